This is an optimization exercise on Yosys and OpenROAD, whose aim is small area, not a production implementation.
At most, simulation tests tie the RTL to the original design; equivalence was not proved.
Runs are listed by start time; runs that overlapped did not see each other's results, and the first one shown may already differ from the original design.
Some runs may be left out. An edit can pass the tests and still lose a function that they never use.
Only the layout flow was run in run 3; the RTL was not checked for function there.
No activity file was given, so power comes from the tool's default toggle rates.

<file path="config.mk">
export PLATFORM = sky130hd
export DESIGN_NAME = fifo
export DESIGN_NICKNAME = fifo
export VERILOG_FILES = /design/flow/design.v
export SDC_FILE = /design/flow/constraint.sdc
export NUM_CORES = 4
export LEC_CHECK = 0
export CAP_MARGIN = 20
export CORE_MARGIN = 2
export CORE_UTILIZATION = 40
export SLEW_MARGIN = 20
</file>
<file path="run.sh">
#!/bin/bash
# synth_recipe.tcl (not shown) runs the flow's synth.tcl, then flattens the netlist and writes it again
# the make line also repeats each setting of config.mk as NAME=value (left out here)
make -C /OpenROAD-flow-scripts/flow DESIGN_CONFIG=/design/flow/config.mk WORK_HOME=/design/flow/orfs CLKGATE_MAP_FILE= SYNTH_SCRIPT=/design/flow/synth_recipe.tcl finish
</file>
<file path="design.v">
module memory #(
  parameter DWIDTH             = 4,
  parameter AWIDTH             = 8
)(
  input                     clk_i,
  input [DWIDTH-1:0]        data_write_i,
  input [AWIDTH-1:0]  data_write_ind_i,
  input                     wrreq_i,
  input [AWIDTH-1:0]  data_read_ind_i,
  input                     rdreq_i,
  output logic [DWIDTH-1:0] readen_out
);
  logic[DWIDTH - 1:0] data[(1 << AWIDTH) - 1:0];
  always_ff @(posedge clk_i)
    begin
      if(wrreq_i)
        begin
          data[data_write_ind_i] <= data_write_i;
        end
    end
  always_ff @(posedge clk_i)
    begin
      if(rdreq_i)
        begin
          readen_out <= data[data_read_ind_i];
        end
    end
endmodule
module fifo #(
  parameter DWIDTH             = 4,
  parameter AWIDTH             = 8,
  parameter SHOWAHEAD          = 1,
  parameter ALMOST_FULL_VALUE  = 6,
  parameter ALMOST_EMPTY_VALUE = 2,
  parameter REGISTER_OUTPUT    = 0
)(
  input                     clk_i,
  input                     srst_i,
  input [DWIDTH-1:0]        data_i,
  input                     wrreq_i,
  input                     rdreq_i,
  output logic [DWIDTH-1:0] q_o,
  output logic              empty_o,
  output logic              full_o,
  output logic [AWIDTH:0]   usedw_o,
  output logic              almost_full_o,
  output logic              almost_empty_o
);
  logic [(AWIDTH):0] read_ind;
  logic [(AWIDTH):0] write_ind;
  logic [AWIDTH:0]                    size;
  logic [DWIDTH-1:0] q_o2;
  logic[(AWIDTH):0] read_ind_memory;
  logic writen_to_empty;
  logic  read_allow;
  assign read_allow      = (rdreq_i || (writen_to_empty));
  memory #(
  .DWIDTH ( DWIDTH ),
  .AWIDTH ( AWIDTH + 1 )
  ) memory_block (
    .clk_i            (clk_i),
    .data_write_i     (data_i),
    .data_write_ind_i (write_ind),
    .wrreq_i          (wrreq_i),
    .data_read_ind_i  (read_ind_memory),
    .rdreq_i          (read_allow),
    .readen_out       (q_o2)
  );
  assign usedw_o = size;
  always_ff @(posedge clk_i)
    begin
      if(srst_i)
        begin
          almost_full_o <= '0;
        end
      else
        begin
          if(rdreq_i && !wrreq_i)
            almost_full_o <= (size - 1 >= ALMOST_FULL_VALUE);
          else
            if(!rdreq_i && wrreq_i)
              almost_full_o <= (size + 1 >= ALMOST_FULL_VALUE);
        end
    end
  always_ff @(posedge clk_i)
    begin
      if(srst_i)
        begin
          almost_empty_o <= '1;
        end
      else
        begin
          if(rdreq_i && !wrreq_i)
            almost_empty_o <= (size - 1 < ALMOST_EMPTY_VALUE);
          else
            if(!rdreq_i && wrreq_i)
              almost_empty_o <= (size + 1 < ALMOST_EMPTY_VALUE);
        end
    end
  always_ff @(posedge clk_i)
    begin
      if(srst_i)
        begin
          read_ind <= '0;
        end
      else
        begin
          if(rdreq_i)
            if(read_ind != (1 << AWIDTH))
              read_ind <= read_ind + 1'b1;
            else
              read_ind <= '0;
        end
    end
  always_ff @(posedge clk_i)
    begin
      if(srst_i)
        begin
          write_ind <= '0;
        end
      else
        begin
          if(wrreq_i)
            if(write_ind != (1 << AWIDTH))
              write_ind <= write_ind + 1'b1;
            else
              write_ind <= '0;
        end
    end
  always_ff @(posedge clk_i)
    begin
      if(srst_i)
        size <= 0;
      else
        begin
          if(!rdreq_i && wrreq_i)
            size <= size + 1;
          else
            if(rdreq_i && !wrreq_i)
              size <= size - 1;
        end
    end
  always_comb
    begin
      if(!rdreq_i)
        read_ind_memory = (read_ind);
      else
        if(read_ind != (1 << AWIDTH))
          read_ind_memory = read_ind + 1'b1;
        else
          read_ind_memory = '0;
    end
  always_comb
    begin
      if(!((read_ind == write_ind || writen_to_empty)))
        q_o = q_o2;
      else
        q_o = '0;
    end
  always_ff @(posedge clk_i)
    begin
      if(srst_i)
        begin
          full_o <= '0;
        end
      else
        begin
          if(size + 1 == (1 << AWIDTH) && wrreq_i && !rdreq_i)
            full_o <= 1'b1;
          else
            if(full_o && rdreq_i)
              full_o <= 1'b0;
        end
    end
  always_ff @(posedge clk_i)
    begin
      if(srst_i)
        begin
          writen_to_empty <= 0;
        end
      else
        begin
          writen_to_empty <= 0;
          if(size == 0)
            begin
              if(wrreq_i)
                writen_to_empty <= 1;
            end
          else
            if(size == 1)
              if(wrreq_i && rdreq_i)
                writen_to_empty <= 1;     
        end
    end
  always_ff @(posedge clk_i)
    begin
      if(srst_i)
        empty_o <= 1;
      else
        begin
          if(size == 0 && !wrreq_i && !rdreq_i)
            empty_o <= 1;
          else
            if(size == 0 && wrreq_i)
              empty_o <= 1;
            else
              if(size == 1 && rdreq_i)
                empty_o <= 1; 
              else
                empty_o <= 0; 
         end
    end
endmodule
</file>
<file path="constraint.sdc">
create_clock -name core_clock -period 5.0 [get_ports {clk_i}]
set_input_delay 1.0000 -clock core_clock [delete_from_list [all_inputs] [get_ports {clk_i}]]
set_output_delay 1.0000 -clock core_clock [all_outputs]
set_load 0.01 [all_outputs]
</file>
==> results.txt, run 1 <==
CTS buffer count=210; Synth Net Count=6378; worst r2r path cells=15; Comb power frac=11.0%; asr flop ratio synth=0%; Final nets=6551; Slew @ Worst Pin=1.20 ns; RSZ-0062 raised after global routing=no; via/cell ratio=5.81; most frequent cells in the layout=edfxtp_1, nand2_1, nand3_1, nor2_1, buf_4; Synth Instances=6355; Initial DRT Pass Iterations=6; Cell Area, Synth=0.0849 mm^2; Tmin final=4.66 ns; DRT iter0 DRCs=7253; initial antenna violation count=1; Buf/Inv on CP=5; Final Hold Viols=0; Slew HR=19.9%; Synth warnings=2; Reg area=0.0623 mm^2; initial core utilization=40.1%; status=complete, no violations; total number of vias=55300; Max Cap Viol=0; hold crit path type=reg -> reg; DIE HEIGHT=465 um; sequential share of power=49.5%; post-synthesis sequential area ratio=73.3%; Worst-Skew Late Latency=0.86 ns; PnR worst setup slack=0.339 ns; Pint=29500 uW; Area after DPL=0.0909 mm^2; Peak Freq=0.215 GHz; element type at the critical path start=flip-flop; number of post-CTS setup repair buffers=0; Unique masters post-synth=77; Static Leak=0.0322 uW; CTS sink cnt=2084; P&R area growth vs syn=14.8%; critical path class=reg -> reg; WHS Path Cells=2; post-cts resize count=0; Yosys top cell by area=edfxtp_1; Setup crit end kind=flip-flop; DR DRC count=0; Port Buffer Count=24; Clock Power Share=39.5%; Yosys reg bits=2084; critical path required time=5.58 ns; Max Root-Sink Buffers=3; Max VDD drop=353 uV; Worst path depth=15; post-DP HPWL=161000 um; Mapped Avg Cell Area=13.4 um^2; remaining global-route overflow=0; Fin Setup TNS=0 ns; Layout Skew=0.0420 ns; CP arrival=5.24 ns; core area=0.212 mm^2; first-pass GRT wire length=375000 um; reg-to-reg slack, setup=0.34 ns; CTS tree=built; routability cong.=0.909; wire per inst=27.1 um; Top FF cell, synth=edfxtp_1; Crit-path slowest cell=a221oi_1; most common cell after layout, fill and taps aside=edfxtp_1; Slew Viols, Final=0; # fillers=18500; Reg clk slew, reported paths=0.06 ns; PwrDens=399 mW/mm^2; top cells by area in the synthesized netlist=edfxtp_1, nand2_1, nand3_1; share of cells above drive strength 1=12.8%; crit path cell chain=inv_1 > ha_1 > mux2_8 > buf_12 > buf_4 > mux2i_1 > mux2i_1 > a32oi_1 > nand3_1 > a221oi_1 > buf_4 > o21ai_0 > a31oi_1 > buf_4 > o311ai_1; EDFF count, synth=2052; H-tree levels=4; Die ar.=0.216 mm^2; P_sw=9470 uW; GRT Overall Usage=23.5%; CP max FO=29; largest net degree at the start of global routing=137; delay-heaviest family, CP=compound AO/OA/AOI/OAI gates; clk root buf=clkbuf_16; Row Count=169; post-layout instance area=0.0975 mm^2; die width=465 um; Total Wirelength=258000 um; number of global-route vias before repair=54000; I/O pin count=25; sw frac=24.3%; Place WS=-0.325 ns; Multi-input gate area=0.0208 mm^2; CP dominant cell by count=buf_4; Tcrit/Tclk final=93.2%; Hold-fix buffers, CTS=0; final setup fails=0; max incr delay on CP=0.86 ns; Post-DRT Antenna Nets=0; Yosys top cell area share=72.5%
-- layout make-up --
| type | count | share of cell area [%] |
|---|---|---|
| timing repair buffer | 416 | 4.38 |
| multi-input combinational | 3806 | 21.3 |
| clock inverter | 108 | 0.974 |
| antenna | 1 | 0.00257 |
| clock buffer | 277 | 5.86 |
| inverter | 10 | 0.0385 |
| sequential | 2084 | 63.8 |
| tap | 2821 | 3.62 |
-- worst register-to-register path, cell delays in order, from the launching register on --
cell      delay [ns]
dfxtp_1         0.47
inv_1           0.11
ha_1            0.42
mux2_8          0.46
buf_12          0.26
buf_4           0.37
mux2i_1         0.23
mux2i_1         0.10
a32oi_1         0.15
nand3_1         0.10
a221oi_1        0.86
buf_4           0.30
o21ai_0         0.11
a31oi_1         0.18
buf_4           0.15
o311ai_1        0.10
-- power by group through the flow --
stage	sequential, uW	clock, uW	combinational [uW]
2_1_floorplan	19600	0	2440
3_3_place_gp	19600	0	4230
3_5_place_dp	19600	0	4250
4_1_cts	19300	15500	4270
5_1_grt	19300	16200	4590
6_report	19300	15400	4290
-- registers in the layout, summed over array words and instances, names as in the netlist --
| name | flops |
|---|---|
| size | 9 |
| writen_to_empty | 1 |
| almost_full_o | 1 |
| memory_block.readen_out | 4 |
| empty_o | 1 |
| full_o | 1 |
| write_ind | 9 |
| memory_block.data | 2048 |
| almost_empty_o | 1 |
| read_ind | 9 |
-- synthesized netlist by cell type (all sizes together) (37+ instances only) --
| cell | count |
|---|---|
| clkbuf | 211 |
| nand3 | 833 |
| mux2i | 99 |
| and3 | 67 |
| buf | 244 |
| nand2 | 1522 |
| a31oi | 109 |
| a32oi | 46 |
| a21oi | 56 |
| nor2 | 583 |
| o21ai | 37 |
| mux4 | 120 |
| edfxtp | 2052 |
-- worst paths after layout --
kind                                     start                    endpoint
worst max-delay path               read_ind[0]  memory_block.readen_out[2]
worst min-delay path            almost_empty_o              almost_empty_o
worst max register to register     read_ind[0]  memory_block.readen_out[2]
worst min register to register  almost_empty_o              almost_empty_o
-- cell families (layout without fill, tap and decap cells) --
kind of cell,count (synthesis),count (layout),share of synthesized area [%]
mux,224,224,4.45
xor+xnor,34,34,0.351
fa+ha+maj,15,15,0.221
simple gates,3110,3110,15.5
flops,2084,2084,73.3
buf+inv,465,811,2.61
other cells,0,1,0
compound gates,423,423,3.58
-- routing by layer --
metal / track usage, % / vias to the layer above / wire [um]
li1: - / 23800 / -
met1: 32.1 / 28100 / 103000
met2: 36.9 / 2869 / 119000
met3: 4.61 / 548 / 24800
met4: 9.60 / 0 / 11300
met5: 0 / - / 0
-- through the flow --
stage                     hold slack (ns)  cells  util [%]  power (uW)
after CTS                           0.530   9521      46.1       39000
after detailed placement            0.515   9136      42.9       23900
after floorplan                     0.514   6355         -       22100
after global placement              0.503   9136      42.9       23900
after global routing                0.546   9522      46.1       40000
final                               0.532   9523      46.1       38900
==> run 2, diff against run 1 <==
==> design.v (replaced) <==
module memory #(
  parameter DWIDTH = 4,
  parameter AWIDTH = 8
)(
  input                     clk_i,
  input [DWIDTH-1:0]        data_i,
  input                     wrreq_i,
  input [AWIDTH-1:0]        rd_ind_i,
  output logic [DWIDTH-1:0] q_o
);
  logic [DWIDTH-1:0] data [(1 << AWIDTH) - 1:0];
  always_ff @(posedge clk_i)
    if (wrreq_i)
      for (int i = 0; i < (1 << AWIDTH); i++)
        data[(i + 1) % (1 << AWIDTH)] <= (i == 0) ? data_i : data[i];
  assign q_o = data[rd_ind_i];
endmodule
module fifo #(
  parameter DWIDTH             = 4,
  parameter AWIDTH             = 8,
  parameter SHOWAHEAD          = 1,
  parameter ALMOST_FULL_VALUE  = 6,
  parameter ALMOST_EMPTY_VALUE = 2,
  parameter REGISTER_OUTPUT    = 0
)(
  input                     clk_i,
  input                     srst_i,
  input [DWIDTH-1:0]        data_i,
  input                     wrreq_i,
  input                     rdreq_i,
  output logic [DWIDTH-1:0] q_o,
  output logic              empty_o,
  output logic              full_o,
  output logic [AWIDTH:0]   usedw_o,
  output logic              almost_full_o,
  output logic              almost_empty_o
);
  logic [AWIDTH:0]   size;
  logic [DWIDTH-1:0] rd_word;
  memory #(
    .DWIDTH ( DWIDTH ),
    .AWIDTH ( AWIDTH )
  ) memory_block (
    .clk_i   (clk_i),
    .data_i  (data_i),
    .wrreq_i (wrreq_i),
    .rd_ind_i(size[AWIDTH-1:0]),
    .q_o     (rd_word)
  );
  assign usedw_o        = size;
  assign almost_full_o  = (size >= ALMOST_FULL_VALUE);
  assign almost_empty_o = (size < ALMOST_EMPTY_VALUE);
  assign q_o            = empty_o ? '0 : rd_word;
  always_ff @(posedge clk_i)
    if (srst_i)
      size <= '0;
    else if (wrreq_i && !rdreq_i)
      size <= size + 1'b1;
    else if (rdreq_i && !wrreq_i)
      size <= size - 1'b1;
  always_ff @(posedge clk_i)
    if (srst_i)
      full_o <= 1'b0;
    else if (size == (1 << AWIDTH) - 1 && wrreq_i && !rdreq_i)
      full_o <= 1'b1;
    else if (rdreq_i)
      full_o <= 1'b0;
  always_ff @(posedge clk_i)
    if (srst_i)
      empty_o <= 1'b1;
    else
      empty_o <= (size == 0) || (size == 1 && rdreq_i);
endmodule
==> run 2 against run 1 <==
  * Now fails the layout checks on negative setup slack
  * Maximum frequency shrank 8.4%
  * Critical path depth shrank 3
  * Register-to-register slack gained 2.2 ns
  * Sequential power shrank 45%
  * Combinational power shrank 18%
  * Global-route usage grew 12 points
  * Final cell count shrank 54%
  * Core utilization grew 3.2 points
  * Clock power shrank 47%
==> results.txt, run 2 <==
status=failed layout checks; violated checks=negative setup slack; Final nets=2927; WHS Endpoint=memory_block.data[200][0]; final setup fails=3; placed cell count=4088; max reg flops=1024; Finished Layout Cells=4379; DR DRC count=0; remaining global-route overflow=0; most frequent cells in the layout=edfxtp_1, buf_4, a22oi_1, nand3_1, clkbuf_16; routability cong.=1.02; Reg clk slew, reported paths=0.06 ns; Cell Area, Synth=0.0410 mm^2; total number of vias=30500; Yosys reg bits=1035; Yosys top cell by area=edfxtp_1; Max Cap Viol=0; critical path required time=4.00 ns; H-tree levels=3; Static Leak=0.0166 uW; Slew @ Worst Pin=1.04 ns; EDFF count, synth=1024; Peak Freq=0.197 GHz; Most flops, register=memory_block.data; Top FF cell, synth=edfxtp_1; Yosys top cell area share=75.0%; Initial DRT Pass Iterations=6; Crit-path slowest cell=or4_4; WHS Path Cells=0; GRT Overall Usage=35.7%; DIE HEIGHT=324 um; Final Hold Viols=0; wire per inst=43.2 um; most numerous cell in the Yosys netlist=edfxtp_1; Tmin final=5.09 ns; reg-to-reg slack, setup=2.53 ns; Post-DRT Antenna Nets=0; P&R area growth vs syn=22.3%; top cells by area in the synthesized netlist=edfxtp_1, a22oi_1, nand3_1; CP dominant cell by count=buf_6; post-DP HPWL=132000 um; clk root buf=clkbuf_16; Layout Skew=0.0288 ns; Worst-Skew Late Latency=0.74 ns; crit path cell chain=buf_6 > ha_4 > and3b_2 > buf_12 > a22oi_2 > o22ai_2 > or4_4 > nor4_4 > nand4_1 > or3_1 > o21a_2 > buf_6; Slew Viols, Final=0; DRT iter0 DRCs=5940; first-pass GRT wire length=252000 um; Slew HR=30.3%; post-synthesis sequential area ratio=75.5%; Reg2Reg Launch Point=size[3]; Mapped Avg Cell Area=15.7 um^2; CTS tree=built; die width=324 um; Max VDD drop=324 uV; Post-synth top cells=edfxtp_1, a22oi_1, nand3_1, clkbuf_1, o22ai_1; Worst R2R End=size[7]; Hold-fix buffers, CTS=0; Worst path depth=12; PwrDens=444 mW/mm^2; number of global-route vias before repair=28700; most common cell after layout, fill and taps aside=edfxtp_1; hold crit path type=reg -> reg; I/O pin count=25; Total Wirelength=189000 um; max incr delay on CP=0.57 ns; largest net degree at the start of global routing=164; Die ar.=0.105 mm^2; Max Root-Sink Buffers=3; Synth warnings=3; Largest regs=memory_block.data: 1024 flops, size: 9 flops; CTS buffer count=109; delay-heaviest family, CP=simple AND/OR/NAND/NOR gates; CP max FO=20; via/cell ratio=6.95; initial antenna violation count=12; Tcrit/Tclk final=102%; Buf/Inv on CP=3; HP Start=memory_block.data[199][0]; Setup crit end kind=output pin; share of cells above drive strength 1=23.6%; element type at the critical path start=flip-flop; post-layout util=49.3%; Power Total=22300 uW; CTS sink cnt=1035; asr flop ratio synth=0%; Hold WS=0.442 ns; RSZ-0062 raised after global routing=yes; critical path class=reg -> out; Unique masters post-synth=80; worst r2r path cells=9; Row Count=117; core area=0.102 mm^2; Port Buffer Count=24; PnR worst setup slack=-0.0879 ns; initial core utilization=40.3%; Synth Instances=2609; CP arrival=4.09 ns; Synth Net Count=2624
[run 2: worst register-to-register path: stages (launching register included)]
cell,delay [ns]
dfxtp_4,0.46
buf_12,0.19
buf_4,0.24
nand2_1,0.36
buf_4,0.33
nor3_1,0.21
nand2_1,0.07
a21oi_1,0.27
xnor2_1,0.15
nor2_1,0.05
[run 2: cells by family after synthesis]
group           after synthesis  synth area share (%)
flops                      1035                  75.5
compound gates              695                  12.4
simple gates                606                  8.48
buf+inv                     237                  2.61
mux                          20                 0.522
xor+xnor                      9                 0.192
fa+ha+maj                     7                 0.214
[run 2: report_power, final]
group / leakage [uW] / switching (uW) / internal, uW
sequential: 0.0101 / 444 / 10100
combinational: 0.00478 / 2290 / 1230
clock: 0.00171 / 3570 / 4600
total: 0.0166 / 6300 / 16000
[run 2: area by class of cell]
cell class / instances / area, um^2
antenna: 6 / 15.0
clock buffer: 136 / 2910
sequential: 1035 / 31000
timing repair buffer: 418 / 4140
multi-input combinational: 1337 / 9690
tap: 1368 / 1710
clock inverter: 68 / 607
fill: 8630 / 51600
inverter: 11 / 43.8
[run 2: metrics by stage]
step | TNS [ns] | cell area [um^2] | setup WS (ns)
after floorplan | 0 | 41000 | 0.843
after global placement | -1.03 | 45000 | -0.361
after detailed placement | -0.785 | 45000 | -0.297
after CTS | -0.118 | 49800 | -0.110
after global routing | -0.368 | 50100 | -0.147
final | -0.174 | 50100 | -0.0879
[run 2: what timing repair did]
| item | 4_1_cts | 5_1_grt |
|---|---|---|
| resized for setup | 147 | 54 |
| pin swaps | 47 | 35 |
| endpoints found under the setup margin | 4 | 4 |
| setup buffers | 69 | 10 |
| cloned | 4 | 1 |
[run 2: routing by layer]
metal	vias up	GRT usage, %	routed length [um]
li1	11500	-	-
met1	15500	48.3	70900
met5	-	0	46
met2	2779	52.2	81000
met4	6	20.0	13400
met3	646	9.46	23800
[run 2: worst max path at each step]
stage                        end  startpoint  slack [ns]
final                     q_o[3]     size[0]       -0.09
after global routing      q_o[0]     size[6]       -0.15
after CTS                 q_o[3]     size[0]       -0.11
after detailed placement  q_o[0]     size[7]       -0.30
after global placement    q_o[1]     size[2]       -0.36
after floorplan           q_o[0]     size[1]        0.84
==> run 3, diff against run 2 <==
--- a/design.v
+++ b/design.v
@@ -8,10 +8,744 @@
   input [AWIDTH-1:0]        rd_ind_i,
+  input                     rd_en_i,
   output logic [DWIDTH-1:0] q_o
 );
-  logic [DWIDTH-1:0] data [(1 << AWIDTH) - 1:0];
+  localparam DEPTH = 1 << AWIDTH;
+  logic [DWIDTH-1:0] data [DEPTH-1:0];
   always_ff @(posedge clk_i)
     if (wrreq_i)
-      for (int i = 0; i < (1 << AWIDTH); i++)
-        data[(i + 1) % (1 << AWIDTH)] <= (i == 0) ? data_i : data[i];
-  assign q_o = data[rd_ind_i];
+      for (int i = 0; i < DEPTH; i++)
+        data[(i + 1) % DEPTH] <= (i == 0) ? data_i : data[i];
+  logic [63:0] row;
+  logic [3:0] col;
+  wire n1, n2, n3, n4, n5, n6, n7, n8, n9, n10, n11, n12, n13, n14, n15, n16, n17, n18, n19, n20, n21, n22, n23, n24, n25, n26, n27, n28, n29, n30, n31, n32, n33, n34, n35, n36, n37, n38, n39, n40, n41, n42, n43, n44, n45, n46, n47, n48, n49, n50, n51, n52, n53, n54, n55, n56, n57, n58, n59, n60, n61, n62, n63, n64, n65, n66, n67, n68, n69, n70, n71, n72, n73, n74, n75, n76, n77, n78, n79, n80, n81, n82, n83, n84, n85, n86, n87, n88, n89, n90, n91, n92, n93, n94, n95, n96, n97, n98, n99, n100, n101, n102, n103, n104, n105, n106, n107, n108, n109, n110, n111, n112, n113, n114, n115, n116, n117, n118, n119, n120, n121, n122, n123, n124, n125, n126, n127, n128, n129, n130, n131, n132, n133, n134, n135, n136, n137, n138, n139, n140, n141, n142, n143, n144, n145, n146, n147, n148, n149, n150, n151, n152, n153, n154, n155, n156, n157, n158, n159, n160, n161, n162, n163, n164, n165, n166, n167, n168, n169, n170, n171, n172, n173, n174, n175, n176, n177, n178, n179, n180, n181, n182, n183, n184, n185, n186, n187, n188, n189, n190, n191, n192, n193, n194, n195, n196, n197, n198, n199, n200, n201, n202, n203, n204, n205, n206, n207, n208, n209, n210, n211, n212, n213, n214, n215, n216, n217, n218, n219, n220, n221, n222, n223, n224, n225, n226, n227, n228, n229, n230, n231, n232, n233, n234, n235, n236, n237, n238, n239, n240, n241, n242, n243, n244, n245, n246, n247, n248, n249, n250, n251, n252, n253, n254, n255, n256, n257, n258, n259, n260, n261, n262, n263, n264, n265, n266, n267, n268, n269, n270, n271, n272, n273, n274, n275, n276, n277, n278, n279, n280, n281, n282, n283, n284, n285, n286, n287, n288, n289, n290, n291, n292, n293, n294, n295, n296, n297, n298, n299, n300, n301, n302, n303, n304, n305, n306, n307, n308, n309, n310, n311, n312, n313, n314, n315, n316, n317, n318, n319, n320, n321, n322, n323, n324, n325, n326, n327, n328, n329, n330, n331, n332, n333, n334, n335, n336, n337, n338, n339, n340, n341, n342, n343, n344, n345, n346, n347, n348, n349, n350, n351, n352, n353, n354, n355, n356, n357, n358, n359, n360, n361, n362, n363, n364, n365, n366, n367, n368, n369, n370, n371, n372, n373, n374, n375, n376, n377, n378, n379, n380, n381, n382, n383, n384, n385, n386, n387, n388, n389, n390, n391, n392, n393, n394, n395, n396, n397, n398, n399, n400, n401, n402, n403, n404, n405, n406, n407, n408, n409, n410, n411, n412, n413, n414, n415, n416, n417, n418, n419, n420, n421, n422, n423, n424, n425, n426, n427, n428, n429, n430, n431, n432, n433, n434, n435, n436, n437, n438, n439, n440, n441, n442, n443, n444, n445, n446, n447, n448, n449, n450, n451, n452, n453, n454, n455, n456, n457, n458, n459, n460, n461, n462, n463, n464, n465, n466, n467, n468, n469, n470, n471, n472, n473, n474, n475, n476, n477, n478, n479, n480, n481, n482, n483, n484, n485, n486, n487, n488, n489, n490, n491, n492, n493, n494, n495, n496, n497, n498, n499, n500, n501, n502, n503, n504, n505, n506, n507, n508, n509, n510, n511, n512, n513, n514, n515, n516, n517, n518, n519, n520, n521, n522, n523, n524, n525, n526, n527, n528, n529, n530, n531, n532, n533, n534, n535, n536, n537, n538, n539, n540, n541, n542, n543, n544, n545, n546, n547, n548, n549, n550, n551, n552, n553, n554, n555, n556, n557, n558, n559, n560, n561, n562, n563, n564, n565, n566, n567, n568, n569, n570, n571, n572, n573, n574, n575, n576, n577, n578, n579, n580, n581, n582, n583, n584, n585, n586, n587, n588, n589, n590, n591, n592, n593, n594, n595, n596, n597, n598, n599, n600, n601, n602, n603, n604, n605, n606, n607, n608, n609, n610, n611, n612, n613, n614, n615, n616;
+  rd_inv u1 (rd_ind_i[0], n1);
+  rd_inv u2 (rd_ind_i[1], n2);
+  rd_inv u3 (rd_ind_i[2], n3);
+  rd_inv u4 (rd_ind_i[3], n4);
+  rd_inv u5 (rd_ind_i[4], n5);
+  rd_inv u6 (rd_ind_i[5], n6);
+  rd_inv u7 (rd_ind_i[6], n7);
+  rd_inv u8 (rd_ind_i[7], n8);
+  rd_nand3 u9 (n3, n4, n5, n9);
+  rd_nand3 u10 (rd_ind_i[2], n4, n5, n10);
+  rd_nand3 u11 (n3, rd_ind_i[3], n5, n11);
+  rd_nand3 u12 (rd_ind_i[2], rd_ind_i[3], n5, n12);
+  rd_nand3 u13 (n3, n4, rd_ind_i[4], n13);
+  rd_nand3 u14 (rd_ind_i[2], n4, rd_ind_i[4], n14);
+  rd_nand3 u15 (n3, rd_ind_i[3], rd_ind_i[4], n15);
+  rd_nand3 u16 (rd_ind_i[2], rd_ind_i[3], rd_ind_i[4], n16);
+  rd_nand3 u17 (n6, n7, n8, n17);
+  rd_nand3 u18 (rd_ind_i[5], n7, n8, n18);
+  rd_nand3 u19 (n6, rd_ind_i[6], n8, n19);
+  rd_nand3 u20 (rd_ind_i[5], rd_ind_i[6], n8, n20);
+  rd_nand3 u21 (n6, n7, rd_ind_i[7], n21);
+  rd_nand3 u22 (rd_ind_i[5], n7, rd_ind_i[7], n22);
+  rd_nand3 u23 (n6, rd_ind_i[6], rd_ind_i[7], n23);
+  rd_nand3 u24 (rd_ind_i[5], rd_ind_i[6], rd_ind_i[7], n24);
+  rd_nor2 u25 (n17, n9, n25);
+  assign row[0] = n25;
+  rd_nor2 u26 (n17, n10, n26);
+  assign row[1] = n26;
+  rd_nor2 u27 (n17, n11, n27);
+  assign row[2] = n27;
+  rd_nor2 u28 (n17, n12, n28);
+  assign row[3] = n28;
+  rd_nor2 u29 (n17, n13, n29);
+  assign row[4] = n29;
+  rd_nor2 u30 (n17, n14, n30);
+  assign row[5] = n30;
+  rd_nor2 u31 (n17, n15, n31);
+  assign row[6] = n31;
+  rd_nor2 u32 (n17, n16, n32);
+  assign row[7] = n32;
+  rd_nor2 u33 (n18, n9, n33);
+  assign row[8] = n33;
+  rd_nor2 u34 (n18, n10, n34);
+  assign row[9] = n34;
+  rd_nor2 u35 (n18, n11, n35);
+  assign row[10] = n35;
+  rd_nor2 u36 (n18, n12, n36);
+  assign row[11] = n36;
+  rd_nor2 u37 (n18, n13, n37);
+  assign row[12] = n37;
+  rd_nor2 u38 (n18, n14, n38);
+  assign row[13] = n38;
+  rd_nor2 u39 (n18, n15, n39);
+  assign row[14] = n39;
+  rd_nor2 u40 (n18, n16, n40);
+  assign row[15] = n40;
+  rd_nor2 u41 (n19, n9, n41);
+  assign row[16] = n41;
+  rd_nor2 u42 (n19, n10, n42);
+  assign row[17] = n42;
+  rd_nor2 u43 (n19, n11, n43);
+  assign row[18] = n43;
+  rd_nor2 u44 (n19, n12, n44);
+  assign row[19] = n44;
+  rd_nor2 u45 (n19, n13, n45);
+  assign row[20] = n45;
+  rd_nor2 u46 (n19, n14, n46);
+  assign row[21] = n46;
+  rd_nor2 u47 (n19, n15, n47);
+  assign row[22] = n47;
+  rd_nor2 u48 (n19, n16, n48);
+  assign row[23] = n48;
+  rd_nor2 u49 (n20, n9, n49);
+  assign row[24] = n49;
+  rd_nor2 u50 (n20, n10, n50);
+  assign row[25] = n50;
+  rd_nor2 u51 (n20, n11, n51);
+  assign row[26] = n51;
+  rd_nor2 u52 (n20, n12, n52);
+  assign row[27] = n52;
+  rd_nor2 u53 (n20, n13, n53);
+  assign row[28] = n53;
+  rd_nor2 u54 (n20, n14, n54);
+  assign row[29] = n54;
+  rd_nor2 u55 (n20, n15, n55);
+  assign row[30] = n55;
+  rd_nor2 u56 (n20, n16, n56);
+  assign row[31] = n56;
+  rd_nor2 u57 (n21, n9, n57);
+  assign row[32] = n57;
+  rd_nor2 u58 (n21, n10, n58);
+  assign row[33] = n58;
+  rd_nor2 u59 (n21, n11, n59);
+  assign row[34] = n59;
+  rd_nor2 u60 (n21, n12, n60);
+  assign row[35] = n60;
+  rd_nor2 u61 (n21, n13, n61);
+  assign row[36] = n61;
+  rd_nor2 u62 (n21, n14, n62);
+  assign row[37] = n62;
+  rd_nor2 u63 (n21, n15, n63);
+  assign row[38] = n63;
+  rd_nor2 u64 (n21, n16, n64);
+  assign row[39] = n64;
+  rd_nor2 u65 (n22, n9, n65);
+  assign row[40] = n65;
+  rd_nor2 u66 (n22, n10, n66);
+  assign row[41] = n66;
+  rd_nor2 u67 (n22, n11, n67);
+  assign row[42] = n67;
+  rd_nor2 u68 (n22, n12, n68);
+  assign row[43] = n68;
+  rd_nor2 u69 (n22, n13, n69);
+  assign row[44] = n69;
+  rd_nor2 u70 (n22, n14, n70);
+  assign row[45] = n70;
+  rd_nor2 u71 (n22, n15, n71);
+  assign row[46] = n71;
+  rd_nor2 u72 (n22, n16, n72);
+  assign row[47] = n72;
+  rd_nor2 u73 (n23, n9, n73);
+  assign row[48] = n73;
+  rd_nor2 u74 (n23, n10, n74);
+  assign row[49] = n74;
+  rd_nor2 u75 (n23, n11, n75);
+  assign row[50] = n75;
+  rd_nor2 u76 (n23, n12, n76);
+  assign row[51] = n76;
+  rd_nor2 u77 (n23, n13, n77);
+  assign row[52] = n77;
+  rd_nor2 u78 (n23, n14, n78);
+  assign row[53] = n78;
+  rd_nor2 u79 (n23, n15, n79);
+  assign row[54] = n79;
+  rd_nor2 u80 (n23, n16, n80);
+  assign row[55] = n80;
+  rd_nor2 u81 (n24, n9, n81);
+  assign row[56] = n81;
+  rd_nor2 u82 (n24, n10, n82);
+  assign row[57] = n82;
+  rd_nor2 u83 (n24, n11, n83);
+  assign row[58] = n83;
+  rd_nor2 u84 (n24, n12, n84);
+  assign row[59] = n84;
+  rd_nor2 u85 (n24, n13, n85);
+  assign row[60] = n85;
+  rd_nor2 u86 (n24, n14, n86);
+  assign row[61] = n86;
+  rd_nor2 u87 (n24, n15, n87);
+  assign row[62] = n87;
+  rd_nor2 u88 (n24, n16, n88);
+  assign row[63] = n88;
+  rd_and3 u89 (rd_en_i, n1, n2, n89);
+  assign col[0] = n89;
+  rd_and3 u90 (rd_en_i, rd_ind_i[0], n2, n90);
+  assign col[1] = n90;
+  rd_and3 u91 (rd_en_i, n1, rd_ind_i[1], n91);
+  assign col[2] = n91;
+  rd_and3 u92 (rd_en_i, rd_ind_i[0], rd_ind_i[1], n92);
+  assign col[3] = n92;
+  rd_aoi222 u93 (data[0][0], row[0], data[4][0], row[1], data[8][0], row[2], n93);
+  rd_aoi222 u94 (data[12][0], row[3], data[16][0], row[4], data[20][0], row[5], n94);
+  rd_aoi222 u95 (data[24][0], row[6], data[28][0], row[7], data[32][0], row[8], n95);
+  rd_aoi222 u96 (data[36][0], row[9], data[40][0], row[10], data[44][0], row[11], n96);
+  rd_aoi222 u97 (data[48][0], row[12], data[52][0], row[13], data[56][0], row[14], n97);
+  rd_aoi222 u98 (data[60][0], row[15], data[64][0], row[16], data[68][0], row[17], n98);
+  rd_aoi222 u99 (data[72][0], row[18], data[76][0], row[19], data[80][0], row[20], n99);
+  rd_aoi222 u100 (data[84][0], row[21], data[88][0], row[22], data[92][0], row[23], n100);
+  rd_aoi222 u101 (data[96][0], row[24], data[100][0], row[25], data[104][0], row[26], n101);
+  rd_aoi222 u102 (data[108][0], row[27], data[112][0], row[28], data[116][0], row[29], n102);
+  rd_aoi222 u103 (data[120][0], row[30], data[124][0], row[31], data[128][0], row[32], n103);
+  rd_aoi222 u104 (data[132][0], row[33], data[136][0], row[34], data[140][0], row[35], n104);
+  rd_aoi222 u105 (data[144][0], row[36], data[148][0], row[37], data[152][0], row[38], n105);
+  rd_aoi222 u106 (data[156][0], row[39], data[160][0], row[40], data[164][0], row[41], n106);
+  rd_aoi222 u107 (data[168][0], row[42], data[172][0], row[43], data[176][0], row[44], n107);
+  rd_aoi222 u108 (data[180][0], row[45], data[184][0], row[46], data[188][0], row[47], n108);
+  rd_aoi222 u109 (data[192][0], row[48], data[196][0], row[49], data[200][0], row[50], n109);
+  rd_aoi222 u110 (data[204][0], row[51], data[208][0], row[52], data[212][0], row[53], n110);
+  rd_aoi222 u111 (data[216][0], row[54], data[220][0], row[55], data[224][0], row[56], n111);
+  rd_aoi222 u112 (data[228][0], row[57], data[232][0], row[58], data[236][0], row[59], n112);
+  rd_aoi222 u113 (data[240][0], row[60], data[244][0], row[61], data[248][0], row[62], n113);
+  rd_nand2 u114 (data[252][0], row[63], n114);
+  rd_nand4 u115 (n93, n94, n95, n96, n115);
+  rd_nand4 u116 (n97, n98, n99, n100, n116);
+  rd_nand4 u117 (n101, n102, n103, n104, n117);
+  rd_nand4 u118 (n105, n106, n107, n108, n118);
+  rd_nand4 u119 (n109, n110, n111, n112, n119);
+  rd_nand2 u120 (n113, n114, n120);
+  rd_nor2 u121 (n115, n116, n121);
+  rd_nor2 u122 (n117, n118, n122);
+  rd_nor2 u123 (n119, n120, n123);
+  rd_nand3 u124 (n121, n122, n123, n124);
+  rd_aoi222 u125 (data[1][0], row[0], data[5][0], row[1], data[9][0], row[2], n125);
+  rd_aoi222 u126 (data[13][0], row[3], data[17][0], row[4], data[21][0], row[5], n126);
+  rd_aoi222 u127 (data[25][0], row[6], data[29][0], row[7], data[33][0], row[8], n127);
+  rd_aoi222 u128 (data[37][0], row[9], data[41][0], row[10], data[45][0], row[11], n128);
+  rd_aoi222 u129 (data[49][0], row[12], data[53][0], row[13], data[57][0], row[14], n129);
+  rd_aoi222 u130 (data[61][0], row[15], data[65][0], row[16], data[69][0], row[17], n130);
+  rd_aoi222 u131 (data[73][0], row[18], data[77][0], row[19], data[81][0], row[20], n131);
+  rd_aoi222 u132 (data[85][0], row[21], data[89][0], row[22], data[93][0], row[23], n132);
+  rd_aoi222 u133 (data[97][0], row[24], data[101][0], row[25], data[105][0], row[26], n133);
+  rd_aoi222 u134 (data[109][0], row[27], data[113][0], row[28], data[117][0], row[29], n134);
+  rd_aoi222 u135 (data[121][0], row[30], data[125][0], row[31], data[129][0], row[32], n135);
+  rd_aoi222 u136 (data[133][0], row[33], data[137][0], row[34], data[141][0], row[35], n136);
+  rd_aoi222 u137 (data[145][0], row[36], data[149][0], row[37], data[153][0], row[38], n137);
+  rd_aoi222 u138 (data[157][0], row[39], data[161][0], row[40], data[165][0], row[41], n138);
+  rd_aoi222 u139 (data[169][0], row[42], data[173][0], row[43], data[177][0], row[44], n139);
+  rd_aoi222 u140 (data[181][0], row[45], data[185][0], row[46], data[189][0], row[47], n140);
+  rd_aoi222 u141 (data[193][0], row[48], data[197][0], row[49], data[201][0], row[50], n141);
+  rd_aoi222 u142 (data[205][0], row[51], data[209][0], row[52], data[213][0], row[53], n142);
+  rd_aoi222 u143 (data[217][0], row[54], data[221][0], row[55], data[225][0], row[56], n143);
+  rd_aoi222 u144 (data[229][0], row[57], data[233][0], row[58], data[237][0], row[59], n144);
+  rd_aoi222 u145 (data[241][0], row[60], data[245][0], row[61], data[249][0], row[62], n145);
+  rd_nand2 u146 (data[253][0], row[63], n146);
+  rd_nand4 u147 (n125, n126, n127, n128, n147);
+  rd_nand4 u148 (n129, n130, n131, n132, n148);
+  rd_nand4 u149 (n133, n134, n135, n136, n149);
+  rd_nand4 u150 (n137, n138, n139, n140, n150);
+  rd_nand4 u151 (n141, n142, n143, n144, n151);
+  rd_nand2 u152 (n145, n146, n152);
+  rd_nor2 u153 (n147, n148, n153);
+  rd_nor2 u154 (n149, n150, n154);
+  rd_nor2 u155 (n151, n152, n155);
+  rd_nand3 u156 (n153, n154, n155, n156);
+  rd_aoi222 u157 (data[2][0], row[0], data[6][0], row[1], data[10][0], row[2], n157);
+  rd_aoi222 u158 (data[14][0], row[3], data[18][0], row[4], data[22][0], row[5], n158);
+  rd_aoi222 u159 (data[26][0], row[6], data[30][0], row[7], data[34][0], row[8], n159);
+  rd_aoi222 u160 (data[38][0], row[9], data[42][0], row[10], data[46][0], row[11], n160);
+  rd_aoi222 u161 (data[50][0], row[12], data[54][0], row[13], data[58][0], row[14], n161);
+  rd_aoi222 u162 (data[62][0], row[15], data[66][0], row[16], data[70][0], row[17], n162);
+  rd_aoi222 u163 (data[74][0], row[18], data[78][0], row[19], data[82][0], row[20], n163);
+  rd_aoi222 u164 (data[86][0], row[21], data[90][0], row[22], data[94][0], row[23], n164);
+  rd_aoi222 u165 (data[98][0], row[24], data[102][0], row[25], data[106][0], row[26], n165);
+  rd_aoi222 u166 (data[110][0], row[27], data[114][0], row[28], data[118][0], row[29], n166);
+  rd_aoi222 u167 (data[122][0], row[30], data[126][0], row[31], data[130][0], row[32], n167);
+  rd_aoi222 u168 (data[134][0], row[33], data[138][0], row[34], data[142][0], row[35], n168);
+  rd_aoi222 u169 (data[146][0], row[36], data[150][0], row[37], data[154][0], row[38], n169);
+  rd_aoi222 u170 (data[158][0], row[39], data[162][0], row[40], data[166][0], row[41], n170);
+  rd_aoi222 u171 (data[170][0], row[42], data[174][0], row[43], data[178][0], row[44], n171);
+  rd_aoi222 u172 (data[182][0], row[45], data[186][0], row[46], data[190][0], row[47], n172);
+  rd_aoi222 u173 (data[194][0], row[48], data[198][0], row[49], data[202][0], row[50], n173);
+  rd_aoi222 u174 (data[206][0], row[51], data[210][0], row[52], data[214][0], row[53], n174);
+  rd_aoi222 u175 (data[218][0], row[54], data[222][0], row[55], data[226][0], row[56], n175);
+  rd_aoi222 u176 (data[230][0], row[57], data[234][0], row[58], data[238][0], row[59], n176);
+  rd_aoi222 u177 (data[242][0], row[60], data[246][0], row[61], data[250][0], row[62], n177);
+  rd_nand2 u178 (data[254][0], row[63], n178);
+  rd_nand4 u179 (n157, n158, n159, n160, n179);
+  rd_nand4 u180 (n161, n162, n163, n164, n180);
+  rd_nand4 u181 (n165, n166, n167, n168, n181);
+  rd_nand4 u182 (n169, n170, n171, n172, n182);
+  rd_nand4 u183 (n173, n174, n175, n176, n183);
+  rd_nand2 u184 (n177, n178, n184);
+  rd_nor2 u185 (n179, n180, n185);
+  rd_nor2 u186 (n181, n182, n186);
+  rd_nor2 u187 (n183, n184, n187);
+  rd_nand3 u188 (n185, n186, n187, n188);
+  rd_aoi222 u189 (data[3][0], row[0], data[7][0], row[1], data[11][0], row[2], n189);
+  rd_aoi222 u190 (data[15][0], row[3], data[19][0], row[4], data[23][0], row[5], n190);
+  rd_aoi222 u191 (data[27][0], row[6], data[31][0], row[7], data[35][0], row[8], n191);
+  rd_aoi222 u192 (data[39][0], row[9], data[43][0], row[10], data[47][0], row[11], n192);
+  rd_aoi222 u193 (data[51][0], row[12], data[55][0], row[13], data[59][0], row[14], n193);
+  rd_aoi222 u194 (data[63][0], row[15], data[67][0], row[16], data[71][0], row[17], n194);
+  rd_aoi222 u195 (data[75][0], row[18], data[79][0], row[19], data[83][0], row[20], n195);
+  rd_aoi222 u196 (data[87][0], row[21], data[91][0], row[22], data[95][0], row[23], n196);
+  rd_aoi222 u197 (data[99][0], row[24], data[103][0], row[25], data[107][0], row[26], n197);
+  rd_aoi222 u198 (data[111][0], row[27], data[115][0], row[28], data[119][0], row[29], n198);
+  rd_aoi222 u199 (data[123][0], row[30], data[127][0], row[31], data[131][0], row[32], n199);
+  rd_aoi222 u200 (data[135][0], row[33], data[139][0], row[34], data[143][0], row[35], n200);
+  rd_aoi222 u201 (data[147][0], row[36], data[151][0], row[37], data[155][0], row[38], n201);
+  rd_aoi222 u202 (data[159][0], row[39], data[163][0], row[40], data[167][0], row[41], n202);
+  rd_aoi222 u203 (data[171][0], row[42], data[175][0], row[43], data[179][0], row[44], n203);
+  rd_aoi222 u204 (data[183][0], row[45], data[187][0], row[46], data[191][0], row[47], n204);
+  rd_aoi222 u205 (data[195][0], row[48], data[199][0], row[49], data[203][0], row[50], n205);
+  rd_aoi222 u206 (data[207][0], row[51], data[211][0], row[52], data[215][0], row[53], n206);
+  rd_aoi222 u207 (data[219][0], row[54], data[223][0], row[55], data[227][0], row[56], n207);
+  rd_aoi222 u208 (data[231][0], row[57], data[235][0], row[58], data[239][0], row[59], n208);
+  rd_aoi222 u209 (data[243][0], row[60], data[247][0], row[61], data[251][0], row[62], n209);
+  rd_nand2 u210 (data[255][0], row[63], n210);
+  rd_nand4 u211 (n189, n190, n191, n192, n211);
+  rd_nand4 u212 (n193, n194, n195, n196, n212);
+  rd_nand4 u213 (n197, n198, n199, n200, n213);
+  rd_nand4 u214 (n201, n202, n203, n204, n214);
+  rd_nand4 u215 (n205, n206, n207, n208, n215);
+  rd_nand2 u216 (n209, n210, n216);
+  rd_nor2 u217 (n211, n212, n217);
+  rd_nor2 u218 (n213, n214, n218);
+  rd_nor2 u219 (n215, n216, n219);
+  rd_nand3 u220 (n217, n218, n219, n220);
+  rd_aoi222 u221 (n124, col[0], n156, col[1], n188, col[2], n221);
+  rd_nand2 u222 (n220, col[3], n222);
+  rd_nand2 u223 (n221, n222, n223);
+  assign q_o[0] = n223;
+  rd_aoi222 u224 (data[0][1], row[0], data[4][1], row[1], data[8][1], row[2], n224);
+  rd_aoi222 u225 (data[12][1], row[3], data[16][1], row[4], data[20][1], row[5], n225);
+  rd_aoi222 u226 (data[24][1], row[6], data[28][1], row[7], data[32][1], row[8], n226);
+  rd_aoi222 u227 (data[36][1], row[9], data[40][1], row[10], data[44][1], row[11], n227);
+  rd_aoi222 u228 (data[48][1], row[12], data[52][1], row[13], data[56][1], row[14], n228);
+  rd_aoi222 u229 (data[60][1], row[15], data[64][1], row[16], data[68][1], row[17], n229);
+  rd_aoi222 u230 (data[72][1], row[18], data[76][1], row[19], data[80][1], row[20], n230);
+  rd_aoi222 u231 (data[84][1], row[21], data[88][1], row[22], data[92][1], row[23], n231);
+  rd_aoi222 u232 (data[96][1], row[24], data[100][1], row[25], data[104][1], row[26], n232);
+  rd_aoi222 u233 (data[108][1], row[27], data[112][1], row[28], data[116][1], row[29], n233);
+  rd_aoi222 u234 (data[120][1], row[30], data[124][1], row[31], data[128][1], row[32], n234);
+  rd_aoi222 u235 (data[132][1], row[33], data[136][1], row[34], data[140][1], row[35], n235);
+  rd_aoi222 u236 (data[144][1], row[36], data[148][1], row[37], data[152][1], row[38], n236);
+  rd_aoi222 u237 (data[156][1], row[39], data[160][1], row[40], data[164][1], row[41], n237);
+  rd_aoi222 u238 (data[168][1], row[42], data[172][1], row[43], data[176][1], row[44], n238);
+  rd_aoi222 u239 (data[180][1], row[45], data[184][1], row[46], data[188][1], row[47], n239);
+  rd_aoi222 u240 (data[192][1], row[48], data[196][1], row[49], data[200][1], row[50], n240);
+  rd_aoi222 u241 (data[204][1], row[51], data[208][1], row[52], data[212][1], row[53], n241);
+  rd_aoi222 u242 (data[216][1], row[54], data[220][1], row[55], data[224][1], row[56], n242);
+  rd_aoi222 u243 (data[228][1], row[57], data[232][1], row[58], data[236][1], row[59], n243);
+  rd_aoi222 u244 (data[240][1], row[60], data[244][1], row[61], data[248][1], row[62], n244);
+  rd_nand2 u245 (data[252][1], row[63], n245);
+  rd_nand4 u246 (n224, n225, n226, n227, n246);
+  rd_nand4 u247 (n228, n229, n230, n231, n247);
+  rd_nand4 u248 (n232, n233, n234, n235, n248);
+  rd_nand4 u249 (n236, n237, n238, n239, n249);
+  rd_nand4 u250 (n240, n241, n242, n243, n250);
+  rd_nand2 u251 (n244, n245, n251);
+  rd_nor2 u252 (n246, n247, n252);
+  rd_nor2 u253 (n248, n249, n253);
+  rd_nor2 u254 (n250, n251, n254);
+  rd_nand3 u255 (n252, n253, n254, n255);
+  rd_aoi222 u256 (data[1][1], row[0], data[5][1], row[1], data[9][1], row[2], n256);
+  rd_aoi222 u257 (data[13][1], row[3], data[17][1], row[4], data[21][1], row[5], n257);
+  rd_aoi222 u258 (data[25][1], row[6], data[29][1], row[7], data[33][1], row[8], n258);
+  rd_aoi222 u259 (data[37][1], row[9], data[41][1], row[10], data[45][1], row[11], n259);
+  rd_aoi222 u260 (data[49][1], row[12], data[53][1], row[13], data[57][1], row[14], n260);
+  rd_aoi222 u261 (data[61][1], row[15], data[65][1], row[16], data[69][1], row[17], n261);
+  rd_aoi222 u262 (data[73][1], row[18], data[77][1], row[19], data[81][1], row[20], n262);
+  rd_aoi222 u263 (data[85][1], row[21], data[89][1], row[22], data[93][1], row[23], n263);
+  rd_aoi222 u264 (data[97][1], row[24], data[101][1], row[25], data[105][1], row[26], n264);
+  rd_aoi222 u265 (data[109][1], row[27], data[113][1], row[28], data[117][1], row[29], n265);
+  rd_aoi222 u266 (data[121][1], row[30], data[125][1], row[31], data[129][1], row[32], n266);
+  rd_aoi222 u267 (data[133][1], row[33], data[137][1], row[34], data[141][1], row[35], n267);
+  rd_aoi222 u268 (data[145][1], row[36], data[149][1], row[37], data[153][1], row[38], n268);
+  rd_aoi222 u269 (data[157][1], row[39], data[161][1], row[40], data[165][1], row[41], n269);
+  rd_aoi222 u270 (data[169][1], row[42], data[173][1], row[43], data[177][1], row[44], n270);
+  rd_aoi222 u271 (data[181][1], row[45], data[185][1], row[46], data[189][1], row[47], n271);
+  rd_aoi222 u272 (data[193][1], row[48], data[197][1], row[49], data[201][1], row[50], n272);
+  rd_aoi222 u273 (data[205][1], row[51], data[209][1], row[52], data[213][1], row[53], n273);
+  rd_aoi222 u274 (data[217][1], row[54], data[221][1], row[55], data[225][1], row[56], n274);
+  rd_aoi222 u275 (data[229][1], row[57], data[233][1], row[58], data[237][1], row[59], n275);
+  rd_aoi222 u276 (data[241][1], row[60], data[245][1], row[61], data[249][1], row[62], n276);
+  rd_nand2 u277 (data[253][1], row[63], n277);
+  rd_nand4 u278 (n256, n257, n258, n259, n278);
+  rd_nand4 u279 (n260, n261, n262, n263, n279);
+  rd_nand4 u280 (n264, n265, n266, n267, n280);
+  rd_nand4 u281 (n268, n269, n270, n271, n281);
+  rd_nand4 u282 (n272, n273, n274, n275, n282);
+  rd_nand2 u283 (n276, n277, n283);
+  rd_nor2 u284 (n278, n279, n284);
+  rd_nor2 u285 (n280, n281, n285);
+  rd_nor2 u286 (n282, n283, n286);
+  rd_nand3 u287 (n284, n285, n286, n287);
+  rd_aoi222 u288 (data[2][1], row[0], data[6][1], row[1], data[10][1], row[2], n288);
+  rd_aoi222 u289 (data[14][1], row[3], data[18][1], row[4], data[22][1], row[5], n289);
+  rd_aoi222 u290 (data[26][1], row[6], data[30][1], row[7], data[34][1], row[8], n290);
+  rd_aoi222 u291 (data[38][1], row[9], data[42][1], row[10], data[46][1], row[11], n291);
+  rd_aoi222 u292 (data[50][1], row[12], data[54][1], row[13], data[58][1], row[14], n292);
+  rd_aoi222 u293 (data[62][1], row[15], data[66][1], row[16], data[70][1], row[17], n293);
+  rd_aoi222 u294 (data[74][1], row[18], data[78][1], row[19], data[82][1], row[20], n294);
+  rd_aoi222 u295 (data[86][1], row[21], data[90][1], row[22], data[94][1], row[23], n295);
+  rd_aoi222 u296 (data[98][1], row[24], data[102][1], row[25], data[106][1], row[26], n296);
+  rd_aoi222 u297 (data[110][1], row[27], data[114][1], row[28], data[118][1], row[29], n297);
+  rd_aoi222 u298 (data[122][1], row[30], data[126][1], row[31], data[130][1], row[32], n298);
+  rd_aoi222 u299 (data[134][1], row[33], data[138][1], row[34], data[142][1], row[35], n299);
+  rd_aoi222 u300 (data[146][1], row[36], data[150][1], row[37], data[154][1], row[38], n300);
+  rd_aoi222 u301 (data[158][1], row[39], data[162][1], row[40], data[166][1], row[41], n301);
+  rd_aoi222 u302 (data[170][1], row[42], data[174][1], row[43], data[178][1], row[44], n302);
+  rd_aoi222 u303 (data[182][1], row[45], data[186][1], row[46], data[190][1], row[47], n303);
+  rd_aoi222 u304 (data[194][1], row[48], data[198][1], row[49], data[202][1], row[50], n304);
+  rd_aoi222 u305 (data[206][1], row[51], data[210][1], row[52], data[214][1], row[53], n305);
+  rd_aoi222 u306 (data[218][1], row[54], data[222][1], row[55], data[226][1], row[56], n306);
+  rd_aoi222 u307 (data[230][1], row[57], data[234][1], row[58], data[238][1], row[59], n307);
+  rd_aoi222 u308 (data[242][1], row[60], data[246][1], row[61], data[250][1], row[62], n308);
+  rd_nand2 u309 (data[254][1], row[63], n309);
+  rd_nand4 u310 (n288, n289, n290, n291, n310);
+  rd_nand4 u311 (n292, n293, n294, n295, n311);
+  rd_nand4 u312 (n296, n297, n298, n299, n312);
+  rd_nand4 u313 (n300, n301, n302, n303, n313);
+  rd_nand4 u314 (n304, n305, n306, n307, n314);
+  rd_nand2 u315 (n308, n309, n315);
+  rd_nor2 u316 (n310, n311, n316);
+  rd_nor2 u317 (n312, n313, n317);
+  rd_nor2 u318 (n314, n315, n318);
+  rd_nand3 u319 (n316, n317, n318, n319);
+  rd_aoi222 u320 (data[3][1], row[0], data[7][1], row[1], data[11][1], row[2], n320);
+  rd_aoi222 u321 (data[15][1], row[3], data[19][1], row[4], data[23][1], row[5], n321);
+  rd_aoi222 u322 (data[27][1], row[6], data[31][1], row[7], data[35][1], row[8], n322);
+  rd_aoi222 u323 (data[39][1], row[9], data[43][1], row[10], data[47][1], row[11], n323);
+  rd_aoi222 u324 (data[51][1], row[12], data[55][1], row[13], data[59][1], row[14], n324);
+  rd_aoi222 u325 (data[63][1], row[15], data[67][1], row[16], data[71][1], row[17], n325);
+  rd_aoi222 u326 (data[75][1], row[18], data[79][1], row[19], data[83][1], row[20], n326);
+  rd_aoi222 u327 (data[87][1], row[21], data[91][1], row[22], data[95][1], row[23], n327);
+  rd_aoi222 u328 (data[99][1], row[24], data[103][1], row[25], data[107][1], row[26], n328);
+  rd_aoi222 u329 (data[111][1], row[27], data[115][1], row[28], data[119][1], row[29], n329);
+  rd_aoi222 u330 (data[123][1], row[30], data[127][1], row[31], data[131][1], row[32], n330);
+  rd_aoi222 u331 (data[135][1], row[33], data[139][1], row[34], data[143][1], row[35], n331);
+  rd_aoi222 u332 (data[147][1], row[36], data[151][1], row[37], data[155][1], row[38], n332);
+  rd_aoi222 u333 (data[159][1], row[39], data[163][1], row[40], data[167][1], row[41], n333);
+  rd_aoi222 u334 (data[171][1], row[42], data[175][1], row[43], data[179][1], row[44], n334);
+  rd_aoi222 u335 (data[183][1], row[45], data[187][1], row[46], data[191][1], row[47], n335);
+  rd_aoi222 u336 (data[195][1], row[48], data[199][1], row[49], data[203][1], row[50], n336);
+  rd_aoi222 u337 (data[207][1], row[51], data[211][1], row[52], data[215][1], row[53], n337);
+  rd_aoi222 u338 (data[219][1], row[54], data[223][1], row[55], data[227][1], row[56], n338);
+  rd_aoi222 u339 (data[231][1], row[57], data[235][1], row[58], data[239][1], row[59], n339);
+  rd_aoi222 u340 (data[243][1], row[60], data[247][1], row[61], data[251][1], row[62], n340);
+  rd_nand2 u341 (data[255][1], row[63], n341);
+  rd_nand4 u342 (n320, n321, n322, n323, n342);
+  rd_nand4 u343 (n324, n325, n326, n327, n343);
+  rd_nand4 u344 (n328, n329, n330, n331, n344);
+  rd_nand4 u345 (n332, n333, n334, n335, n345);
+  rd_nand4 u346 (n336, n337, n338, n339, n346);
+  rd_nand2 u347 (n340, n341, n347);
+  rd_nor2 u348 (n342, n343, n348);
+  rd_nor2 u349 (n344, n345, n349);
+  rd_nor2 u350 (n346, n347, n350);
+  rd_nand3 u351 (n348, n349, n350, n351);
+  rd_aoi222 u352 (n255, col[0], n287, col[1], n319, col[2], n352);
+  rd_nand2 u353 (n351, col[3], n353);
+  rd_nand2 u354 (n352, n353, n354);
+  assign q_o[1] = n354;
+  rd_aoi222 u355 (data[0][2], row[0], data[4][2], row[1], data[8][2], row[2], n355);
+  rd_aoi222 u356 (data[12][2], row[3], data[16][2], row[4], data[20][2], row[5], n356);
+  rd_aoi222 u357 (data[24][2], row[6], data[28][2], row[7], data[32][2], row[8], n357);
+  rd_aoi222 u358 (data[36][2], row[9], data[40][2], row[10], data[44][2], row[11], n358);
+  rd_aoi222 u359 (data[48][2], row[12], data[52][2], row[13], data[56][2], row[14], n359);
+  rd_aoi222 u360 (data[60][2], row[15], data[64][2], row[16], data[68][2], row[17], n360);
+  rd_aoi222 u361 (data[72][2], row[18], data[76][2], row[19], data[80][2], row[20], n361);
+  rd_aoi222 u362 (data[84][2], row[21], data[88][2], row[22], data[92][2], row[23], n362);
+  rd_aoi222 u363 (data[96][2], row[24], data[100][2], row[25], data[104][2], row[26], n363);
+  rd_aoi222 u364 (data[108][2], row[27], data[112][2], row[28], data[116][2], row[29], n364);
+  rd_aoi222 u365 (data[120][2], row[30], data[124][2], row[31], data[128][2], row[32], n365);
+  rd_aoi222 u366 (data[132][2], row[33], data[136][2], row[34], data[140][2], row[35], n366);
+  rd_aoi222 u367 (data[144][2], row[36], data[148][2], row[37], data[152][2], row[38], n367);
+  rd_aoi222 u368 (data[156][2], row[39], data[160][2], row[40], data[164][2], row[41], n368);
+  rd_aoi222 u369 (data[168][2], row[42], data[172][2], row[43], data[176][2], row[44], n369);
+  rd_aoi222 u370 (data[180][2], row[45], data[184][2], row[46], data[188][2], row[47], n370);
+  rd_aoi222 u371 (data[192][2], row[48], data[196][2], row[49], data[200][2], row[50], n371);
+  rd_aoi222 u372 (data[204][2], row[51], data[208][2], row[52], data[212][2], row[53], n372);
+  rd_aoi222 u373 (data[216][2], row[54], data[220][2], row[55], data[224][2], row[56], n373);
+  rd_aoi222 u374 (data[228][2], row[57], data[232][2], row[58], data[236][2], row[59], n374);
+  rd_aoi222 u375 (data[240][2], row[60], data[244][2], row[61], data[248][2], row[62], n375);
+  rd_nand2 u376 (data[252][2], row[63], n376);
+  rd_nand4 u377 (n355, n356, n357, n358, n377);
+  rd_nand4 u378 (n359, n360, n361, n362, n378);
+  rd_nand4 u379 (n363, n364, n365, n366, n379);
+  rd_nand4 u380 (n367, n368, n369, n370, n380);
+  rd_nand4 u381 (n371, n372, n373, n374, n381);
+  rd_nand2 u382 (n375, n376, n382);
+  rd_nor2 u383 (n377, n378, n383);
+  rd_nor2 u384 (n379, n380, n384);
+  rd_nor2 u385 (n381, n382, n385);
+  rd_nand3 u386 (n383, n384, n385, n386);
+  rd_aoi222 u387 (data[1][2], row[0], data[5][2], row[1], data[9][2], row[2], n387);
+  rd_aoi222 u388 (data[13][2], row[3], data[17][2], row[4], data[21][2], row[5], n388);
+  rd_aoi222 u389 (data[25][2], row[6], data[29][2], row[7], data[33][2], row[8], n389);
+  rd_aoi222 u390 (data[37][2], row[9], data[41][2], row[10], data[45][2], row[11], n390);
+  rd_aoi222 u391 (data[49][2], row[12], data[53][2], row[13], data[57][2], row[14], n391);
+  rd_aoi222 u392 (data[61][2], row[15], data[65][2], row[16], data[69][2], row[17], n392);
+  rd_aoi222 u393 (data[73][2], row[18], data[77][2], row[19], data[81][2], row[20], n393);
+  rd_aoi222 u394 (data[85][2], row[21], data[89][2], row[22], data[93][2], row[23], n394);
+  rd_aoi222 u395 (data[97][2], row[24], data[101][2], row[25], data[105][2], row[26], n395);
+  rd_aoi222 u396 (data[109][2], row[27], data[113][2], row[28], data[117][2], row[29], n396);
+  rd_aoi222 u397 (data[121][2], row[30], data[125][2], row[31], data[129][2], row[32], n397);
+  rd_aoi222 u398 (data[133][2], row[33], data[137][2], row[34], data[141][2], row[35], n398);
+  rd_aoi222 u399 (data[145][2], row[36], data[149][2], row[37], data[153][2], row[38], n399);
+  rd_aoi222 u400 (data[157][2], row[39], data[161][2], row[40], data[165][2], row[41], n400);
+  rd_aoi222 u401 (data[169][2], row[42], data[173][2], row[43], data[177][2], row[44], n401);
+  rd_aoi222 u402 (data[181][2], row[45], data[185][2], row[46], data[189][2], row[47], n402);
+  rd_aoi222 u403 (data[193][2], row[48], data[197][2], row[49], data[201][2], row[50], n403);
+  rd_aoi222 u404 (data[205][2], row[51], data[209][2], row[52], data[213][2], row[53], n404);
+  rd_aoi222 u405 (data[217][2], row[54], data[221][2], row[55], data[225][2], row[56], n405);
+  rd_aoi222 u406 (data[229][2], row[57], data[233][2], row[58], data[237][2], row[59], n406);
+  rd_aoi222 u407 (data[241][2], row[60], data[245][2], row[61], data[249][2], row[62], n407);
+  rd_nand2 u408 (data[253][2], row[63], n408);
+  rd_nand4 u409 (n387, n388, n389, n390, n409);
+  rd_nand4 u410 (n391, n392, n393, n394, n410);
+  rd_nand4 u411 (n395, n396, n397, n398, n411);
+  rd_nand4 u412 (n399, n400, n401, n402, n412);
+  rd_nand4 u413 (n403, n404, n405, n406, n413);
+  rd_nand2 u414 (n407, n408, n414);
+  rd_nor2 u415 (n409, n410, n415);
+  rd_nor2 u416 (n411, n412, n416);
+  rd_nor2 u417 (n413, n414, n417);
+  rd_nand3 u418 (n415, n416, n417, n418);
+  rd_aoi222 u419 (data[2][2], row[0], data[6][2], row[1], data[10][2], row[2], n419);
+  rd_aoi222 u420 (data[14][2], row[3], data[18][2], row[4], data[22][2], row[5], n420);
+  rd_aoi222 u421 (data[26][2], row[6], data[30][2], row[7], data[34][2], row[8], n421);
+  rd_aoi222 u422 (data[38][2], row[9], data[42][2], row[10], data[46][2], row[11], n422);
+  rd_aoi222 u423 (data[50][2], row[12], data[54][2], row[13], data[58][2], row[14], n423);
+  rd_aoi222 u424 (data[62][2], row[15], data[66][2], row[16], data[70][2], row[17], n424);
+  rd_aoi222 u425 (data[74][2], row[18], data[78][2], row[19], data[82][2], row[20], n425);
+  rd_aoi222 u426 (data[86][2], row[21], data[90][2], row[22], data[94][2], row[23], n426);
+  rd_aoi222 u427 (data[98][2], row[24], data[102][2], row[25], data[106][2], row[26], n427);
+  rd_aoi222 u428 (data[110][2], row[27], data[114][2], row[28], data[118][2], row[29], n428);
+  rd_aoi222 u429 (data[122][2], row[30], data[126][2], row[31], data[130][2], row[32], n429);
+  rd_aoi222 u430 (data[134][2], row[33], data[138][2], row[34], data[142][2], row[35], n430);
+  rd_aoi222 u431 (data[146][2], row[36], data[150][2], row[37], data[154][2], row[38], n431);
+  rd_aoi222 u432 (data[158][2], row[39], data[162][2], row[40], data[166][2], row[41], n432);
+  rd_aoi222 u433 (data[170][2], row[42], data[174][2], row[43], data[178][2], row[44], n433);
+  rd_aoi222 u434 (data[182][2], row[45], data[186][2], row[46], data[190][2], row[47], n434);
+  rd_aoi222 u435 (data[194][2], row[48], data[198][2], row[49], data[202][2], row[50], n435);
+  rd_aoi222 u436 (data[206][2], row[51], data[210][2], row[52], data[214][2], row[53], n436);
+  rd_aoi222 u437 (data[218][2], row[54], data[222][2], row[55], data[226][2], row[56], n437);
+  rd_aoi222 u438 (data[230][2], row[57], data[234][2], row[58], data[238][2], row[59], n438);
+  rd_aoi222 u439 (data[242][2], row[60], data[246][2], row[61], data[250][2], row[62], n439);
+  rd_nand2 u440 (data[254][2], row[63], n440);
+  rd_nand4 u441 (n419, n420, n421, n422, n441);
+  rd_nand4 u442 (n423, n424, n425, n426, n442);
+  rd_nand4 u443 (n427, n428, n429, n430, n443);
+  rd_nand4 u444 (n431, n432, n433, n434, n444);
+  rd_nand4 u445 (n435, n436, n437, n438, n445);
+  rd_nand2 u446 (n439, n440, n446);
+  rd_nor2 u447 (n441, n442, n447);
+  rd_nor2 u448 (n443, n444, n448);
+  rd_nor2 u449 (n445, n446, n449);
+  rd_nand3 u450 (n447, n448, n449, n450);
+  rd_aoi222 u451 (data[3][2], row[0], data[7][2], row[1], data[11][2], row[2], n451);
+  rd_aoi222 u452 (data[15][2], row[3], data[19][2], row[4], data[23][2], row[5], n452);
+  rd_aoi222 u453 (data[27][2], row[6], data[31][2], row[7], data[35][2], row[8], n453);
+  rd_aoi222 u454 (data[39][2], row[9], data[43][2], row[10], data[47][2], row[11], n454);
+  rd_aoi222 u455 (data[51][2], row[12], data[55][2], row[13], data[59][2], row[14], n455);
+  rd_aoi222 u456 (data[63][2], row[15], data[67][2], row[16], data[71][2], row[17], n456);
+  rd_aoi222 u457 (data[75][2], row[18], data[79][2], row[19], data[83][2], row[20], n457);
+  rd_aoi222 u458 (data[87][2], row[21], data[91][2], row[22], data[95][2], row[23], n458);
+  rd_aoi222 u459 (data[99][2], row[24], data[103][2], row[25], data[107][2], row[26], n459);
+  rd_aoi222 u460 (data[111][2], row[27], data[115][2], row[28], data[119][2], row[29], n460);
+  rd_aoi222 u461 (data[123][2], row[30], data[127][2], row[31], data[131][2], row[32], n461);
+  rd_aoi222 u462 (data[135][2], row[33], data[139][2], row[34], data[143][2], row[35], n462);
+  rd_aoi222 u463 (data[147][2], row[36], data[151][2], row[37], data[155][2], row[38], n463);
+  rd_aoi222 u464 (data[159][2], row[39], data[163][2], row[40], data[167][2], row[41], n464);
+  rd_aoi222 u465 (data[171][2], row[42], data[175][2], row[43], data[179][2], row[44], n465);
+  rd_aoi222 u466 (data[183][2], row[45], data[187][2], row[46], data[191][2], row[47], n466);
+  rd_aoi222 u467 (data[195][2], row[48], data[199][2], row[49], data[203][2], row[50], n467);
+  rd_aoi222 u468 (data[207][2], row[51], data[211][2], row[52], data[215][2], row[53], n468);
+  rd_aoi222 u469 (data[219][2], row[54], data[223][2], row[55], data[227][2], row[56], n469);
+  rd_aoi222 u470 (data[231][2], row[57], data[235][2], row[58], data[239][2], row[59], n470);
+  rd_aoi222 u471 (data[243][2], row[60], data[247][2], row[61], data[251][2], row[62], n471);
+  rd_nand2 u472 (data[255][2], row[63], n472);
+  rd_nand4 u473 (n451, n452, n453, n454, n473);
+  rd_nand4 u474 (n455, n456, n457, n458, n474);
+  rd_nand4 u475 (n459, n460, n461, n462, n475);
+  rd_nand4 u476 (n463, n464, n465, n466, n476);
+  rd_nand4 u477 (n467, n468, n469, n470, n477);
+  rd_nand2 u478 (n471, n472, n478);
+  rd_nor2 u479 (n473, n474, n479);
+  rd_nor2 u480 (n475, n476, n480);
+  rd_nor2 u481 (n477, n478, n481);
+  rd_nand3 u482 (n479, n480, n481, n482);
+  rd_aoi222 u483 (n386, col[0], n418, col[1], n450, col[2], n483);
+  rd_nand2 u484 (n482, col[3], n484);
+  rd_nand2 u485 (n483, n484, n485);
+  assign q_o[2] = n485;
+  rd_aoi222 u486 (data[0][3], row[0], data[4][3], row[1], data[8][3], row[2], n486);
+  rd_aoi222 u487 (data[12][3], row[3], data[16][3], row[4], data[20][3], row[5], n487);
+  rd_aoi222 u488 (data[24][3], row[6], data[28][3], row[7], data[32][3], row[8], n488);
+  rd_aoi222 u489 (data[36][3], row[9], data[40][3], row[10], data[44][3], row[11], n489);
+  rd_aoi222 u490 (data[48][3], row[12], data[52][3], row[13], data[56][3], row[14], n490);
+  rd_aoi222 u491 (data[60][3], row[15], data[64][3], row[16], data[68][3], row[17], n491);
+  rd_aoi222 u492 (data[72][3], row[18], data[76][3], row[19], data[80][3], row[20], n492);
+  rd_aoi222 u493 (data[84][3], row[21], data[88][3], row[22], data[92][3], row[23], n493);
+  rd_aoi222 u494 (data[96][3], row[24], data[100][3], row[25], data[104][3], row[26], n494);
+  rd_aoi222 u495 (data[108][3], row[27], data[112][3], row[28], data[116][3], row[29], n495);
+  rd_aoi222 u496 (data[120][3], row[30], data[124][3], row[31], data[128][3], row[32], n496);
+  rd_aoi222 u497 (data[132][3], row[33], data[136][3], row[34], data[140][3], row[35], n497);
+  rd_aoi222 u498 (data[144][3], row[36], data[148][3], row[37], data[152][3], row[38], n498);
+  rd_aoi222 u499 (data[156][3], row[39], data[160][3], row[40], data[164][3], row[41], n499);
+  rd_aoi222 u500 (data[168][3], row[42], data[172][3], row[43], data[176][3], row[44], n500);
+  rd_aoi222 u501 (data[180][3], row[45], data[184][3], row[46], data[188][3], row[47], n501);
+  rd_aoi222 u502 (data[192][3], row[48], data[196][3], row[49], data[200][3], row[50], n502);
+  rd_aoi222 u503 (data[204][3], row[51], data[208][3], row[52], data[212][3], row[53], n503);
+  rd_aoi222 u504 (data[216][3], row[54], data[220][3], row[55], data[224][3], row[56], n504);
+  rd_aoi222 u505 (data[228][3], row[57], data[232][3], row[58], data[236][3], row[59], n505);
+  rd_aoi222 u506 (data[240][3], row[60], data[244][3], row[61], data[248][3], row[62], n506);
+  rd_nand2 u507 (data[252][3], row[63], n507);
+  rd_nand4 u508 (n486, n487, n488, n489, n508);
+  rd_nand4 u509 (n490, n491, n492, n493, n509);
+  rd_nand4 u510 (n494, n495, n496, n497, n510);
+  rd_nand4 u511 (n498, n499, n500, n501, n511);
+  rd_nand4 u512 (n502, n503, n504, n505, n512);
+  rd_nand2 u513 (n506, n507, n513);
+  rd_nor2 u514 (n508, n509, n514);
+  rd_nor2 u515 (n510, n511, n515);
+  rd_nor2 u516 (n512, n513, n516);
+  rd_nand3 u517 (n514, n515, n516, n517);
+  rd_aoi222 u518 (data[1][3], row[0], data[5][3], row[1], data[9][3], row[2], n518);
+  rd_aoi222 u519 (data[13][3], row[3], data[17][3], row[4], data[21][3], row[5], n519);
+  rd_aoi222 u520 (data[25][3], row[6], data[29][3], row[7], data[33][3], row[8], n520);
+  rd_aoi222 u521 (data[37][3], row[9], data[41][3], row[10], data[45][3], row[11], n521);
+  rd_aoi222 u522 (data[49][3], row[12], data[53][3], row[13], data[57][3], row[14], n522);
+  rd_aoi222 u523 (data[61][3], row[15], data[65][3], row[16], data[69][3], row[17], n523);
+  rd_aoi222 u524 (data[73][3], row[18], data[77][3], row[19], data[81][3], row[20], n524);
+  rd_aoi222 u525 (data[85][3], row[21], data[89][3], row[22], data[93][3], row[23], n525);
+  rd_aoi222 u526 (data[97][3], row[24], data[101][3], row[25], data[105][3], row[26], n526);
+  rd_aoi222 u527 (data[109][3], row[27], data[113][3], row[28], data[117][3], row[29], n527);
+  rd_aoi222 u528 (data[121][3], row[30], data[125][3], row[31], data[129][3], row[32], n528);
+  rd_aoi222 u529 (data[133][3], row[33], data[137][3], row[34], data[141][3], row[35], n529);
+  rd_aoi222 u530 (data[145][3], row[36], data[149][3], row[37], data[153][3], row[38], n530);
+  rd_aoi222 u531 (data[157][3], row[39], data[161][3], row[40], data[165][3], row[41], n531);
+  rd_aoi222 u532 (data[169][3], row[42], data[173][3], row[43], data[177][3], row[44], n532);
+  rd_aoi222 u533 (data[181][3], row[45], data[185][3], row[46], data[189][3], row[47], n533);
+  rd_aoi222 u534 (data[193][3], row[48], data[197][3], row[49], data[201][3], row[50], n534);
+  rd_aoi222 u535 (data[205][3], row[51], data[209][3], row[52], data[213][3], row[53], n535);
+  rd_aoi222 u536 (data[217][3], row[54], data[221][3], row[55], data[225][3], row[56], n536);
+  rd_aoi222 u537 (data[229][3], row[57], data[233][3], row[58], data[237][3], row[59], n537);
+  rd_aoi222 u538 (data[241][3], row[60], data[245][3], row[61], data[249][3], row[62], n538);
+  rd_nand2 u539 (data[253][3], row[63], n539);
+  rd_nand4 u540 (n518, n519, n520, n521, n540);
+  rd_nand4 u541 (n522, n523, n524, n525, n541);
+  rd_nand4 u542 (n526, n527, n528, n529, n542);
+  rd_nand4 u543 (n530, n531, n532, n533, n543);
+  rd_nand4 u544 (n534, n535, n536, n537, n544);
+  rd_nand2 u545 (n538, n539, n545);
+  rd_nor2 u546 (n540, n541, n546);
+  rd_nor2 u547 (n542, n543, n547);
+  rd_nor2 u548 (n544, n545, n548);
+  rd_nand3 u549 (n546, n547, n548, n549);
+  rd_aoi222 u550 (data[2][3], row[0], data[6][3], row[1], data[10][3], row[2], n550);
+  rd_aoi222 u551 (data[14][3], row[3], data[18][3], row[4], data[22][3], row[5], n551);
+  rd_aoi222 u552 (data[26][3], row[6], data[30][3], row[7], data[34][3], row[8], n552);
+  rd_aoi222 u553 (data[38][3], row[9], data[42][3], row[10], data[46][3], row[11], n553);
+  rd_aoi222 u554 (data[50][3], row[12], data[54][3], row[13], data[58][3], row[14], n554);
+  rd_aoi222 u555 (data[62][3], row[15], data[66][3], row[16], data[70][3], row[17], n555);
+  rd_aoi222 u556 (data[74][3], row[18], data[78][3], row[19], data[82][3], row[20], n556);
+  rd_aoi222 u557 (data[86][3], row[21], data[90][3], row[22], data[94][3], row[23], n557);
+  rd_aoi222 u558 (data[98][3], row[24], data[102][3], row[25], data[106][3], row[26], n558);
+  rd_aoi222 u559 (data[110][3], row[27], data[114][3], row[28], data[118][3], row[29], n559);
+  rd_aoi222 u560 (data[122][3], row[30], data[126][3], row[31], data[130][3], row[32], n560);
+  rd_aoi222 u561 (data[134][3], row[33], data[138][3], row[34], data[142][3], row[35], n561);
+  rd_aoi222 u562 (data[146][3], row[36], data[150][3], row[37], data[154][3], row[38], n562);
+  rd_aoi222 u563 (data[158][3], row[39], data[162][3], row[40], data[166][3], row[41], n563);
+  rd_aoi222 u564 (data[170][3], row[42], data[174][3], row[43], data[178][3], row[44], n564);
+  rd_aoi222 u565 (data[182][3], row[45], data[186][3], row[46], data[190][3], row[47], n565);
+  rd_aoi222 u566 (data[194][3], row[48], data[198][3], row[49], data[202][3], row[50], n566);
+  rd_aoi222 u567 (data[206][3], row[51], data[210][3], row[52], data[214][3], row[53], n567);
+  rd_aoi222 u568 (data[218][3], row[54], data[222][3], row[55], data[226][3], row[56], n568);
+  rd_aoi222 u569 (data[230][3], row[57], data[234][3], row[58], data[238][3], row[59], n569);
+  rd_aoi222 u570 (data[242][3], row[60], data[246][3], row[61], data[250][3], row[62], n570);
+  rd_nand2 u571 (data[254][3], row[63], n571);
+  rd_nand4 u572 (n550, n551, n552, n553, n572);
+  rd_nand4 u573 (n554, n555, n556, n557, n573);
+  rd_nand4 u574 (n558, n559, n560, n561, n574);
+  rd_nand4 u575 (n562, n563, n564, n565, n575);
+  rd_nand4 u576 (n566, n567, n568, n569, n576);
+  rd_nand2 u577 (n570, n571, n577);
+  rd_nor2 u578 (n572, n573, n578);
+  rd_nor2 u579 (n574, n575, n579);
+  rd_nor2 u580 (n576, n577, n580);
+  rd_nand3 u581 (n578, n579, n580, n581);
+  rd_aoi222 u582 (data[3][3], row[0], data[7][3], row[1], data[11][3], row[2], n582);
+  rd_aoi222 u583 (data[15][3], row[3], data[19][3], row[4], data[23][3], row[5], n583);
+  rd_aoi222 u584 (data[27][3], row[6], data[31][3], row[7], data[35][3], row[8], n584);
+  rd_aoi222 u585 (data[39][3], row[9], data[43][3], row[10], data[47][3], row[11], n585);
+  rd_aoi222 u586 (data[51][3], row[12], data[55][3], row[13], data[59][3], row[14], n586);
+  rd_aoi222 u587 (data[63][3], row[15], data[67][3], row[16], data[71][3], row[17], n587);
+  rd_aoi222 u588 (data[75][3], row[18], data[79][3], row[19], data[83][3], row[20], n588);
+  rd_aoi222 u589 (data[87][3], row[21], data[91][3], row[22], data[95][3], row[23], n589);
+  rd_aoi222 u590 (data[99][3], row[24], data[103][3], row[25], data[107][3], row[26], n590);
+  rd_aoi222 u591 (data[111][3], row[27], data[115][3], row[28], data[119][3], row[29], n591);
+  rd_aoi222 u592 (data[123][3], row[30], data[127][3], row[31], data[131][3], row[32], n592);
+  rd_aoi222 u593 (data[135][3], row[33], data[139][3], row[34], data[143][3], row[35], n593);
+  rd_aoi222 u594 (data[147][3], row[36], data[151][3], row[37], data[155][3], row[38], n594);
+  rd_aoi222 u595 (data[159][3], row[39], data[163][3], row[40], data[167][3], row[41], n595);
+  rd_aoi222 u596 (data[171][3], row[42], data[175][3], row[43], data[179][3], row[44], n596);
+  rd_aoi222 u597 (data[183][3], row[45], data[187][3], row[46], data[191][3], row[47], n597);
+  rd_aoi222 u598 (data[195][3], row[48], data[199][3], row[49], data[203][3], row[50], n598);
+  rd_aoi222 u599 (data[207][3], row[51], data[211][3], row[52], data[215][3], row[53], n599);
+  rd_aoi222 u600 (data[219][3], row[54], data[223][3], row[55], data[227][3], row[56], n600);
+  rd_aoi222 u601 (data[231][3], row[57], data[235][3], row[58], data[239][3], row[59], n601);
+  rd_aoi222 u602 (data[243][3], row[60], data[247][3], row[61], data[251][3], row[62], n602);
+  rd_nand2 u603 (data[255][3], row[63], n603);
+  rd_nand4 u604 (n582, n583, n584, n585, n604);
+  rd_nand4 u605 (n586, n587, n588, n589, n605);
+  rd_nand4 u606 (n590, n591, n592, n593, n606);
+  rd_nand4 u607 (n594, n595, n596, n597, n607);
+  rd_nand4 u608 (n598, n599, n600, n601, n608);
+  rd_nand2 u609 (n602, n603, n609);
+  rd_nor2 u610 (n604, n605, n610);
+  rd_nor2 u611 (n606, n607, n611);
+  rd_nor2 u612 (n608, n609, n612);
+  rd_nand3 u613 (n610, n611, n612, n613);
+  rd_aoi222 u614 (n517, col[0], n549, col[1], n581, col[2], n614);
+  rd_nand2 u615 (n613, col[3], n615);
+  rd_nand2 u616 (n614, n615, n616);
+  assign q_o[3] = n616;
+endmodule
+module rd_aoi222 (
+  input  a0, s0, a1, s1, a2, s2,
+  output y
+);
+  assign y = ~(a0 & s0 | a1 & s1 | a2 & s2);
+endmodule
+module rd_nand2 (
+  input  a, b,
+  output y
+);
+  assign y = ~(a & b);
+endmodule
+module rd_nand3 (
+  input  a, b, c,
+  output y
+);
+  assign y = ~(a & b & c);
+endmodule
+module rd_nand4 (
+  input  a, b, c, d,
+  output y
+);
+  assign y = ~(a & b & c & d);
+endmodule
+module rd_nor2 (
+  input  a, b,
+  output y
+);
+  assign y = ~(a | b);
+endmodule
+module rd_inv (
+  input  a,
+  output y
+);
+  assign y = ~a;
+endmodule
+module rd_and3 (
+  input  a, b, c,
+  output y
+);
+  assign y = a & b & c;
 endmodule
@@ -47,2 +781,3 @@
     .rd_ind_i(size[AWIDTH-1:0]),
+    .rd_en_i (!empty_o),
     .q_o     (rd_word)
@@ -52,3 +787,3 @@
   assign almost_empty_o = (size < ALMOST_EMPTY_VALUE);
-  assign q_o            = empty_o ? '0 : rd_word;
+  assign q_o            = rd_word;
   always_ff @(posedge clk_i)
--- a/config.mk
+++ b/config.mk
@@ -9,3 +9,6 @@
 export CORE_MARGIN = 2
-export CORE_UTILIZATION = 40
+export CORE_UTILIZATION = 70
+export CTS_BUF_LIST = sky130_fd_sc_hd__clkbuf_4 sky130_fd_sc_hd__clkbuf_8
 export SLEW_MARGIN = 20
+export SYNTH_HIERARCHICAL = 1
+export SYNTH_MINIMUM_KEEP_SIZE = 0
==> run 3 against run 2 <==
  * Now clean on timing, DRC and antenna
  * Clock power down 18%
  * Clock skew down 0.0089 ns
  * Combinational power shrank 66%
  * Die area fell by 49%
  * Largest power group unchanged
==> results.txt, run 3 <==
status=complete, no violations; Area after DPL=0.0380 mm^2; P&R area growth vs syn=13.8%; asr flop ratio synth=0%; DRT iter0 DRCs=4924; largest family of logic cells by synthesized area=compound AO/OA/AOI/OAI gates; Power Total=18300 uW; total number of vias=20300; EDFF count, synth=1024; placed cell count=2509; remaining global-route overflow=0; length of routed met2 wiring=37100 um; Post-DRT Antenna Nets=0; via/cell ratio=7.26; Peak Freq=0.202 GHz; Max Cap Viol=0; core area=0.0512 mm^2; element type at the critical path start=flip-flop; Yosys reg bits=1035; DIE HEIGHT=231 um; DR DRC count=0; Final Hold Viols=0; top sig layer=met5; Yosys top cell area share=84.9%; PwrDens=445 mW/mm^2; CP max FO=16; Top FF cell, synth=edfxtp_1; Unique masters post-synth=34; post-synthesis sequential area ratio=85.5%; Synth warnings=10; Max VDD drop=348 uV; Tcrit/Tclk final=99.0%; Tmin final=4.95 ns; routability cong.=0.916; Slew Viols, Final=0; Post-synth top cells=edfxtp_1, a222oi_1, nor2_1, nand4_1, nand2_1; I/O pin count=25; Row Count=83; clk root buf=clkbuf_8; post-layout instance area=0.0412 mm^2; most common cell after layout, fill and taps aside=edfxtp_1; hold crit path type=reg -> reg; critical path required time=4.00 ns; XOR/XNOR Fraction of Synth Area=0.0967%; initial antenna violation count=2; Reg clk slew, reported paths=0.06 ns; initial core utilization=70.7%; Slew HR=22.7%; Largest regs=memory_block.data: 1024 flops, size: 9 flops; most frequent cells in the layout=edfxtp_1, a222oi_1, clkbuf_8, nor2_1, nand4_1; wire per inst=29.3 um; Synth Net Count=1744; CTS buffer count=157; Compound-Gate Fraction of Synth Area=9.74%; Worst-Skew Late Latency=0.80 ns; max reg flops=1024; Port Buffer Count=24; H-tree levels=4; simple-gate share of the synthesized area=3.99%; largest net degree at the start of global routing=202; Total Wirelength=81800 um; Initial DRT Pass Iterations=14; Setup crit end kind=output pin; CTS tree=built; Layout Skew=0.0199 ns; Finished Layout Cells=2792; # fillers=2542; die width=231 um; share of cells above drive strength 1=18.1%; post-DP HPWL=51400 um; met1 wire length=31600 um; CTS sink cnt=1035; Static Leak=0.0139 uW; met3 routed WL=10400 um; critical path class=reg -> out; top cells by area in the synthesized netlist=edfxtp_1, a222oi_1, nand4_1; Die ar.=0.0536 mm^2; final setup fails=0; Post-Synth Adder-Cell Area=0.242%; Cell Area, Synth=0.0362 mm^2; Slew @ Worst Pin=1.16 ns; Synth Instances=1729; Most flops, register=memory_block.data; mux cell area share after synthesis=0.114%; PnR worst setup slack=0.0509 ns; Place WS=0.468 ns; Yosys top cell by area=edfxtp_1; Max Root-Sink Buffers=3; CP arrival=3.95 ns; Final nets=2006; first-pass GRT wire length=121000 um; Mapped Avg Cell Area=20.9 um^2; most numerous cell in the Yosys netlist=edfxtp_1; number of global-route vias before repair=19400; GRT Overall Usage=31.1%
## run 3: changes by cell type in the layout (fill, tap and decap cells not counted), moves of 46 or more
cell / delta
a222oi_1: +328
buf_12: -49
nand3_1: -183
clkbuf_4: +46
buf_4: -224
a32oi_1: -60
a22oi_1: -210
o22ai_1: -85
a21oi_1: -53
clkbuf_8: +168
a22o_1: -48
clkbuf_16: -114
## run 3: logic make-up after synthesis
kind of cell,count (synthesis)
flops,1035
compound gates,359
simple gates,299
buf+inv,21
fa+ha+maj,7
xor+xnor,4
mux,4
## run 3: final timing paths
kind / start / to / slack [ns] / depth (start not counted)
max: size[5] / q_o[1] / 0.05 / 12
min: memory_block.data[72][0] / memory_block.data[73][0] / 0.44 / 0
max reg2reg: size[1] / size[8] / 2.85 / 8
min reg2reg: memory_block.data[72][0] / memory_block.data[73][0] / 0.44 / 0
## run 3: final cells by class
class,instances,area [um^2],share of cell area (%)
clock inverter,65,360,0.875
antenna,1,2.50,0.00607
timing repair buffer,110,963,2.34
multi-input combinational,673,5330,12.9
inverter,14,56.3,0.137
sequential,1035,31000,75.2
tap,680,851,2.06
clock buffer,214,2660,6.45
## run 3: metal layers
metal  up-vias  track usage [%]
li1       8479                -
met1     10100             46.7
met3       179             8.65
met2      1531             44.1
met4         2             13.0
met5         -                0
## run 3: worst max-delay path, stage by stage, from the launching register on
cell and delay [ns]:
dfxtp_4 0.39, clkinvlp_4 0.15, nand3_1 0.13, buf_4 0.18
nor2_1 0.05, buf_4 0.21, a222oi_1 0.35, nand4_1 0.34
nor2_2 0.32, nand3_1 0.11, a222oi_1 0.37, nand2_1 0.20
dlygate4sd2_1 0.33
## run 3: per-stage QoR
stage	setup TNS, ns	hold slack [ns]	util (%)
final	0	0.440	80.5
after detailed placement	0	0.431	74.2
after global routing	-0.0601	0.449	80.5
after global placement	0	0.427	74.1
after floorplan	0	0.426	-
after CTS	-0.0385	0.438	80.2
## run 3: timing repair
action                     CTS  global route
pin swaps                   23            22
buffers inserted             0             3
resized for setup           35            25
hold buffers                 0             0
setup endpoints to repair    4             4
## run 3: modules after synthesis (local to each module, per instance), a selection
| module | copies in the design | area (um^2) | flops+latches | cells inside |
|---|---|---|---|---|
| rd_nand4 | 80 | 6.26 | 0 | 1 |
| rd_nand2 | 40 | 3.75 | 0 | 1 |
| rd_nand3 | 32 | 5.00 | 0 | 1 |
| fifo | 1 | 749 | 11 | 85 |
| rd_and3 | 4 | 6.26 | 0 | 1 |
| rd_aoi222 | 340 | 10.0 | 0 | 1 |
| rd_nor2 | 112 | 3.75 | 0 | 1 |
| rd_inv | 8 | 3.75 | 0 | 1 |
## run 3: power breakdown
group	internal, uW	switching, uW	leakage, uW
Sequential	10100	306	0.0101
Combinational	368	817	0.00215
Clock	3580	3130	0.00160
Total	14100	4260	0.0139
==> run 4, diff against run 3 <==
==> design.v (replaced) <==
module memory #(
  parameter DWIDTH = 4,
  parameter AWIDTH = 8
)(
  input                     clk_i,
  input [DWIDTH-1:0]        data_i,
  input                     wrreq_i,
  input [AWIDTH-1:0]        rd_ind_i,
  output logic [DWIDTH-1:0] q_o
);
  localparam DEPTH = 1 << AWIDTH;
  logic [DWIDTH-1:0] data [DEPTH-1:0];
  always_ff @(posedge clk_i)
    if (wrreq_i) begin
      data[2] <= data_i;
      for (int i = 2; i < DEPTH; i++)
        data[(i + 1) % DEPTH] <= data[i];
    end
  logic [63:0] row;
  logic [3:0] col;
  wire n1, n2, n3, n4, n5, n6, n7, n8, n9, n10, n11, n12, n13, n14, n15, n16, n17, n18, n19, n20, n21, n22, n23, n24, n25, n26, n27, n28, n29, n30, n31, n32, n33, n34, n35, n36, n37, n38, n39, n40, n41, n42, n43, n44, n45, n46, n47, n48, n49, n50, n51, n52, n53, n54, n55, n56, n57, n58, n59, n60, n61, n62, n63, n64, n65, n66, n67, n68, n69, n70, n71, n72, n73, n74, n75, n76, n77, n78, n79, n80, n81, n82, n83, n84, n85, n86, n87, n88, n89, n90, n91, n92, n93, n94, n95, n96, n97, n98, n99, n100, n101, n102, n103, n104, n105, n106, n107, n108, n109, n110, n111, n112, n113, n114, n115, n116, n117, n118, n119, n120, n121, n122, n123, n124, n125, n126, n127, n128, n129, n130, n131, n132, n133, n134, n135, n136, n137, n138, n139, n140, n141, n142, n143, n144, n145, n146, n147, n148, n149, n150, n151, n152, n153, n154, n155, n156, n157, n158, n159, n160, n161, n162, n163, n164, n165, n166, n167, n168, n169, n170, n171, n172, n173, n174, n175, n176, n177, n178, n179, n180, n181, n182, n183, n184, n185, n186, n187, n188, n189, n190, n191, n192, n193, n194, n195, n196, n197, n198, n199, n200, n201, n202, n203, n204, n205, n206, n207, n208, n209, n210, n211, n212, n213, n214, n215, n216, n217, n218, n219, n220, n221, n222, n223, n224, n225, n226, n227, n228, n229, n230, n231, n232, n233, n234, n235, n236, n237, n238, n239, n240, n241, n242, n243, n244, n245, n246, n247, n248, n249, n250, n251, n252, n253, n254, n255, n256, n257, n258, n259, n260, n261, n262, n263, n264, n265, n266, n267, n268, n269, n270, n271, n272, n273, n274, n275, n276, n277, n278, n279, n280, n281, n282, n283, n284, n285, n286, n287, n288, n289, n290, n291, n292, n293, n294, n295, n296, n297, n298, n299, n300, n301, n302, n303, n304, n305, n306, n307, n308, n309, n310, n311, n312, n313, n314, n315, n316, n317, n318, n319, n320, n321, n322, n323, n324, n325, n326, n327, n328, n329, n330, n331, n332, n333, n334, n335, n336, n337, n338, n339, n340, n341, n342, n343, n344, n345, n346, n347, n348, n349, n350, n351, n352, n353, n354, n355, n356, n357, n358, n359, n360, n361, n362, n363, n364, n365, n366, n367, n368, n369, n370, n371, n372, n373, n374, n375, n376, n377, n378, n379, n380, n381, n382, n383, n384, n385, n386, n387, n388, n389, n390, n391, n392, n393, n394, n395, n396, n397, n398, n399, n400, n401, n402, n403, n404, n405, n406, n407, n408, n409, n410, n411, n412, n413, n414, n415, n416, n417, n418, n419, n420, n421, n422, n423, n424, n425, n426, n427, n428, n429, n430, n431, n432, n433, n434, n435, n436, n437, n438, n439, n440, n441, n442, n443, n444, n445, n446, n447, n448, n449, n450, n451, n452, n453, n454, n455, n456, n457, n458, n459, n460, n461, n462, n463, n464, n465, n466, n467, n468, n469, n470, n471, n472, n473, n474, n475, n476, n477, n478, n479, n480, n481, n482, n483, n484, n485, n486, n487, n488, n489, n490, n491, n492, n493, n494, n495, n496, n497, n498, n499, n500, n501, n502, n503, n504, n505, n506, n507, n508, n509, n510, n511, n512, n513, n514, n515, n516, n517, n518, n519, n520, n521, n522, n523, n524, n525, n526, n527, n528, n529, n530, n531, n532, n533, n534, n535, n536, n537, n538, n539, n540, n541, n542, n543, n544, n545, n546, n547, n548, n549, n550, n551, n552, n553, n554, n555, n556, n557, n558, n559, n560, n561, n562, n563, n564, n565, n566, n567, n568, n569, n570, n571, n572, n573, n574, n575, n576, n577, n578, n579, n580, n581, n582, n583, n584, n585, n586, n587, n588, n589, n590, n591, n592, n593, n594, n595, n596, n597, n598, n599, n600, n601, n602, n603, n604, n605, n606, n607, n608, n609, n610, n611, n612;
  rd_inv u1 (rd_ind_i[0], n1);
  rd_inv u2 (rd_ind_i[1], n2);
  rd_inv u3 (rd_ind_i[2], n3);
  rd_inv u4 (rd_ind_i[3], n4);
  rd_inv u5 (rd_ind_i[4], n5);
  rd_inv u6 (rd_ind_i[5], n6);
  rd_inv u7 (rd_ind_i[6], n7);
  rd_inv u8 (rd_ind_i[7], n8);
  rd_nand3 u9 (n3, n4, n5, n9);
  rd_nand3 u10 (rd_ind_i[2], n4, n5, n10);
  rd_nand3 u11 (n3, rd_ind_i[3], n5, n11);
  rd_nand3 u12 (rd_ind_i[2], rd_ind_i[3], n5, n12);
  rd_nand3 u13 (n3, n4, rd_ind_i[4], n13);
  rd_nand3 u14 (rd_ind_i[2], n4, rd_ind_i[4], n14);
  rd_nand3 u15 (n3, rd_ind_i[3], rd_ind_i[4], n15);
  rd_nand3 u16 (rd_ind_i[2], rd_ind_i[3], rd_ind_i[4], n16);
  rd_nand3 u17 (n6, n7, n8, n17);
  rd_nand3 u18 (rd_ind_i[5], n7, n8, n18);
  rd_nand3 u19 (n6, rd_ind_i[6], n8, n19);
  rd_nand3 u20 (rd_ind_i[5], rd_ind_i[6], n8, n20);
  rd_nand3 u21 (n6, n7, rd_ind_i[7], n21);
  rd_nand3 u22 (rd_ind_i[5], n7, rd_ind_i[7], n22);
  rd_nand3 u23 (n6, rd_ind_i[6], rd_ind_i[7], n23);
  rd_nand3 u24 (rd_ind_i[5], rd_ind_i[6], rd_ind_i[7], n24);
  rd_nor2 u25 (n17, n9, n25);
  assign row[0] = n25;
  rd_nor2 u26 (n17, n10, n26);
  assign row[1] = n26;
  rd_nor2 u27 (n17, n11, n27);
  assign row[2] = n27;
  rd_nor2 u28 (n17, n12, n28);
  assign row[3] = n28;
  rd_nor2 u29 (n17, n13, n29);
  assign row[4] = n29;
  rd_nor2 u30 (n17, n14, n30);
  assign row[5] = n30;
  rd_nor2 u31 (n17, n15, n31);
  assign row[6] = n31;
  rd_nor2 u32 (n17, n16, n32);
  assign row[7] = n32;
  rd_nor2 u33 (n18, n9, n33);
  assign row[8] = n33;
  rd_nor2 u34 (n18, n10, n34);
  assign row[9] = n34;
  rd_nor2 u35 (n18, n11, n35);
  assign row[10] = n35;
  rd_nor2 u36 (n18, n12, n36);
  assign row[11] = n36;
  rd_nor2 u37 (n18, n13, n37);
  assign row[12] = n37;
  rd_nor2 u38 (n18, n14, n38);
  assign row[13] = n38;
  rd_nor2 u39 (n18, n15, n39);
  assign row[14] = n39;
  rd_nor2 u40 (n18, n16, n40);
  assign row[15] = n40;
  rd_nor2 u41 (n19, n9, n41);
  assign row[16] = n41;
  rd_nor2 u42 (n19, n10, n42);
  assign row[17] = n42;
  rd_nor2 u43 (n19, n11, n43);
  assign row[18] = n43;
  rd_nor2 u44 (n19, n12, n44);
  assign row[19] = n44;
  rd_nor2 u45 (n19, n13, n45);
  assign row[20] = n45;
  rd_nor2 u46 (n19, n14, n46);
  assign row[21] = n46;
  rd_nor2 u47 (n19, n15, n47);
  assign row[22] = n47;
  rd_nor2 u48 (n19, n16, n48);
  assign row[23] = n48;
  rd_nor2 u49 (n20, n9, n49);
  assign row[24] = n49;
  rd_nor2 u50 (n20, n10, n50);
  assign row[25] = n50;
  rd_nor2 u51 (n20, n11, n51);
  assign row[26] = n51;
  rd_nor2 u52 (n20, n12, n52);
  assign row[27] = n52;
  rd_nor2 u53 (n20, n13, n53);
  assign row[28] = n53;
  rd_nor2 u54 (n20, n14, n54);
  assign row[29] = n54;
  rd_nor2 u55 (n20, n15, n55);
  assign row[30] = n55;
  rd_nor2 u56 (n20, n16, n56);
  assign row[31] = n56;
  rd_nor2 u57 (n21, n9, n57);
  assign row[32] = n57;
  rd_nor2 u58 (n21, n10, n58);
  assign row[33] = n58;
  rd_nor2 u59 (n21, n11, n59);
  assign row[34] = n59;
  rd_nor2 u60 (n21, n12, n60);
  assign row[35] = n60;
  rd_nor2 u61 (n21, n13, n61);
  assign row[36] = n61;
  rd_nor2 u62 (n21, n14, n62);
  assign row[37] = n62;
  rd_nor2 u63 (n21, n15, n63);
  assign row[38] = n63;
  rd_nor2 u64 (n21, n16, n64);
  assign row[39] = n64;
  rd_nor2 u65 (n22, n9, n65);
  assign row[40] = n65;
  rd_nor2 u66 (n22, n10, n66);
  assign row[41] = n66;
  rd_nor2 u67 (n22, n11, n67);
  assign row[42] = n67;
  rd_nor2 u68 (n22, n12, n68);
  assign row[43] = n68;
  rd_nor2 u69 (n22, n13, n69);
  assign row[44] = n69;
  rd_nor2 u70 (n22, n14, n70);
  assign row[45] = n70;
  rd_nor2 u71 (n22, n15, n71);
  assign row[46] = n71;
  rd_nor2 u72 (n22, n16, n72);
  assign row[47] = n72;
  rd_nor2 u73 (n23, n9, n73);
  assign row[48] = n73;
  rd_nor2 u74 (n23, n10, n74);
  assign row[49] = n74;
  rd_nor2 u75 (n23, n11, n75);
  assign row[50] = n75;
  rd_nor2 u76 (n23, n12, n76);
  assign row[51] = n76;
  rd_nor2 u77 (n23, n13, n77);
  assign row[52] = n77;
  rd_nor2 u78 (n23, n14, n78);
  assign row[53] = n78;
  rd_nor2 u79 (n23, n15, n79);
  assign row[54] = n79;
  rd_nor2 u80 (n23, n16, n80);
  assign row[55] = n80;
  rd_nor2 u81 (n24, n9, n81);
  assign row[56] = n81;
  rd_nor2 u82 (n24, n10, n82);
  assign row[57] = n82;
  rd_nor2 u83 (n24, n11, n83);
  assign row[58] = n83;
  rd_nor2 u84 (n24, n12, n84);
  assign row[59] = n84;
  rd_nor2 u85 (n24, n13, n85);
  assign row[60] = n85;
  rd_nor2 u86 (n24, n14, n86);
  assign row[61] = n86;
  rd_nor2 u87 (n24, n15, n87);
  assign row[62] = n87;
  rd_nor2 u88 (n24, n16, n88);
  assign row[63] = n88;
  rd_and2 u89 (n1, n2, n89);
  assign col[0] = n89;
  rd_and2 u90 (rd_ind_i[0], n2, n90);
  assign col[1] = n90;
  rd_and2 u91 (n1, rd_ind_i[1], n91);
  assign col[2] = n91;
  rd_and2 u92 (rd_ind_i[0], rd_ind_i[1], n92);
  assign col[3] = n92;
  rd_aoi222 u93 (data[0][0], row[0], data[4][0], row[1], data[8][0], row[2], n93);
  rd_aoi222 u94 (data[12][0], row[3], data[16][0], row[4], data[20][0], row[5], n94);
  rd_aoi222 u95 (data[24][0], row[6], data[28][0], row[7], data[32][0], row[8], n95);
  rd_aoi222 u96 (data[36][0], row[9], data[40][0], row[10], data[44][0], row[11], n96);
  rd_aoi222 u97 (data[48][0], row[12], data[52][0], row[13], data[56][0], row[14], n97);
  rd_aoi222 u98 (data[60][0], row[15], data[64][0], row[16], data[68][0], row[17], n98);
  rd_aoi222 u99 (data[72][0], row[18], data[76][0], row[19], data[80][0], row[20], n99);
  rd_aoi222 u100 (data[84][0], row[21], data[88][0], row[22], data[92][0], row[23], n100);
  rd_aoi222 u101 (data[96][0], row[24], data[100][0], row[25], data[104][0], row[26], n101);
  rd_aoi222 u102 (data[108][0], row[27], data[112][0], row[28], data[116][0], row[29], n102);
  rd_aoi222 u103 (data[120][0], row[30], data[124][0], row[31], data[128][0], row[32], n103);
  rd_aoi222 u104 (data[132][0], row[33], data[136][0], row[34], data[140][0], row[35], n104);
  rd_aoi222 u105 (data[144][0], row[36], data[148][0], row[37], data[152][0], row[38], n105);
  rd_aoi222 u106 (data[156][0], row[39], data[160][0], row[40], data[164][0], row[41], n106);
  rd_aoi222 u107 (data[168][0], row[42], data[172][0], row[43], data[176][0], row[44], n107);
  rd_aoi222 u108 (data[180][0], row[45], data[184][0], row[46], data[188][0], row[47], n108);
  rd_aoi222 u109 (data[192][0], row[48], data[196][0], row[49], data[200][0], row[50], n109);
  rd_aoi222 u110 (data[204][0], row[51], data[208][0], row[52], data[212][0], row[53], n110);
  rd_aoi222 u111 (data[216][0], row[54], data[220][0], row[55], data[224][0], row[56], n111);
  rd_aoi222 u112 (data[228][0], row[57], data[232][0], row[58], data[236][0], row[59], n112);
  rd_aoi222 u113 (data[240][0], row[60], data[244][0], row[61], data[248][0], row[62], n113);
  rd_nand2 u114 (data[252][0], row[63], n114);
  rd_nand4 u115 (n93, n94, n95, n96, n115);
  rd_nand4 u116 (n97, n98, n99, n100, n116);
  rd_nand4 u117 (n101, n102, n103, n104, n117);
  rd_nand4 u118 (n105, n106, n107, n108, n118);
  rd_nand4 u119 (n109, n110, n111, n112, n119);
  rd_nand2 u120 (n113, n114, n120);
  rd_nor2 u121 (n115, n116, n121);
  rd_nor2 u122 (n117, n118, n122);
  rd_nor2 u123 (n119, n120, n123);
  rd_nand3 u124 (n121, n122, n123, n124);
  rd_aoi222 u125 (data[5][0], row[1], data[9][0], row[2], data[13][0], row[3], n125);
  rd_aoi222 u126 (data[17][0], row[4], data[21][0], row[5], data[25][0], row[6], n126);
  rd_aoi222 u127 (data[29][0], row[7], data[33][0], row[8], data[37][0], row[9], n127);
  rd_aoi222 u128 (data[41][0], row[10], data[45][0], row[11], data[49][0], row[12], n128);
  rd_aoi222 u129 (data[53][0], row[13], data[57][0], row[14], data[61][0], row[15], n129);
  rd_aoi222 u130 (data[65][0], row[16], data[69][0], row[17], data[73][0], row[18], n130);
  rd_aoi222 u131 (data[77][0], row[19], data[81][0], row[20], data[85][0], row[21], n131);
  rd_aoi222 u132 (data[89][0], row[22], data[93][0], row[23], data[97][0], row[24], n132);
  rd_aoi222 u133 (data[101][0], row[25], data[105][0], row[26], data[109][0], row[27], n133);
  rd_aoi222 u134 (data[113][0], row[28], data[117][0], row[29], data[121][0], row[30], n134);
  rd_aoi222 u135 (data[125][0], row[31], data[129][0], row[32], data[133][0], row[33], n135);
  rd_aoi222 u136 (data[137][0], row[34], data[141][0], row[35], data[145][0], row[36], n136);
  rd_aoi222 u137 (data[149][0], row[37], data[153][0], row[38], data[157][0], row[39], n137);
  rd_aoi222 u138 (data[161][0], row[40], data[165][0], row[41], data[169][0], row[42], n138);
  rd_aoi222 u139 (data[173][0], row[43], data[177][0], row[44], data[181][0], row[45], n139);
  rd_aoi222 u140 (data[185][0], row[46], data[189][0], row[47], data[193][0], row[48], n140);
  rd_aoi222 u141 (data[197][0], row[49], data[201][0], row[50], data[205][0], row[51], n141);
  rd_aoi222 u142 (data[209][0], row[52], data[213][0], row[53], data[217][0], row[54], n142);
  rd_aoi222 u143 (data[221][0], row[55], data[225][0], row[56], data[229][0], row[57], n143);
  rd_aoi222 u144 (data[233][0], row[58], data[237][0], row[59], data[241][0], row[60], n144);
  rd_aoi222 u145 (data[245][0], row[61], data[249][0], row[62], data[253][0], row[63], n145);
  rd_nand4 u146 (n125, n126, n127, n128, n146);
  rd_nand4 u147 (n129, n130, n131, n132, n147);
  rd_nand4 u148 (n133, n134, n135, n136, n148);
  rd_nand4 u149 (n137, n138, n139, n140, n149);
  rd_nand4 u150 (n141, n142, n143, n144, n150);
  rd_inv u151 (n145, n151);
  rd_nor2 u152 (n146, n147, n152);
  rd_nor2 u153 (n148, n149, n153);
  rd_nor2 u154 (n150, n151, n154);
  rd_nand3 u155 (n152, n153, n154, n155);
  rd_aoi222 u156 (data[2][0], row[0], data[6][0], row[1], data[10][0], row[2], n156);
  rd_aoi222 u157 (data[14][0], row[3], data[18][0], row[4], data[22][0], row[5], n157);
  rd_aoi222 u158 (data[26][0], row[6], data[30][0], row[7], data[34][0], row[8], n158);
  rd_aoi222 u159 (data[38][0], row[9], data[42][0], row[10], data[46][0], row[11], n159);
  rd_aoi222 u160 (data[50][0], row[12], data[54][0], row[13], data[58][0], row[14], n160);
  rd_aoi222 u161 (data[62][0], row[15], data[66][0], row[16], data[70][0], row[17], n161);
  rd_aoi222 u162 (data[74][0], row[18], data[78][0], row[19], data[82][0], row[20], n162);
  rd_aoi222 u163 (data[86][0], row[21], data[90][0], row[22], data[94][0], row[23], n163);
  rd_aoi222 u164 (data[98][0], row[24], data[102][0], row[25], data[106][0], row[26], n164);
  rd_aoi222 u165 (data[110][0], row[27], data[114][0], row[28], data[118][0], row[29], n165);
  rd_aoi222 u166 (data[122][0], row[30], data[126][0], row[31], data[130][0], row[32], n166);
  rd_aoi222 u167 (data[134][0], row[33], data[138][0], row[34], data[142][0], row[35], n167);
  rd_aoi222 u168 (data[146][0], row[36], data[150][0], row[37], data[154][0], row[38], n168);
  rd_aoi222 u169 (data[158][0], row[39], data[162][0], row[40], data[166][0], row[41], n169);
  rd_aoi222 u170 (data[170][0], row[42], data[174][0], row[43], data[178][0], row[44], n170);
  rd_aoi222 u171 (data[182][0], row[45], data[186][0], row[46], data[190][0], row[47], n171);
  rd_aoi222 u172 (data[194][0], row[48], data[198][0], row[49], data[202][0], row[50], n172);
  rd_aoi222 u173 (data[206][0], row[51], data[210][0], row[52], data[214][0], row[53], n173);
  rd_aoi222 u174 (data[218][0], row[54], data[222][0], row[55], data[226][0], row[56], n174);
  rd_aoi222 u175 (data[230][0], row[57], data[234][0], row[58], data[238][0], row[59], n175);
  rd_aoi222 u176 (data[242][0], row[60], data[246][0], row[61], data[250][0], row[62], n176);
  rd_nand2 u177 (data[254][0], row[63], n177);
  rd_nand4 u178 (n156, n157, n158, n159, n178);
  rd_nand4 u179 (n160, n161, n162, n163, n179);
  rd_nand4 u180 (n164, n165, n166, n167, n180);
  rd_nand4 u181 (n168, n169, n170, n171, n181);
  rd_nand4 u182 (n172, n173, n174, n175, n182);
  rd_nand2 u183 (n176, n177, n183);
  rd_nor2 u184 (n178, n179, n184);
  rd_nor2 u185 (n180, n181, n185);
  rd_nor2 u186 (n182, n183, n186);
  rd_nand3 u187 (n184, n185, n186, n187);
  rd_aoi222 u188 (data[3][0], row[0], data[7][0], row[1], data[11][0], row[2], n188);
  rd_aoi222 u189 (data[15][0], row[3], data[19][0], row[4], data[23][0], row[5], n189);
  rd_aoi222 u190 (data[27][0], row[6], data[31][0], row[7], data[35][0], row[8], n190);
  rd_aoi222 u191 (data[39][0], row[9], data[43][0], row[10], data[47][0], row[11], n191);
  rd_aoi222 u192 (data[51][0], row[12], data[55][0], row[13], data[59][0], row[14], n192);
  rd_aoi222 u193 (data[63][0], row[15], data[67][0], row[16], data[71][0], row[17], n193);
  rd_aoi222 u194 (data[75][0], row[18], data[79][0], row[19], data[83][0], row[20], n194);
  rd_aoi222 u195 (data[87][0], row[21], data[91][0], row[22], data[95][0], row[23], n195);
  rd_aoi222 u196 (data[99][0], row[24], data[103][0], row[25], data[107][0], row[26], n196);
  rd_aoi222 u197 (data[111][0], row[27], data[115][0], row[28], data[119][0], row[29], n197);
  rd_aoi222 u198 (data[123][0], row[30], data[127][0], row[31], data[131][0], row[32], n198);
  rd_aoi222 u199 (data[135][0], row[33], data[139][0], row[34], data[143][0], row[35], n199);
  rd_aoi222 u200 (data[147][0], row[36], data[151][0], row[37], data[155][0], row[38], n200);
  rd_aoi222 u201 (data[159][0], row[39], data[163][0], row[40], data[167][0], row[41], n201);
  rd_aoi222 u202 (data[171][0], row[42], data[175][0], row[43], data[179][0], row[44], n202);
  rd_aoi222 u203 (data[183][0], row[45], data[187][0], row[46], data[191][0], row[47], n203);
  rd_aoi222 u204 (data[195][0], row[48], data[199][0], row[49], data[203][0], row[50], n204);
  rd_aoi222 u205 (data[207][0], row[51], data[211][0], row[52], data[215][0], row[53], n205);
  rd_aoi222 u206 (data[219][0], row[54], data[223][0], row[55], data[227][0], row[56], n206);
  rd_aoi222 u207 (data[231][0], row[57], data[235][0], row[58], data[239][0], row[59], n207);
  rd_aoi222 u208 (data[243][0], row[60], data[247][0], row[61], data[251][0], row[62], n208);
  rd_nand2 u209 (data[255][0], row[63], n209);
  rd_nand4 u210 (n188, n189, n190, n191, n210);
  rd_nand4 u211 (n192, n193, n194, n195, n211);
  rd_nand4 u212 (n196, n197, n198, n199, n212);
  rd_nand4 u213 (n200, n201, n202, n203, n213);
  rd_nand4 u214 (n204, n205, n206, n207, n214);
  rd_nand2 u215 (n208, n209, n215);
  rd_nor2 u216 (n210, n211, n216);
  rd_nor2 u217 (n212, n213, n217);
  rd_nor2 u218 (n214, n215, n218);
  rd_nand3 u219 (n216, n217, n218, n219);
  rd_aoi222 u220 (n124, col[0], n155, col[1], n187, col[2], n220);
  rd_nand2 u221 (n219, col[3], n221);
  rd_nand2 u222 (n220, n221, n222);
  assign q_o[0] = n222;
  rd_aoi222 u223 (data[0][1], row[0], data[4][1], row[1], data[8][1], row[2], n223);
  rd_aoi222 u224 (data[12][1], row[3], data[16][1], row[4], data[20][1], row[5], n224);
  rd_aoi222 u225 (data[24][1], row[6], data[28][1], row[7], data[32][1], row[8], n225);
  rd_aoi222 u226 (data[36][1], row[9], data[40][1], row[10], data[44][1], row[11], n226);
  rd_aoi222 u227 (data[48][1], row[12], data[52][1], row[13], data[56][1], row[14], n227);
  rd_aoi222 u228 (data[60][1], row[15], data[64][1], row[16], data[68][1], row[17], n228);
  rd_aoi222 u229 (data[72][1], row[18], data[76][1], row[19], data[80][1], row[20], n229);
  rd_aoi222 u230 (data[84][1], row[21], data[88][1], row[22], data[92][1], row[23], n230);
  rd_aoi222 u231 (data[96][1], row[24], data[100][1], row[25], data[104][1], row[26], n231);
  rd_aoi222 u232 (data[108][1], row[27], data[112][1], row[28], data[116][1], row[29], n232);
  rd_aoi222 u233 (data[120][1], row[30], data[124][1], row[31], data[128][1], row[32], n233);
  rd_aoi222 u234 (data[132][1], row[33], data[136][1], row[34], data[140][1], row[35], n234);
  rd_aoi222 u235 (data[144][1], row[36], data[148][1], row[37], data[152][1], row[38], n235);
  rd_aoi222 u236 (data[156][1], row[39], data[160][1], row[40], data[164][1], row[41], n236);
  rd_aoi222 u237 (data[168][1], row[42], data[172][1], row[43], data[176][1], row[44], n237);
  rd_aoi222 u238 (data[180][1], row[45], data[184][1], row[46], data[188][1], row[47], n238);
  rd_aoi222 u239 (data[192][1], row[48], data[196][1], row[49], data[200][1], row[50], n239);
  rd_aoi222 u240 (data[204][1], row[51], data[208][1], row[52], data[212][1], row[53], n240);
  rd_aoi222 u241 (data[216][1], row[54], data[220][1], row[55], data[224][1], row[56], n241);
  rd_aoi222 u242 (data[228][1], row[57], data[232][1], row[58], data[236][1], row[59], n242);
  rd_aoi222 u243 (data[240][1], row[60], data[244][1], row[61], data[248][1], row[62], n243);
  rd_nand2 u244 (data[252][1], row[63], n244);
  rd_nand4 u245 (n223, n224, n225, n226, n245);
  rd_nand4 u246 (n227, n228, n229, n230, n246);
  rd_nand4 u247 (n231, n232, n233, n234, n247);
  rd_nand4 u248 (n235, n236, n237, n238, n248);
  rd_nand4 u249 (n239, n240, n241, n242, n249);
  rd_nand2 u250 (n243, n244, n250);
  rd_nor2 u251 (n245, n246, n251);
  rd_nor2 u252 (n247, n248, n252);
  rd_nor2 u253 (n249, n250, n253);
  rd_nand3 u254 (n251, n252, n253, n254);
  rd_aoi222 u255 (data[5][1], row[1], data[9][1], row[2], data[13][1], row[3], n255);
  rd_aoi222 u256 (data[17][1], row[4], data[21][1], row[5], data[25][1], row[6], n256);
  rd_aoi222 u257 (data[29][1], row[7], data[33][1], row[8], data[37][1], row[9], n257);
  rd_aoi222 u258 (data[41][1], row[10], data[45][1], row[11], data[49][1], row[12], n258);
  rd_aoi222 u259 (data[53][1], row[13], data[57][1], row[14], data[61][1], row[15], n259);
  rd_aoi222 u260 (data[65][1], row[16], data[69][1], row[17], data[73][1], row[18], n260);
  rd_aoi222 u261 (data[77][1], row[19], data[81][1], row[20], data[85][1], row[21], n261);
  rd_aoi222 u262 (data[89][1], row[22], data[93][1], row[23], data[97][1], row[24], n262);
  rd_aoi222 u263 (data[101][1], row[25], data[105][1], row[26], data[109][1], row[27], n263);
  rd_aoi222 u264 (data[113][1], row[28], data[117][1], row[29], data[121][1], row[30], n264);
  rd_aoi222 u265 (data[125][1], row[31], data[129][1], row[32], data[133][1], row[33], n265);
  rd_aoi222 u266 (data[137][1], row[34], data[141][1], row[35], data[145][1], row[36], n266);
  rd_aoi222 u267 (data[149][1], row[37], data[153][1], row[38], data[157][1], row[39], n267);
  rd_aoi222 u268 (data[161][1], row[40], data[165][1], row[41], data[169][1], row[42], n268);
  rd_aoi222 u269 (data[173][1], row[43], data[177][1], row[44], data[181][1], row[45], n269);
  rd_aoi222 u270 (data[185][1], row[46], data[189][1], row[47], data[193][1], row[48], n270);
  rd_aoi222 u271 (data[197][1], row[49], data[201][1], row[50], data[205][1], row[51], n271);
  rd_aoi222 u272 (data[209][1], row[52], data[213][1], row[53], data[217][1], row[54], n272);
  rd_aoi222 u273 (data[221][1], row[55], data[225][1], row[56], data[229][1], row[57], n273);
  rd_aoi222 u274 (data[233][1], row[58], data[237][1], row[59], data[241][1], row[60], n274);
  rd_aoi222 u275 (data[245][1], row[61], data[249][1], row[62], data[253][1], row[63], n275);
  rd_nand4 u276 (n255, n256, n257, n258, n276);
  rd_nand4 u277 (n259, n260, n261, n262, n277);
  rd_nand4 u278 (n263, n264, n265, n266, n278);
  rd_nand4 u279 (n267, n268, n269, n270, n279);
  rd_nand4 u280 (n271, n272, n273, n274, n280);
  rd_inv u281 (n275, n281);
  rd_nor2 u282 (n276, n277, n282);
  rd_nor2 u283 (n278, n279, n283);
  rd_nor2 u284 (n280, n281, n284);
  rd_nand3 u285 (n282, n283, n284, n285);
  rd_aoi222 u286 (data[2][1], row[0], data[6][1], row[1], data[10][1], row[2], n286);
  rd_aoi222 u287 (data[14][1], row[3], data[18][1], row[4], data[22][1], row[5], n287);
  rd_aoi222 u288 (data[26][1], row[6], data[30][1], row[7], data[34][1], row[8], n288);
  rd_aoi222 u289 (data[38][1], row[9], data[42][1], row[10], data[46][1], row[11], n289);
  rd_aoi222 u290 (data[50][1], row[12], data[54][1], row[13], data[58][1], row[14], n290);
  rd_aoi222 u291 (data[62][1], row[15], data[66][1], row[16], data[70][1], row[17], n291);
  rd_aoi222 u292 (data[74][1], row[18], data[78][1], row[19], data[82][1], row[20], n292);
  rd_aoi222 u293 (data[86][1], row[21], data[90][1], row[22], data[94][1], row[23], n293);
  rd_aoi222 u294 (data[98][1], row[24], data[102][1], row[25], data[106][1], row[26], n294);
  rd_aoi222 u295 (data[110][1], row[27], data[114][1], row[28], data[118][1], row[29], n295);
  rd_aoi222 u296 (data[122][1], row[30], data[126][1], row[31], data[130][1], row[32], n296);
  rd_aoi222 u297 (data[134][1], row[33], data[138][1], row[34], data[142][1], row[35], n297);
  rd_aoi222 u298 (data[146][1], row[36], data[150][1], row[37], data[154][1], row[38], n298);
  rd_aoi222 u299 (data[158][1], row[39], data[162][1], row[40], data[166][1], row[41], n299);
  rd_aoi222 u300 (data[170][1], row[42], data[174][1], row[43], data[178][1], row[44], n300);
  rd_aoi222 u301 (data[182][1], row[45], data[186][1], row[46], data[190][1], row[47], n301);
  rd_aoi222 u302 (data[194][1], row[48], data[198][1], row[49], data[202][1], row[50], n302);
  rd_aoi222 u303 (data[206][1], row[51], data[210][1], row[52], data[214][1], row[53], n303);
  rd_aoi222 u304 (data[218][1], row[54], data[222][1], row[55], data[226][1], row[56], n304);
  rd_aoi222 u305 (data[230][1], row[57], data[234][1], row[58], data[238][1], row[59], n305);
  rd_aoi222 u306 (data[242][1], row[60], data[246][1], row[61], data[250][1], row[62], n306);
  rd_nand2 u307 (data[254][1], row[63], n307);
  rd_nand4 u308 (n286, n287, n288, n289, n308);
  rd_nand4 u309 (n290, n291, n292, n293, n309);
  rd_nand4 u310 (n294, n295, n296, n297, n310);
  rd_nand4 u311 (n298, n299, n300, n301, n311);
  rd_nand4 u312 (n302, n303, n304, n305, n312);
  rd_nand2 u313 (n306, n307, n313);
  rd_nor2 u314 (n308, n309, n314);
  rd_nor2 u315 (n310, n311, n315);
  rd_nor2 u316 (n312, n313, n316);
  rd_nand3 u317 (n314, n315, n316, n317);
  rd_aoi222 u318 (data[3][1], row[0], data[7][1], row[1], data[11][1], row[2], n318);
  rd_aoi222 u319 (data[15][1], row[3], data[19][1], row[4], data[23][1], row[5], n319);
  rd_aoi222 u320 (data[27][1], row[6], data[31][1], row[7], data[35][1], row[8], n320);
  rd_aoi222 u321 (data[39][1], row[9], data[43][1], row[10], data[47][1], row[11], n321);
  rd_aoi222 u322 (data[51][1], row[12], data[55][1], row[13], data[59][1], row[14], n322);
  rd_aoi222 u323 (data[63][1], row[15], data[67][1], row[16], data[71][1], row[17], n323);
  rd_aoi222 u324 (data[75][1], row[18], data[79][1], row[19], data[83][1], row[20], n324);
  rd_aoi222 u325 (data[87][1], row[21], data[91][1], row[22], data[95][1], row[23], n325);
  rd_aoi222 u326 (data[99][1], row[24], data[103][1], row[25], data[107][1], row[26], n326);
  rd_aoi222 u327 (data[111][1], row[27], data[115][1], row[28], data[119][1], row[29], n327);
  rd_aoi222 u328 (data[123][1], row[30], data[127][1], row[31], data[131][1], row[32], n328);
  rd_aoi222 u329 (data[135][1], row[33], data[139][1], row[34], data[143][1], row[35], n329);
  rd_aoi222 u330 (data[147][1], row[36], data[151][1], row[37], data[155][1], row[38], n330);
  rd_aoi222 u331 (data[159][1], row[39], data[163][1], row[40], data[167][1], row[41], n331);
  rd_aoi222 u332 (data[171][1], row[42], data[175][1], row[43], data[179][1], row[44], n332);
  rd_aoi222 u333 (data[183][1], row[45], data[187][1], row[46], data[191][1], row[47], n333);
  rd_aoi222 u334 (data[195][1], row[48], data[199][1], row[49], data[203][1], row[50], n334);
  rd_aoi222 u335 (data[207][1], row[51], data[211][1], row[52], data[215][1], row[53], n335);
  rd_aoi222 u336 (data[219][1], row[54], data[223][1], row[55], data[227][1], row[56], n336);
  rd_aoi222 u337 (data[231][1], row[57], data[235][1], row[58], data[239][1], row[59], n337);
  rd_aoi222 u338 (data[243][1], row[60], data[247][1], row[61], data[251][1], row[62], n338);
  rd_nand2 u339 (data[255][1], row[63], n339);
  rd_nand4 u340 (n318, n319, n320, n321, n340);
  rd_nand4 u341 (n322, n323, n324, n325, n341);
  rd_nand4 u342 (n326, n327, n328, n329, n342);
  rd_nand4 u343 (n330, n331, n332, n333, n343);
  rd_nand4 u344 (n334, n335, n336, n337, n344);
  rd_nand2 u345 (n338, n339, n345);
  rd_nor2 u346 (n340, n341, n346);
  rd_nor2 u347 (n342, n343, n347);
  rd_nor2 u348 (n344, n345, n348);
  rd_nand3 u349 (n346, n347, n348, n349);
  rd_aoi222 u350 (n254, col[0], n285, col[1], n317, col[2], n350);
  rd_nand2 u351 (n349, col[3], n351);
  rd_nand2 u352 (n350, n351, n352);
  assign q_o[1] = n352;
  rd_aoi222 u353 (data[0][2], row[0], data[4][2], row[1], data[8][2], row[2], n353);
  rd_aoi222 u354 (data[12][2], row[3], data[16][2], row[4], data[20][2], row[5], n354);
  rd_aoi222 u355 (data[24][2], row[6], data[28][2], row[7], data[32][2], row[8], n355);
  rd_aoi222 u356 (data[36][2], row[9], data[40][2], row[10], data[44][2], row[11], n356);
  rd_aoi222 u357 (data[48][2], row[12], data[52][2], row[13], data[56][2], row[14], n357);
  rd_aoi222 u358 (data[60][2], row[15], data[64][2], row[16], data[68][2], row[17], n358);
  rd_aoi222 u359 (data[72][2], row[18], data[76][2], row[19], data[80][2], row[20], n359);
  rd_aoi222 u360 (data[84][2], row[21], data[88][2], row[22], data[92][2], row[23], n360);
  rd_aoi222 u361 (data[96][2], row[24], data[100][2], row[25], data[104][2], row[26], n361);
  rd_aoi222 u362 (data[108][2], row[27], data[112][2], row[28], data[116][2], row[29], n362);
  rd_aoi222 u363 (data[120][2], row[30], data[124][2], row[31], data[128][2], row[32], n363);
  rd_aoi222 u364 (data[132][2], row[33], data[136][2], row[34], data[140][2], row[35], n364);
  rd_aoi222 u365 (data[144][2], row[36], data[148][2], row[37], data[152][2], row[38], n365);
  rd_aoi222 u366 (data[156][2], row[39], data[160][2], row[40], data[164][2], row[41], n366);
  rd_aoi222 u367 (data[168][2], row[42], data[172][2], row[43], data[176][2], row[44], n367);
  rd_aoi222 u368 (data[180][2], row[45], data[184][2], row[46], data[188][2], row[47], n368);
  rd_aoi222 u369 (data[192][2], row[48], data[196][2], row[49], data[200][2], row[50], n369);
  rd_aoi222 u370 (data[204][2], row[51], data[208][2], row[52], data[212][2], row[53], n370);
  rd_aoi222 u371 (data[216][2], row[54], data[220][2], row[55], data[224][2], row[56], n371);
  rd_aoi222 u372 (data[228][2], row[57], data[232][2], row[58], data[236][2], row[59], n372);
  rd_aoi222 u373 (data[240][2], row[60], data[244][2], row[61], data[248][2], row[62], n373);
  rd_nand2 u374 (data[252][2], row[63], n374);
  rd_nand4 u375 (n353, n354, n355, n356, n375);
  rd_nand4 u376 (n357, n358, n359, n360, n376);
  rd_nand4 u377 (n361, n362, n363, n364, n377);
  rd_nand4 u378 (n365, n366, n367, n368, n378);
  rd_nand4 u379 (n369, n370, n371, n372, n379);
  rd_nand2 u380 (n373, n374, n380);
  rd_nor2 u381 (n375, n376, n381);
  rd_nor2 u382 (n377, n378, n382);
  rd_nor2 u383 (n379, n380, n383);
  rd_nand3 u384 (n381, n382, n383, n384);
  rd_aoi222 u385 (data[5][2], row[1], data[9][2], row[2], data[13][2], row[3], n385);
  rd_aoi222 u386 (data[17][2], row[4], data[21][2], row[5], data[25][2], row[6], n386);
  rd_aoi222 u387 (data[29][2], row[7], data[33][2], row[8], data[37][2], row[9], n387);
  rd_aoi222 u388 (data[41][2], row[10], data[45][2], row[11], data[49][2], row[12], n388);
  rd_aoi222 u389 (data[53][2], row[13], data[57][2], row[14], data[61][2], row[15], n389);
  rd_aoi222 u390 (data[65][2], row[16], data[69][2], row[17], data[73][2], row[18], n390);
  rd_aoi222 u391 (data[77][2], row[19], data[81][2], row[20], data[85][2], row[21], n391);
  rd_aoi222 u392 (data[89][2], row[22], data[93][2], row[23], data[97][2], row[24], n392);
  rd_aoi222 u393 (data[101][2], row[25], data[105][2], row[26], data[109][2], row[27], n393);
  rd_aoi222 u394 (data[113][2], row[28], data[117][2], row[29], data[121][2], row[30], n394);
  rd_aoi222 u395 (data[125][2], row[31], data[129][2], row[32], data[133][2], row[33], n395);
  rd_aoi222 u396 (data[137][2], row[34], data[141][2], row[35], data[145][2], row[36], n396);
  rd_aoi222 u397 (data[149][2], row[37], data[153][2], row[38], data[157][2], row[39], n397);
  rd_aoi222 u398 (data[161][2], row[40], data[165][2], row[41], data[169][2], row[42], n398);
  rd_aoi222 u399 (data[173][2], row[43], data[177][2], row[44], data[181][2], row[45], n399);
  rd_aoi222 u400 (data[185][2], row[46], data[189][2], row[47], data[193][2], row[48], n400);
  rd_aoi222 u401 (data[197][2], row[49], data[201][2], row[50], data[205][2], row[51], n401);
  rd_aoi222 u402 (data[209][2], row[52], data[213][2], row[53], data[217][2], row[54], n402);
  rd_aoi222 u403 (data[221][2], row[55], data[225][2], row[56], data[229][2], row[57], n403);
  rd_aoi222 u404 (data[233][2], row[58], data[237][2], row[59], data[241][2], row[60], n404);
  rd_aoi222 u405 (data[245][2], row[61], data[249][2], row[62], data[253][2], row[63], n405);
  rd_nand4 u406 (n385, n386, n387, n388, n406);
  rd_nand4 u407 (n389, n390, n391, n392, n407);
  rd_nand4 u408 (n393, n394, n395, n396, n408);
  rd_nand4 u409 (n397, n398, n399, n400, n409);
  rd_nand4 u410 (n401, n402, n403, n404, n410);
  rd_inv u411 (n405, n411);
  rd_nor2 u412 (n406, n407, n412);
  rd_nor2 u413 (n408, n409, n413);
  rd_nor2 u414 (n410, n411, n414);
  rd_nand3 u415 (n412, n413, n414, n415);
  rd_aoi222 u416 (data[2][2], row[0], data[6][2], row[1], data[10][2], row[2], n416);
  rd_aoi222 u417 (data[14][2], row[3], data[18][2], row[4], data[22][2], row[5], n417);
  rd_aoi222 u418 (data[26][2], row[6], data[30][2], row[7], data[34][2], row[8], n418);
  rd_aoi222 u419 (data[38][2], row[9], data[42][2], row[10], data[46][2], row[11], n419);
  rd_aoi222 u420 (data[50][2], row[12], data[54][2], row[13], data[58][2], row[14], n420);
  rd_aoi222 u421 (data[62][2], row[15], data[66][2], row[16], data[70][2], row[17], n421);
  rd_aoi222 u422 (data[74][2], row[18], data[78][2], row[19], data[82][2], row[20], n422);
  rd_aoi222 u423 (data[86][2], row[21], data[90][2], row[22], data[94][2], row[23], n423);
  rd_aoi222 u424 (data[98][2], row[24], data[102][2], row[25], data[106][2], row[26], n424);
  rd_aoi222 u425 (data[110][2], row[27], data[114][2], row[28], data[118][2], row[29], n425);
  rd_aoi222 u426 (data[122][2], row[30], data[126][2], row[31], data[130][2], row[32], n426);
  rd_aoi222 u427 (data[134][2], row[33], data[138][2], row[34], data[142][2], row[35], n427);
  rd_aoi222 u428 (data[146][2], row[36], data[150][2], row[37], data[154][2], row[38], n428);
  rd_aoi222 u429 (data[158][2], row[39], data[162][2], row[40], data[166][2], row[41], n429);
  rd_aoi222 u430 (data[170][2], row[42], data[174][2], row[43], data[178][2], row[44], n430);
  rd_aoi222 u431 (data[182][2], row[45], data[186][2], row[46], data[190][2], row[47], n431);
  rd_aoi222 u432 (data[194][2], row[48], data[198][2], row[49], data[202][2], row[50], n432);
  rd_aoi222 u433 (data[206][2], row[51], data[210][2], row[52], data[214][2], row[53], n433);
  rd_aoi222 u434 (data[218][2], row[54], data[222][2], row[55], data[226][2], row[56], n434);
  rd_aoi222 u435 (data[230][2], row[57], data[234][2], row[58], data[238][2], row[59], n435);
  rd_aoi222 u436 (data[242][2], row[60], data[246][2], row[61], data[250][2], row[62], n436);
  rd_nand2 u437 (data[254][2], row[63], n437);
  rd_nand4 u438 (n416, n417, n418, n419, n438);
  rd_nand4 u439 (n420, n421, n422, n423, n439);
  rd_nand4 u440 (n424, n425, n426, n427, n440);
  rd_nand4 u441 (n428, n429, n430, n431, n441);
  rd_nand4 u442 (n432, n433, n434, n435, n442);
  rd_nand2 u443 (n436, n437, n443);
  rd_nor2 u444 (n438, n439, n444);
  rd_nor2 u445 (n440, n441, n445);
  rd_nor2 u446 (n442, n443, n446);
  rd_nand3 u447 (n444, n445, n446, n447);
  rd_aoi222 u448 (data[3][2], row[0], data[7][2], row[1], data[11][2], row[2], n448);
  rd_aoi222 u449 (data[15][2], row[3], data[19][2], row[4], data[23][2], row[5], n449);
  rd_aoi222 u450 (data[27][2], row[6], data[31][2], row[7], data[35][2], row[8], n450);
  rd_aoi222 u451 (data[39][2], row[9], data[43][2], row[10], data[47][2], row[11], n451);
  rd_aoi222 u452 (data[51][2], row[12], data[55][2], row[13], data[59][2], row[14], n452);
  rd_aoi222 u453 (data[63][2], row[15], data[67][2], row[16], data[71][2], row[17], n453);
  rd_aoi222 u454 (data[75][2], row[18], data[79][2], row[19], data[83][2], row[20], n454);
  rd_aoi222 u455 (data[87][2], row[21], data[91][2], row[22], data[95][2], row[23], n455);
  rd_aoi222 u456 (data[99][2], row[24], data[103][2], row[25], data[107][2], row[26], n456);
  rd_aoi222 u457 (data[111][2], row[27], data[115][2], row[28], data[119][2], row[29], n457);
  rd_aoi222 u458 (data[123][2], row[30], data[127][2], row[31], data[131][2], row[32], n458);
  rd_aoi222 u459 (data[135][2], row[33], data[139][2], row[34], data[143][2], row[35], n459);
  rd_aoi222 u460 (data[147][2], row[36], data[151][2], row[37], data[155][2], row[38], n460);
  rd_aoi222 u461 (data[159][2], row[39], data[163][2], row[40], data[167][2], row[41], n461);
  rd_aoi222 u462 (data[171][2], row[42], data[175][2], row[43], data[179][2], row[44], n462);
  rd_aoi222 u463 (data[183][2], row[45], data[187][2], row[46], data[191][2], row[47], n463);
  rd_aoi222 u464 (data[195][2], row[48], data[199][2], row[49], data[203][2], row[50], n464);
  rd_aoi222 u465 (data[207][2], row[51], data[211][2], row[52], data[215][2], row[53], n465);
  rd_aoi222 u466 (data[219][2], row[54], data[223][2], row[55], data[227][2], row[56], n466);
  rd_aoi222 u467 (data[231][2], row[57], data[235][2], row[58], data[239][2], row[59], n467);
  rd_aoi222 u468 (data[243][2], row[60], data[247][2], row[61], data[251][2], row[62], n468);
  rd_nand2 u469 (data[255][2], row[63], n469);
  rd_nand4 u470 (n448, n449, n450, n451, n470);
  rd_nand4 u471 (n452, n453, n454, n455, n471);
  rd_nand4 u472 (n456, n457, n458, n459, n472);
  rd_nand4 u473 (n460, n461, n462, n463, n473);
  rd_nand4 u474 (n464, n465, n466, n467, n474);
  rd_nand2 u475 (n468, n469, n475);
  rd_nor2 u476 (n470, n471, n476);
  rd_nor2 u477 (n472, n473, n477);
  rd_nor2 u478 (n474, n475, n478);
  rd_nand3 u479 (n476, n477, n478, n479);
  rd_aoi222 u480 (n384, col[0], n415, col[1], n447, col[2], n480);
  rd_nand2 u481 (n479, col[3], n481);
  rd_nand2 u482 (n480, n481, n482);
  assign q_o[2] = n482;
  rd_aoi222 u483 (data[0][3], row[0], data[4][3], row[1], data[8][3], row[2], n483);
  rd_aoi222 u484 (data[12][3], row[3], data[16][3], row[4], data[20][3], row[5], n484);
  rd_aoi222 u485 (data[24][3], row[6], data[28][3], row[7], data[32][3], row[8], n485);
  rd_aoi222 u486 (data[36][3], row[9], data[40][3], row[10], data[44][3], row[11], n486);
  rd_aoi222 u487 (data[48][3], row[12], data[52][3], row[13], data[56][3], row[14], n487);
  rd_aoi222 u488 (data[60][3], row[15], data[64][3], row[16], data[68][3], row[17], n488);
  rd_aoi222 u489 (data[72][3], row[18], data[76][3], row[19], data[80][3], row[20], n489);
  rd_aoi222 u490 (data[84][3], row[21], data[88][3], row[22], data[92][3], row[23], n490);
  rd_aoi222 u491 (data[96][3], row[24], data[100][3], row[25], data[104][3], row[26], n491);
  rd_aoi222 u492 (data[108][3], row[27], data[112][3], row[28], data[116][3], row[29], n492);
  rd_aoi222 u493 (data[120][3], row[30], data[124][3], row[31], data[128][3], row[32], n493);
  rd_aoi222 u494 (data[132][3], row[33], data[136][3], row[34], data[140][3], row[35], n494);
  rd_aoi222 u495 (data[144][3], row[36], data[148][3], row[37], data[152][3], row[38], n495);
  rd_aoi222 u496 (data[156][3], row[39], data[160][3], row[40], data[164][3], row[41], n496);
  rd_aoi222 u497 (data[168][3], row[42], data[172][3], row[43], data[176][3], row[44], n497);
  rd_aoi222 u498 (data[180][3], row[45], data[184][3], row[46], data[188][3], row[47], n498);
  rd_aoi222 u499 (data[192][3], row[48], data[196][3], row[49], data[200][3], row[50], n499);
  rd_aoi222 u500 (data[204][3], row[51], data[208][3], row[52], data[212][3], row[53], n500);
  rd_aoi222 u501 (data[216][3], row[54], data[220][3], row[55], data[224][3], row[56], n501);
  rd_aoi222 u502 (data[228][3], row[57], data[232][3], row[58], data[236][3], row[59], n502);
  rd_aoi222 u503 (data[240][3], row[60], data[244][3], row[61], data[248][3], row[62], n503);
  rd_nand2 u504 (data[252][3], row[63], n504);
  rd_nand4 u505 (n483, n484, n485, n486, n505);
  rd_nand4 u506 (n487, n488, n489, n490, n506);
  rd_nand4 u507 (n491, n492, n493, n494, n507);
  rd_nand4 u508 (n495, n496, n497, n498, n508);
  rd_nand4 u509 (n499, n500, n501, n502, n509);
  rd_nand2 u510 (n503, n504, n510);
  rd_nor2 u511 (n505, n506, n511);
  rd_nor2 u512 (n507, n508, n512);
  rd_nor2 u513 (n509, n510, n513);
  rd_nand3 u514 (n511, n512, n513, n514);
  rd_aoi222 u515 (data[5][3], row[1], data[9][3], row[2], data[13][3], row[3], n515);
  rd_aoi222 u516 (data[17][3], row[4], data[21][3], row[5], data[25][3], row[6], n516);
  rd_aoi222 u517 (data[29][3], row[7], data[33][3], row[8], data[37][3], row[9], n517);
  rd_aoi222 u518 (data[41][3], row[10], data[45][3], row[11], data[49][3], row[12], n518);
  rd_aoi222 u519 (data[53][3], row[13], data[57][3], row[14], data[61][3], row[15], n519);
  rd_aoi222 u520 (data[65][3], row[16], data[69][3], row[17], data[73][3], row[18], n520);
  rd_aoi222 u521 (data[77][3], row[19], data[81][3], row[20], data[85][3], row[21], n521);
  rd_aoi222 u522 (data[89][3], row[22], data[93][3], row[23], data[97][3], row[24], n522);
  rd_aoi222 u523 (data[101][3], row[25], data[105][3], row[26], data[109][3], row[27], n523);
  rd_aoi222 u524 (data[113][3], row[28], data[117][3], row[29], data[121][3], row[30], n524);
  rd_aoi222 u525 (data[125][3], row[31], data[129][3], row[32], data[133][3], row[33], n525);
  rd_aoi222 u526 (data[137][3], row[34], data[141][3], row[35], data[145][3], row[36], n526);
  rd_aoi222 u527 (data[149][3], row[37], data[153][3], row[38], data[157][3], row[39], n527);
  rd_aoi222 u528 (data[161][3], row[40], data[165][3], row[41], data[169][3], row[42], n528);
  rd_aoi222 u529 (data[173][3], row[43], data[177][3], row[44], data[181][3], row[45], n529);
  rd_aoi222 u530 (data[185][3], row[46], data[189][3], row[47], data[193][3], row[48], n530);
  rd_aoi222 u531 (data[197][3], row[49], data[201][3], row[50], data[205][3], row[51], n531);
  rd_aoi222 u532 (data[209][3], row[52], data[213][3], row[53], data[217][3], row[54], n532);
  rd_aoi222 u533 (data[221][3], row[55], data[225][3], row[56], data[229][3], row[57], n533);
  rd_aoi222 u534 (data[233][3], row[58], data[237][3], row[59], data[241][3], row[60], n534);
  rd_aoi222 u535 (data[245][3], row[61], data[249][3], row[62], data[253][3], row[63], n535);
  rd_nand4 u536 (n515, n516, n517, n518, n536);
  rd_nand4 u537 (n519, n520, n521, n522, n537);
  rd_nand4 u538 (n523, n524, n525, n526, n538);
  rd_nand4 u539 (n527, n528, n529, n530, n539);
  rd_nand4 u540 (n531, n532, n533, n534, n540);
  rd_inv u541 (n535, n541);
  rd_nor2 u542 (n536, n537, n542);
  rd_nor2 u543 (n538, n539, n543);
  rd_nor2 u544 (n540, n541, n544);
  rd_nand3 u545 (n542, n543, n544, n545);
  rd_aoi222 u546 (data[2][3], row[0], data[6][3], row[1], data[10][3], row[2], n546);
  rd_aoi222 u547 (data[14][3], row[3], data[18][3], row[4], data[22][3], row[5], n547);
  rd_aoi222 u548 (data[26][3], row[6], data[30][3], row[7], data[34][3], row[8], n548);
  rd_aoi222 u549 (data[38][3], row[9], data[42][3], row[10], data[46][3], row[11], n549);
  rd_aoi222 u550 (data[50][3], row[12], data[54][3], row[13], data[58][3], row[14], n550);
  rd_aoi222 u551 (data[62][3], row[15], data[66][3], row[16], data[70][3], row[17], n551);
  rd_aoi222 u552 (data[74][3], row[18], data[78][3], row[19], data[82][3], row[20], n552);
  rd_aoi222 u553 (data[86][3], row[21], data[90][3], row[22], data[94][3], row[23], n553);
  rd_aoi222 u554 (data[98][3], row[24], data[102][3], row[25], data[106][3], row[26], n554);
  rd_aoi222 u555 (data[110][3], row[27], data[114][3], row[28], data[118][3], row[29], n555);
  rd_aoi222 u556 (data[122][3], row[30], data[126][3], row[31], data[130][3], row[32], n556);
  rd_aoi222 u557 (data[134][3], row[33], data[138][3], row[34], data[142][3], row[35], n557);
  rd_aoi222 u558 (data[146][3], row[36], data[150][3], row[37], data[154][3], row[38], n558);
  rd_aoi222 u559 (data[158][3], row[39], data[162][3], row[40], data[166][3], row[41], n559);
  rd_aoi222 u560 (data[170][3], row[42], data[174][3], row[43], data[178][3], row[44], n560);
  rd_aoi222 u561 (data[182][3], row[45], data[186][3], row[46], data[190][3], row[47], n561);
  rd_aoi222 u562 (data[194][3], row[48], data[198][3], row[49], data[202][3], row[50], n562);
  rd_aoi222 u563 (data[206][3], row[51], data[210][3], row[52], data[214][3], row[53], n563);
  rd_aoi222 u564 (data[218][3], row[54], data[222][3], row[55], data[226][3], row[56], n564);
  rd_aoi222 u565 (data[230][3], row[57], data[234][3], row[58], data[238][3], row[59], n565);
  rd_aoi222 u566 (data[242][3], row[60], data[246][3], row[61], data[250][3], row[62], n566);
  rd_nand2 u567 (data[254][3], row[63], n567);
  rd_nand4 u568 (n546, n547, n548, n549, n568);
  rd_nand4 u569 (n550, n551, n552, n553, n569);
  rd_nand4 u570 (n554, n555, n556, n557, n570);
  rd_nand4 u571 (n558, n559, n560, n561, n571);
  rd_nand4 u572 (n562, n563, n564, n565, n572);
  rd_nand2 u573 (n566, n567, n573);
  rd_nor2 u574 (n568, n569, n574);
  rd_nor2 u575 (n570, n571, n575);
  rd_nor2 u576 (n572, n573, n576);
  rd_nand3 u577 (n574, n575, n576, n577);
  rd_aoi222 u578 (data[3][3], row[0], data[7][3], row[1], data[11][3], row[2], n578);
  rd_aoi222 u579 (data[15][3], row[3], data[19][3], row[4], data[23][3], row[5], n579);
  rd_aoi222 u580 (data[27][3], row[6], data[31][3], row[7], data[35][3], row[8], n580);
  rd_aoi222 u581 (data[39][3], row[9], data[43][3], row[10], data[47][3], row[11], n581);
  rd_aoi222 u582 (data[51][3], row[12], data[55][3], row[13], data[59][3], row[14], n582);
  rd_aoi222 u583 (data[63][3], row[15], data[67][3], row[16], data[71][3], row[17], n583);
  rd_aoi222 u584 (data[75][3], row[18], data[79][3], row[19], data[83][3], row[20], n584);
  rd_aoi222 u585 (data[87][3], row[21], data[91][3], row[22], data[95][3], row[23], n585);
  rd_aoi222 u586 (data[99][3], row[24], data[103][3], row[25], data[107][3], row[26], n586);
  rd_aoi222 u587 (data[111][3], row[27], data[115][3], row[28], data[119][3], row[29], n587);
  rd_aoi222 u588 (data[123][3], row[30], data[127][3], row[31], data[131][3], row[32], n588);
  rd_aoi222 u589 (data[135][3], row[33], data[139][3], row[34], data[143][3], row[35], n589);
  rd_aoi222 u590 (data[147][3], row[36], data[151][3], row[37], data[155][3], row[38], n590);
  rd_aoi222 u591 (data[159][3], row[39], data[163][3], row[40], data[167][3], row[41], n591);
  rd_aoi222 u592 (data[171][3], row[42], data[175][3], row[43], data[179][3], row[44], n592);
  rd_aoi222 u593 (data[183][3], row[45], data[187][3], row[46], data[191][3], row[47], n593);
  rd_aoi222 u594 (data[195][3], row[48], data[199][3], row[49], data[203][3], row[50], n594);
  rd_aoi222 u595 (data[207][3], row[51], data[211][3], row[52], data[215][3], row[53], n595);
  rd_aoi222 u596 (data[219][3], row[54], data[223][3], row[55], data[227][3], row[56], n596);
  rd_aoi222 u597 (data[231][3], row[57], data[235][3], row[58], data[239][3], row[59], n597);
  rd_aoi222 u598 (data[243][3], row[60], data[247][3], row[61], data[251][3], row[62], n598);
  rd_nand2 u599 (data[255][3], row[63], n599);
  rd_nand4 u600 (n578, n579, n580, n581, n600);
  rd_nand4 u601 (n582, n583, n584, n585, n601);
  rd_nand4 u602 (n586, n587, n588, n589, n602);
  rd_nand4 u603 (n590, n591, n592, n593, n603);
  rd_nand4 u604 (n594, n595, n596, n597, n604);
  rd_nand2 u605 (n598, n599, n605);
  rd_nor2 u606 (n600, n601, n606);
  rd_nor2 u607 (n602, n603, n607);
  rd_nor2 u608 (n604, n605, n608);
  rd_nand3 u609 (n606, n607, n608, n609);
  rd_aoi222 u610 (n514, col[0], n545, col[1], n577, col[2], n610);
  rd_nand2 u611 (n609, col[3], n611);
  rd_nand2 u612 (n610, n611, n612);
  assign q_o[3] = n612;
endmodule
module rd_aoi222 (
  input  a0, s0, a1, s1, a2, s2,
  output y
);
  assign y = ~(a0 & s0 | a1 & s1 | a2 & s2);
endmodule
module rd_nand2 (
  input  a, b,
  output y
);
  assign y = ~(a & b);
endmodule
module rd_nand3 (
  input  a, b, c,
  output y
);
  assign y = ~(a & b & c);
endmodule
module rd_nand4 (
  input  a, b, c, d,
  output y
);
  assign y = ~(a & b & c & d);
endmodule
module rd_nor2 (
  input  a, b,
  output y
);
  assign y = ~(a | b);
endmodule
module rd_inv (
  input  a,
  output y
);
  assign y = ~a;
endmodule
module rd_and2 (
  input  a, b,
  output y
);
  assign y = a & b;
endmodule
module fifo #(
  parameter DWIDTH             = 4,
  parameter AWIDTH             = 8,
  parameter SHOWAHEAD          = 1,
  parameter ALMOST_FULL_VALUE  = 6,
  parameter ALMOST_EMPTY_VALUE = 2,
  parameter REGISTER_OUTPUT    = 0
)(
  input                     clk_i,
  input                     srst_i,
  input [DWIDTH-1:0]        data_i,
  input                     wrreq_i,
  input                     rdreq_i,
  output logic [DWIDTH-1:0] q_o,
  output logic              empty_o,
  output logic              full_o,
  output logic [AWIDTH:0]   usedw_o,
  output logic              almost_full_o,
  output logic              almost_empty_o
);
  logic [AWIDTH:0]   size;
  logic [DWIDTH-1:0] head;
  logic [DWIDTH-1:0] next_word;
  memory #(
    .DWIDTH ( DWIDTH ),
    .AWIDTH ( AWIDTH )
  ) memory_block (
    .clk_i   (clk_i),
    .data_i  (data_i),
    .wrreq_i (wrreq_i),
    .rd_ind_i(size[AWIDTH-1:0]),
    .q_o     (next_word)
  );
  assign usedw_o        = size;
  assign almost_full_o  = (size >= ALMOST_FULL_VALUE);
  assign almost_empty_o = (size < ALMOST_EMPTY_VALUE);
  assign q_o            = empty_o ? '0 : head;
  always_ff @(posedge clk_i)
    if (rdreq_i || size == 0)
      head <= (size < 2) ? data_i : next_word;
  always_ff @(posedge clk_i)
    if (srst_i)
      size <= '0;
    else if (wrreq_i && !rdreq_i)
      size <= size + 1'b1;
    else if (rdreq_i && !wrreq_i)
      size <= size - 1'b1;
  always_ff @(posedge clk_i)
    if (srst_i)
      full_o <= 1'b0;
    else if (size == (1 << AWIDTH) - 1 && wrreq_i && !rdreq_i)
      full_o <= 1'b1;
    else if (rdreq_i)
      full_o <= 1'b0;
  always_ff @(posedge clk_i)
    if (srst_i)
      empty_o <= 1'b1;
    else
      empty_o <= (size == 0) || (size == 1 && rdreq_i);
endmodule
==> flow/run.sh (new file) <==
#!/bin/bash
# Own flow: the standard layout (standard.sh) with three changes to how
# the layout is made:
#  - clock tree synthesis without dummy loads,
#  - port buffers of the smallest buffer cell,
#  - the power-recovery pass of global routing, which downsizes gates that
#    have slack to spare.
# Each tool's full output stays in orfs/logs; make's output goes to standard.log.
set -o pipefail
bash standard.sh \
  "CTS_ARGS=-sink_clustering_enable -repair_clock_nets -dont_use_dummy_load -sink_clustering_size 30 -sink_clustering_max_diameter 60 -buf_list sky130_fd_sc_hd__clkbuf_16" \
  "BUFFER_PORTS_ARGS=-buffer_cell sky130_fd_sc_hd__buf_1" \
  RECOVER_POWER=100 \
  finish > standard.log 2>&1
==> standard.sh (new file) <==
#!/bin/bash
# synth_recipe.tcl (not shown) runs the flow's synth.tcl, then flattens the netlist and writes it again
# the make line also repeats each setting of config.mk as NAME=value (left out here)
make -C /OpenROAD-flow-scripts/flow DESIGN_CONFIG=/design/flow/config.mk WORK_HOME=/design/flow/orfs CLKGATE_MAP_FILE= SYNTH_SCRIPT=/design/flow/synth_recipe.tcl "${@:-finish}"
--- a/config.mk
+++ b/config.mk
@@ -7,7 +7,9 @@
 export LEC_CHECK = 0
-export CAP_MARGIN = 20
+export CAP_MARGIN = 10
 export CORE_MARGIN = 2
 export CORE_UTILIZATION = 70
-export CTS_BUF_LIST = sky130_fd_sc_hd__clkbuf_4 sky130_fd_sc_hd__clkbuf_8
-export SLEW_MARGIN = 20
+export CTS_BUF_LIST = sky130_fd_sc_hd__clkbuf_16
+export CTS_CLUSTER_DIAMETER = 60
+export CTS_CLUSTER_SIZE = 30
+export SLEW_MARGIN = 10
 export SYNTH_HIERARCHICAL = 1
removed: run.sh
==> run 4 against run 3 <==
  * Largest power group unchanged
  * Wire length rose by 1.1%
  * Critical path type is now reg -> reg
  * Non-clock buffer count fell by 15
  * Now fails the layout checks on max-capacitance violations, max-slew violations
  * Largest cell class unchanged
  * Critical path depth fell by 1
==> results.txt, run 4 <==
status=failed layout checks; violated checks=max-capacitance violations, max-slew violations; via/cell ratio=7.77; top cells by area in the synthesized netlist=edfxtp_1, a222oi_1, nand4_1; total number of vias=19800; number of global-route vias before repair=18300; mux cell area share after synthesis=0.193%; GRT Overall Usage=30.9%; PnR worst setup slack=0.593 ns; simple-gate share of the synthesized area=4.03%; Layout Skew=0.0651 ns; Post-Synth Adder-Cell Area=0.241%; Row Count=83; crit path cell chain=inv_1 > nand3_1 > nor2_1 > clkbuf_1 > a222oi_1 > nand4_1 > nor2_1 > nand3_1 > a222oi_1 > nand2_1 > mux2_1; Max Cap Viol=2; Synth Instances=1735; post-cts resize count=0; met1 wire length=32000 um; delay-heaviest family, CP=simple AND/OR/NAND/NOR gates; antenna diode count=0; Slew HR=-74.1%; Yosys reg bits=1035; CP max FO=16; RSZ-0062 raised after global routing=no; share of cells above drive strength 1=6.68%; Synth warnings=10; asr flop ratio synth=0%; Finished Layout Cells=2550; die width=232 um; critical path required time=5.33 ns; WHS Endpoint=memory_block.data[57][0]; worst r2r path cells=11; Yosys top cell area share=84.8%; element type at the critical path start=flip-flop; wire per inst=32.4 um; post-layout instance area=0.0389 mm^2; Port Buffer Count=24; Synth Net Count=1750; Max Root-Sink Buffers=3; DIE HEIGHT=232 um; Post-synth top cells=edfxtp_1, a222oi_1, nor2_1, nand4_1, nand2_1; Crit-path slowest cell=a222oi_1; post-DP HPWL=54200 um; critical path class=reg -> reg; Compound-Gate Fraction of Synth Area=9.69%; length of routed met2 wiring=35600 um; P&R area growth vs syn=7.32%; Peak Freq=0.227 GHz; reg-to-reg slack, setup=0.59 ns; Mapped Avg Cell Area=20.9 um^2; Worst R2R End=head[2]; hold crit path type=reg -> reg; Largest regs=memory_block.data: 1020 flops, size: 9 flops, head: 4 flops; Most flops, register=memory_block.data; DR DRC count=0; Post-DRT Antenna Nets=0; Buf/Inv on CP=2; final setup fails=0; post-synthesis sequential area ratio=85.4%; most numerous cell in the Yosys netlist=edfxtp_1; I/O pin count=25; met3 routed WL=11600 um; largest family of logic cells by synthesized area=compound AO/OA/AOI/OAI gates; most common cell after layout, fill and taps aside=edfxtp_1; most frequent cells in the layout=edfxtp_1, a222oi_1, nor2_1, nand4_1, buf_4; max reg flops=1020; HP Start=memory_block.data[56][0]; Setup crit end kind=flip-flop; DRT iter0 DRCs=5044; EDFF count, synth=1024; placed cell count=2499; number of post-CTS setup repair buffers=0; core area=0.0513 mm^2; initial core utilization=70.7%; Hold-fix buffers, CTS=0; Final Hold Viols=0; Slew Viols, Final=237; Place WS=1.09 ns; first-pass GRT wire length=120000 um; H-tree levels=2; Worst-Skew Late Latency=0.65 ns; CTS sink cnt=1035; initial antenna violation count=1; PwrDens=405 mW/mm^2; Static Leak=0.0127 uW; CTS tree=built; remaining global-route overflow=0; Fin Setup TNS=0 ns; Tcrit/Tclk final=88.1%; CP arrival=4.74 ns; Slew @ Worst Pin=2.61 ns; Final nets=1887; Initial DRT Pass Iterations=17; Tmin final=4.41 ns; largest net degree at the start of global routing=193; clk root buf=clkbuf_16; routability cong.=0.989; Area after DPL=0.0377 mm^2; Yosys top cell by area=edfxtp_1; Unique masters post-synth=36; top sig layer=met5; Die ar.=0.0537 mm^2; CTS buffer count=50; Reg clk slew, reported paths=0.11 ns; Reg2Reg Launch Point=size[3]; Max VDD drop=392 uV; WHS Path Cells=0; max incr delay on CP=0.67 ns; Cell Area, Synth=0.0363 mm^2; XOR/XNOR Fraction of Synth Area=0.121%; Total Wirelength=82700 um; Top FF cell, synth=edfxtp_1
[run 4: logic make-up after synthesis]
kind of cell               after synthesis
adders and majority gates                7
DFF                                   1035
AOI/OAI and AO/OA                      358
and+or+nand+nor                        299
xor gates and xnor gates                 5
buffers and inverters                   26
muxes                                    5
[run 4: worst reg2reg max path: cells and delay by family, from the launching register on]
kind,cells,cell delay (ns)
buffers and inverters,2,0.59
and+or+nand+nor,6,1.59
DFF,1,0.59
AOI/OAI and AO/OA,2,1.06
muxes,1,0.29
[run 4: area by class of cell]
class	instances	area [um^2]
Inverter	16	60.1
Timing Repair Buffer	95	638
Clock buffer	50	1250
Sequential cell	1035	31000
Fill cell	2847	12400
Multi-Input combinational cell	674	5160
Tap cell	680	851
[run 4: layer usage]
metal	up-vias	GRT usage [%]
met3	171	6.37
met4	2	11.6
li1	8136	-
met2	1633	43.1
met1	9878	49.5
met5	-	0
[run 4: worst max-delay path by stage]
stage | startpoint | end | slack (ns) | cells past startpoint
2_1_floorplan | size[7] | head[0] | 2.23 | 11
3_3_place_gp | size[4] | head[2] | 1.19 | 10
3_5_place_dp | size[3] | head[0] | 1.09 | 11
4_1_cts | size[3] | head[0] | 1.04 | 11
5_1_grt | wrreq_i | memory_block.data[211][3] | 0.50 | 3
6_report | size[3] | head[2] | 0.59 | 11
[run 4: metrics by stage]
step,hold slack [ns],utilization [%],total power [uW]
final,0.411,75.9,15800
after CTS,0.400,76.0,15800
after floorplan,0.426,-,11100
after detailed placement,0.433,73.6,11700
after global placement,0.429,73.6,11700
after global routing,0.423,75.9,16200
[run 4: power by group]
| part | internal (uW) | switching [uW] |
|---|---|---|
| clock | 1780 | 2440 |
| sequential | 10100 | 333 |
| combinational | 312 | 780 |
| total | 12200 | 3560 |
[run 4: Yosys stat by module, one instance, submodules excluded, excerpt]
module	cells inside	area, um^2	copies in the design
fifo	99	945	1
rd_and2	1	6.26	4
rd_aoi222	1	10.0	340
rd_inv	1	3.75	12
rd_nand2	1	3.75	32
rd_nand3	1	5.00	32
rd_nand4	1	6.26	80
rd_nor2	1	3.75	112
==> run 5, diff against run 4 <==
==> run.sh (new file) <==
#!/bin/bash
# synth_recipe.tcl (not shown) runs the flow's synth.tcl, then flattens the netlist and writes it again
# the make line also repeats each setting of config.mk as NAME=value (left out here)
make -C /OpenROAD-flow-scripts/flow DESIGN_CONFIG=/design/flow/config.mk WORK_HOME=/design/flow/orfs CLKGATE_MAP_FILE= SYNTH_SCRIPT=/design/flow/synth_recipe.tcl finish
removed: flow/run.sh
removed: standard.sh
==> run 5 against run 4 <==
  * The run now finishes clean
  * Final area grew 1.6%
  * Total power grew 5.0%
  * Sequential cell count is the same
  * Area after synthesis is the same
  * Register-to-register slack lost 0.22 ns
  * Clock-buffer cell count grew 3
  * Clock skew shrank 0.041 ns
  * Die area is the same
  * Setup slack lost 0.22 ns
  * Highest routed layer is now met4
==> results.txt, run 5 <==
status=complete, no violations; H-tree levels=2; Max Cap Viol=0; Synth Net Count=1750; largest net degree at the start of global routing=181; Die ar.=0.0537 mm^2; CTS tree=built; DRT iter0 DRCs=5152; hold crit path type=reg -> reg; CP arrival=5.01 ns; post-layout util=77.1%; Yosys top cell area share=84.8%; HP Start=memory_block.data[223][2]; EDFF count, synth=1024; Synth warnings=10; Setup crit end kind=flip-flop; GRT Overall Usage=31.2%; Max VDD drop=471 uV; core area=0.0513 mm^2; most frequent cells in the layout=edfxtp_1, a222oi_1, nor2_1, nand4_1, clkbuf_16; antenna diode count=0; Power Total=16600 uW; Slew @ Worst Pin=1.30 ns; share of cells above drive strength 1=8.39%; Unique masters post-synth=36; Peak Freq=0.216 GHz; post-cts resize count=0; asr flop ratio synth=0%; Reg2Reg Launch Point=size[4]; Post-synth top cells=edfxtp_1, a222oi_1, nor2_1, nand4_1, nand2_1; clk root buf=clkbuf_16; RSZ-0062 raised after global routing=no; P&R area growth vs syn=9.03%; Synth Instances=1735; Hold-fix buffers, CTS=0; post-layout instance area=0.0396 mm^2; I/O pin count=25; initial core utilization=70.7%; number of post-CTS setup repair buffers=0; Final Hold Viols=0; Fin Setup TNS=0 ns; top cells by area in the synthesized netlist=edfxtp_1, a222oi_1, nand4_1; number of global-route vias before repair=18500; Worst-Skew Late Latency=0.64 ns; Area after DPL=0.0378 mm^2; Tcrit/Tclk final=92.5%; Hold WS=0.446 ns; critical path class=reg -> reg; total number of vias=20000; most common cell after layout, fill and taps aside=edfxtp_1; DIE HEIGHT=232 um; most numerous cell in the Yosys netlist=edfxtp_1; via/cell ratio=7.76; CP max FO=16; Top FF cell, synth=edfxtp_1; critical path required time=5.38 ns; Max Root-Sink Buffers=3; Yosys reg bits=1035; Crit. Startpoint=size[4]; Reg clk slew, reported paths=0.10 ns; Total Wirelength=83500 um; post-DP HPWL=53900 um; initial antenna violation count=0; routability cong.=0.980; Tmin final=4.63 ns; Mapped Avg Cell Area=20.9 um^2; Most flops, register=memory_block.data; post-synthesis sequential area ratio=85.4%; Slew Viols, Final=0; Layout Skew=0.0240 ns; Row Count=83; Yosys top cell by area=edfxtp_1; Cell Area, Synth=0.0363 mm^2; CTS sink cnt=1035; CTS buffer count=50; remaining global-route overflow=0; Port Buffer Count=24; first-pass GRT wire length=121000 um; Final nets=1874; Largest regs=memory_block.data: 1020 flops, size: 9 flops, head: 4 flops; max reg flops=1020; element type at the critical path start=flip-flop; PwrDens=419 mW/mm^2; Static Leak=0.0130 uW; final setup fails=0; Post-DRT Antenna Nets=0; DR DRC count=0; Initial DRT Pass Iterations=14; Slew HR=13.3%; die width=232 um; wire per inst=32.4 um
[run 5: final timing paths]
path                                             endpoint  cells after the start  slack, ns
worst max-delay path                              head[0]                     10       0.37
worst min-delay path            memory_block.data[224][2]                      0       0.45
worst max register to register                    head[0]                     10       0.37
worst min register to register  memory_block.data[224][2]                      0       0.45
[run 5: layer usage]
metal	global-route usage [%]	share of wire, %	vias to the layer above
met3	4.92	13	136
met1	50.5	39	10100
met4	11.1	3.9	0
met2	44.1	44	1620
met5	0	0	-
li1	-	-	8147
[run 5: kinds of logic (layout without fill, tap and decap cells)]
family / Yosys count / count (layout) / synth area share, %
DFF: 1035 / 1035 / 85.4
AOI/OAI and AO/OA: 358 / 358 / 9.69
and+or+nand+nor: 299 / 299 / 4.03
buffers and inverters: 26 / 186 / 0.355
adders and majority gates: 7 / 7 / 0.241
xor gates and xnor gates: 5 / 5 / 0.121
muxes: 5 / 5 / 0.193
[run 5: area by class of cell]
class | instances | area (um^2)
Fill cell | 2799 | 11700
Timing Repair Buffer | 82 | 768
Sequential cell | 1035 | 31000
Multi-Input combinational cell | 674 | 5190
Clock buffer | 53 | 1330
Tap cell | 680 | 851
Clock inverter | 35 | 385
Inverter | 16 | 60.1
[run 5: Yosys stat by module (local to each module, per instance), excerpt]
module     area [um^2]  copies in the design  flops+latches
rd_nor2           3.75                   112              0
rd_nand2          3.75                    32              0
rd_inv            3.75                    12              0
rd_nand4          6.26                    80              0
rd_and2           6.26                     4              0
rd_nand3          5.00                    32              0
rd_aoi222         10.0                   340              0
fifo               945                     1             15
[run 5: power breakdown]
| part | internal, uW | switching (uW) |
|---|---|---|
| Clock | 2120 | 2810 |
| Combinational | 384 | 796 |
| Sequential | 10100 | 338 |
| Total | 12600 | 3950 |
[run 5: worst max-delay path, cell delays in order (launching register included)]
cell,delay (ns)
dfxtp_1,0.61
inv_1,0.17
nand3_1,0.46
nor2_1,0.46
a222oi_1,0.63
nand4_1,0.35
nor2_1,0.58
nand3_1,0.16
a222oi_1,0.55
nand2_1,0.12
mux2_4,0.28
[run 5: metrics by stage]
| stage | cells | worst slack (ns) |
|---|---|---|
| 2_1_floorplan | 1735 | 2.23 |
| 3_3_place_gp | 2486 | 0.648 |
| 3_5_place_dp | 2486 | 0.505 |
| 4_1_cts | 2574 | 0.451 |
| 5_1_grt | 2575 | 0.360 |
| 6_report | 2575 | 0.373 |
==> run 6, diff against run 5 <==
==> flow/run.sh (new file) <==
#!/bin/bash
# Own flow: the standard layout (standard.sh) with two changes to how
# the layout is made:
#  - clock tree synthesis without dummy loads,
#  - port buffers of the smallest buffer cell (repair_design still sizes them).
# Each tool's full output stays in orfs/logs; make's output goes to standard.log.
set -o pipefail
bash standard.sh \
  "CTS_ARGS=-sink_clustering_enable -repair_clock_nets -dont_use_dummy_load -sink_clustering_size 30 -sink_clustering_max_diameter 60 -buf_list sky130_fd_sc_hd__clkbuf_16" \
  "BUFFER_PORTS_ARGS=-buffer_cell sky130_fd_sc_hd__buf_1" \
  finish > standard.log 2>&1
==> standard.sh (new file) <==
#!/bin/bash
# synth_recipe.tcl (not shown) runs the flow's synth.tcl, then flattens the netlist and writes it again
# the make line also repeats each setting of config.mk as NAME=value (left out here)
make -C /OpenROAD-flow-scripts/flow DESIGN_CONFIG=/design/flow/config.mk WORK_HOME=/design/flow/orfs CLKGATE_MAP_FILE= SYNTH_SCRIPT=/design/flow/synth_recipe.tcl "${@:-finish}"
removed: run.sh
==> run 6 against run 5 <==
  * Via count shrank 1.0%
  * Setup slack improved by 0.57 ns
  * Non-clock buffer count grew 13
  * Clock skew rose by 0.042 ns
  * Critical endpoint is now head[2]
  * Final cell count decreased by 0.97%
  * Die area stayed put
  * Largest cell class unchanged
==> results.txt, run 6 <==
status=complete, no violations; hold crit path type=reg -> reg; routability cong.=0.989; DRT iter0 DRCs=5102; post-layout util=76.0%; core area=0.0513 mm^2; Fin Setup TNS=0 ns; Yosys reg bits=1035; Die ar.=0.0537 mm^2; Static Leak=0.0127 uW; wire per inst=32.4 um; Largest regs=memory_block.data: 1020 flops, size: 9 flops, head: 4 flops; P&R area growth vs syn=7.54%; via/cell ratio=7.76; most numerous cell in the Yosys netlist=edfxtp_1; largest net degree at the start of global routing=193; Synth warnings=10; Total Wirelength=82600 um; max reg flops=1020; CTS tree=built; Cell Area, Synth=0.0363 mm^2; Critical Path Sink=head[2]; Max Root-Sink Buffers=3; number of post-CTS setup repair buffers=0; Multi-input gate area=0.00519 mm^2; Synth Net Count=1750; Setup crit end kind=flip-flop; Worst-Skew Late Latency=0.65 ns; Most flops, register=memory_block.data; Hold WS=0.400 ns; Top FF cell, synth=edfxtp_1; Yosys top cell area share=84.8%; clk root buf=clkbuf_16; post-synthesis sequential area ratio=85.4%; Layout Skew=0.0660 ns; Slew @ Worst Pin=1.17 ns; initial core utilization=70.7%; Crit. Startpoint=size[3]; CTS sink cnt=1035; share of cells above drive strength 1=7.27%; most common cell after layout, fill and taps aside=edfxtp_1; RSZ-0062 raised after global routing=no; Worst R2R End=head[2]; Hold-fix buffers, CTS=0; Row Count=83; post-cts resize count=0; CTS buffer count=50; reg-to-reg slack, setup=0.94 ns; Slew Viols, Final=0; final setup fails=0; remaining global-route overflow=0; total number of vias=19800; Initial DRT Pass Iterations=12; element type at the critical path start=flip-flop; post-DP HPWL=54200 um; PwrDens=405 mW/mm^2; most frequent cells in the layout=edfxtp_1, a222oi_1, nor2_1, nand4_1, buf_4; Reg clk slew, reported paths=0.11 ns; Max VDD drop=387 uV; Synth Instances=1735; Tcrit/Tclk final=81.1%; WHS Path Cells=0; number of global-route vias before repair=18300; H-tree levels=2; Peak Freq=0.247 GHz; antenna diode count=0; die width=232 um; initial antenna violation count=1; first-pass GRT wire length=120000 um; Post-DRT Antenna Nets=0; top cells by area in the synthesized netlist=edfxtp_1, a222oi_1, nand4_1; Unique masters post-synth=36; Max Cap Viol=0; DR DRC count=0; # fillers=2834; Reg area=0.0310 mm^2; Reg2Reg Launch Point=size[3]; Slew HR=21.8%; I/O pin count=25; Mapped Avg Cell Area=20.9 um^2; CP max FO=16; Port Buffer Count=24; Tmin final=4.06 ns; asr flop ratio synth=0%; critical path required time=5.34 ns; critical path class=reg -> reg; EDFF count, synth=1024; Yosys top cell by area=edfxtp_1; Power Total=15800 uW; GRT Overall Usage=30.9%; worst r2r path cells=11; Post-synth top cells=edfxtp_1, a222oi_1, nor2_1, nand4_1, nand2_1; DIE HEIGHT=232 um; Final Hold Viols=0; Final nets=1887; CP arrival=4.40 ns
==> run 6: logic make-up (layout without fill, tap and decap cells) <==
group                      count (synthesis)  after routing  share of synthesized area (%)
AOI/OAI and AO/OA                        358            358                           9.69
xor gates and xnor gates                   5              5                          0.121
adders and majority gates                  7              7                          0.241
buffers and inverters                     26            161                          0.355
DFF                                     1035           1035                           85.4
muxes                                      5              5                          0.193
and+or+nand+nor                          299            299                           4.03
==> run 6: power by group <==
group / internal (uW) / switching, uW / total [uW] / leakage [uW]
logic: 336 / 783 / 1120 / 0.00200
clock network: 1780 / 2440 / 4220 / 0.000616
registers: 10100 / 334 / 10500 / 0.0101
==> run 6: modules after synthesis (local to each module, per instance), excerpt <==
module	cells	flip-flops and latches	copies in the design	area [um^2]
rd_nand4	1	0	80	6.26
fifo	99	15	1	945
rd_nand2	1	0	32	3.75
rd_nand3	1	0	32	5.00
rd_and2	1	0	4	6.26
rd_nor2	1	0	112	3.75
rd_aoi222	1	0	340	10.0
rd_inv	1	0	12	3.75
==> run 6: how the worst min path moves through the flow <==
| stage | from | endpoint | slack [ns] |
|---|---|---|---|
| finish | memory_block.data[56][0] | memory_block.data[57][0] | 0.40 |
| global route | memory_block.data[110][3] | memory_block.data[111][3] | 0.42 |
| CTS | memory_block.data[56][0] | memory_block.data[57][0] | 0.40 |
| detailed placement | memory_block.data[120][0] | memory_block.data[121][0] | 0.43 |
| global placement | memory_block.data[89][3] | memory_block.data[90][3] | 0.43 |
| floorplan | memory_block.data[99][0] | memory_block.data[100][0] | 0.43 |
==> run 6: cell type report <==
type / instances / share of cell area, %
inverter: 16 / 0.154
timing repair buffer: 95 / 1.78
sequential: 1035 / 79.4
tap: 680 / 2.18
multi-input combinational: 674 / 13.3
clock buffer: 50 / 3.21
==> run 6: per-layer routing <==
| layer | vias up | routed length (um) | track usage [%] |
|---|---|---|---|
| li1 | 8127 | - | - |
| met1 | 9882 | 32100 | 49.5 |
| met2 | 1605 | 35700 | 43.1 |
| met3 | 174 | 11200 | 6.37 |
| met4 | 2 | 3480 | 11.6 |
| met5 | - | 56 | 0 |
==> run 6: critical path, stage by stage, from the launching register on <==
cell	delay, ns
dfxtp_1	0.60
inv_1	0.18
nand3_1	0.39
nor2_1	0.10
buf_4	0.23
a222oi_1	0.53
nand4_1	0.30
nor2_1	0.52
nand3_1	0.16
a222oi_1	0.39
nand2_1	0.11
mux2_4	0.27
==> run 6: stage by stage <==
step	cell area [um^2]	instances	setup slack (ns)
2_1_floorplan	36300	1735	2.23
3_3_place_gp	37700	2498	1.19
3_5_place_dp	37700	2499	1.09
4_1_cts	39000	2549	1.04
5_1_grt	39000	2550	0.846
6_report	39000	2550	0.944
==> run 7, diff against run 6 <==
==> design.v (replaced) <==
module memory #(
  parameter DWIDTH = 4,
  parameter AWIDTH = 8
)(
  input                     clk_i,
  input [DWIDTH-1:0]        data_i,
  input                     wrreq_i,
  input [AWIDTH-1:0]        rd_ind_i,
  output logic [DWIDTH-1:0] q_o
);
  localparam DEPTH = 1 << AWIDTH;
  logic [DWIDTH-1:0] data [DEPTH-1:0];
  always_ff @(posedge clk_i)
    if (wrreq_i) begin
      data[2] <= data_i;
      for (int i = 2; i < DEPTH; i++)
        data[(i + 1) % DEPTH] <= data[i];
    end
  logic [63:0] row;
  logic [3:0] col;
  wire n1, n2, n3, n4, n5, n6, n7, n8, n9, n10, n11, n12, n13, n14, n15, n16, n17, n18, n19, n20, n21, n22, n23, n24, n25, n26, n27, n28, n29, n30, n31, n32, n33, n34, n35, n36, n37, n38, n39, n40, n41, n42, n43, n44, n45, n46, n47, n48, n49, n50, n51, n52, n53, n54, n55, n56, n57, n58, n59, n60, n61, n62, n63, n64, n65, n66, n67, n68, n69, n70, n71, n72, n73, n74, n75, n76, n77, n78, n79, n80, n81, n82, n83, n84, n85, n86, n87, n88, n89, n90, n91, n92, n93, n94, n95, n96, n97, n98, n99, n100, n101, n102, n103, n104, n105, n106, n107, n108, n109, n110, n111, n112, n113, n114, n115, n116, n117, n118, n119, n120, n121, n122, n123, n124, n125, n126, n127, n128, n129, n130, n131, n132, n133, n134, n135, n136, n137, n138, n139, n140, n141, n142, n143, n144, n145, n146, n147, n148, n149, n150, n151, n152, n153, n154, n155, n156, n157, n158, n159, n160, n161, n162, n163, n164, n165, n166, n167, n168, n169, n170, n171, n172, n173, n174, n175, n176, n177, n178, n179, n180, n181, n182, n183, n184, n185, n186, n187, n188, n189, n190, n191, n192, n193, n194, n195, n196, n197, n198, n199, n200, n201, n202, n203, n204, n205, n206, n207, n208, n209, n210, n211, n212, n213, n214, n215, n216, n217, n218, n219, n220, n221, n222, n223, n224, n225, n226, n227, n228, n229, n230, n231, n232, n233, n234, n235, n236, n237, n238, n239, n240, n241, n242, n243, n244, n245, n246, n247, n248, n249, n250, n251, n252, n253, n254, n255, n256, n257, n258, n259, n260, n261, n262, n263, n264, n265, n266, n267, n268, n269, n270, n271, n272, n273, n274, n275, n276, n277, n278, n279, n280, n281, n282, n283, n284, n285, n286, n287, n288, n289, n290, n291, n292, n293, n294, n295, n296, n297, n298, n299, n300, n301, n302, n303, n304, n305, n306, n307, n308, n309, n310, n311, n312, n313, n314, n315, n316, n317, n318, n319, n320, n321, n322, n323, n324, n325, n326, n327, n328, n329, n330, n331, n332, n333, n334, n335, n336, n337, n338, n339, n340, n341, n342, n343, n344, n345, n346, n347, n348, n349, n350, n351, n352, n353, n354, n355, n356, n357, n358, n359, n360, n361, n362, n363, n364, n365, n366, n367, n368, n369, n370, n371, n372, n373, n374, n375, n376, n377, n378, n379, n380, n381, n382, n383, n384, n385, n386, n387, n388, n389, n390, n391, n392, n393, n394, n395, n396, n397, n398, n399, n400, n401, n402, n403, n404, n405, n406, n407, n408, n409, n410, n411, n412, n413, n414, n415, n416, n417, n418, n419, n420, n421, n422, n423, n424, n425, n426, n427, n428, n429, n430, n431, n432, n433, n434, n435, n436, n437, n438, n439, n440, n441, n442, n443, n444, n445, n446, n447, n448, n449, n450, n451, n452, n453, n454, n455, n456, n457, n458, n459, n460, n461, n462, n463, n464, n465, n466, n467, n468, n469, n470, n471, n472, n473, n474, n475, n476, n477, n478, n479, n480, n481, n482, n483, n484, n485, n486, n487, n488, n489, n490, n491, n492, n493, n494, n495, n496, n497, n498, n499, n500, n501, n502, n503, n504, n505, n506, n507, n508, n509, n510, n511, n512, n513, n514, n515, n516, n517, n518, n519, n520, n521, n522, n523, n524, n525, n526, n527, n528, n529, n530, n531, n532, n533, n534, n535, n536, n537, n538, n539, n540, n541, n542, n543, n544, n545, n546, n547, n548, n549, n550, n551, n552, n553, n554, n555, n556, n557, n558, n559, n560, n561, n562, n563, n564, n565, n566, n567, n568, n569, n570, n571, n572, n573, n574, n575, n576, n577, n578, n579, n580, n581, n582, n583, n584, n585, n586, n587, n588, n589, n590, n591, n592, n593, n594, n595, n596, n597, n598, n599, n600, n601, n602, n603, n604, n605, n606, n607, n608, n609, n610, n611, n612, n613, n614, n615, n616;
  rd_inv u1 (rd_ind_i[0], n1);
  rd_inv u2 (rd_ind_i[1], n2);
  rd_inv u3 (rd_ind_i[2], n3);
  rd_inv u4 (rd_ind_i[3], n4);
  rd_inv u5 (rd_ind_i[4], n5);
  rd_inv u6 (rd_ind_i[5], n6);
  rd_inv u7 (rd_ind_i[6], n7);
  rd_inv u8 (rd_ind_i[7], n8);
  rd_nand3 u9 (n3, n4, n5, n9);
  rd_nand3 u10 (rd_ind_i[2], n4, n5, n10);
  rd_nand3 u11 (n3, rd_ind_i[3], n5, n11);
  rd_nand3 u12 (rd_ind_i[2], rd_ind_i[3], n5, n12);
  rd_nand3 u13 (n3, n4, rd_ind_i[4], n13);
  rd_nand3 u14 (rd_ind_i[2], n4, rd_ind_i[4], n14);
  rd_nand3 u15 (n3, rd_ind_i[3], rd_ind_i[4], n15);
  rd_nand3 u16 (rd_ind_i[2], rd_ind_i[3], rd_ind_i[4], n16);
  rd_nand3 u17 (n6, n7, n8, n17);
  rd_nand3 u18 (rd_ind_i[5], n7, n8, n18);
  rd_nand3 u19 (n6, rd_ind_i[6], n8, n19);
  rd_nand3 u20 (rd_ind_i[5], rd_ind_i[6], n8, n20);
  rd_nand3 u21 (n6, n7, rd_ind_i[7], n21);
  rd_nand3 u22 (rd_ind_i[5], n7, rd_ind_i[7], n22);
  rd_nand3 u23 (n6, rd_ind_i[6], rd_ind_i[7], n23);
  rd_nand3 u24 (rd_ind_i[5], rd_ind_i[6], rd_ind_i[7], n24);
  rd_nor2 u25 (n17, n9, n25);
  assign row[0] = n25;
  rd_nor2 u26 (n17, n10, n26);
  assign row[1] = n26;
  rd_nor2 u27 (n17, n11, n27);
  assign row[2] = n27;
  rd_nor2 u28 (n17, n12, n28);
  assign row[3] = n28;
  rd_nor2 u29 (n17, n13, n29);
  assign row[4] = n29;
  rd_nor2 u30 (n17, n14, n30);
  assign row[5] = n30;
  rd_nor2 u31 (n17, n15, n31);
  assign row[6] = n31;
  rd_nor2 u32 (n17, n16, n32);
  assign row[7] = n32;
  rd_nor2 u33 (n18, n9, n33);
  assign row[8] = n33;
  rd_nor2 u34 (n18, n10, n34);
  assign row[9] = n34;
  rd_nor2 u35 (n18, n11, n35);
  assign row[10] = n35;
  rd_nor2 u36 (n18, n12, n36);
  assign row[11] = n36;
  rd_nor2 u37 (n18, n13, n37);
  assign row[12] = n37;
  rd_nor2 u38 (n18, n14, n38);
  assign row[13] = n38;
  rd_nor2 u39 (n18, n15, n39);
  assign row[14] = n39;
  rd_nor2 u40 (n18, n16, n40);
  assign row[15] = n40;
  rd_nor2 u41 (n19, n9, n41);
  assign row[16] = n41;
  rd_nor2 u42 (n19, n10, n42);
  assign row[17] = n42;
  rd_nor2 u43 (n19, n11, n43);
  assign row[18] = n43;
  rd_nor2 u44 (n19, n12, n44);
  assign row[19] = n44;
  rd_nor2 u45 (n19, n13, n45);
  assign row[20] = n45;
  rd_nor2 u46 (n19, n14, n46);
  assign row[21] = n46;
  rd_nor2 u47 (n19, n15, n47);
  assign row[22] = n47;
  rd_nor2 u48 (n19, n16, n48);
  assign row[23] = n48;
  rd_nor2 u49 (n20, n9, n49);
  assign row[24] = n49;
  rd_nor2 u50 (n20, n10, n50);
  assign row[25] = n50;
  rd_nor2 u51 (n20, n11, n51);
  assign row[26] = n51;
  rd_nor2 u52 (n20, n12, n52);
  assign row[27] = n52;
  rd_nor2 u53 (n20, n13, n53);
  assign row[28] = n53;
  rd_nor2 u54 (n20, n14, n54);
  assign row[29] = n54;
  rd_nor2 u55 (n20, n15, n55);
  assign row[30] = n55;
  rd_nor2 u56 (n20, n16, n56);
  assign row[31] = n56;
  rd_nor2 u57 (n21, n9, n57);
  assign row[32] = n57;
  rd_nor2 u58 (n21, n10, n58);
  assign row[33] = n58;
  rd_nor2 u59 (n21, n11, n59);
  assign row[34] = n59;
  rd_nor2 u60 (n21, n12, n60);
  assign row[35] = n60;
  rd_nor2 u61 (n21, n13, n61);
  assign row[36] = n61;
  rd_nor2 u62 (n21, n14, n62);
  assign row[37] = n62;
  rd_nor2 u63 (n21, n15, n63);
  assign row[38] = n63;
  rd_nor2 u64 (n21, n16, n64);
  assign row[39] = n64;
  rd_nor2 u65 (n22, n9, n65);
  assign row[40] = n65;
  rd_nor2 u66 (n22, n10, n66);
  assign row[41] = n66;
  rd_nor2 u67 (n22, n11, n67);
  assign row[42] = n67;
  rd_nor2 u68 (n22, n12, n68);
  assign row[43] = n68;
  rd_nor2 u69 (n22, n13, n69);
  assign row[44] = n69;
  rd_nor2 u70 (n22, n14, n70);
  assign row[45] = n70;
  rd_nor2 u71 (n22, n15, n71);
  assign row[46] = n71;
  rd_nor2 u72 (n22, n16, n72);
  assign row[47] = n72;
  rd_nor2 u73 (n23, n9, n73);
  assign row[48] = n73;
  rd_nor2 u74 (n23, n10, n74);
  assign row[49] = n74;
  rd_nor2 u75 (n23, n11, n75);
  assign row[50] = n75;
  rd_nor2 u76 (n23, n12, n76);
  assign row[51] = n76;
  rd_nor2 u77 (n23, n13, n77);
  assign row[52] = n77;
  rd_nor2 u78 (n23, n14, n78);
  assign row[53] = n78;
  rd_nor2 u79 (n23, n15, n79);
  assign row[54] = n79;
  rd_nor2 u80 (n23, n16, n80);
  assign row[55] = n80;
  rd_nor2 u81 (n24, n9, n81);
  assign row[56] = n81;
  rd_nor2 u82 (n24, n10, n82);
  assign row[57] = n82;
  rd_nor2 u83 (n24, n11, n83);
  assign row[58] = n83;
  rd_nor2 u84 (n24, n12, n84);
  assign row[59] = n84;
  rd_nor2 u85 (n24, n13, n85);
  assign row[60] = n85;
  rd_nor2 u86 (n24, n14, n86);
  assign row[61] = n86;
  rd_nor2 u87 (n24, n15, n87);
  assign row[62] = n87;
  rd_nor2 u88 (n24, n16, n88);
  assign row[63] = n88;
  rd_and2 u89 (n1, n2, n89);
  assign col[0] = n89;
  rd_and2 u90 (rd_ind_i[0], n2, n90);
  assign col[1] = n90;
  rd_and2 u91 (n1, rd_ind_i[1], n91);
  assign col[2] = n91;
  rd_and2 u92 (rd_ind_i[0], rd_ind_i[1], n92);
  assign col[3] = n92;
  rd_aoi222 u93 (data[0][0], row[0], data[4][0], row[1], data[8][0], row[2], n93);
  rd_aoi222 u94 (data[12][0], row[3], data[16][0], row[4], data[20][0], row[5], n94);
  rd_aoi222 u95 (data[24][0], row[6], data[28][0], row[7], data[32][0], row[8], n95);
  rd_aoi222 u96 (data[36][0], row[9], data[40][0], row[10], data[44][0], row[11], n96);
  rd_aoi222 u97 (data[48][0], row[12], data[52][0], row[13], data[56][0], row[14], n97);
  rd_aoi222 u98 (data[60][0], row[15], data[64][0], row[16], data[68][0], row[17], n98);
  rd_aoi222 u99 (data[72][0], row[18], data[76][0], row[19], data[80][0], row[20], n99);
  rd_aoi222 u100 (data[84][0], row[21], data[88][0], row[22], data[92][0], row[23], n100);
  rd_aoi222 u101 (data[96][0], row[24], data[100][0], row[25], data[104][0], row[26], n101);
  rd_aoi222 u102 (data[108][0], row[27], data[112][0], row[28], data[116][0], row[29], n102);
  rd_aoi222 u103 (data[120][0], row[30], data[124][0], row[31], data[128][0], row[32], n103);
  rd_aoi222 u104 (data[132][0], row[33], data[136][0], row[34], data[140][0], row[35], n104);
  rd_aoi222 u105 (data[144][0], row[36], data[148][0], row[37], data[152][0], row[38], n105);
  rd_aoi222 u106 (data[156][0], row[39], data[160][0], row[40], data[164][0], row[41], n106);
  rd_aoi222 u107 (data[168][0], row[42], data[172][0], row[43], data[176][0], row[44], n107);
  rd_aoi222 u108 (data[180][0], row[45], data[184][0], row[46], data[188][0], row[47], n108);
  rd_aoi222 u109 (data[192][0], row[48], data[196][0], row[49], data[200][0], row[50], n109);
  rd_aoi222 u110 (data[204][0], row[51], data[208][0], row[52], data[212][0], row[53], n110);
  rd_aoi222 u111 (data[216][0], row[54], data[220][0], row[55], data[224][0], row[56], n111);
  rd_aoi222 u112 (data[228][0], row[57], data[232][0], row[58], data[236][0], row[59], n112);
  rd_aoi222 u113 (data[240][0], row[60], data[244][0], row[61], data[248][0], row[62], n113);
  rd_nand2 u114 (data[252][0], row[63], n114);
  rd_nand4 u115 (n93, n94, n95, n96, n115);
  rd_nand4 u116 (n97, n98, n99, n100, n116);
  rd_nand4 u117 (n101, n102, n103, n104, n117);
  rd_nand4 u118 (n105, n106, n107, n108, n118);
  rd_nand4 u119 (n109, n110, n111, n112, n119);
  rd_nand2 u120 (n113, n114, n120);
  rd_nor2 u121 (n115, n116, n121);
  rd_nor2 u122 (n117, n118, n122);
  rd_nor2 u123 (n119, n120, n123);
  rd_nand3 u124 (n121, n122, n123, n124);
  rd_aoi222 u125 (data[2][0], row[0], data[5][0], row[1], data[9][0], row[2], n125);
  rd_aoi222 u126 (data[13][0], row[3], data[17][0], row[4], data[21][0], row[5], n126);
  rd_aoi222 u127 (data[25][0], row[6], data[29][0], row[7], data[33][0], row[8], n127);
  rd_aoi222 u128 (data[37][0], row[9], data[41][0], row[10], data[45][0], row[11], n128);
  rd_aoi222 u129 (data[49][0], row[12], data[53][0], row[13], data[57][0], row[14], n129);
  rd_aoi222 u130 (data[61][0], row[15], data[65][0], row[16], data[69][0], row[17], n130);
  rd_aoi222 u131 (data[73][0], row[18], data[77][0], row[19], data[81][0], row[20], n131);
  rd_aoi222 u132 (data[85][0], row[21], data[89][0], row[22], data[93][0], row[23], n132);
  rd_aoi222 u133 (data[97][0], row[24], data[101][0], row[25], data[105][0], row[26], n133);
  rd_aoi222 u134 (data[109][0], row[27], data[113][0], row[28], data[117][0], row[29], n134);
  rd_aoi222 u135 (data[121][0], row[30], data[125][0], row[31], data[129][0], row[32], n135);
  rd_aoi222 u136 (data[133][0], row[33], data[137][0], row[34], data[141][0], row[35], n136);
  rd_aoi222 u137 (data[145][0], row[36], data[149][0], row[37], data[153][0], row[38], n137);
  rd_aoi222 u138 (data[157][0], row[39], data[161][0], row[40], data[165][0], row[41], n138);
  rd_aoi222 u139 (data[169][0], row[42], data[173][0], row[43], data[177][0], row[44], n139);
  rd_aoi222 u140 (data[181][0], row[45], data[185][0], row[46], data[189][0], row[47], n140);
  rd_aoi222 u141 (data[193][0], row[48], data[197][0], row[49], data[201][0], row[50], n141);
  rd_aoi222 u142 (data[205][0], row[51], data[209][0], row[52], data[213][0], row[53], n142);
  rd_aoi222 u143 (data[217][0], row[54], data[221][0], row[55], data[225][0], row[56], n143);
  rd_aoi222 u144 (data[229][0], row[57], data[233][0], row[58], data[237][0], row[59], n144);
  rd_aoi222 u145 (data[241][0], row[60], data[245][0], row[61], data[249][0], row[62], n145);
  rd_nand2 u146 (data[253][0], row[63], n146);
  rd_nand4 u147 (n125, n126, n127, n128, n147);
  rd_nand4 u148 (n129, n130, n131, n132, n148);
  rd_nand4 u149 (n133, n134, n135, n136, n149);
  rd_nand4 u150 (n137, n138, n139, n140, n150);
  rd_nand4 u151 (n141, n142, n143, n144, n151);
  rd_nand2 u152 (n145, n146, n152);
  rd_nor2 u153 (n147, n148, n153);
  rd_nor2 u154 (n149, n150, n154);
  rd_nor2 u155 (n151, n152, n155);
  rd_nand3 u156 (n153, n154, n155, n156);
  rd_aoi222 u157 (data[2][0], row[0], data[6][0], row[1], data[10][0], row[2], n157);
  rd_aoi222 u158 (data[14][0], row[3], data[18][0], row[4], data[22][0], row[5], n158);
  rd_aoi222 u159 (data[26][0], row[6], data[30][0], row[7], data[34][0], row[8], n159);
  rd_aoi222 u160 (data[38][0], row[9], data[42][0], row[10], data[46][0], row[11], n160);
  rd_aoi222 u161 (data[50][0], row[12], data[54][0], row[13], data[58][0], row[14], n161);
  rd_aoi222 u162 (data[62][0], row[15], data[66][0], row[16], data[70][0], row[17], n162);
  rd_aoi222 u163 (data[74][0], row[18], data[78][0], row[19], data[82][0], row[20], n163);
  rd_aoi222 u164 (data[86][0], row[21], data[90][0], row[22], data[94][0], row[23], n164);
  rd_aoi222 u165 (data[98][0], row[24], data[102][0], row[25], data[106][0], row[26], n165);
  rd_aoi222 u166 (data[110][0], row[27], data[114][0], row[28], data[118][0], row[29], n166);
  rd_aoi222 u167 (data[122][0], row[30], data[126][0], row[31], data[130][0], row[32], n167);
  rd_aoi222 u168 (data[134][0], row[33], data[138][0], row[34], data[142][0], row[35], n168);
  rd_aoi222 u169 (data[146][0], row[36], data[150][0], row[37], data[154][0], row[38], n169);
  rd_aoi222 u170 (data[158][0], row[39], data[162][0], row[40], data[166][0], row[41], n170);
  rd_aoi222 u171 (data[170][0], row[42], data[174][0], row[43], data[178][0], row[44], n171);
  rd_aoi222 u172 (data[182][0], row[45], data[186][0], row[46], data[190][0], row[47], n172);
  rd_aoi222 u173 (data[194][0], row[48], data[198][0], row[49], data[202][0], row[50], n173);
  rd_aoi222 u174 (data[206][0], row[51], data[210][0], row[52], data[214][0], row[53], n174);
  rd_aoi222 u175 (data[218][0], row[54], data[222][0], row[55], data[226][0], row[56], n175);
  rd_aoi222 u176 (data[230][0], row[57], data[234][0], row[58], data[238][0], row[59], n176);
  rd_aoi222 u177 (data[242][0], row[60], data[246][0], row[61], data[250][0], row[62], n177);
  rd_nand2 u178 (data[254][0], row[63], n178);
  rd_nand4 u179 (n157, n158, n159, n160, n179);
  rd_nand4 u180 (n161, n162, n163, n164, n180);
  rd_nand4 u181 (n165, n166, n167, n168, n181);
  rd_nand4 u182 (n169, n170, n171, n172, n182);
  rd_nand4 u183 (n173, n174, n175, n176, n183);
  rd_nand2 u184 (n177, n178, n184);
  rd_nor2 u185 (n179, n180, n185);
  rd_nor2 u186 (n181, n182, n186);
  rd_nor2 u187 (n183, n184, n187);
  rd_nand3 u188 (n185, n186, n187, n188);
  rd_aoi222 u189 (data[3][0], row[0], data[7][0], row[1], data[11][0], row[2], n189);
  rd_aoi222 u190 (data[15][0], row[3], data[19][0], row[4], data[23][0], row[5], n190);
  rd_aoi222 u191 (data[27][0], row[6], data[31][0], row[7], data[35][0], row[8], n191);
  rd_aoi222 u192 (data[39][0], row[9], data[43][0], row[10], data[47][0], row[11], n192);
  rd_aoi222 u193 (data[51][0], row[12], data[55][0], row[13], data[59][0], row[14], n193);
  rd_aoi222 u194 (data[63][0], row[15], data[67][0], row[16], data[71][0], row[17], n194);
  rd_aoi222 u195 (data[75][0], row[18], data[79][0], row[19], data[83][0], row[20], n195);
  rd_aoi222 u196 (data[87][0], row[21], data[91][0], row[22], data[95][0], row[23], n196);
  rd_aoi222 u197 (data[99][0], row[24], data[103][0], row[25], data[107][0], row[26], n197);
  rd_aoi222 u198 (data[111][0], row[27], data[115][0], row[28], data[119][0], row[29], n198);
  rd_aoi222 u199 (data[123][0], row[30], data[127][0], row[31], data[131][0], row[32], n199);
  rd_aoi222 u200 (data[135][0], row[33], data[139][0], row[34], data[143][0], row[35], n200);
  rd_aoi222 u201 (data[147][0], row[36], data[151][0], row[37], data[155][0], row[38], n201);
  rd_aoi222 u202 (data[159][0], row[39], data[163][0], row[40], data[167][0], row[41], n202);
  rd_aoi222 u203 (data[171][0], row[42], data[175][0], row[43], data[179][0], row[44], n203);
  rd_aoi222 u204 (data[183][0], row[45], data[187][0], row[46], data[191][0], row[47], n204);
  rd_aoi222 u205 (data[195][0], row[48], data[199][0], row[49], data[203][0], row[50], n205);
  rd_aoi222 u206 (data[207][0], row[51], data[211][0], row[52], data[215][0], row[53], n206);
  rd_aoi222 u207 (data[219][0], row[54], data[223][0], row[55], data[227][0], row[56], n207);
  rd_aoi222 u208 (data[231][0], row[57], data[235][0], row[58], data[239][0], row[59], n208);
  rd_aoi222 u209 (data[243][0], row[60], data[247][0], row[61], data[251][0], row[62], n209);
  rd_nand2 u210 (data[255][0], row[63], n210);
  rd_nand4 u211 (n189, n190, n191, n192, n211);
  rd_nand4 u212 (n193, n194, n195, n196, n212);
  rd_nand4 u213 (n197, n198, n199, n200, n213);
  rd_nand4 u214 (n201, n202, n203, n204, n214);
  rd_nand4 u215 (n205, n206, n207, n208, n215);
  rd_nand2 u216 (n209, n210, n216);
  rd_nor2 u217 (n211, n212, n217);
  rd_nor2 u218 (n213, n214, n218);
  rd_nor2 u219 (n215, n216, n219);
  rd_nand3 u220 (n217, n218, n219, n220);
  rd_aoi222 u221 (n124, col[0], n156, col[1], n188, col[2], n221);
  rd_nand2 u222 (n220, col[3], n222);
  rd_nand2 u223 (n221, n222, n223);
  assign q_o[0] = n223;
  rd_aoi222 u224 (data[0][1], row[0], data[4][1], row[1], data[8][1], row[2], n224);
  rd_aoi222 u225 (data[12][1], row[3], data[16][1], row[4], data[20][1], row[5], n225);
  rd_aoi222 u226 (data[24][1], row[6], data[28][1], row[7], data[32][1], row[8], n226);
  rd_aoi222 u227 (data[36][1], row[9], data[40][1], row[10], data[44][1], row[11], n227);
  rd_aoi222 u228 (data[48][1], row[12], data[52][1], row[13], data[56][1], row[14], n228);
  rd_aoi222 u229 (data[60][1], row[15], data[64][1], row[16], data[68][1], row[17], n229);
  rd_aoi222 u230 (data[72][1], row[18], data[76][1], row[19], data[80][1], row[20], n230);
  rd_aoi222 u231 (data[84][1], row[21], data[88][1], row[22], data[92][1], row[23], n231);
  rd_aoi222 u232 (data[96][1], row[24], data[100][1], row[25], data[104][1], row[26], n232);
  rd_aoi222 u233 (data[108][1], row[27], data[112][1], row[28], data[116][1], row[29], n233);
  rd_aoi222 u234 (data[120][1], row[30], data[124][1], row[31], data[128][1], row[32], n234);
  rd_aoi222 u235 (data[132][1], row[33], data[136][1], row[34], data[140][1], row[35], n235);
  rd_aoi222 u236 (data[144][1], row[36], data[148][1], row[37], data[152][1], row[38], n236);
  rd_aoi222 u237 (data[156][1], row[39], data[160][1], row[40], data[164][1], row[41], n237);
  rd_aoi222 u238 (data[168][1], row[42], data[172][1], row[43], data[176][1], row[44], n238);
  rd_aoi222 u239 (data[180][1], row[45], data[184][1], row[46], data[188][1], row[47], n239);
  rd_aoi222 u240 (data[192][1], row[48], data[196][1], row[49], data[200][1], row[50], n240);
  rd_aoi222 u241 (data[204][1], row[51], data[208][1], row[52], data[212][1], row[53], n241);
  rd_aoi222 u242 (data[216][1], row[54], data[220][1], row[55], data[224][1], row[56], n242);
  rd_aoi222 u243 (data[228][1], row[57], data[232][1], row[58], data[236][1], row[59], n243);
  rd_aoi222 u244 (data[240][1], row[60], data[244][1], row[61], data[248][1], row[62], n244);
  rd_nand2 u245 (data[252][1], row[63], n245);
  rd_nand4 u246 (n224, n225, n226, n227, n246);
  rd_nand4 u247 (n228, n229, n230, n231, n247);
  rd_nand4 u248 (n232, n233, n234, n235, n248);
  rd_nand4 u249 (n236, n237, n238, n239, n249);
  rd_nand4 u250 (n240, n241, n242, n243, n250);
  rd_nand2 u251 (n244, n245, n251);
  rd_nor2 u252 (n246, n247, n252);
  rd_nor2 u253 (n248, n249, n253);
  rd_nor2 u254 (n250, n251, n254);
  rd_nand3 u255 (n252, n253, n254, n255);
  rd_aoi222 u256 (data[2][1], row[0], data[5][1], row[1], data[9][1], row[2], n256);
  rd_aoi222 u257 (data[13][1], row[3], data[17][1], row[4], data[21][1], row[5], n257);
  rd_aoi222 u258 (data[25][1], row[6], data[29][1], row[7], data[33][1], row[8], n258);
  rd_aoi222 u259 (data[37][1], row[9], data[41][1], row[10], data[45][1], row[11], n259);
  rd_aoi222 u260 (data[49][1], row[12], data[53][1], row[13], data[57][1], row[14], n260);
  rd_aoi222 u261 (data[61][1], row[15], data[65][1], row[16], data[69][1], row[17], n261);
  rd_aoi222 u262 (data[73][1], row[18], data[77][1], row[19], data[81][1], row[20], n262);
  rd_aoi222 u263 (data[85][1], row[21], data[89][1], row[22], data[93][1], row[23], n263);
  rd_aoi222 u264 (data[97][1], row[24], data[101][1], row[25], data[105][1], row[26], n264);
  rd_aoi222 u265 (data[109][1], row[27], data[113][1], row[28], data[117][1], row[29], n265);
  rd_aoi222 u266 (data[121][1], row[30], data[125][1], row[31], data[129][1], row[32], n266);
  rd_aoi222 u267 (data[133][1], row[33], data[137][1], row[34], data[141][1], row[35], n267);
  rd_aoi222 u268 (data[145][1], row[36], data[149][1], row[37], data[153][1], row[38], n268);
  rd_aoi222 u269 (data[157][1], row[39], data[161][1], row[40], data[165][1], row[41], n269);
  rd_aoi222 u270 (data[169][1], row[42], data[173][1], row[43], data[177][1], row[44], n270);
  rd_aoi222 u271 (data[181][1], row[45], data[185][1], row[46], data[189][1], row[47], n271);
  rd_aoi222 u272 (data[193][1], row[48], data[197][1], row[49], data[201][1], row[50], n272);
  rd_aoi222 u273 (data[205][1], row[51], data[209][1], row[52], data[213][1], row[53], n273);
  rd_aoi222 u274 (data[217][1], row[54], data[221][1], row[55], data[225][1], row[56], n274);
  rd_aoi222 u275 (data[229][1], row[57], data[233][1], row[58], data[237][1], row[59], n275);
  rd_aoi222 u276 (data[241][1], row[60], data[245][1], row[61], data[249][1], row[62], n276);
  rd_nand2 u277 (data[253][1], row[63], n277);
  rd_nand4 u278 (n256, n257, n258, n259, n278);
  rd_nand4 u279 (n260, n261, n262, n263, n279);
  rd_nand4 u280 (n264, n265, n266, n267, n280);
  rd_nand4 u281 (n268, n269, n270, n271, n281);
  rd_nand4 u282 (n272, n273, n274, n275, n282);
  rd_nand2 u283 (n276, n277, n283);
  rd_nor2 u284 (n278, n279, n284);
  rd_nor2 u285 (n280, n281, n285);
  rd_nor2 u286 (n282, n283, n286);
  rd_nand3 u287 (n284, n285, n286, n287);
  rd_aoi222 u288 (data[2][1], row[0], data[6][1], row[1], data[10][1], row[2], n288);
  rd_aoi222 u289 (data[14][1], row[3], data[18][1], row[4], data[22][1], row[5], n289);
  rd_aoi222 u290 (data[26][1], row[6], data[30][1], row[7], data[34][1], row[8], n290);
  rd_aoi222 u291 (data[38][1], row[9], data[42][1], row[10], data[46][1], row[11], n291);
  rd_aoi222 u292 (data[50][1], row[12], data[54][1], row[13], data[58][1], row[14], n292);
  rd_aoi222 u293 (data[62][1], row[15], data[66][1], row[16], data[70][1], row[17], n293);
  rd_aoi222 u294 (data[74][1], row[18], data[78][1], row[19], data[82][1], row[20], n294);
  rd_aoi222 u295 (data[86][1], row[21], data[90][1], row[22], data[94][1], row[23], n295);
  rd_aoi222 u296 (data[98][1], row[24], data[102][1], row[25], data[106][1], row[26], n296);
  rd_aoi222 u297 (data[110][1], row[27], data[114][1], row[28], data[118][1], row[29], n297);
  rd_aoi222 u298 (data[122][1], row[30], data[126][1], row[31], data[130][1], row[32], n298);
  rd_aoi222 u299 (data[134][1], row[33], data[138][1], row[34], data[142][1], row[35], n299);
  rd_aoi222 u300 (data[146][1], row[36], data[150][1], row[37], data[154][1], row[38], n300);
  rd_aoi222 u301 (data[158][1], row[39], data[162][1], row[40], data[166][1], row[41], n301);
  rd_aoi222 u302 (data[170][1], row[42], data[174][1], row[43], data[178][1], row[44], n302);
  rd_aoi222 u303 (data[182][1], row[45], data[186][1], row[46], data[190][1], row[47], n303);
  rd_aoi222 u304 (data[194][1], row[48], data[198][1], row[49], data[202][1], row[50], n304);
  rd_aoi222 u305 (data[206][1], row[51], data[210][1], row[52], data[214][1], row[53], n305);
  rd_aoi222 u306 (data[218][1], row[54], data[222][1], row[55], data[226][1], row[56], n306);
  rd_aoi222 u307 (data[230][1], row[57], data[234][1], row[58], data[238][1], row[59], n307);
  rd_aoi222 u308 (data[242][1], row[60], data[246][1], row[61], data[250][1], row[62], n308);
  rd_nand2 u309 (data[254][1], row[63], n309);
  rd_nand4 u310 (n288, n289, n290, n291, n310);
  rd_nand4 u311 (n292, n293, n294, n295, n311);
  rd_nand4 u312 (n296, n297, n298, n299, n312);
  rd_nand4 u313 (n300, n301, n302, n303, n313);
  rd_nand4 u314 (n304, n305, n306, n307, n314);
  rd_nand2 u315 (n308, n309, n315);
  rd_nor2 u316 (n310, n311, n316);
  rd_nor2 u317 (n312, n313, n317);
  rd_nor2 u318 (n314, n315, n318);
  rd_nand3 u319 (n316, n317, n318, n319);
  rd_aoi222 u320 (data[3][1], row[0], data[7][1], row[1], data[11][1], row[2], n320);
  rd_aoi222 u321 (data[15][1], row[3], data[19][1], row[4], data[23][1], row[5], n321);
  rd_aoi222 u322 (data[27][1], row[6], data[31][1], row[7], data[35][1], row[8], n322);
  rd_aoi222 u323 (data[39][1], row[9], data[43][1], row[10], data[47][1], row[11], n323);
  rd_aoi222 u324 (data[51][1], row[12], data[55][1], row[13], data[59][1], row[14], n324);
  rd_aoi222 u325 (data[63][1], row[15], data[67][1], row[16], data[71][1], row[17], n325);
  rd_aoi222 u326 (data[75][1], row[18], data[79][1], row[19], data[83][1], row[20], n326);
  rd_aoi222 u327 (data[87][1], row[21], data[91][1], row[22], data[95][1], row[23], n327);
  rd_aoi222 u328 (data[99][1], row[24], data[103][1], row[25], data[107][1], row[26], n328);
  rd_aoi222 u329 (data[111][1], row[27], data[115][1], row[28], data[119][1], row[29], n329);
  rd_aoi222 u330 (data[123][1], row[30], data[127][1], row[31], data[131][1], row[32], n330);
  rd_aoi222 u331 (data[135][1], row[33], data[139][1], row[34], data[143][1], row[35], n331);
  rd_aoi222 u332 (data[147][1], row[36], data[151][1], row[37], data[155][1], row[38], n332);
  rd_aoi222 u333 (data[159][1], row[39], data[163][1], row[40], data[167][1], row[41], n333);
  rd_aoi222 u334 (data[171][1], row[42], data[175][1], row[43], data[179][1], row[44], n334);
  rd_aoi222 u335 (data[183][1], row[45], data[187][1], row[46], data[191][1], row[47], n335);
  rd_aoi222 u336 (data[195][1], row[48], data[199][1], row[49], data[203][1], row[50], n336);
  rd_aoi222 u337 (data[207][1], row[51], data[211][1], row[52], data[215][1], row[53], n337);
  rd_aoi222 u338 (data[219][1], row[54], data[223][1], row[55], data[227][1], row[56], n338);
  rd_aoi222 u339 (data[231][1], row[57], data[235][1], row[58], data[239][1], row[59], n339);
  rd_aoi222 u340 (data[243][1], row[60], data[247][1], row[61], data[251][1], row[62], n340);
  rd_nand2 u341 (data[255][1], row[63], n341);
  rd_nand4 u342 (n320, n321, n322, n323, n342);
  rd_nand4 u343 (n324, n325, n326, n327, n343);
  rd_nand4 u344 (n328, n329, n330, n331, n344);
  rd_nand4 u345 (n332, n333, n334, n335, n345);
  rd_nand4 u346 (n336, n337, n338, n339, n346);
  rd_nand2 u347 (n340, n341, n347);
  rd_nor2 u348 (n342, n343, n348);
  rd_nor2 u349 (n344, n345, n349);
  rd_nor2 u350 (n346, n347, n350);
  rd_nand3 u351 (n348, n349, n350, n351);
  rd_aoi222 u352 (n255, col[0], n287, col[1], n319, col[2], n352);
  rd_nand2 u353 (n351, col[3], n353);
  rd_nand2 u354 (n352, n353, n354);
  assign q_o[1] = n354;
  rd_aoi222 u355 (data[0][2], row[0], data[4][2], row[1], data[8][2], row[2], n355);
  rd_aoi222 u356 (data[12][2], row[3], data[16][2], row[4], data[20][2], row[5], n356);
  rd_aoi222 u357 (data[24][2], row[6], data[28][2], row[7], data[32][2], row[8], n357);
  rd_aoi222 u358 (data[36][2], row[9], data[40][2], row[10], data[44][2], row[11], n358);
  rd_aoi222 u359 (data[48][2], row[12], data[52][2], row[13], data[56][2], row[14], n359);
  rd_aoi222 u360 (data[60][2], row[15], data[64][2], row[16], data[68][2], row[17], n360);
  rd_aoi222 u361 (data[72][2], row[18], data[76][2], row[19], data[80][2], row[20], n361);
  rd_aoi222 u362 (data[84][2], row[21], data[88][2], row[22], data[92][2], row[23], n362);
  rd_aoi222 u363 (data[96][2], row[24], data[100][2], row[25], data[104][2], row[26], n363);
  rd_aoi222 u364 (data[108][2], row[27], data[112][2], row[28], data[116][2], row[29], n364);
  rd_aoi222 u365 (data[120][2], row[30], data[124][2], row[31], data[128][2], row[32], n365);
  rd_aoi222 u366 (data[132][2], row[33], data[136][2], row[34], data[140][2], row[35], n366);
  rd_aoi222 u367 (data[144][2], row[36], data[148][2], row[37], data[152][2], row[38], n367);
  rd_aoi222 u368 (data[156][2], row[39], data[160][2], row[40], data[164][2], row[41], n368);
  rd_aoi222 u369 (data[168][2], row[42], data[172][2], row[43], data[176][2], row[44], n369);
  rd_aoi222 u370 (data[180][2], row[45], data[184][2], row[46], data[188][2], row[47], n370);
  rd_aoi222 u371 (data[192][2], row[48], data[196][2], row[49], data[200][2], row[50], n371);
  rd_aoi222 u372 (data[204][2], row[51], data[208][2], row[52], data[212][2], row[53], n372);
  rd_aoi222 u373 (data[216][2], row[54], data[220][2], row[55], data[224][2], row[56], n373);
  rd_aoi222 u374 (data[228][2], row[57], data[232][2], row[58], data[236][2], row[59], n374);
  rd_aoi222 u375 (data[240][2], row[60], data[244][2], row[61], data[248][2], row[62], n375);
  rd_nand2 u376 (data[252][2], row[63], n376);
  rd_nand4 u377 (n355, n356, n357, n358, n377);
  rd_nand4 u378 (n359, n360, n361, n362, n378);
  rd_nand4 u379 (n363, n364, n365, n366, n379);
  rd_nand4 u380 (n367, n368, n369, n370, n380);
  rd_nand4 u381 (n371, n372, n373, n374, n381);
  rd_nand2 u382 (n375, n376, n382);
  rd_nor2 u383 (n377, n378, n383);
  rd_nor2 u384 (n379, n380, n384);
  rd_nor2 u385 (n381, n382, n385);
  rd_nand3 u386 (n383, n384, n385, n386);
  rd_aoi222 u387 (data[2][2], row[0], data[5][2], row[1], data[9][2], row[2], n387);
  rd_aoi222 u388 (data[13][2], row[3], data[17][2], row[4], data[21][2], row[5], n388);
  rd_aoi222 u389 (data[25][2], row[6], data[29][2], row[7], data[33][2], row[8], n389);
  rd_aoi222 u390 (data[37][2], row[9], data[41][2], row[10], data[45][2], row[11], n390);
  rd_aoi222 u391 (data[49][2], row[12], data[53][2], row[13], data[57][2], row[14], n391);
  rd_aoi222 u392 (data[61][2], row[15], data[65][2], row[16], data[69][2], row[17], n392);
  rd_aoi222 u393 (data[73][2], row[18], data[77][2], row[19], data[81][2], row[20], n393);
  rd_aoi222 u394 (data[85][2], row[21], data[89][2], row[22], data[93][2], row[23], n394);
  rd_aoi222 u395 (data[97][2], row[24], data[101][2], row[25], data[105][2], row[26], n395);
  rd_aoi222 u396 (data[109][2], row[27], data[113][2], row[28], data[117][2], row[29], n396);
  rd_aoi222 u397 (data[121][2], row[30], data[125][2], row[31], data[129][2], row[32], n397);
  rd_aoi222 u398 (data[133][2], row[33], data[137][2], row[34], data[141][2], row[35], n398);
  rd_aoi222 u399 (data[145][2], row[36], data[149][2], row[37], data[153][2], row[38], n399);
  rd_aoi222 u400 (data[157][2], row[39], data[161][2], row[40], data[165][2], row[41], n400);
  rd_aoi222 u401 (data[169][2], row[42], data[173][2], row[43], data[177][2], row[44], n401);
  rd_aoi222 u402 (data[181][2], row[45], data[185][2], row[46], data[189][2], row[47], n402);
  rd_aoi222 u403 (data[193][2], row[48], data[197][2], row[49], data[201][2], row[50], n403);
  rd_aoi222 u404 (data[205][2], row[51], data[209][2], row[52], data[213][2], row[53], n404);
  rd_aoi222 u405 (data[217][2], row[54], data[221][2], row[55], data[225][2], row[56], n405);
  rd_aoi222 u406 (data[229][2], row[57], data[233][2], row[58], data[237][2], row[59], n406);
  rd_aoi222 u407 (data[241][2], row[60], data[245][2], row[61], data[249][2], row[62], n407);
  rd_nand2 u408 (data[253][2], row[63], n408);
  rd_nand4 u409 (n387, n388, n389, n390, n409);
  rd_nand4 u410 (n391, n392, n393, n394, n410);
  rd_nand4 u411 (n395, n396, n397, n398, n411);
  rd_nand4 u412 (n399, n400, n401, n402, n412);
  rd_nand4 u413 (n403, n404, n405, n406, n413);
  rd_nand2 u414 (n407, n408, n414);
  rd_nor2 u415 (n409, n410, n415);
  rd_nor2 u416 (n411, n412, n416);
  rd_nor2 u417 (n413, n414, n417);
  rd_nand3 u418 (n415, n416, n417, n418);
  rd_aoi222 u419 (data[2][2], row[0], data[6][2], row[1], data[10][2], row[2], n419);
  rd_aoi222 u420 (data[14][2], row[3], data[18][2], row[4], data[22][2], row[5], n420);
  rd_aoi222 u421 (data[26][2], row[6], data[30][2], row[7], data[34][2], row[8], n421);
  rd_aoi222 u422 (data[38][2], row[9], data[42][2], row[10], data[46][2], row[11], n422);
  rd_aoi222 u423 (data[50][2], row[12], data[54][2], row[13], data[58][2], row[14], n423);
  rd_aoi222 u424 (data[62][2], row[15], data[66][2], row[16], data[70][2], row[17], n424);
  rd_aoi222 u425 (data[74][2], row[18], data[78][2], row[19], data[82][2], row[20], n425);
  rd_aoi222 u426 (data[86][2], row[21], data[90][2], row[22], data[94][2], row[23], n426);
  rd_aoi222 u427 (data[98][2], row[24], data[102][2], row[25], data[106][2], row[26], n427);
  rd_aoi222 u428 (data[110][2], row[27], data[114][2], row[28], data[118][2], row[29], n428);
  rd_aoi222 u429 (data[122][2], row[30], data[126][2], row[31], data[130][2], row[32], n429);
  rd_aoi222 u430 (data[134][2], row[33], data[138][2], row[34], data[142][2], row[35], n430);
  rd_aoi222 u431 (data[146][2], row[36], data[150][2], row[37], data[154][2], row[38], n431);
  rd_aoi222 u432 (data[158][2], row[39], data[162][2], row[40], data[166][2], row[41], n432);
  rd_aoi222 u433 (data[170][2], row[42], data[174][2], row[43], data[178][2], row[44], n433);
  rd_aoi222 u434 (data[182][2], row[45], data[186][2], row[46], data[190][2], row[47], n434);
  rd_aoi222 u435 (data[194][2], row[48], data[198][2], row[49], data[202][2], row[50], n435);
  rd_aoi222 u436 (data[206][2], row[51], data[210][2], row[52], data[214][2], row[53], n436);
  rd_aoi222 u437 (data[218][2], row[54], data[222][2], row[55], data[226][2], row[56], n437);
  rd_aoi222 u438 (data[230][2], row[57], data[234][2], row[58], data[238][2], row[59], n438);
  rd_aoi222 u439 (data[242][2], row[60], data[246][2], row[61], data[250][2], row[62], n439);
  rd_nand2 u440 (data[254][2], row[63], n440);
  rd_nand4 u441 (n419, n420, n421, n422, n441);
  rd_nand4 u442 (n423, n424, n425, n426, n442);
  rd_nand4 u443 (n427, n428, n429, n430, n443);
  rd_nand4 u444 (n431, n432, n433, n434, n444);
  rd_nand4 u445 (n435, n436, n437, n438, n445);
  rd_nand2 u446 (n439, n440, n446);
  rd_nor2 u447 (n441, n442, n447);
  rd_nor2 u448 (n443, n444, n448);
  rd_nor2 u449 (n445, n446, n449);
  rd_nand3 u450 (n447, n448, n449, n450);
  rd_aoi222 u451 (data[3][2], row[0], data[7][2], row[1], data[11][2], row[2], n451);
  rd_aoi222 u452 (data[15][2], row[3], data[19][2], row[4], data[23][2], row[5], n452);
  rd_aoi222 u453 (data[27][2], row[6], data[31][2], row[7], data[35][2], row[8], n453);
  rd_aoi222 u454 (data[39][2], row[9], data[43][2], row[10], data[47][2], row[11], n454);
  rd_aoi222 u455 (data[51][2], row[12], data[55][2], row[13], data[59][2], row[14], n455);
  rd_aoi222 u456 (data[63][2], row[15], data[67][2], row[16], data[71][2], row[17], n456);
  rd_aoi222 u457 (data[75][2], row[18], data[79][2], row[19], data[83][2], row[20], n457);
  rd_aoi222 u458 (data[87][2], row[21], data[91][2], row[22], data[95][2], row[23], n458);
  rd_aoi222 u459 (data[99][2], row[24], data[103][2], row[25], data[107][2], row[26], n459);
  rd_aoi222 u460 (data[111][2], row[27], data[115][2], row[28], data[119][2], row[29], n460);
  rd_aoi222 u461 (data[123][2], row[30], data[127][2], row[31], data[131][2], row[32], n461);
  rd_aoi222 u462 (data[135][2], row[33], data[139][2], row[34], data[143][2], row[35], n462);
  rd_aoi222 u463 (data[147][2], row[36], data[151][2], row[37], data[155][2], row[38], n463);
  rd_aoi222 u464 (data[159][2], row[39], data[163][2], row[40], data[167][2], row[41], n464);
  rd_aoi222 u465 (data[171][2], row[42], data[175][2], row[43], data[179][2], row[44], n465);
  rd_aoi222 u466 (data[183][2], row[45], data[187][2], row[46], data[191][2], row[47], n466);
  rd_aoi222 u467 (data[195][2], row[48], data[199][2], row[49], data[203][2], row[50], n467);
  rd_aoi222 u468 (data[207][2], row[51], data[211][2], row[52], data[215][2], row[53], n468);
  rd_aoi222 u469 (data[219][2], row[54], data[223][2], row[55], data[227][2], row[56], n469);
  rd_aoi222 u470 (data[231][2], row[57], data[235][2], row[58], data[239][2], row[59], n470);
  rd_aoi222 u471 (data[243][2], row[60], data[247][2], row[61], data[251][2], row[62], n471);
  rd_nand2 u472 (data[255][2], row[63], n472);
  rd_nand4 u473 (n451, n452, n453, n454, n473);
  rd_nand4 u474 (n455, n456, n457, n458, n474);
  rd_nand4 u475 (n459, n460, n461, n462, n475);
  rd_nand4 u476 (n463, n464, n465, n466, n476);
  rd_nand4 u477 (n467, n468, n469, n470, n477);
  rd_nand2 u478 (n471, n472, n478);
  rd_nor2 u479 (n473, n474, n479);
  rd_nor2 u480 (n475, n476, n480);
  rd_nor2 u481 (n477, n478, n481);
  rd_nand3 u482 (n479, n480, n481, n482);
  rd_aoi222 u483 (n386, col[0], n418, col[1], n450, col[2], n483);
  rd_nand2 u484 (n482, col[3], n484);
  rd_nand2 u485 (n483, n484, n485);
  assign q_o[2] = n485;
  rd_aoi222 u486 (data[0][3], row[0], data[4][3], row[1], data[8][3], row[2], n486);
  rd_aoi222 u487 (data[12][3], row[3], data[16][3], row[4], data[20][3], row[5], n487);
  rd_aoi222 u488 (data[24][3], row[6], data[28][3], row[7], data[32][3], row[8], n488);
  rd_aoi222 u489 (data[36][3], row[9], data[40][3], row[10], data[44][3], row[11], n489);
  rd_aoi222 u490 (data[48][3], row[12], data[52][3], row[13], data[56][3], row[14], n490);
  rd_aoi222 u491 (data[60][3], row[15], data[64][3], row[16], data[68][3], row[17], n491);
  rd_aoi222 u492 (data[72][3], row[18], data[76][3], row[19], data[80][3], row[20], n492);
  rd_aoi222 u493 (data[84][3], row[21], data[88][3], row[22], data[92][3], row[23], n493);
  rd_aoi222 u494 (data[96][3], row[24], data[100][3], row[25], data[104][3], row[26], n494);
  rd_aoi222 u495 (data[108][3], row[27], data[112][3], row[28], data[116][3], row[29], n495);
  rd_aoi222 u496 (data[120][3], row[30], data[124][3], row[31], data[128][3], row[32], n496);
  rd_aoi222 u497 (data[132][3], row[33], data[136][3], row[34], data[140][3], row[35], n497);
  rd_aoi222 u498 (data[144][3], row[36], data[148][3], row[37], data[152][3], row[38], n498);
  rd_aoi222 u499 (data[156][3], row[39], data[160][3], row[40], data[164][3], row[41], n499);
  rd_aoi222 u500 (data[168][3], row[42], data[172][3], row[43], data[176][3], row[44], n500);
  rd_aoi222 u501 (data[180][3], row[45], data[184][3], row[46], data[188][3], row[47], n501);
  rd_aoi222 u502 (data[192][3], row[48], data[196][3], row[49], data[200][3], row[50], n502);
  rd_aoi222 u503 (data[204][3], row[51], data[208][3], row[52], data[212][3], row[53], n503);
  rd_aoi222 u504 (data[216][3], row[54], data[220][3], row[55], data[224][3], row[56], n504);
  rd_aoi222 u505 (data[228][3], row[57], data[232][3], row[58], data[236][3], row[59], n505);
  rd_aoi222 u506 (data[240][3], row[60], data[244][3], row[61], data[248][3], row[62], n506);
  rd_nand2 u507 (data[252][3], row[63], n507);
  rd_nand4 u508 (n486, n487, n488, n489, n508);
  rd_nand4 u509 (n490, n491, n492, n493, n509);
  rd_nand4 u510 (n494, n495, n496, n497, n510);
  rd_nand4 u511 (n498, n499, n500, n501, n511);
  rd_nand4 u512 (n502, n503, n504, n505, n512);
  rd_nand2 u513 (n506, n507, n513);
  rd_nor2 u514 (n508, n509, n514);
  rd_nor2 u515 (n510, n511, n515);
  rd_nor2 u516 (n512, n513, n516);
  rd_nand3 u517 (n514, n515, n516, n517);
  rd_aoi222 u518 (data[2][3], row[0], data[5][3], row[1], data[9][3], row[2], n518);
  rd_aoi222 u519 (data[13][3], row[3], data[17][3], row[4], data[21][3], row[5], n519);
  rd_aoi222 u520 (data[25][3], row[6], data[29][3], row[7], data[33][3], row[8], n520);
  rd_aoi222 u521 (data[37][3], row[9], data[41][3], row[10], data[45][3], row[11], n521);
  rd_aoi222 u522 (data[49][3], row[12], data[53][3], row[13], data[57][3], row[14], n522);
  rd_aoi222 u523 (data[61][3], row[15], data[65][3], row[16], data[69][3], row[17], n523);
  rd_aoi222 u524 (data[73][3], row[18], data[77][3], row[19], data[81][3], row[20], n524);
  rd_aoi222 u525 (data[85][3], row[21], data[89][3], row[22], data[93][3], row[23], n525);
  rd_aoi222 u526 (data[97][3], row[24], data[101][3], row[25], data[105][3], row[26], n526);
  rd_aoi222 u527 (data[109][3], row[27], data[113][3], row[28], data[117][3], row[29], n527);
  rd_aoi222 u528 (data[121][3], row[30], data[125][3], row[31], data[129][3], row[32], n528);
  rd_aoi222 u529 (data[133][3], row[33], data[137][3], row[34], data[141][3], row[35], n529);
  rd_aoi222 u530 (data[145][3], row[36], data[149][3], row[37], data[153][3], row[38], n530);
  rd_aoi222 u531 (data[157][3], row[39], data[161][3], row[40], data[165][3], row[41], n531);
  rd_aoi222 u532 (data[169][3], row[42], data[173][3], row[43], data[177][3], row[44], n532);
  rd_aoi222 u533 (data[181][3], row[45], data[185][3], row[46], data[189][3], row[47], n533);
  rd_aoi222 u534 (data[193][3], row[48], data[197][3], row[49], data[201][3], row[50], n534);
  rd_aoi222 u535 (data[205][3], row[51], data[209][3], row[52], data[213][3], row[53], n535);
  rd_aoi222 u536 (data[217][3], row[54], data[221][3], row[55], data[225][3], row[56], n536);
  rd_aoi222 u537 (data[229][3], row[57], data[233][3], row[58], data[237][3], row[59], n537);
  rd_aoi222 u538 (data[241][3], row[60], data[245][3], row[61], data[249][3], row[62], n538);
  rd_nand2 u539 (data[253][3], row[63], n539);
  rd_nand4 u540 (n518, n519, n520, n521, n540);
  rd_nand4 u541 (n522, n523, n524, n525, n541);
  rd_nand4 u542 (n526, n527, n528, n529, n542);
  rd_nand4 u543 (n530, n531, n532, n533, n543);
  rd_nand4 u544 (n534, n535, n536, n537, n544);
  rd_nand2 u545 (n538, n539, n545);
  rd_nor2 u546 (n540, n541, n546);
  rd_nor2 u547 (n542, n543, n547);
  rd_nor2 u548 (n544, n545, n548);
  rd_nand3 u549 (n546, n547, n548, n549);
  rd_aoi222 u550 (data[2][3], row[0], data[6][3], row[1], data[10][3], row[2], n550);
  rd_aoi222 u551 (data[14][3], row[3], data[18][3], row[4], data[22][3], row[5], n551);
  rd_aoi222 u552 (data[26][3], row[6], data[30][3], row[7], data[34][3], row[8], n552);
  rd_aoi222 u553 (data[38][3], row[9], data[42][3], row[10], data[46][3], row[11], n553);
  rd_aoi222 u554 (data[50][3], row[12], data[54][3], row[13], data[58][3], row[14], n554);
  rd_aoi222 u555 (data[62][3], row[15], data[66][3], row[16], data[70][3], row[17], n555);
  rd_aoi222 u556 (data[74][3], row[18], data[78][3], row[19], data[82][3], row[20], n556);
  rd_aoi222 u557 (data[86][3], row[21], data[90][3], row[22], data[94][3], row[23], n557);
  rd_aoi222 u558 (data[98][3], row[24], data[102][3], row[25], data[106][3], row[26], n558);
  rd_aoi222 u559 (data[110][3], row[27], data[114][3], row[28], data[118][3], row[29], n559);
  rd_aoi222 u560 (data[122][3], row[30], data[126][3], row[31], data[130][3], row[32], n560);
  rd_aoi222 u561 (data[134][3], row[33], data[138][3], row[34], data[142][3], row[35], n561);
  rd_aoi222 u562 (data[146][3], row[36], data[150][3], row[37], data[154][3], row[38], n562);
  rd_aoi222 u563 (data[158][3], row[39], data[162][3], row[40], data[166][3], row[41], n563);
  rd_aoi222 u564 (data[170][3], row[42], data[174][3], row[43], data[178][3], row[44], n564);
  rd_aoi222 u565 (data[182][3], row[45], data[186][3], row[46], data[190][3], row[47], n565);
  rd_aoi222 u566 (data[194][3], row[48], data[198][3], row[49], data[202][3], row[50], n566);
  rd_aoi222 u567 (data[206][3], row[51], data[210][3], row[52], data[214][3], row[53], n567);
  rd_aoi222 u568 (data[218][3], row[54], data[222][3], row[55], data[226][3], row[56], n568);
  rd_aoi222 u569 (data[230][3], row[57], data[234][3], row[58], data[238][3], row[59], n569);
  rd_aoi222 u570 (data[242][3], row[60], data[246][3], row[61], data[250][3], row[62], n570);
  rd_nand2 u571 (data[254][3], row[63], n571);
  rd_nand4 u572 (n550, n551, n552, n553, n572);
  rd_nand4 u573 (n554, n555, n556, n557, n573);
  rd_nand4 u574 (n558, n559, n560, n561, n574);
  rd_nand4 u575 (n562, n563, n564, n565, n575);
  rd_nand4 u576 (n566, n567, n568, n569, n576);
  rd_nand2 u577 (n570, n571, n577);
  rd_nor2 u578 (n572, n573, n578);
  rd_nor2 u579 (n574, n575, n579);
  rd_nor2 u580 (n576, n577, n580);
  rd_nand3 u581 (n578, n579, n580, n581);
  rd_aoi222 u582 (data[3][3], row[0], data[7][3], row[1], data[11][3], row[2], n582);
  rd_aoi222 u583 (data[15][3], row[3], data[19][3], row[4], data[23][3], row[5], n583);
  rd_aoi222 u584 (data[27][3], row[6], data[31][3], row[7], data[35][3], row[8], n584);
  rd_aoi222 u585 (data[39][3], row[9], data[43][3], row[10], data[47][3], row[11], n585);
  rd_aoi222 u586 (data[51][3], row[12], data[55][3], row[13], data[59][3], row[14], n586);
  rd_aoi222 u587 (data[63][3], row[15], data[67][3], row[16], data[71][3], row[17], n587);
  rd_aoi222 u588 (data[75][3], row[18], data[79][3], row[19], data[83][3], row[20], n588);
  rd_aoi222 u589 (data[87][3], row[21], data[91][3], row[22], data[95][3], row[23], n589);
  rd_aoi222 u590 (data[99][3], row[24], data[103][3], row[25], data[107][3], row[26], n590);
  rd_aoi222 u591 (data[111][3], row[27], data[115][3], row[28], data[119][3], row[29], n591);
  rd_aoi222 u592 (data[123][3], row[30], data[127][3], row[31], data[131][3], row[32], n592);
  rd_aoi222 u593 (data[135][3], row[33], data[139][3], row[34], data[143][3], row[35], n593);
  rd_aoi222 u594 (data[147][3], row[36], data[151][3], row[37], data[155][3], row[38], n594);
  rd_aoi222 u595 (data[159][3], row[39], data[163][3], row[40], data[167][3], row[41], n595);
  rd_aoi222 u596 (data[171][3], row[42], data[175][3], row[43], data[179][3], row[44], n596);
  rd_aoi222 u597 (data[183][3], row[45], data[187][3], row[46], data[191][3], row[47], n597);
  rd_aoi222 u598 (data[195][3], row[48], data[199][3], row[49], data[203][3], row[50], n598);
  rd_aoi222 u599 (data[207][3], row[51], data[211][3], row[52], data[215][3], row[53], n599);
  rd_aoi222 u600 (data[219][3], row[54], data[223][3], row[55], data[227][3], row[56], n600);
  rd_aoi222 u601 (data[231][3], row[57], data[235][3], row[58], data[239][3], row[59], n601);
  rd_aoi222 u602 (data[243][3], row[60], data[247][3], row[61], data[251][3], row[62], n602);
  rd_nand2 u603 (data[255][3], row[63], n603);
  rd_nand4 u604 (n582, n583, n584, n585, n604);
  rd_nand4 u605 (n586, n587, n588, n589, n605);
  rd_nand4 u606 (n590, n591, n592, n593, n606);
  rd_nand4 u607 (n594, n595, n596, n597, n607);
  rd_nand4 u608 (n598, n599, n600, n601, n608);
  rd_nand2 u609 (n602, n603, n609);
  rd_nor2 u610 (n604, n605, n610);
  rd_nor2 u611 (n606, n607, n611);
  rd_nor2 u612 (n608, n609, n612);
  rd_nand3 u613 (n610, n611, n612, n613);
  rd_aoi222 u614 (n517, col[0], n549, col[1], n581, col[2], n614);
  rd_nand2 u615 (n613, col[3], n615);
  rd_nand2 u616 (n614, n615, n616);
  assign q_o[3] = n616;
endmodule
module rd_aoi222 (
  input  a0, s0, a1, s1, a2, s2,
  output y
);
  assign y = ~(a0 & s0 | a1 & s1 | a2 & s2);
endmodule
module rd_nand2 (
  input  a, b,
  output y
);
  assign y = ~(a & b);
endmodule
module rd_nand3 (
  input  a, b, c,
  output y
);
  assign y = ~(a & b & c);
endmodule
module rd_nand4 (
  input  a, b, c, d,
  output y
);
  assign y = ~(a & b & c & d);
endmodule
module rd_nor2 (
  input  a, b,
  output y
);
  assign y = ~(a | b);
endmodule
module rd_inv (
  input  a,
  output y
);
  assign y = ~a;
endmodule
module rd_and2 (
  input  a, b,
  output y
);
  assign y = a & b;
endmodule
module fifo #(
  parameter DWIDTH             = 4,
  parameter AWIDTH             = 8,
  parameter SHOWAHEAD          = 1,
  parameter ALMOST_FULL_VALUE  = 6,
  parameter ALMOST_EMPTY_VALUE = 2,
  parameter REGISTER_OUTPUT    = 0
)(
  input                     clk_i,
  input                     srst_i,
  input [DWIDTH-1:0]        data_i,
  input                     wrreq_i,
  input                     rdreq_i,
  output logic [DWIDTH-1:0] q_o,
  output logic              empty_o,
  output logic              full_o,
  output logic [AWIDTH:0]   usedw_o,
  output logic              almost_full_o,
  output logic              almost_empty_o
);
  logic [AWIDTH:0]   size;
  logic [AWIDTH:0]   size_next;
  logic              full_next;
  logic              empty_next;
  logic              head_en;
  logic [DWIDTH-1:0] head;
  logic [DWIDTH-1:0] head_next;
  logic [DWIDTH-1:0] next_word;
  memory #(
    .DWIDTH ( DWIDTH ),
    .AWIDTH ( AWIDTH )
  ) memory_block (
    .clk_i   (clk_i),
    .data_i  (data_i),
    .wrreq_i (wrreq_i),
    .rd_ind_i(size[AWIDTH-1:0]),
    .q_o     (next_word)
  );
  control #(
    .DWIDTH            ( DWIDTH ),
    .AWIDTH            ( AWIDTH ),
    .ALMOST_FULL_VALUE ( ALMOST_FULL_VALUE ),
    .ALMOST_EMPTY_VALUE( ALMOST_EMPTY_VALUE )
  ) control_block (
    .srst_i          (srst_i),
    .wrreq_i         (wrreq_i),
    .rdreq_i         (rdreq_i),
    .size_i          (size),
    .full_i          (full_o),
    .empty_i         (empty_o),
    .head_i          (head),
    .next_word_i     (next_word),
    .size_next_o     (size_next),
    .full_next_o     (full_next),
    .empty_next_o    (empty_next),
    .head_en_o       (head_en),
    .head_next_o     (head_next),
    .q_o             (q_o),
    .almost_full_o   (almost_full_o),
    .almost_empty_o  (almost_empty_o)
  );
  assign usedw_o = size;
  always_ff @(posedge clk_i)
    if (head_en)
      head <= head_next;
  always_ff @(posedge clk_i) begin
    size    <= size_next;
    full_o  <= full_next;
    empty_o <= empty_next;
  end
endmodule
module control #(
  parameter DWIDTH             = 4,
  parameter AWIDTH             = 8,
  parameter ALMOST_FULL_VALUE  = 6,
  parameter ALMOST_EMPTY_VALUE = 2
)(
  input                     srst_i,
  input                     wrreq_i,
  input                     rdreq_i,
  input [AWIDTH:0]          size_i,
  input                     full_i,
  input                     empty_i,
  input [DWIDTH-1:0]        head_i,
  input [DWIDTH-1:0]        next_word_i,
  output logic [AWIDTH:0]   size_next_o,
  output logic              full_next_o,
  output logic              empty_next_o,
  output logic              head_en_o,
  output logic [DWIDTH-1:0] head_next_o,
  output logic [DWIDTH-1:0] q_o,
  output logic              almost_full_o,
  output logic              almost_empty_o
);
  assign almost_full_o  = (size_i >= ALMOST_FULL_VALUE);
  assign almost_empty_o = (size_i < ALMOST_EMPTY_VALUE);
  assign q_o            = empty_i ? '0 : head_i;
  assign head_en_o   = rdreq_i || empty_i;
  assign head_next_o = next_word_i;
  logic             dn;
  logic [AWIDTH+1:0] carry;
  assign dn       = rdreq_i && !wrreq_i;
  assign carry[0] = rdreq_i ^ wrreq_i;
  always_comb
    for (int j = 0; j <= AWIDTH; j++) begin
      carry[j+1]     = carry[j] && (size_i[j] ^ dn);
      size_next_o[j] = !srst_i && (size_i[j] ^ carry[j]);
    end
  always_comb
    if (srst_i)
      full_next_o = 1'b0;
    else if (size_i == (1 << AWIDTH) - 1 && wrreq_i && !rdreq_i)
      full_next_o = 1'b1;
    else if (rdreq_i)
      full_next_o = 1'b0;
    else
      full_next_o = full_i;
  always_comb
    if (srst_i)
      empty_next_o = 1'b1;
    else
      empty_next_o = (size_i == 0) || (size_i == 1 && rdreq_i);
endmodule
==> flow/run.sh (replaced) <==
#!/bin/bash
# Own flow: the standard layout (standard.sh) with two changes to how
# the layout is made:
#  - clock tree synthesis with small leaf buffers (clkbuf_4 driving clusters
#    of at most 10 flip-flops) and no dummy loads,
#  - port buffers of the smallest buffer cell (repair_design still sizes them).
# Each tool's full output stays in orfs/logs; make's output goes to standard.log.
set -o pipefail
bash standard.sh \
  "CTS_ARGS=-sink_clustering_enable -repair_clock_nets -dont_use_dummy_load -sink_clustering_size 10 -sink_clustering_max_diameter 30 -buf_list sky130_fd_sc_hd__clkbuf_4 -root_buf sky130_fd_sc_hd__clkbuf_16" \
  "BUFFER_PORTS_ARGS=-buffer_cell sky130_fd_sc_hd__buf_1" \
  finish > standard.log 2>&1
==> run 7 against run 6 <==
  * Clock skew up 0.014 ns
  * Sequential power about the same
  * Largest cell class unchanged
  * Largest power group unchanged
  * Register-to-register slack better by 0.33 ns
  * Highest routed layer unchanged
  * Still clean on timing, DRC and antenna
  * Global-route usage down 0.24 points
==> results.txt, run 7 <==
DR DRC count=0; DRT iter0 DRCs=4612; Port Buffer Count=24; CTS tree=built; met1 wire length=31100 um; Final Hold Viols=0; remaining global-route overflow=0; Hold-fix buffers, CTS=0; critical path class=reg -> reg; Synth Instances=1725; met3 routed WL=12100 um; routability cong.=0.898; EDFF count, synth=1024; # fillers=2890; Largest regs=memory_block.data: 1020 flops, size: 9 flops, head: 4 flops; Power Total=15000 uW; Reg clk slew, reported paths=0.09 ns; Tcrit/Tclk final=74.5%; hold crit path type=reg -> reg; top cells by area in the synthesized netlist=edfxtp_1, a222oi_1, nand4_1; final setup fails=0; reg-to-reg slack, setup=1.27 ns; post-layout instance area=0.0387 mm^2; Worst-Skew Late Latency=0.72 ns; clk root buf=clkbuf_16; I/O pin count=25; element type at the critical path start=flip-flop; Multi-input gate area=0.00511 mm^2; share of cells above drive strength 1=11.9%; post-cts resize count=0; GRT Overall Usage=30.7%; Max VDD drop=281 uV; CP arrival=4.16 ns; Hold WS=0.404 ns; Yosys reg bits=1035; top sig layer=met5; max reg flops=1020; largest net degree at the start of global routing=210; post-synthesis sequential area ratio=85.6%; Post-DRT Antenna Nets=0; Pint=11700 uW; Fin Setup TNS=0 ns; Unique masters post-synth=35; Cell Area, Synth=0.0362 mm^2; Synth warnings=11; Final nets=1961; Reg2Reg Launch Point=size[2]; P_sw=3270 uW; first-pass GRT wire length=118000 um; CP max FO=16; Total Wirelength=81000 um; Mapped Avg Cell Area=21.0 um^2; critical path required time=5.43 ns; Row Count=83; Reg area=0.0310 mm^2; HP Start=memory_block.data[149][0]; Peak Freq=0.268 GHz; DIE HEIGHT=231 um; initial core utilization=70.6%; number of global-route vias before repair=18600; most frequent cells in the layout=edfxtp_1, a222oi_1, clkbuf_4, nor2_1, nand4_1; sequential share of power=69.5%; post-DP HPWL=52000 um; most common cell after layout, fill and taps aside=edfxtp_1; total number of vias=19900; Post-synth top cells=edfxtp_1, a222oi_1, nor2_1, nand4_1, nand2_1; Clock Power Share=27.1%; P&R area growth vs syn=7.10%; initial antenna violation count=2; placed cell count=2468; Area after DPL=0.0375 mm^2; WHS Endpoint=memory_block.data[150][0]; Slew @ Worst Pin=1.35 ns; worst r2r path cells=9; Top FF cell, synth=edfxtp_1; Comb power frac=3.4%; Worst R2R End=head[3]; core area=0.0512 mm^2; Setup crit end kind=flip-flop; sw frac=21.8%; length of routed met2 wiring=35400 um; CTS sink cnt=1035; Tmin final=3.73 ns; WHS Path Cells=0; most numerous cell in the Yosys netlist=edfxtp_1; Finished Layout Cells=2632; via/cell ratio=7.55; Slew Viols, Final=0; asr flop ratio synth=0%; Die ar.=0.0535 mm^2; RSZ-0062 raised after global routing=no; Yosys top cell area share=85.0%; Most flops, register=memory_block.data; Initial DRT Pass Iterations=16; status=complete, no violations; Static Leak=0.0126 uW; Max Root-Sink Buffers=3; Max Cap Viol=0; Slew HR=9.65%; Layout Skew=0.0800 ns; die width=231 um; H-tree levels=4; CTS buffer count=160; number of post-CTS setup repair buffers=0; Synth Net Count=1734; PwrDens=387 mW/mm^2; wire per inst=30.8 um; Yosys top cell by area=edfxtp_1
## run 7: cell count changes in the layout (fill, tap and decap cells not counted), moves of 3 or more
| cell | change |
|---|---|
| nor2_2 | +4 |
| clkbuf_4 | +159 |
| clkbuf_16 | -49 |
| nand2_1 | +6 |
| ha_1 | -6 |
| nand4_1 | -3 |
| a21oi_1 | -5 |
| inv_1 | -7 |
| buf_4 | -19 |
| mux2_4 | -3 |
## run 7: area by class of cell
cell class / count / area share [%]
tap: 680 / 2.20
sequential: 1035 / 80.0
clock buffer: 160 / 3.15
timing repair buffer: 76 / 1.42
multi-input combinational: 670 / 13.2
antenna: 2 / 0.0129
inverter: 9 / 0.0872
## run 7: through the flow
step | util (%) | setup WS [ns]
2_1_floorplan | - | 2.40
3_3_place_gp | 73.2 | 1.52
3_5_place_dp | 73.2 | 1.48
4_1_cts | 75.6 | 1.48
5_1_grt | 75.7 | 1.19
6_report | 75.7 | 1.27
## run 7: routing by layer
| layer | up-vias | GRT usage, % |
|---|---|---|
| met5 | - | 0 |
| met4 | 2 | 12.2 |
| met3 | 142 | 8.94 |
| met2 | 1628 | 42.2 |
| met1 | 9796 | 47.3 |
| li1 | 8308 | - |
## run 7: worst max path at each step
stage	startpoint	endpoint	slack (ns)
6_report	size[2]	head[3]	1.27
5_1_grt	size[2]	head[2]	1.19
4_1_cts	size[2]	head[2]	1.48
3_5_place_dp	size[2]	head[2]	1.48
3_3_place_gp	size[2]	head[2]	1.52
2_1_floorplan	size[2]	head[0]	2.40
## run 7: power by group through the flow
stage	Combinational [uW]	Sequential (uW)	Clock, uW
after detailed placement	497	10600	0
final	504	10400	4060
after global routing	532	10500	4500
after CTS	496	10400	4180
after global placement	487	10600	0
after floorplan	192	10500	0
## run 7: kinds of logic (layout without fill, tap and decap cells)
kind of cell,Yosys count,in the layout,share of synthesized area (%)
AND/OR/NAND/NOR,307,307,4.11
XOR/XNOR,8,8,0.194
flip-flops,1035,1035,85.6
adder cells (fa/ha/maj),1,1,0.0346
multiplexers,3,3,0.104
other,0,2,0
AO/OA/AOI/OAI,351,351,9.63
buffers and inverters,20,245,0.304
## run 7: critical path, stage by stage (launching register included)
cell and delay [ns]:
dfxtp_1 0.58, inv_1 0.16, nand3_1 0.44, nor2_1 0.41
a222oi_1 0.58, nand4_1 0.25, nor2_1 0.48, nand3_1 0.14
a222oi_1 0.34, nand2_1 0.12
## run 7: per-module statistics from Yosys, one instance, submodules excluded, a selection
| module | flip-flops and latches | cells | times used | area [um^2] |
|---|---|---|---|---|
| rd_inv | 0 | 1 | 8 | 3.75 |
| rd_nand3 | 0 | 1 | 32 | 5.00 |
| rd_nor2 | 0 | 1 | 112 | 3.75 |
| rd_nand4 | 0 | 1 | 80 | 6.26 |
| rd_nand2 | 0 | 1 | 40 | 3.75 |
| fifo | 15 | 15 | 1 | 340 |
==> run 8, diff against run 7 <==
--- a/design.v
+++ b/design.v
@@ -29,145 +29,145 @@
   rd_inv u8 (rd_ind_i[7], n8);
-  rd_nand3 u9 (n3, n4, n5, n9);
-  rd_nand3 u10 (rd_ind_i[2], n4, n5, n10);
-  rd_nand3 u11 (n3, rd_ind_i[3], n5, n11);
-  rd_nand3 u12 (rd_ind_i[2], rd_ind_i[3], n5, n12);
-  rd_nand3 u13 (n3, n4, rd_ind_i[4], n13);
-  rd_nand3 u14 (rd_ind_i[2], n4, rd_ind_i[4], n14);
-  rd_nand3 u15 (n3, rd_ind_i[3], rd_ind_i[4], n15);
-  rd_nand3 u16 (rd_ind_i[2], rd_ind_i[3], rd_ind_i[4], n16);
-  rd_nand3 u17 (n6, n7, n8, n17);
-  rd_nand3 u18 (rd_ind_i[5], n7, n8, n18);
-  rd_nand3 u19 (n6, rd_ind_i[6], n8, n19);
-  rd_nand3 u20 (rd_ind_i[5], rd_ind_i[6], n8, n20);
-  rd_nand3 u21 (n6, n7, rd_ind_i[7], n21);
-  rd_nand3 u22 (rd_ind_i[5], n7, rd_ind_i[7], n22);
-  rd_nand3 u23 (n6, rd_ind_i[6], rd_ind_i[7], n23);
-  rd_nand3 u24 (rd_ind_i[5], rd_ind_i[6], rd_ind_i[7], n24);
-  rd_nor2 u25 (n17, n9, n25);
+  rd_and3 u9 (n3, n4, n5, n9);
+  rd_and3 u10 (rd_ind_i[2], n4, n5, n10);
+  rd_and3 u11 (n3, rd_ind_i[3], n5, n11);
+  rd_and3 u12 (rd_ind_i[2], rd_ind_i[3], n5, n12);
+  rd_and3 u13 (n3, n4, rd_ind_i[4], n13);
+  rd_and3 u14 (rd_ind_i[2], n4, rd_ind_i[4], n14);
+  rd_and3 u15 (n3, rd_ind_i[3], rd_ind_i[4], n15);
+  rd_and3 u16 (rd_ind_i[2], rd_ind_i[3], rd_ind_i[4], n16);
+  rd_and3 u17 (n6, n7, n8, n17);
+  rd_and3 u18 (rd_ind_i[5], n7, n8, n18);
+  rd_and3 u19 (n6, rd_ind_i[6], n8, n19);
+  rd_and3 u20 (rd_ind_i[5], rd_ind_i[6], n8, n20);
+  rd_and3 u21 (n6, n7, rd_ind_i[7], n21);
+  rd_and3 u22 (rd_ind_i[5], n7, rd_ind_i[7], n22);
+  rd_and3 u23 (n6, rd_ind_i[6], rd_ind_i[7], n23);
+  rd_and3 u24 (rd_ind_i[5], rd_ind_i[6], rd_ind_i[7], n24);
+  rd_and2 u25 (n17, n9, n25);
   assign row[0] = n25;
-  rd_nor2 u26 (n17, n10, n26);
+  rd_and2 u26 (n17, n10, n26);
   assign row[1] = n26;
-  rd_nor2 u27 (n17, n11, n27);
+  rd_and2 u27 (n17, n11, n27);
   assign row[2] = n27;
-  rd_nor2 u28 (n17, n12, n28);
+  rd_and2 u28 (n17, n12, n28);
   assign row[3] = n28;
-  rd_nor2 u29 (n17, n13, n29);
+  rd_and2 u29 (n17, n13, n29);
   assign row[4] = n29;
-  rd_nor2 u30 (n17, n14, n30);
+  rd_and2 u30 (n17, n14, n30);
   assign row[5] = n30;
-  rd_nor2 u31 (n17, n15, n31);
+  rd_and2 u31 (n17, n15, n31);
   assign row[6] = n31;
-  rd_nor2 u32 (n17, n16, n32);
+  rd_and2 u32 (n17, n16, n32);
   assign row[7] = n32;
-  rd_nor2 u33 (n18, n9, n33);
+  rd_and2 u33 (n18, n9, n33);
   assign row[8] = n33;
-  rd_nor2 u34 (n18, n10, n34);
+  rd_and2 u34 (n18, n10, n34);
   assign row[9] = n34;
-  rd_nor2 u35 (n18, n11, n35);
+  rd_and2 u35 (n18, n11, n35);
   assign row[10] = n35;
-  rd_nor2 u36 (n18, n12, n36);
+  rd_and2 u36 (n18, n12, n36);
   assign row[11] = n36;
-  rd_nor2 u37 (n18, n13, n37);
+  rd_and2 u37 (n18, n13, n37);
   assign row[12] = n37;
-  rd_nor2 u38 (n18, n14, n38);
+  rd_and2 u38 (n18, n14, n38);
   assign row[13] = n38;
-  rd_nor2 u39 (n18, n15, n39);
+  rd_and2 u39 (n18, n15, n39);
   assign row[14] = n39;
-  rd_nor2 u40 (n18, n16, n40);
+  rd_and2 u40 (n18, n16, n40);
   assign row[15] = n40;
-  rd_nor2 u41 (n19, n9, n41);
+  rd_and2 u41 (n19, n9, n41);
   assign row[16] = n41;
-  rd_nor2 u42 (n19, n10, n42);
+  rd_and2 u42 (n19, n10, n42);
   assign row[17] = n42;
-  rd_nor2 u43 (n19, n11, n43);
+  rd_and2 u43 (n19, n11, n43);
   assign row[18] = n43;
-  rd_nor2 u44 (n19, n12, n44);
+  rd_and2 u44 (n19, n12, n44);
   assign row[19] = n44;
-  rd_nor2 u45 (n19, n13, n45);
+  rd_and2 u45 (n19, n13, n45);
   assign row[20] = n45;
-  rd_nor2 u46 (n19, n14, n46);
+  rd_and2 u46 (n19, n14, n46);
   assign row[21] = n46;
-  rd_nor2 u47 (n19, n15, n47);
+  rd_and2 u47 (n19, n15, n47);
   assign row[22] = n47;
-  rd_nor2 u48 (n19, n16, n48);
+  rd_and2 u48 (n19, n16, n48);
   assign row[23] = n48;
-  rd_nor2 u49 (n20, n9, n49);
+  rd_and2 u49 (n20, n9, n49);
   assign row[24] = n49;
-  rd_nor2 u50 (n20, n10, n50);
+  rd_and2 u50 (n20, n10, n50);
   assign row[25] = n50;
-  rd_nor2 u51 (n20, n11, n51);
+  rd_and2 u51 (n20, n11, n51);
   assign row[26] = n51;
-  rd_nor2 u52 (n20, n12, n52);
+  rd_and2 u52 (n20, n12, n52);
   assign row[27] = n52;
-  rd_nor2 u53 (n20, n13, n53);
+  rd_and2 u53 (n20, n13, n53);
   assign row[28] = n53;
-  rd_nor2 u54 (n20, n14, n54);
+  rd_and2 u54 (n20, n14, n54);
   assign row[29] = n54;
-  rd_nor2 u55 (n20, n15, n55);
+  rd_and2 u55 (n20, n15, n55);
   assign row[30] = n55;
-  rd_nor2 u56 (n20, n16, n56);
+  rd_and2 u56 (n20, n16, n56);
   assign row[31] = n56;
-  rd_nor2 u57 (n21, n9, n57);
+  rd_and2 u57 (n21, n9, n57);
   assign row[32] = n57;
-  rd_nor2 u58 (n21, n10, n58);
+  rd_and2 u58 (n21, n10, n58);
   assign row[33] = n58;
-  rd_nor2 u59 (n21, n11, n59);
+  rd_and2 u59 (n21, n11, n59);
   assign row[34] = n59;
-  rd_nor2 u60 (n21, n12, n60);
+  rd_and2 u60 (n21, n12, n60);
   assign row[35] = n60;
-  rd_nor2 u61 (n21, n13, n61);
+  rd_and2 u61 (n21, n13, n61);
   assign row[36] = n61;
-  rd_nor2 u62 (n21, n14, n62);
+  rd_and2 u62 (n21, n14, n62);
   assign row[37] = n62;
-  rd_nor2 u63 (n21, n15, n63);
+  rd_and2 u63 (n21, n15, n63);
   assign row[38] = n63;
-  rd_nor2 u64 (n21, n16, n64);
+  rd_and2 u64 (n21, n16, n64);
   assign row[39] = n64;
-  rd_nor2 u65 (n22, n9, n65);
+  rd_and2 u65 (n22, n9, n65);
   assign row[40] = n65;
-  rd_nor2 u66 (n22, n10, n66);
+  rd_and2 u66 (n22, n10, n66);
   assign row[41] = n66;
-  rd_nor2 u67 (n22, n11, n67);
+  rd_and2 u67 (n22, n11, n67);
   assign row[42] = n67;
-  rd_nor2 u68 (n22, n12, n68);
+  rd_and2 u68 (n22, n12, n68);
   assign row[43] = n68;
-  rd_nor2 u69 (n22, n13, n69);
+  rd_and2 u69 (n22, n13, n69);
   assign row[44] = n69;
-  rd_nor2 u70 (n22, n14, n70);
+  rd_and2 u70 (n22, n14, n70);
   assign row[45] = n70;
-  rd_nor2 u71 (n22, n15, n71);
+  rd_and2 u71 (n22, n15, n71);
   assign row[46] = n71;
-  rd_nor2 u72 (n22, n16, n72);
+  rd_and2 u72 (n22, n16, n72);
   assign row[47] = n72;
-  rd_nor2 u73 (n23, n9, n73);
+  rd_and2 u73 (n23, n9, n73);
   assign row[48] = n73;
-  rd_nor2 u74 (n23, n10, n74);
+  rd_and2 u74 (n23, n10, n74);
   assign row[49] = n74;
-  rd_nor2 u75 (n23, n11, n75);
+  rd_and2 u75 (n23, n11, n75);
   assign row[50] = n75;
-  rd_nor2 u76 (n23, n12, n76);
+  rd_and2 u76 (n23, n12, n76);
   assign row[51] = n76;
-  rd_nor2 u77 (n23, n13, n77);
+  rd_and2 u77 (n23, n13, n77);
   assign row[52] = n77;
-  rd_nor2 u78 (n23, n14, n78);
+  rd_and2 u78 (n23, n14, n78);
   assign row[53] = n78;
-  rd_nor2 u79 (n23, n15, n79);
+  rd_and2 u79 (n23, n15, n79);
   assign row[54] = n79;
-  rd_nor2 u80 (n23, n16, n80);
+  rd_and2 u80 (n23, n16, n80);
   assign row[55] = n80;
-  rd_nor2 u81 (n24, n9, n81);
+  rd_and2 u81 (n24, n9, n81);
   assign row[56] = n81;
-  rd_nor2 u82 (n24, n10, n82);
+  rd_and2 u82 (n24, n10, n82);
   assign row[57] = n82;
-  rd_nor2 u83 (n24, n11, n83);
+  rd_and2 u83 (n24, n11, n83);
   assign row[58] = n83;
-  rd_nor2 u84 (n24, n12, n84);
+  rd_and2 u84 (n24, n12, n84);
   assign row[59] = n84;
-  rd_nor2 u85 (n24, n13, n85);
+  rd_and2 u85 (n24, n13, n85);
   assign row[60] = n85;
-  rd_nor2 u86 (n24, n14, n86);
+  rd_and2 u86 (n24, n14, n86);
   assign row[61] = n86;
-  rd_nor2 u87 (n24, n15, n87);
+  rd_and2 u87 (n24, n15, n87);
   assign row[62] = n87;
-  rd_nor2 u88 (n24, n16, n88);
+  rd_and2 u88 (n24, n16, n88);
   assign row[63] = n88;
@@ -752,2 +752,8 @@
 endmodule
+module rd_and3 (
+  input  a, b, c,
+  output y
+);
+  assign y = a & b & c;
+endmodule
 module fifo #(
==> run 8 against run 7 <==
  * Setup slack got worse by 0.0027 ns
  * First-iteration DRC count decreased by 2.9%
  * Non-clock buffer count decreased by 44
  * Core utilization decreased by 0.52 points
  * Synthesized cell count unchanged
  * Combinational power decreased by 5.4%
  * Clock-buffer cell count decreased by 4
  * Critical path depth unchanged
  * Die area increased by 0.49%
  * Largest power group unchanged
  * Global-route usage decreased by 0.38 points
  * Final cell count decreased by 1.8%
==> results.txt, run 8 <==
first-pass GRT wire length=117000 um; Synth warnings=11; Hold-fix buffers, CTS=0; critical path required time=5.39 ns; routability cong.=0.885; core area=0.0513 mm^2; die width=232 um; DRT iter0 DRCs=4478; status=complete, no violations; Crit-path slowest cell=dfxtp_1; placed cell count=2426; post-cts resize count=0; Top FF cell, synth=edfxtp_1; most numerous cell in the Yosys netlist=edfxtp_1; total number of vias=19600; CP dominant cell by count=a222oi_1; Mapped Avg Cell Area=21.1 um^2; Max VDD drop=282 uV; Reg2Reg Launch Point=size[3]; Tmin final=3.73 ns; CP arrival=4.12 ns; initial antenna violation count=1; number of post-CTS setup repair buffers=0; share of cells above drive strength 1=9.31%; Final Hold Viols=0; top cells by area in the synthesized netlist=edfxtp_1, a222oi_1, nand4_1; clk root buf=clkbuf_16; largest net degree at the start of global routing=179; most frequent cells in the layout=edfxtp_1, a222oi_1, clkbuf_4, nand4_1, and2_1; critical path class=reg -> reg; Initial DRT Pass Iterations=13; CTS tree=built; Slew @ Worst Pin=1.06 ns; Worst-Skew Late Latency=0.74 ns; Static Leak=0.0126 uW; Unique masters post-synth=36; Most flops, register=memory_block.data; DR DRC count=0; Final nets=1913; initial core utilization=70.9%; Peak Freq=0.268 GHz; post-synthesis sequential area ratio=85.2%; Post-synth top cells=edfxtp_1, a222oi_1, nand4_1, and2_1, nor2_1; EDFF count, synth=1024; Total Wirelength=79900 um; Reg clk slew, reported paths=0.10 ns; max incr delay on CP=0.59 ns; hold crit path type=reg -> reg; Hold WS=0.397 ns; Row Count=83; Max Root-Sink Buffers=3; Synth Instances=1725; wire per inst=30.9 um; Setup crit end kind=flip-flop; element type at the critical path start=flip-flop; remaining global-route overflow=0; CP max FO=16; Largest regs=memory_block.data: 1020 flops, size: 9 flops, head: 4 flops; CTS buffer count=156; Yosys top cell area share=84.6%; Port Buffer Count=24; PnR worst setup slack=1.27 ns; Max Cap Viol=0; DIE HEIGHT=232 um; Layout Skew=0.0839 ns; Tcrit/Tclk final=74.6%; Slew HR=29.4%; HP Start=memory_block.data[231][2]; Slew Viols, Final=0; Fin Setup TNS=0 ns; I/O pin count=25; CTS sink cnt=1035; PwrDens=387 mW/mm^2; # fillers=2965; Post-DRT Antenna Nets=0; number of global-route vias before repair=18600; Yosys top cell by area=edfxtp_1; delay-heaviest family, CP=simple AND/OR/NAND/NOR gates; asr flop ratio synth=0%; most common cell after layout, fill and taps aside=edfxtp_1; P&R area growth vs syn=6.05%; GRT Overall Usage=30.3%; RSZ-0062 raised after global routing=no; via/cell ratio=7.59; Yosys reg bits=1035; Cell Area, Synth=0.0363 mm^2; post-DP HPWL=50700 um; Buf/Inv on CP=1; H-tree levels=4; crit path cell chain=inv_1 > and3_1 > and2_1 > a222oi_1 > nand4_1 > nor2_1 > nand3_1 > a222oi_1 > nand2_1; Die ar.=0.0538 mm^2; max reg flops=1020; Crit. Startpoint=size[3]; final setup fails=0; Place WS=1.47 ns; Synth Net Count=1734; post-layout util=75.1%; Finished Layout Cells=2585
-- run 8: cell type report --
type / count / area [um^2] / area share (%)
diodes: 3 / 7.51 / 0.0195
clock buffers: 156 / 1190 / 3.08
inverters: 9 / 33.8 / 0.0876
multi-input cells: 670 / 5270 / 13.7
flip-flops and latches: 1035 / 31000 / 80.3
well taps: 680 / 851 / 2.21
repair buffers: 32 / 229 / 0.594
-- run 8: worst paths after layout --
path | cells after the start | endpoint | slack (ns)
min | 0 | memory_block.data[232][2] | 0.40
max reg2reg | 9 | head[1] | 1.27
min reg2reg | 0 | memory_block.data[232][2] | 0.40
max | 9 | head[1] | 1.27
-- run 8: layer usage --
layer	GRT usage [%]	routed length, um	vias up	part of all wire, %
met5	0	0	-	0
met2	41.8	35500	1461	44
li1	-	-	8218	-
met4	12.6	2770	0	3.5
met3	8.77	10400	162	13
met1	46.4	31300	9788	39
-- run 8: through the flow --
| step | power, uW | cell area, um^2 |
|---|---|---|
| after floorplan | 10600 | 36300 |
| after global placement | 11000 | 37400 |
| after detailed placement | 11100 | 37400 |
| after CTS | 15000 | 38500 |
| after global routing | 15400 | 38500 |
| final | 14900 | 38500 |
-- run 8: power breakdown --
group	switching (uW)	total [uW]	internal, uW
Sequential	307	10400	10100
Combinational	373	477	105
Clock	2580	4040	1460
Total	3260	14900	11700
-- run 8: cells by family (layout without fill, tap and decap cells) --
logic type	after synthesis	after routing	share of synthesized area, %
and+or+nand+nor	307	307	4.58
DFF	1035	1035	85.2
other	0	3	0
muxes	3	3	0.103
xor gates and xnor gates	8	8	0.193
adders and majority gates	1	1	0.0344
buffers and inverters	20	197	0.303
AOI/OAI and AO/OA	351	351	9.58
-- run 8: per-module statistics from Yosys (local to each module, per instance), excerpt --
module,flops+latches,cells inside,times used
fifo,15,15,1
rd_aoi222,0,1,340
rd_and2,0,1,68
rd_and3,0,1,16
rd_nand4,0,1,80
rd_nand3,0,1,16
rd_inv,0,1,8
rd_nand2,0,1,40
rd_nor2,0,1,48
==> run 9, diff against run 8 <==
==> flow/run.sh (replaced) <==
#!/bin/bash
# Own flow: the standard layout (standard.sh) with two changes to how
# the layout is made:
#  - clock tree synthesis with small leaf buffers (clkbuf_4 driving clusters
#    of at most 12 flip-flops) and no dummy loads,
#  - port buffers of the smallest buffer cell (repair_design still sizes them).
# Each tool's full output stays in orfs/logs; make's output goes to standard.log.
set -o pipefail
bash standard.sh \
  "CTS_ARGS=-sink_clustering_enable -repair_clock_nets -dont_use_dummy_load -sink_clustering_size 12 -sink_clustering_max_diameter 30 -buf_list sky130_fd_sc_hd__clkbuf_4 -root_buf sky130_fd_sc_hd__clkbuf_16" \
  "BUFFER_PORTS_ARGS=-buffer_cell sky130_fd_sc_hd__buf_1" \
  finish > standard.log 2>&1
==> run 9 against run 8 <==
  * Still clean on timing, DRC and antenna
  * Final cell count shrank 0.19%
  * First-iteration DRC count grew 3.1%
  * Sequential power is essentially flat
  * Synthesized cell count is the same
  * Clock power is essentially flat
  * Core utilization is essentially flat
  * Non-clock buffer count is the same
  * Highest routed layer unchanged
==> results.txt, run 9 <==
CP arrival=4.15 ns; CTS buffer count=154; Peak Freq=0.269 GHz; WHS Path Cells=0; Yosys top cell by area=edfxtp_1; initial antenna violation count=0; number of post-CTS setup repair buffers=0; DR DRC count=0; Top FF cell, synth=edfxtp_1; max reg flops=1020; status=complete, no violations; met1 usage=46.4%; antenna diode count=0; Power Total=14900 uW; sw frac=21.8%; Pint=11700 uW; most common cell after layout, fill and taps aside=edfxtp_1; Port Buffer Count=24; Hold-fix buffers, CTS=0; Initial DRT Pass Iterations=14; Comb power frac=3.2%; Yosys reg bits=1035; Hold WS=0.402 ns; worst r2r path cells=9; PwrDens=387 mW/mm^2; post-DP HPWL=50700 um; critical path class=reg -> reg; Max VDD drop=281 uV; P&R area growth vs syn=5.99%; core area=0.0513 mm^2; asr flop ratio synth=0%; remaining global-route overflow=0; CTS tree=built; Clock Power Share=26.9%; DRT iter0 DRCs=4616; wire per inst=31.0 um; Static Leak=0.0126 uW; H-tree levels=4; # fillers=2972; DIE HEIGHT=232 um; Synth warnings=11; Yosys top cell area share=84.6%; largest net degree at the start of global routing=179; Row Count=83; Fin Setup TNS=0 ns; post-synthesis sequential area ratio=85.2%; I/O pin count=25; Largest regs=memory_block.data: 1020 flops, size: 9 flops, head: 4 flops; sequential share of power=69.9%; most frequent cells in the layout=edfxtp_1, a222oi_1, clkbuf_4, nand4_1, and2_1; final setup fails=0; Most flops, register=memory_block.data; Tmin final=3.71 ns; element type at the critical path start=flip-flop; Post-synth top cells=edfxtp_1, a222oi_1, nand4_1, and2_1, nor2_1; total number of vias=19600; Slew HR=28.0%; critical path required time=5.43 ns; CTS sink cnt=1035; Area after DPL=0.0374 mm^2; top cells by area in the synthesized netlist=edfxtp_1, a222oi_1, nand4_1; initial core utilization=70.9%; Worst-Skew Late Latency=0.70 ns; number of global-route vias before repair=18600; P_sw=3240 uW; via/cell ratio=7.60; Slew @ Worst Pin=1.08 ns; Final Hold Viols=0; Cell Area, Synth=0.0363 mm^2; Total Wirelength=80000 um; most numerous cell in the Yosys netlist=edfxtp_1; HP Start=memory_block.data[30][0]; Reg clk slew, reported paths=0.12 ns; GRT Overall Usage=30.3%; Max Root-Sink Buffers=3; Post-DRT Antenna Nets=0; Slew Viols, Final=0; Unique masters post-synth=36; Mapped Avg Cell Area=21.1 um^2; M2 GR Usage=41.4%; Final nets=1911; die width=232 um; reg-to-reg slack, setup=1.29 ns; Reg2Reg Launch Point=size[3]; RSZ-0062 raised after global routing=no; clk root buf=clkbuf_16; Die ar.=0.0538 mm^2; Synth Net Count=1734; Setup crit end kind=flip-flop; Tcrit/Tclk final=74.3%; Layout Skew=0.0726 ns; post-cts resize count=0; post-layout instance area=0.0385 mm^2; routability cong.=0.885; EDFF count, synth=1024; share of cells above drive strength 1=9.21%; busiest metal layer after global routing=met1; Worst R2R End=head[3]; met3 Use GR=8.13%; Max Cap Viol=0; first-pass GRT wire length=117000 um; Synth Instances=1725; hold crit path type=reg -> reg; WHS Endpoint=memory_block.data[31][0]; CP max FO=16
-- run 9: cell counts after synthesis --
Identical to the previous run, type by type.
-- run 9: per-layer routing --
metal  vias to the layer above  share of wire [%]  wire length [um]
met1                      9775                 39             31500
li1                       8227                  -                 -
met5                         -                  0                 0
met3                       166                 13             10300
met2                      1440                 44             35100
met4                         0                3.9              3100
-- run 9: layout make-up --
cell class	count	area [um^2]	share of cell area [%]
Timing Repair Buffer	32	229	0.594
Sequential cell	1035	31000	80.4
Tap cell	680	851	2.21
Inverter	9	33.8	0.0877
Multi-Input combinational cell	670	5270	13.7
Clock buffer	154	1170	3.05
-- run 9: logic make-up after synthesis --
group / share of synthesized area, %
DFF: 85.2
buffers and inverters: 0.303
and+or+nand+nor: 4.58
adders and majority gates: 0.0344
xor gates and xnor gates: 0.193
AOI/OAI and AO/OA: 9.58
muxes: 0.103
-- run 9: worst max-delay path by stage --
stage / from / slack (ns) / endpoint / depth (start not counted)
detailed placement: size[3] / 1.47 / head[3] / 9
global placement: size[2] / 1.41 / head[3] / 9
finish: size[3] / 1.29 / head[3] / 9
global route: size[3] / 1.15 / head[3] / 9
CTS: size[3] / 1.42 / head[1] / 9
floorplan: size[5] / 2.41 / head[0] / 11
-- run 9: critical path: stages, from the launching register on --
cell,delay (ns)
dfxtp_1,0.58
inv_1,0.14
and3_1,0.32
and2_1,0.49
a222oi_1,0.51
nand4_1,0.32
nor2_1,0.56
nand3_1,0.14
a222oi_1,0.28
nand2_1,0.10
-- run 9: stage by stage --
stage | instances | setup WS, ns | util, %
floorplan | 1725 | 2.41 | -
global placement | 2426 | 1.41 | 72.8
detailed placement | 2426 | 1.47 | 72.8
CTS | 2580 | 1.42 | 75.1
global route | 2580 | 1.15 | 75.1
finish | 2580 | 1.29 | 75.1
-- run 9: power groups by stage --
stage / Sequential [uW] / Combinational (uW) / Clock, uW
6_report: 10400 / 479 / 4010
5_1_grt: 10500 / 505 / 4430
4_1_cts: 10400 / 469 / 4110
3_5_place_dp: 10600 / 470 / 0
3_3_place_gp: 10600 / 463 / 0
2_1_floorplan: 10400 / 191 / 0
-- run 9: Yosys stat by module, one instance, submodules excluded, excerpt --
module,flops+latches,copies in the design,cell area [um^2],cells inside
fifo,15,1,340,15
rd_nand4,0,80,6.26,1
rd_and3,0,16,6.26,1
rd_nor2,0,48,3.75,1
rd_aoi222,0,340,10.0,1
rd_inv,0,8,3.75,1
rd_nand2,0,40,3.75,1
rd_and2,0,68,6.26,1
==> run 10, diff against run 9 <==
==> flow/run.sh (replaced) <==
#!/bin/bash
# Own flow: the standard layout (standard.sh) with two changes to how
# the layout is made:
#  - clock tree synthesis with leaf buffers of clkbuf_8 driving clusters
#    of at most 20 flip-flops) and no dummy loads,
#  - port buffers of the smallest buffer cell (repair_design still sizes them).
# Each tool's full output stays in orfs/logs; make's output goes to standard.log.
set -o pipefail
bash standard.sh \
  "CTS_ARGS=-sink_clustering_enable -repair_clock_nets -dont_use_dummy_load -sink_clustering_size 20 -sink_clustering_max_diameter 40 -buf_list sky130_fd_sc_hd__clkbuf_8 -root_buf sky130_fd_sc_hd__clkbuf_16" \
  "BUFFER_PORTS_ARGS=-buffer_cell sky130_fd_sc_hd__buf_1" \
  finish > standard.log 2>&1
==> run 10 against run 9 <==
  * Still clean on timing, DRC and antenna
  * Clock-buffer cell count is 45 lower
  * Final area up 1.1%
  * Sequential cell count did not move
  * Setup slack improved by 0.023 ns
  * Total power up 4.9%
  * Clock power rose by 18%
  * Sequential share of layout area is 0.88 points lower
  * Via count down 0.74%
  * Critical endpoint is now head[1]
  * Largest power group unchanged
==> results.txt, run 10 <==
status=complete, no violations; Worst R2R End=head[1]; H-tree levels=3; P&R area growth vs syn=7.17%; initial core utilization=70.9%; Slew HR=30.7%; routability cong.=0.885; Top FF cell, synth=edfxtp_1; Final Hold Viols=0; most numerous cell in the Yosys netlist=edfxtp_1; critical path required time=5.37 ns; Initial DRT Pass Iterations=13; Post-Synth Adder-Cell Area=0.0344%; Row Count=83; Crit. Startpoint=size[3]; EDFF count, synth=1024; CTS tree=built; total number of vias=19500; Pint=12300 uW; Worst-Skew Late Latency=0.64 ns; Peak Freq=0.271 GHz; XOR/XNOR Fraction of Synth Area=0.193%; P_sw=3310 uW; DRT iter0 DRCs=4777; Critical Path Sink=head[1]; Power Total=15600 uW; Static Leak=0.0127 uW; Unique masters post-synth=36; initial antenna violation count=0; reg-to-reg slack, setup=1.31 ns; Synth warnings=11; GRT Overall Usage=30.1%; Synth Instances=1725; Compound-Gate Fraction of Synth Area=9.58%; hold crit path type=reg -> reg; share of cells above drive strength 1=7.01%; core area=0.0513 mm^2; Slew Viols, Final=0; top cells by area in the synthesized netlist=edfxtp_1, a222oi_1, nand4_1; sw frac=21.1%; first-pass GRT wire length=116000 um; Reg clk slew, reported paths=0.10 ns; post-cts resize count=0; Setup crit end kind=flip-flop; DR DRC count=0; Comb power frac=3.1%; element type at the critical path start=flip-flop; Mapped Avg Cell Area=21.1 um^2; CTS buffer count=109; Synth Net Count=1734; simple-gate share of the synthesized area=4.58%; via/cell ratio=7.68; Post-synth top cells=edfxtp_1, a222oi_1, nand4_1, and2_1, nor2_1; Tmin final=3.69 ns; number of global-route vias before repair=18300; Yosys top cell area share=84.6%; Yosys top cell by area=edfxtp_1; I/O pin count=25; Hold-fix buffers, CTS=0; post-synthesis sequential area ratio=85.2%; final setup fails=0; PwrDens=401 mW/mm^2; Max VDD drop=329 uV; critical path class=reg -> reg; post-DP HPWL=50700 um; mux cell area share after synthesis=0.103%; Tcrit/Tclk final=73.8%; Layout Skew=0.0616 ns; Reg2Reg Launch Point=size[3]; sequential share of power=66.7%; Fin Setup TNS=0 ns; largest family of logic cells by synthesized area=compound AO/OA/AOI/OAI gates; Final nets=1866; most frequent cells in the layout=edfxtp_1, a222oi_1, clkbuf_8, nand4_1, and2_1; RSZ-0062 raised after global routing=no; DIE HEIGHT=232 um; antenna diode count=0; Post-DRT Antenna Nets=0; Max Root-Sink Buffers=3; Max Cap Viol=0; remaining global-route overflow=0; asr flop ratio synth=0%; CP max FO=16; CTS sink cnt=1035; Most flops, register=memory_block.data; Slew @ Worst Pin=1.04 ns; worst r2r path cells=9; Largest regs=memory_block.data: 1020 flops, size: 9 flops, head: 4 flops; wire per inst=31.7 um; max reg flops=1020; number of post-CTS setup repair buffers=0; CP arrival=4.06 ns; clk root buf=clkbuf_16; Die ar.=0.0538 mm^2; Cell Area, Synth=0.0363 mm^2; most common cell after layout, fill and taps aside=edfxtp_1; largest net degree at the start of global routing=179; die width=232 um; Yosys reg bits=1035; Total Wirelength=80500 um; Port Buffer Count=24; Clock Power Share=30.2%
[run 10: critical path, stage by stage (launching register included)]
cell	delay, ns
dfxtp_1	0.58
inv_1	0.14
and3_1	0.32
and2_1	0.49
a222oi_1	0.55
nand4_1	0.27
nor2_1	0.48
nand3_1	0.17
a222oi_1	0.35
nand2_1	0.11
[run 10: Yosys stat by module (local to each module, per instance), a selection]
module,flops+latches,cell area (um^2),cells
fifo,15,340,15
rd_aoi222,0,10.0,1
rd_and2,0,6.26,1
rd_and3,0,6.26,1
rd_nand4,0,6.26,1
rd_nand3,0,5.00,1
rd_inv,0,3.75,1
rd_nand2,0,3.75,1
rd_nor2,0,3.75,1
[run 10: cells by family (layout without fill, tap and decap cells)]
family	count (synthesis)	count (layout)
DFF	1035	1035
AOI/OAI and AO/OA	351	351
and+or+nand+nor	307	307
buffers and inverters	20	150
xor gates and xnor gates	8	8
muxes	3	3
adders and majority gates	1	1
[run 10: worst min-delay path by stage]
| stage | startpoint | end | slack, ns | depth (start not counted) |
|---|---|---|---|---|
| finish | memory_block.data[248][3] | memory_block.data[249][3] | 0.41 | 0 |
| global route | memory_block.data[162][1] | memory_block.data[163][1] | 0.41 | 0 |
| CTS | memory_block.data[60][2] | memory_block.data[61][2] | 0.41 | 0 |
| detailed placement | memory_block.data[245][0] | memory_block.data[246][0] | 0.43 | 0 |
| global placement | memory_block.data[86][3] | memory_block.data[87][3] | 0.43 | 0 |
| floorplan | memory_block.data[99][0] | memory_block.data[100][0] | 0.43 | 0 |
[run 10: per-layer routing]
metal / share of wire, % / global-route usage, %
met1: 39 / 45.9
met2: 44 / 42.4
met3: 14 / 8.63
met4: 3.5 / 10.9
met5: 0 / 0
[run 10: metrics by stage]
stage,cell area [um^2],instances,utilization (%),setup WS [ns],hold slack [ns]
floorplan,36300,1725,-,2.41,0.426
global placement,37400,2426,72.8,1.41,0.427
detailed placement,37400,2426,72.8,1.47,0.433
CTS,39000,2535,75.9,1.45,0.406
global route,39000,2535,75.9,1.18,0.407
finish,39000,2535,75.9,1.31,0.411
[run 10: power by group through the flow]
| stage | clock network, uW | logic (uW) | registers (uW) |
|---|---|---|---|
| after floorplan | 0 | 191 | 10400 |
| after global placement | 0 | 463 | 10600 |
| after detailed placement | 0 | 470 | 10600 |
| after CTS | 4820 | 469 | 10400 |
| after global routing | 5110 | 505 | 10500 |
| final | 4720 | 482 | 10400 |
[run 10: cell type report]
type | count | area (um^2)
fillers | 2859 | 12300
well taps | 680 | 851
inverters | 9 | 33.8
clock buffers | 109 | 1600
repair buffers | 32 | 229
multi-input cells | 670 | 5270
flip-flops and latches | 1035 | 31000

## re-timing with driven ports
The flow's constraints put no driver on any port. The routed layouts listed below were extracted and timed again, unchanged, in two steps. Step 1 (the two cells are an assumption about what drives the block):
set clk [get_ports {clk_i}]
set_driving_cell -lib_cell sky130_fd_sc_hd__clkbuf_16 $clk
set_driving_cell -lib_cell sky130_fd_sc_hd__buf_2 [delete_from_list [all_inputs] $clk]
Step 2 also shifts input and output timing later by t, the mid clock arrival at the registers, as if the neighbouring blocks saw the same clock. a / b / c = ideal / step 1 / step 2; a / b = the first two.
| run | t (ns) | slack for setup (ns) | worst setup path after step 2 | clock arrival spread, ns | pins driven straight from the clock port |
|---|---|---|---|---|---|
| run 1 | 0.929 | 0.339 / 0.339 / -0.392 | input to register | 0.050 / 0.050 | 1 |
| run 2 | 0.798 | -0.088 / -0.165 / 0.634 | register to output | 0.029 / 0.029 | 1 |
| run 3 | 0.852 | 0.051 / -0.011 / 0.841 | register to output | 0.029 / 0.028 | 1 |
| run 4 | 0.681 | 0.593 / 0.593 / 0.129 | input to register | 0.065 / 0.065 | 1 |
| run 5 | 0.684 | 0.373 / 0.373 / 0.373 | register to register | 0.034 / 0.033 | 1 |
| run 6 | 0.681 | 0.944 / 0.944 / 0.944 | register to register | 0.066 / 0.066 | 1 |
| run 7 | 0.736 | 1.274 / 1.274 / 1.274 | register to register | 0.087 / 0.088 | 1 |
| run 8 | 0.751 | 1.271 / 1.271 / 1.271 | register to register | 0.100 / 0.100 | 1 |
| run 9 | 0.732 | 1.286 / 1.286 / 1.286 | register to register | 0.085 / 0.085 | 1 |
| run 10 | 0.669 | 1.309 / 1.309 / 1.309 | register to register | 0.069 / 0.068 | 1 |
With both steps, setup timing fails in run 1, where it was met with ideal ports. For run 1, which loses most, drivers alone change the setup slack by 0.000 ns; drivers and shift together by -0.731 ns.
